This is an optimization exercise on Yosys and OpenROAD, whose aim is small area, not a production implementation. At most, simulation tests tie the RTL to the original design; equivalence was not proved. Order is by start time. A run may have started before the one above it ended, and the first run may already hold edits. Not every run is shown, and edits may drop behaviour that the tests do not exercise. Function not checked in runs 8, 10 and 11: the RTL went through the layout flow alone. In runs 4 to 13 the design's own scripts or RTL, not TritonCTS, make the clock network. The clock port is modelled as an ideal driver, which makes a skipped or thinned clock tree look cheaper than it is; a real chip needs a root buffer or a tree.

===== flow/design.v =====
module ModeMessage (
    input [2:0] mode,
	input wire [3:0] msg,
    output reg [41:0] display
);
    parameter UNARM   =  3'b000;     
    parameter ARMS    =  3'b001;     
    parameter ARMA    =  3'b010;     
    parameter RESET   =  3'b011;     
	parameter DISPLAY =  3'b100;     
    localparam A    = 7'b0001000;
    localparam E    = 7'b0000110;
    localparam M1   = 7'b0101011;  
	localparam M2   = 7'b0101011;  
    localparam N    = 7'b1001000; 
    localparam R    = 7'b0101111;
    localparam S    = 7'b0010010;
    localparam T    = 7'b0000111;
    localparam U    = 7'b1000001;
    localparam OFF  = 7'b1111111;
	localparam ONE  = 7'b1111001;
	localparam ZERO = 7'b1000000;
    always@(*) begin
        case(mode)
            UNARM: begin
				display[41:35] = U;
                display[34:28] = N;
                display[27:21] = A;
                display[20:14] = R;
                display[13:7]  = M1;
                display[6:0]   = M2;
            end
            ARMS: begin
				display[41:35] = A;
                display[34:28] = R;
                display[27:21] = M1;
                display[20:14] = M2;
                display[13:7]  = OFF;
                display[6:0]   = S;
            end
            ARMA: begin
				display[41:35] = A;
                display[34:28] = R;
                display[27:21] = M1;
                display[20:14] = M2;
                display[13:7]  = OFF;
                display[6:0]   = A;
            end
            RESET: begin
				display[41:35] = OFF;
                display[34:28] = R;
                display[27:21] = E;
                display[20:14] = S;
                display[13:7]  = E;
                display[6:0]   = T;
            end
			DISPLAY: begin
				display[41:35] = OFF;
                display[34:28] = OFF;
                display[27:21] = msg[0]? ZERO: ONE;
                display[20:14] = msg[1]? ZERO: ONE;
                display[13:7]  = msg[2]? ZERO: ONE;
                display[6:0]   = msg[3]? ZERO: ONE;
				end
			default: begin
			    display[41:35] = OFF;
                display[34:28] = OFF;
                display[27:21] = OFF;
                display[20:14] = OFF;
                display[13:7]  = OFF;
                display[6:0]   = OFF;
		    end
        endcase
    end
endmodule
module HCSRO4 (
    input wire clk,                
    input wire rst,                
    input wire echo,               
    output reg trig,               
    output reg [32:0] distance_cm  
);
    parameter TRIG_DELAY  = 500;      
    parameter DELAY_60_MS = 30000;    
    localparam IDLE       = 3'b000;
    localparam SEND_PULSE = 3'b001;
    localparam WAIT_ECHO  = 3'b010;
    localparam MEASURE    = 3'b011;
    localparam WAIT_CYCLE = 3'b100;
	reg cycle_complete;
    reg [3:0] state;
    reg [21:0] counter;          
    reg [32:0] echo_counter;     
    always@(posedge clk) begin
        counter <= (cycle_complete || !rst)? 0 : counter + 1;
        if(!rst) begin
            trig           <= 0;
            state          <= IDLE;
            cycle_complete <= 0;
            echo_counter   <= 0;
            distance_cm    <= 0;
        end else begin
            case(state) 
                IDLE: begin
					cycle_complete <= 0;
                    echo_counter <= 0; 
                    trig <= 1;
                    state <= SEND_PULSE;
                end
                SEND_PULSE: begin  
                    if(counter > TRIG_DELAY) begin  
                        trig  <= 0;
                        state <= WAIT_ECHO;
                    end
                end
                WAIT_ECHO: begin  
                    if(echo) echo_counter <= echo_counter + 1;  
                    else if (echo_counter) state <= MEASURE;
                end
                MEASURE: begin  
                    distance_cm <= echo_counter / 2900;  
                    state <= WAIT_CYCLE;
                end
                WAIT_CYCLE: begin  
                    if(counter > DELAY_60_MS) begin
                        cycle_complete <= 1;
						state <= IDLE;
					end
                end
				default: state <= IDLE;
            endcase
        end
    end
endmodule
module AlarmDrive (
	input wire clk,
	input wire rst_n,
	input wire [1:0] alarm_state,
	output wire buzzer,
	output reg police_led,
    output reg [2:0] alarm_leds
);
	parameter ALRMCYCLE_DELAY_1S = 50000;    
	parameter BUZZ_CYCLE_DELAY   = 655;      
	localparam ALRMOFF = 2'b00;   
	localparam ALRMON  = 2'b01;   
	localparam AWAYSEQ = 2'b10;   
	localparam PLCCLD  = 2'b11;   
    reg clk_1hz;
	reg buz_clk;
	reg buz_active;
	reg [2:0] led_state;
	reg [15:0] buz_counter;
	reg [25:0] counter_1hz;
	wire tick_1hz = (counter_1hz >= ALRMCYCLE_DELAY_1S) && !clk_1hz;
	wire tick_buz = (buz_counter >= BUZZ_CYCLE_DELAY) && !buz_clk;
	BuzzerDrive buzz(.clk(clk), .rst_n(rst_n), .tick(tick_buz), .active(buz_active), .buzzer(buzzer));
	always@(posedge clk) begin
		if(!rst_n) begin
			counter_1hz <= 0;
			clk_1hz     <= 0;
			buz_counter <= 0;
			buz_clk     <= 0;
		end else begin
			counter_1hz <= (counter_1hz > ALRMCYCLE_DELAY_1S)? 0 : counter_1hz + 1;
			if(counter_1hz >= ALRMCYCLE_DELAY_1S) clk_1hz <= ~clk_1hz;
			buz_counter <= (buz_counter > BUZZ_CYCLE_DELAY)? 0 : buz_counter + 1;
			if(buz_counter >= BUZZ_CYCLE_DELAY) buz_clk <= ~buz_clk;
		end
	end
	always@(posedge clk) begin 
		if(!rst_n) begin
			buz_active <= 0;
			led_state  <= 3'b010;
			police_led <= 0;
			alarm_leds <= 0;
		end else if(tick_1hz) begin
			case(alarm_state) 
				ALRMOFF: begin
					buz_active <= 0;
					police_led <= 0;
					alarm_leds <= 0;
				end
				ALRMON: begin
				    led_state <= ~led_state;
					buz_active <= ~buz_active;
					police_led <= 0;
					alarm_leds <= led_state;
				end
				AWAYSEQ: begin
					buz_active <= ~buz_active;
					police_led <= 0;
					alarm_leds <= 3'b111;
				end
				PLCCLD: begin
					buz_active <= ~buz_active;
					police_led <= ~police_led;
					alarm_leds <= 0;
				end
			endcase
		end
	end
endmodule
module BuzzerDrive (
	input wire clk,
	input wire rst_n,
	input wire tick,
	input wire active,
	output reg buzzer
);
	always@(posedge clk) begin
		if(!rst_n) buzzer <= 0;
		else if(tick) begin
			if(active) 	buzzer <= ~buzzer;
			else buzzer <= 0;
		end
	end
endmodule
module SecuritySystem (
    input wire clk,                               
    input wire rst_n,                             
    input wire multipurpose_button, mode_change,  
	input wire [3:0] passcode_in,                 
    input wire echo,                             
    output wire trig,                            
    output wire buzzer, police_led,              
    output wire [2:0] alarm_leds,                
    output wire [41:0] display 			         
);
    localparam AWAY_SEQ_DELAY_2S        = 100000;  
    localparam PASSCODE_INPUT_DELAY_10S = 500000;  
    localparam TRESHOLD_DISTANCE_CM     = 5;       
	localparam UNARM =  2'b00;  
    localparam ARMS  =  2'b01;  
    localparam ARMA  =  2'b10;  
    localparam RESET =  2'b11;  
    localparam UNARM_MSG   =  3'b000;  
    localparam ARMS_MSG    =  3'b001;  
    localparam ARMA_MSG    =  3'b010;  
    localparam RESET_MSG   =  3'b011;  
	localparam DISPLAY_MSG =  3'b100;  
    localparam ALRMOFF = 2'b00;   
	localparam ALRMON  = 2'b01;   
	localparam AWAYSEQ = 2'b10;   
	localparam PLCCLD  = 2'b11;   
	localparam TURNOFF   = 2'b00;
	localparam CONFRPASS = 2'b01;
	localparam RESETPASS = 2'b10;
    reg passcode_confirmed;
    reg [2:0] mode_state;
    reg [3:0] passcode;
	reg [1:0] state;
	reg [1:0] alarm_state;
	reg [1:0] button_state;
    reg [27:0] away_seq_delay_counter;
    reg [28:0] passcode_delay_counter;
    reg mode_change_q;
    wire mode_change_fall = mode_change_q && !mode_change;
    wire [1:0] state_next = mode_change_fall ? state + 2'd1 : state;
    wire [32:0] distance_cm;
    ModeMessage #(
        .UNARM(UNARM_MSG), .ARMS(ARMS_MSG), .ARMA(ARMA_MSG), .RESET(RESET_MSG), .DISPLAY(DISPLAY_MSG)
    ) message(.mode(mode_state), .msg(passcode_in), .display(display));
	AlarmDrive alarm(.clk(clk), .rst_n(rst_n), .alarm_state(alarm_state), .buzzer(buzzer), .police_led(police_led), .alarm_leds(alarm_leds));
    HCSRO4 sonic(.clk(clk), .rst(rst_n), .echo(echo), .trig(trig), .distance_cm(distance_cm));
	always@(posedge clk) begin
		if(!rst_n) begin
			state         <= UNARM;
			mode_change_q <= 1;
		end else begin
			state         <= state_next;
			mode_change_q <= mode_change;
		end
	end
    always@(posedge clk) begin
        if(!rst_n) begin
            passcode_confirmed     <= 0;
            mode_state             <= UNARM_MSG;
            passcode               <= 0;
            alarm_state            <= ALRMOFF;
            button_state           <= TURNOFF;
            away_seq_delay_counter <= 0;
            passcode_delay_counter <= 0;
        end else if(!mode_change) begin 
			passcode_delay_counter <= 0;
			away_seq_delay_counter <= 0;
			case(state_next)
                UNARM: begin  
				    button_state <= TURNOFF;
					alarm_state <= ALRMOFF;
					mode_state <= UNARM_MSG;
                end
                ARMS: begin  
					button_state <= CONFRPASS;
					alarm_state <= ALRMOFF;
					mode_state <= ARMS_MSG;
                end
                ARMA: begin  
					button_state <= CONFRPASS;
					alarm_state <= AWAYSEQ;
					mode_state <= ARMA_MSG;
					away_seq_delay_counter <= 1;  
                end
                RESET: begin
					button_state <= CONFRPASS;
					alarm_state <= ALRMOFF;
					mode_state <= RESET_MSG;
                end
                default: begin  
                    button_state <= TURNOFF;
					alarm_state <= ALRMOFF;
					mode_state <= UNARM_MSG;
                end
            endcase
        end else if (!multipurpose_button) begin  
			case(button_state)
				TURNOFF: begin 
				    alarm_state <= ALRMOFF;
				end
				CONFRPASS: begin  
					passcode_confirmed <= 0;
					if(passcode == passcode_in) begin 
						passcode_confirmed <= 1;
						case(state)
							RESET: begin 
								button_state <= RESETPASS;
							end
						    ARMS: begin 
								alarm_state <= ALRMOFF;
								passcode_delay_counter <= 0;
							    away_seq_delay_counter <= 0;
							end
							ARMA: begin 
							    alarm_state <= ALRMOFF;
								passcode_delay_counter <= 0;
								away_seq_delay_counter <= 0;
							end
					    endcase
					end
				end
				RESETPASS: begin
				    button_state <= CONFRPASS;
					mode_state <= DISPLAY_MSG;  
					passcode <= passcode_in;
					passcode_confirmed <= 0;
				end
				default: button_state <= CONFRPASS;  
			endcase
        end else begin
            case(state)
                ARMS: begin  
                    if(alarm_state == ALRMON) begin
                        if(passcode_delay_counter  < PASSCODE_INPUT_DELAY_10S) begin 
                            passcode_delay_counter <= passcode_delay_counter + 1;
                        end else passcode_delay_counter <= 0;
                        if(passcode_delay_counter > 0) begin
                            if(passcode_confirmed) begin  
							    alarm_state <= ALRMOFF;
							    passcode_delay_counter <= 0;
							end
                        end else if (!passcode_delay_counter) begin  
                            alarm_state <= PLCCLD;
                        end
                    end else if(distance_cm < TRESHOLD_DISTANCE_CM) begin  
                        alarm_state <= ALRMON;  
                    end	  
                end
                ARMA: begin  
                    if(away_seq_delay_counter > 0) begin
                        if(away_seq_delay_counter  < AWAY_SEQ_DELAY_2S) begin 
                            away_seq_delay_counter <= away_seq_delay_counter + 1;
                        end else begin 
							away_seq_delay_counter <= 0;
							alarm_state <= ALRMOFF;
						end
                    end else begin  
                        if(alarm_state == ALRMON) begin
						    if(passcode_delay_counter  < PASSCODE_INPUT_DELAY_10S) begin 
						        passcode_delay_counter <= passcode_delay_counter + 1;
							end else passcode_delay_counter <= 0;
							if(passcode_delay_counter > 0) begin
								if(passcode_confirmed) begin  
								    alarm_state <= ALRMOFF;
									passcode_delay_counter <= 0;
								end
							end else if (!passcode_delay_counter) begin  
								alarm_state <= PLCCLD;
							end
						end else if(distance_cm < TRESHOLD_DISTANCE_CM) begin  
							alarm_state <= ALRMON;  
						end
                    end
                end
            endcase 
        end
    end
endmodule

===== flow/run.sh =====
#!/bin/bash
# synth_recipe.tcl (not shown) runs the flow's synth.tcl, then flattens the netlist and writes it again
# the make line also repeats each setting of config.mk as NAME=value (left out here)
make -C /OpenROAD-flow-scripts/flow DESIGN_CONFIG=/design/flow/config.mk WORK_HOME=/design/flow/orfs CLKGATE_MAP_FILE= SYNTH_SCRIPT=/design/flow/synth_recipe.tcl finish

===== flow/config.mk =====
export PLATFORM = sky130hd
export DESIGN_NAME = SecuritySystem
export DESIGN_NICKNAME = SecuritySystem
export VERILOG_FILES = /design/flow/design.v
export SDC_FILE = /design/flow/constraint.sdc
export NUM_CORES = 4
export LEC_CHECK = 0
export CAP_MARGIN = 20
export CORE_MARGIN = 2
export CORE_UTILIZATION = 40
export SLEW_MARGIN = 20

===== flow/constraint.sdc =====
create_clock -name core_clock -period 25.0 [get_ports {clk}]
set_input_delay 5.0000 -clock core_clock [delete_from_list [all_inputs] [get_ports {clk}]]
set_output_delay 5.0000 -clock core_clock [all_outputs]
set_load 0.01 [all_outputs]

==> run summary, run 1 <==
The flow ran to the end and the layout has no timing, DRC or antenna violations. Clock tree synthesis inserted a total of 24 buffers. Of all cell types, the one taking the most synthesized area is sky130_fd_sc_hd__dfxtp_1. The depth of the CTS H-tree is 1. The final count of pins violating max slew came out at 0. After layout, the worst path uses 91.9% of the clock period. The cell depth of the worst hold path is 2. Summed over its instances, the top area cell type makes up 20.0% of the synthesized netlist area.

The total DRC errors in the routed layout is 0. The post-route clock skew came out at 23.1 ps. The largest individual stage delay along the critical path comes from the cell sky130_fd_sc_hd__o22ai_1.

After routing, the total negative slack on setup checks comes to 0 ps. TritonCTS built the clock tree. For the pin with the worst max-slew slack, the measured transition is 1030 ps.

The clock transition at the register clock pins on the worst setup and hold paths after CTS is 70 ps. The clock tree buffer depth came out at 3. The weighted congestion reported at the end of routability-driven placement is 0.888. The number of violations of the max-capacitance limit is 0. The number of clock sinks is 207. The number of global-route vias before repair is 19.6k. For this configuration, the core starts out at a cell density of 40.4%. The global route total overflow is 0. The floorplan has 83 rows.

The worst hold path belongs to the class reg2reg. STA classifies the critical path endpoint as a register. The number of top-level design ports is 57.

Summing every instance area after synthesis gives 20,700 um^2. The time the worst path needs with I/O delays and setup came out at 22,970 ps. The total track usage came out at 20.4%.

In this run the standard cell core region covers 51,300 um^2. The post-layout net count came out at 2,847. The floorplan step defined a die boundary enclosing 53,600 um^2.

After synthesis, the largest family of logic cells by area is compound AO/OA/AOI/OAI gates. The worst setup path is of the reg2reg kind. The proportion of synthesized chip area in sequential cells came out at 20.0%. The post-synthesis area per instance came out at 7.23 um^2. The cts-stage hold buffer count came out at 0. Before antenna repair, the detailed router went through 6 iterations.

The first-pass GRT wire length came out at 95,800 um. The proportion of synthesized flip-flops having asynchronous set or reset is 0%. The multiplexer share of the synthesized area came out at 3.20%.

For this block, the routed nets add up to 56,900 um of wire. The starting DRC count in detailed routing is 1,772. The adder and majority cell fraction of the synthesized area is 1.32%. The count of port buffers added during placement is 55.

Among all flip-flop cells after synthesis, the most frequent one is sky130_fd_sc_hd__dfxtp_1. The synthesized netlist devotes 28.9% of its cell area to simple gates. STA classifies the critical path startpoint as a register. Setup repair after global routing left no endpoint under its margin. The hold violation count in the final report is 0. The wire length per cell came out at 16.2 um. Along the worst path, the maximum fanout reaches 27. The final setup violation count came out at 0. The number of flops mapped to enable cells by yosys is 0. The number of antenna repair diodes is 0. The total via count after detailed routing came out at 21.4k. The count of unique library cells instantiated by Yosys is 144. The clock insertion delay at the later pin of the skew report is 530 ps. The worst slew slack as a fraction of its limit came out at 31.0%. For this run, the slowest stage of the critical path takes 750 ps. The achievable frequency is 0.0435 GHz. The number of synthesized register bits is 207. The synthesis-to-finish area growth is 8.66%.

Fill cells in the final layout number 5,231. The post-synthesis share of cell area spent on xor and xnor gates is 9.19%. The required time at the endpoint of the critical path is 25,470 ps. Entering global routing, the biggest net connects 50 pins. Cells with a size suffix above 1 make up 8.00% of the layout. The number of cells on the worst reg-to-reg path is 71. The y dimension of the die is 232 um.

CTS placed an instance of sky130_fd_sc_hd__clkbuf_16 at the clock tree root. The estimated wirelength of the detail-placed design is 42,600 um. Sorting the synthesized cells by area gives the leading types as sky130_fd_sc_hd__dfxtp_1 (20%), sky130_fd_sc_hd__nor2_1 (6.8%), sky130_fd_sc_hd__xnor2_1 (4.9%). In the synthesized netlist, the number of instances is 2,864.

Yosys printed 5 warnings. Summing the areas of all compound-gate instances in the mapped netlist gives 32.5% of the synthesized area. The data arrival at the endpoint of the critical path is 23,440 ps. The post-detailed-route count of antenna-violating nets is 0.

The x dimension of the die is 232 um. The via density per instance is 6.09. The number of antenna violations at the first check in global routing was 0.
[metrics by stage]
stage / hold slack [ps] / cell area (um^2) / worst slack, ps / util [%] / std cells
after floorplan: 426 / 20800 / 6820 / - / 2879
after global placement: 442 / 21600 / 2090 / 42.0 / 3469
after detailed placement: 446 / 21600 / 1260 / 42.0 / 3469
after CTS: 457 / 22400 / 1210 / 43.7 / 3511
after global routing: 482 / 22500 / 91.2 / 43.9 / 3517
final: 455 / 22500 / 2030 / 43.9 / 3517
[per-layer routing]
metal / wire, um / global-route usage [%]
met1: 26600 / 27.5
met5: 0 / 0
met2: 26700 / 35.2
met4: 1010 / 5.23
met3: 2590 / 1.71
[Yosys cell counts (11+ instances only)]
cell	number
sky130_fd_sc_hd__a211o_1	14
sky130_fd_sc_hd__a211oi_1	41
sky130_fd_sc_hd__a21o_1	27
sky130_fd_sc_hd__a21oi_1	201
sky130_fd_sc_hd__a22oi_1	22
sky130_fd_sc_hd__a31oi_1	49
sky130_fd_sc_hd__and2_1	44
sky130_fd_sc_hd__and3_1	44
sky130_fd_sc_hd__buf_2	24
sky130_fd_sc_hd__buf_4	20
sky130_fd_sc_hd__clkbuf_1	103
sky130_fd_sc_hd__dfxtp_1	207
sky130_fd_sc_hd__ha_1	17
sky130_fd_sc_hd__inv_1	74
sky130_fd_sc_hd__mux2i_1	45
sky130_fd_sc_hd__nand2_1	248
sky130_fd_sc_hd__nand2b_1	23
sky130_fd_sc_hd__nand3_1	117
sky130_fd_sc_hd__nand4_1	41
sky130_fd_sc_hd__nor2_1	378
sky130_fd_sc_hd__nor2b_1	25
sky130_fd_sc_hd__nor3_1	105
sky130_fd_sc_hd__nor3b_1	11
sky130_fd_sc_hd__nor4_1	43
sky130_fd_sc_hd__o2111ai_1	18
sky130_fd_sc_hd__o211a_1	11
sky130_fd_sc_hd__o211ai_1	40
sky130_fd_sc_hd__o21a_1	23
sky130_fd_sc_hd__o21ai_0	126
sky130_fd_sc_hd__o21ai_1	29
sky130_fd_sc_hd__o221ai_1	20
sky130_fd_sc_hd__o22ai_1	28
sky130_fd_sc_hd__o31ai_1	21
sky130_fd_sc_hd__or2_2	20
sky130_fd_sc_hd__or3_1	46
sky130_fd_sc_hd__xnor2_1	116
sky130_fd_sc_hd__xor2_1	77
[worst paths after layout]
path,from,end,slack (ps)
worst max-delay path,sonic.echo_counter[26]$_SDFFE_PN0P_,sonic.distance_cm[0]$_SDFFE_PN0P_,2030
worst min-delay path,sonic.distance_cm[1]$_SDFFE_PN0P_,sonic.distance_cm[1]$_SDFFE_PN0P_,460
worst max register to register,sonic.echo_counter[26]$_SDFFE_PN0P_,sonic.distance_cm[0]$_SDFFE_PN0P_,2030
worst min register to register,sonic.distance_cm[1]$_SDFFE_PN0P_,sonic.distance_cm[1]$_SDFFE_PN0P_,460
[registers in the layout, summed over array words and instances, names as in the netlist, 3 cells and up]
name and cells:
mode_state 3, alarm.led_state 3, alarm.counter_1hz 26, sonic.state 3, alarm.buz_counter 16, passcode_delay_counter 29, sonic.distance_cm 22, sonic.counter 22
alarm.alarm_leds 3, away_seq_delay_counter 28, sonic.echo_counter 33, passcode 4
[logic make-up after synthesis]
kind of cell	Yosys count
and+or+nand+nor	1217
AOI/OAI and AO/OA	914
buffers and inverters	236
DFF	207
xor gates and xnor gates	205
muxes	60
adders and majority gates	23
other	2
[layout make-up]
type / instances / area [um^2] / share of cell area (%)
Clock buffer: 32 / 672 / 2.98
Clock inverter: 10 / 164 / 0.728
Inverter: 79 / 297 / 1.32
Multi-Input combinational cell: 2436 / 15700 / 69.7
Sequential cell: 207 / 4140 / 18.4
Tap cell: 680 / 851 / 3.78
Timing Repair Buffer: 73 / 689 / 3.06
[cell usage in the layout, fill, tap and decap left out, types with 73 or more instances in the layout]
cell type	synthesis	routed
sky130_fd_sc_hd__nor2_1	378	377
sky130_fd_sc_hd__nand2_1	248	247
sky130_fd_sc_hd__dfxtp_1	207	207
sky130_fd_sc_hd__a21oi_1	201	200
sky130_fd_sc_hd__o21ai_0	126	126
sky130_fd_sc_hd__nand3_1	117	116
sky130_fd_sc_hd__xnor2_1	116	113
sky130_fd_sc_hd__nor3_1	105	105
sky130_fd_sc_hd__xor2_1	77	77
sky130_fd_sc_hd__inv_1	74	73
[worst max-delay path: cells and delay by family (launching register included)]
family                 cells  cell delay, ps
AO/OA/AOI/OAI             45           14340
XOR/XNOR                   4            1440
buffers and inverters      2             520
AND/OR/NAND/NOR           16            4140
flip-flops                 1             670
multiplexers               4            1800
[repair_timing]
action                                  4_1_cts  5_1_grt
resized for setup                             0        9
endpoints found under the setup margin        0        2
endpoints found under the hold margin         0        0
setup buffers                                 0        5
Power of run 1 is not shown: the default activity estimate is doubtful for this run.
==> inputs of run 2 (changes only) <==
==> flow/design.v (replaced) <==
module ModeMessage (
    input [2:0] mode,
	input wire [3:0] msg,
    output reg [41:0] display
);
    parameter UNARM   =  3'b000;     
    parameter ARMS    =  3'b001;     
    parameter ARMA    =  3'b010;     
    parameter RESET   =  3'b011;     
	parameter DISPLAY =  3'b100;     
    localparam A    = 7'b0001000;
    localparam E    = 7'b0000110;
    localparam M1   = 7'b0101011;  
	localparam M2   = 7'b0101011;  
    localparam N    = 7'b1001000; 
    localparam R    = 7'b0101111;
    localparam S    = 7'b0010010;
    localparam T    = 7'b0000111;
    localparam U    = 7'b1000001;
    localparam OFF  = 7'b1111111;
	localparam ONE  = 7'b1111001;
	localparam ZERO = 7'b1000000;
    always@(*) begin
        case(mode)
            UNARM: begin
				display[41:35] = U;
                display[34:28] = N;
                display[27:21] = A;
                display[20:14] = R;
                display[13:7]  = M1;
                display[6:0]   = M2;
            end
            ARMS: begin
				display[41:35] = A;
                display[34:28] = R;
                display[27:21] = M1;
                display[20:14] = M2;
                display[13:7]  = OFF;
                display[6:0]   = S;
            end
            ARMA: begin
				display[41:35] = A;
                display[34:28] = R;
                display[27:21] = M1;
                display[20:14] = M2;
                display[13:7]  = OFF;
                display[6:0]   = A;
            end
            RESET: begin
				display[41:35] = OFF;
                display[34:28] = R;
                display[27:21] = E;
                display[20:14] = S;
                display[13:7]  = E;
                display[6:0]   = T;
            end
			DISPLAY: begin
				display[41:35] = OFF;
                display[34:28] = OFF;
                display[27:21] = msg[0]? ZERO: ONE;
                display[20:14] = msg[1]? ZERO: ONE;
                display[13:7]  = msg[2]? ZERO: ONE;
                display[6:0]   = msg[3]? ZERO: ONE;
				end
			default: begin
			    display[41:35] = OFF;
                display[34:28] = OFF;
                display[27:21] = OFF;
                display[20:14] = OFF;
                display[13:7]  = OFF;
                display[6:0]   = OFF;
		    end
        endcase
    end
endmodule
module HCSRO4 (
    input wire clk,
    input wire rst,           
    input wire echo,
    output wire trig,
    output reg door_open
);
    localparam IDLE0  = 3'd0;   
    localparam SEND   = 3'd1;   
    localparam WAITE0 = 3'd2;   
    localparam WAITE1 = 3'd3;   
    localparam MEAS   = 3'd4;
    localparam WCYC   = 3'd5;
    localparam IDLE   = 3'd6;
    reg [2:0] state;
    assign trig = (state == SEND);
    reg [14:0] m;
    wire m_low0 = (m[13:0] == 14'd0);
    wire m_sat  = m_low0 & ~m[14];
    wire m_501  = (m[13] & ~m[12] & ~m[9] & ~m[8] & ~m[7] & ~m[4] & m[3] & ~m[1]);
    wire [14:0] m_step = {m[13:0], (m[14] ^ m[13]) & ~m_low0};
    reg [13:0] e;
    wire e_low0 = (e[12:0] == 13'd0);
    wire e_sat  = e_low0 & ~e[13];
    wire [13:0] e_step = {e[12:0], (e[13] ^ e[1] ^ e[2] ^ e[7]) & ~e_low0};
    always @(posedge clk) begin
        m <= (state == IDLE0) ? 15'b011011000001110 : (state == IDLE) ? 15'b001101100000111 : m_step;
        e <= (state == WAITE0) ? 14'b00100101011010 : e_step;
        if (!rst) begin
            state     <= IDLE0;
            door_open <= 1;
        end else begin
            case (state)
                IDLE0:  state <= SEND;
                IDLE:   state <= SEND;
                SEND:   if (m_501) state <= WAITE0;
                WAITE0: if (echo) state <= WAITE1;
                WAITE1: if (!echo) state <= MEAS;
                MEAS: begin
                    door_open <= ~e_sat;
                    state <= WCYC;
                end
                WCYC:   if (m_sat) state <= IDLE;
                default: state <= IDLE;
            endcase
        end
    end
endmodule
module AlarmDrive (
    input wire clk,
    input wire rst_n,
    input wire [1:0] alarm_state,
    output reg buzzer,
    output reg police_led,
    output wire [2:0] alarm_leds
);
    reg [15:0] t;
    wire tick_1hz = (~t[15] & t[14] & t[13] & ~t[12] & t[11] & ~t[10] & ~t[9] & ~t[8] & ~t[7] & ~t[6] & t[5] & ~t[4] & ~t[3] & ~t[2] & ~t[1] & ~t[0]);
    reg [9:0] b;
    wire tick_buz = (~b[9] & ~b[8] & ~b[7] & b[6] & ~b[5] & ~b[4] & b[3] & b[2] & b[1] & ~b[0]);
    reg buz_active;
    reg led_state;         
    reg led_a, led_b;      
    assign alarm_leds = {led_a, led_b, led_a};
    always @(posedge clk) begin
        if (!rst_n) begin
            t <= 16'b1010000010000011;
            b <= 10'b0100111001;
        end else begin
            t <= {t[14:0], t[15] ^ t[2] ^ tick_1hz};
            b <= {b[8:0], b[9] ^ b[2] ^ tick_buz};
        end
    end
    always @(posedge clk) begin
        if (!rst_n) begin
            buz_active <= 0;
            led_state  <= 0;
            police_led <= 0;
            led_a      <= 0;
            led_b      <= 0;
            buzzer     <= 0;
        end else begin
            if (tick_1hz) begin
                case (alarm_state)
                    2'b00: begin
                        buz_active <= 0; police_led <= 0; led_a <= 0; led_b <= 0;
                    end
                    2'b01: begin
                        led_state <= ~led_state;
                        buz_active <= ~buz_active; police_led <= 0;
                        led_a <= led_state; led_b <= ~led_state;
                    end
                    2'b10: begin
                        buz_active <= ~buz_active; police_led <= 0; led_a <= 1; led_b <= 1;
                    end
                    2'b11: begin
                        buz_active <= ~buz_active; police_led <= ~police_led; led_a <= 0; led_b <= 0;
                    end
                endcase
            end
            if (tick_buz) buzzer <= buz_active & ~buzzer;
        end
    end
endmodule
module SecuritySystem (
    input wire clk,
    input wire rst_n,                             
    input wire multipurpose_button, mode_change,  
    input wire [3:0] passcode_in,
    input wire echo,
    output wire trig,
    output wire buzzer, police_led,
    output wire [2:0] alarm_leds,
    output wire [41:0] display
);
    localparam UNARM = 2'b00;
    localparam ARMS  = 2'b01;
    localparam ARMA  = 2'b10;
    localparam RESET = 2'b11;
    localparam ALRMOFF = 2'b00;
    localparam ALRMON  = 2'b01;
    localparam AWAYSEQ = 2'b10;
    localparam PLCCLD  = 2'b11;
    reg [1:0] state;
    reg mode_change_q;
    reg passcode_confirmed;
    reg show_passcode;          
    reg reset_pass;             
    reg [3:0] passcode;
    reg [1:0] alarm_state;
    reg alarm_new;              
    reg [18:0] c;
    wire c_end = (c[18] & ~c[17] & ~c[16] & c[15] & ~c[14] & ~c[13] & c[12] & ~c[11] & c[10] & ~c[9] & ~c[8] & c[7] & c[6] & ~c[5] & ~c[4] & c[3] & c[2] & ~c[1] & c[0]);
    wire [18:0] c_step = {c[17:0], c[18] ^ c[12]};
    wire mode_change_fall = mode_change_q & ~mode_change;
    wire [1:0] state_next = mode_change_fall ? state + 2'd1 : state;
    wire door_open;
    wire armed = state[0] ^ state[1];
    ModeMessage message(.mode({show_passcode, show_passcode ? 2'b00 : state}), .msg(passcode_in), .display(display));
    AlarmDrive alarm(.clk(clk), .rst_n(rst_n), .alarm_state(alarm_state), .buzzer(buzzer), .police_led(police_led), .alarm_leds(alarm_leds));
    HCSRO4 sonic(.clk(clk), .rst(rst_n), .echo(echo), .trig(trig), .door_open(door_open));
    wire counting = (alarm_state == AWAYSEQ) | ((alarm_state == ALRMON) & ~alarm_new);
    always @(posedge clk) begin
        if (!rst_n) begin
            state         <= UNARM;
            mode_change_q <= 1;
        end else begin
            state         <= state_next;
            mode_change_q <= mode_change;
        end
    end
    always @(posedge clk) begin
        if (!mode_change) c <= 19'b1100000111011010101;
        else if (multipurpose_button) c <= counting ? c_step : 19'b1100010111011010101;
    end
    always @(posedge clk) begin
        if (!rst_n) begin
            passcode_confirmed <= 0;
            show_passcode      <= 0;
            reset_pass         <= 0;
            passcode           <= 0;
            alarm_state        <= ALRMOFF;
        end else if (!mode_change) begin
            show_passcode <= 0;
            reset_pass    <= 0;
            alarm_state   <= (state_next == ARMA) ? AWAYSEQ : ALRMOFF;
        end else if (!multipurpose_button) begin
            if (state != UNARM) begin
                if (reset_pass) begin
                    reset_pass         <= 0;
                    show_passcode      <= 1;
                    passcode           <= passcode_in;
                    passcode_confirmed <= 0;
                end else begin
                    passcode_confirmed <= (passcode == passcode_in);
                    if (passcode == passcode_in) begin
                        if (state == RESET) reset_pass <= 1;
                        else alarm_state <= ALRMOFF;
                    end
                end
            end
        end else if (armed) begin
            case (alarm_state)
                AWAYSEQ: if (c_end) alarm_state <= ALRMOFF;
                ALRMON: begin
                    if (alarm_new) alarm_state <= PLCCLD;
                    else if (passcode_confirmed) alarm_state <= ALRMOFF;
                    alarm_new <= c_end;
                end
                default: if (door_open) begin
                    alarm_state <= ALRMON;
                    alarm_new <= (alarm_state == ALRMOFF);
                end
            endcase
        end
    end
endmodule
==> run 2 against run 1 <==
  * Design area is 79% lower
  * Hold slack got worse by 15 ps
  * Sequential share of layout area is 23 points higher
  * Critical path depth decreased by 67
  * Core utilization is 4.6 points higher
  * Largest cell class is now flip-flops and latches
  * First-iteration DRC count shrank 92%
  * Routed wire length down 87%
  * Count of clock-buffer cells in the layout decreased by 19
  * Cell count is 84% lower
==> run summary, run 2 <==
Entering global routing, the biggest net connects 50 pins. The number of synthesized register bits came out at 97. The clock insertion delay at the later pin of the skew report came out at 360 ps.

The flip-flop count of the largest register, all copies and words added is 19. The post-route clock skew is 10.2 ps. The summed negative setup slack over all endpoints is 0 ps. The number of clock sinks is 97. The achievable frequency is 0.0881 GHz. The dominant cell type by area after synthesis is sky130_fd_sc_hd__dfxtp_1.

The number of setup buffers added after CTS is 0. The number of warnings printed during yosys synthesis came out at 4. The post-route fraction of the period consumed by the critical path is 45.4%. The count of unique library cells instantiated by Yosys came out at 54. The starting DRC count in detailed routing came out at 144. Counting the buffers created by CTS gives 9. The number of flops mapped to enable cells by yosys came out at 1.

In this run the vertical extent of the chip is 103 um. Measured against its own limit, the worst slew margin works out to 57.6%. The share of final-layout standard cells stronger than drive strength 1 came out at 6.82%. The first-pass GRT wire length is 12,000 um.

The type of origin of the critical path is an input pin. The flow ran to the end and the layout has no timing, DRC or antenna violations. The worst setup path is of the in2out kind. The initial cell density of the core came out at 40.6%. The via density per instance came out at 4.83. The number of violations of the max-capacitance limit came out at 0. Setup repair after global routing left no endpoint under its margin. The final setup violation count came out at 0. The final count of pins violating max slew came out at 0. Fill cells in the final layout number 933. The transition time of the tightest slew-check pin is 635 ps. The startpoint identified for the worst hold timing path is sonic.e[10]$_SDFF_PP0_.

STA classifies the critical path endpoint as a primary output. Summed over all nets, the half-perimeter wirelength after detailed placement is 5180 um. The sum of routed wire length over all layers came out at 7240 um. The die area came out at 10,600 um^2. In the final routed layout, each cell accounts on average for 12.6 um. The number of global-route vias before repair is 2,624.

The gate count of the mapped netlist came out at 404. The post-synthesis area per instance came out at 9.70 um^2. The startpoint of the lowest-slack register-to-register path is state[1]$_SDFF_PN0_. The number of antenna violations at the first check in global routing came out at 0. In this run the biggest area consumer among cell types represents 49.1% of the synthesized area. The critical path starts at passcode_in[2]. The total DRC errors in the routed layout came out at 0.

No sink is reached through more buffers than the 2 on the longest clock path. The post-detailed-route count of antenna-violating nets came out at 0. The quantity of gates resized following cts came out at 0. In this run the standard cell core region covers 9640 um^2. The global route total overflow is 0. The first-pass iteration count of the detailed router is 4. In the layout the commonest cells are sky130_fd_sc_hd__dfxtp_1 (96), sky130_fd_sc_hd__clkdlybuf4s50_1 (55), sky130_fd_sc_hd__nand2_1 (29). The worst hold path belongs to the class reg2reg.

Leaving out fill and tap cells, the most frequent cell in the layout is sky130_fd_sc_hd__dfxtp_1. In the synthesized netlist the dominant register cell turns out to be sky130_fd_sc_hd__dfxtp_1. The tree is rooted in a sky130_fd_sc_hd__clkbuf_8. The weighted congestion reported at the end of routability-driven placement is 0.781.

The total number of placement rows is 36. In the final layout, the registers with the most flip-flops are c: 19 flops, alarm.t: 16 flops, sonic.m: 15 flops. The total track usage came out at 14.6%.

Clock-pin slew was measured on the worst setup and hold paths at 80 ps. The x dimension of the die came out at 103 um. The time the worst path needs with I/O delays and setup is 11,350 ps. The count of port buffers added during placement is 55.

The synthesis-to-finish area growth is 19.2%. After synthesis, the most frequently instantiated cells are sky130_fd_sc_hd__dfxtp_1 (96), sky130_fd_sc_hd__nand2_1 (29), sky130_fd_sc_hd__nor2b_1 (27), sky130_fd_sc_hd__nor2_1 (25), sky130_fd_sc_hd__and2_1 (19). TritonCTS built the clock tree. The data arrival at the endpoint of the critical path came out at 6350 ps. In the post-synthesis netlist, the cell with the most instances is sky130_fd_sc_hd__dfxtp_1. The post-layout net count is 452. The proportion of synthesized chip area in sequential cells is 49.8%. Sorting the synthesized cells by area gives the leading types as sky130_fd_sc_hd__dfxtp_1 (49%), sky130_fd_sc_hd__nor2b_1 (4.3%), sky130_fd_sc_hd__buf_4 (3.3%). The largest fanout of any net on the critical path came out at 3. After synthesis, the share of flip-flops with an asynchronous set or reset is 0%. In this run the cell area of the synthesized design comes to 3920 um^2. The number of antenna repair diodes is 0. The total via count after detailed routing came out at 2,765. The hold violation count in the final report came out at 0. The cts-stage hold buffer count came out at 0. The H-tree was split into 3 levels. Data on the critical path is required at its endpoint by 20,000 ps. The number of top-level design ports came out at 57.

More flip-flops sit in one register than any other, and that register is c.
-- run 2: cell types whose count changed after synthesis, sizes merged, moves of 114 or more --
cell,previous run,this run
o21ai,164,13
nor2,383,25
nand3,121,4
nand2,249,29
xnor2,125,11
a21oi,209,15
-- run 2: cell families (layout without fill, tap and decap cells) --
logic type / Yosys count / after routing / synth area share, %
buffers and inverters: 49 / 85 / 6.45
multiplexers: 8 / 8 / 2.04
AND/OR/NAND/NOR: 167 / 167 / 25.5
flip-flops: 97 / 97 / 49.8
XOR/XNOR: 14 / 14 / 3.13
other: 1 / 1 / 0.0957
adder cells (fa/ha/maj): 7 / 7 / 2.24
AO/OA/AOI/OAI: 61 / 61 / 10.7
-- run 2: layout make-up --
cell class	count	area [um^2]	area share [%]
flip-flops and latches	97	1950	41.8
multi-input cells	258	1710	36.7
repair buffers	56	558	11.9
clock buffers	13	169	3.62
well taps	133	166	3.56
clock inverters	2	60.1	1.29
inverters	14	52.6	1.13
-- run 2: final timing paths --
kind                               to  slack, ps  depth (start not counted)
max                       display[12]      13650                          4
min            sonic.e[11]$_SDFF_PP1_        440                          1
max reg2reg  passcode[1]$_SDFFE_PN0P_      23170                          6
min reg2reg    sonic.e[11]$_SDFF_PP1_        440                          1
-- run 2: metrics by stage --
stage,utilization [%],hold WS (ps),instance area (um^2),std cells,setup WS [ps]
global route,48.5,474,4670,573,13580
CTS,48.5,447,4670,573,13640
detailed placement,46.1,424,4440,558,13640
floorplan,-,403,3920,404,14410
finish,48.5,440,4670,573,13650
global placement,46.1,414,4440,558,13670
-- run 2: metal layers --
| metal | part of all wire, % | global-route usage, % |
|---|---|---|
| met2 | 46 | 24.3 |
| met1 | 47 | 17.9 |
| met5 | 0 | 0 |
| met4 | 0.98 | 5.47 |
| met3 | 6.2 | 4.34 |
-- run 2: worst max-delay path: stages --
cell and delay [ps]:
sky130_fd_sc_hd__clkdlybuf4s50_1 450, sky130_fd_sc_hd__o21ai_1 170, sky130_fd_sc_hd__nand2b_1 170, sky130_fd_sc_hd__clkdlybuf4s50_1 550
Power of run 2 is not shown: the default activity estimate is doubtful for this run.
==> inputs of run 3 (changes only) <==
--- a/flow/config.mk
+++ b/flow/config.mk
@@ -6,4 +6,5 @@
 export NUM_CORES = 4
 export LEC_CHECK = 0
+export ABC_AREA = 1
 export CAP_MARGIN = 20
 export CORE_MARGIN = 2
==> run 3 against run 2 <==
  * Critical endpoint is now display[19]
  * Critical path type unchanged
  * Critical path depth shrank 1
  * Non-clock buffer count is the same
  * First-iteration DRC count shrank 6.9%
  * Highest routed layer unchanged
  * Still clean
==> run summary, run 3 <==
The clock insertion delay at the later pin of the skew report came out at 360 ps. The estimated wirelength of the detail-placed design is 5480 um. The worst hold endpoint is alarm.t[13]$_SDFF_PN1_. The number of synthesized register bits came out at 97.

The critical path capture point type is a primary output. The flow ran to the end and the layout has no timing, DRC or antenna violations. The total DRC errors in the routed layout is 0. The hold violation count in the final report is 0. The data arrival at the endpoint of the critical path came out at 6360 ps. The register with the most flip-flops in the final layout is c. The layout has 977 filler cells.

The library cell used most frequently in the layout, excluding fill and tap cells, is sky130_fd_sc_hd__inv_1. The largest net degree at the start of global routing came out at 35. Setup repair after global routing left no endpoint under its margin. The cell depth of the worst hold path came out at 2. The startpoint-to-endpoint class of the critical path is in2out.

Dividing the detail-routed wire length by the instance count gives 11.1 um. The gate count of the mapped netlist came out at 512. The flip-flop count of the largest register, all copies and words added is 19. The total number of placement rows is 36.

The final setup violation count is 0. The summed negative setup slack over all endpoints is 0 ps. The worst slew slack as a fraction of its limit is 44.0%. The clock tree buffer depth is 2. The pre-antenna-repair detailed-routing pass consisted of 4 iterations. The total track usage came out at 14.6%. Clock-pin slew was measured on the worst setup and hold paths at 90 ps. The number of flops mapped to enable cells by yosys is 1. The quantity of gates resized following cts is 0. For the worst setup path, the data required time is 20,000 ps. For the finished layout, the period the worst path requires is 11,360 ps. In this run the biggest area consumer among cell types represents 48.5% of the synthesized area. The number of violations of the max-capacitance limit is 0. The total setup buffers inserted after CTS is 0.

The repair_antennas step left the layout with diodes totalling 0. The CTS tree is built. The setup slack on the worst flop-to-flop path is 22,920 ps. The endpoint identified for the worst register-to-register timing path is c[13]$_SDFFE_PN0P_.

The placed instance count came out at 670. The number of warnings printed during yosys synthesis came out at 4. The via density per instance is 4.60. The post-synthesis share of cell area spent on xor and xnor gates is 1.77%. The detailed router finished its first iteration with 134 violations. The largest registers in the layout are c: 19 flops, alarm.t: 16 flops, sonic.m: 15 flops.

The die covers 10,700 um^2. The total via count after detailed routing came out at 3,157. After synthesis, the mean cell area works out to 7.75 um^2. The y dimension of the die is 104 um.

The post-layout net count came out at 564. The TritonCTS buffer count came out at 9. The global route total overflow came out at 0. The clock tree root buffer cell is sky130_fd_sc_hd__clkbuf_8. The type of origin of the critical path is an input pin. The weighted congestion reported at the end of routability-driven placement came out at 0.877. The x dimension of the die is 104 um.

The worst min-delay path startpoint is alarm.t[12]$_SDFF_PN0_. In this run the worst hold path is classified as reg2reg. The number of antenna violations at the first check in global routing is 0.

The post-route clock skew is 10.1 ps. In this run the standard cell core region covers 9680 um^2. Sequential elements use 49.2% of the synthesized area. By count the netlist is led by sky130_fd_sc_hd__inv_1 (103), sky130_fd_sc_hd__dfxtp_1 (96), sky130_fd_sc_hd__nand2_1 (88), sky130_fd_sc_hd__nor2_1 (51), sky130_fd_sc_hd__a21oi_1 (21).

Summing the areas of all fa, ha and maj instances in the mapped netlist gives 2.21% of the synthesized area. The first-pass GRT wire length is 13,100 um. The most instantiated flip-flop cell in the synthesis netlist is sky130_fd_sc_hd__dfxtp_1. Cells with a size suffix above 1 make up 6.87% of the layout. The main combinational cell family by area after synthesis is simple AND/OR/NAND/NOR gates. The number of clock sinks is 97. The simple-gate portion of the synthesized area came out at 20.6%.

The cts-stage hold buffer count came out at 0. Input and output buffers added on the ports amount to 55. The top cell types in the final layout, fill and taps aside, are sky130_fd_sc_hd__inv_1 (103), sky130_fd_sc_hd__dfxtp_1 (96), sky130_fd_sc_hd__nand2_1 (88). After the flow finishes, the layout carries non-filler instances totaling 686.

At the pin with the least slew margin, the transition time is 834 ps. After layout, the worst path uses 45.4% of the clock period. By area the synthesized netlist is led by sky130_fd_sc_hd__dfxtp_1 (48%), sky130_fd_sc_hd__inv_1 (9.7%), sky130_fd_sc_hd__nand2_1 (8.3%). Once the floorplan was initialized, standard cells occupied 41.0% of the core. The sum of routed wire length over all layers came out at 7580 um.

The share of the synthesized area in compound gates (AO/OA/AOI/OAI) came out at 10.9%. The worst register-to-register path begins at alarm_state[1]$_SDFFE_PN0P_. The achievable frequency is 0.0881 GHz. The multiplexer share of the synthesized area is 0%. The post-synth design cell area is 3970 um^2. The synthesis-to-finish area growth is 18.4%.

Along the worst path, the maximum fanout reaches 4. The final count of pins violating max slew came out at 0. The post-detailed-route count of antenna-violating nets came out at 0.

The proportion of synthesized flip-flops having asynchronous set or reset came out at 0%. Of all cell types, the one taking the most synthesized area is sky130_fd_sc_hd__dfxtp_1. The H-tree generated during clock tree synthesis spans 3 levels.

The number of top-level design ports is 57. Yosys mapped the design onto 35 distinct sky130hd cell types. The final core utilization is 48.5%.

The number of global-route vias before repair is 2,970. The library cell with the highest instance count after synthesis is sky130_fd_sc_hd__inv_1. The number of cells on the worst reg-to-reg path came out at 7.
[run 3: per-stage QoR]
step | hold WS, ps | setup WS (ps) | instance area, um^2
2_1_floorplan | 392 | 14420 | 3970
3_3_place_gp | 411 | 13660 | 4500
3_5_place_dp | 415 | 13630 | 4500
4_1_cts | 436 | 13630 | 4700
5_1_grt | 456 | 13540 | 4700
6_report | 427 | 13640 | 4700
[run 3: layer usage]
metal,vias up,part of all wire (%),track usage (%)
met5,-,0,0
met4,0,1.3,5.89
met3,10,5.6,4.09
met2,74,45,25.1
met1,1425,48,17.4
li1,1648,-,-
[run 3: worst max path at each step]
stage	startpoint	to	slack, ps	cells after the start
2_1_floorplan	passcode_in[1]	display[17]	14420	2
3_3_place_gp	passcode_in[1]	display[19]	13660	3
3_5_place_dp	passcode_in[1]	display[19]	13630	3
4_1_cts	passcode_in[1]	display[19]	13630	3
5_1_grt	passcode_in[1]	display[19]	13540	3
6_report	passcode_in[1]	display[19]	13640	3
[run 3: final cells by class]
type | count | area, um^2 | share of cell area [%]
multi-input combinational | 273 | 1410 | 30.0
timing repair buffer | 56 | 558 | 11.9
sequential | 97 | 1950 | 41.6
inverter | 111 | 417 | 8.87
clock inverter | 5 | 53.8 | 1.15
clock buffer | 11 | 141 | 3.01
tap | 133 | 166 | 3.54
[run 3: logic make-up (layout without fill, tap and decap cells)]
group,Yosys count,after routing
DFF,97,97
adders and majority gates,7,7
xor gates and xnor gates,8,8
AOI/OAI and AO/OA,69,69
and+or+nand+nor,188,188
buffers and inverters,142,183
other,1,1
[run 3: worst max-delay path: stages]
cell and delay [ps]:
sky130_fd_sc_hd__clkdlybuf4s50_1 470, sky130_fd_sc_hd__o21ai_0 290, sky130_fd_sc_hd__clkdlybuf4s50_1 600
Power of run 3 is not shown: the default activity estimate is doubtful for this run.
==> inputs of run 4 (changes only) <==
--- a/flow/design.v
+++ b/flow/design.v
@@ -1,17 +1,11 @@
 module ModeMessage (
-    input [2:0] mode,
-	input wire [3:0] msg,
+    input wire [2:0] mode,
+    input wire [3:0] msg,
     output reg [41:0] display
 );
-    parameter UNARM   =  3'b000;     
-    parameter ARMS    =  3'b001;     
-    parameter ARMA    =  3'b010;     
-    parameter RESET   =  3'b011;     
-	parameter DISPLAY =  3'b100;     
     localparam A    = 7'b0001000;
     localparam E    = 7'b0000110;
-    localparam M1   = 7'b0101011;  
-	localparam M2   = 7'b0101011;  
-    localparam N    = 7'b1001000; 
+    localparam M    = 7'b0101011;
+    localparam N    = 7'b1001000;
     localparam R    = 7'b0101111;
     localparam S    = 7'b0010010;
@@ -19,56 +13,14 @@
     localparam U    = 7'b1000001;
     localparam OFF  = 7'b1111111;
-	localparam ONE  = 7'b1111001;
-	localparam ZERO = 7'b1000000;
-    always@(*) begin
-        case(mode)
-            UNARM: begin
-				display[41:35] = U;
-                display[34:28] = N;
-                display[27:21] = A;
-                display[20:14] = R;
-                display[13:7]  = M1;
-                display[6:0]   = M2;
-            end
-            ARMS: begin
-				display[41:35] = A;
-                display[34:28] = R;
-                display[27:21] = M1;
-                display[20:14] = M2;
-                display[13:7]  = OFF;
-                display[6:0]   = S;
-            end
-            ARMA: begin
-				display[41:35] = A;
-                display[34:28] = R;
-                display[27:21] = M1;
-                display[20:14] = M2;
-                display[13:7]  = OFF;
-                display[6:0]   = A;
-            end
-            RESET: begin
-				display[41:35] = OFF;
-                display[34:28] = R;
-                display[27:21] = E;
-                display[20:14] = S;
-                display[13:7]  = E;
-                display[6:0]   = T;
-            end
-			DISPLAY: begin
-				display[41:35] = OFF;
-                display[34:28] = OFF;
-                display[27:21] = msg[0]? ZERO: ONE;
-                display[20:14] = msg[1]? ZERO: ONE;
-                display[13:7]  = msg[2]? ZERO: ONE;
-                display[6:0]   = msg[3]? ZERO: ONE;
-				end
-			default: begin
-			    display[41:35] = OFF;
-                display[34:28] = OFF;
-                display[27:21] = OFF;
-                display[20:14] = OFF;
-                display[13:7]  = OFF;
-                display[6:0]   = OFF;
-		    end
+    localparam ONE  = 7'b1111001;
+    localparam ZERO = 7'b1000000;
+    always @(*) begin
+        casez (mode)
+            3'b000: display = {U, N, A, R, M, M};
+            3'b001: display = {A, R, M, M, OFF, S};
+            3'b011: display = {A, R, M, M, OFF, A};
+            3'b010: display = {OFF, R, E, S, E, T};
+            default: display = {OFF, OFF, msg[0] ? ZERO : ONE, msg[1] ? ZERO : ONE,
+                                msg[2] ? ZERO : ONE, msg[3] ? ZERO : ONE};
         endcase
     end
@@ -81,25 +33,27 @@
     output reg door_open
 );
-    localparam IDLE0  = 3'd0;   
-    localparam SEND   = 3'd1;   
-    localparam WAITE0 = 3'd2;   
-    localparam WAITE1 = 3'd3;   
-    localparam MEAS   = 3'd4;
-    localparam WCYC   = 3'd5;
-    localparam IDLE   = 3'd6;
+    localparam IDLE0  = 3'd4;
+    localparam SEND   = 3'd2;
+    localparam WAITE0 = 3'd6;
+    localparam WAITE1 = 3'd7;
+    localparam MEAS   = 3'd3;
+    localparam WCYC   = 3'd0;
+    localparam IDLE   = 3'd1;
     reg [2:0] state;
     assign trig = (state == SEND);
-    reg [14:0] m;
+    localparam [14:0] M_P = 15'b010101010101010;
+    reg  [14:0] my;
+    wire [14:0] m = my ^ M_P;
     wire m_low0 = (m[13:0] == 14'd0);
     wire m_sat  = m_low0 & ~m[14];
     wire m_501  = (m[13] & ~m[12] & ~m[9] & ~m[8] & ~m[7] & ~m[4] & m[3] & ~m[1]);
-    wire [14:0] m_step = {m[13:0], (m[14] ^ m[13]) & ~m_low0};
-    reg [13:0] e;
+    localparam [13:0] E_P = 14'b10101010101010;
+    reg  [13:0] ey;
+    wire [13:0] e = ey ^ E_P;
     wire e_low0 = (e[12:0] == 13'd0);
     wire e_sat  = e_low0 & ~e[13];
-    wire [13:0] e_step = {e[12:0], (e[13] ^ e[1] ^ e[2] ^ e[7]) & ~e_low0};
-    always @(posedge clk) begin
-        m <= (state == IDLE0) ? 15'b011011000001110 : (state == IDLE) ? 15'b001101100000111 : m_step;
-        e <= (state == WAITE0) ? 14'b00100101011010 : e_step;
+    always @(posedge clk) begin
+        my <= ((!rst || state == IDLE) ? 15'b001101100000111 : {m[13:0], (m[14] ^ m[13]) & ~m_low0}) ^ M_P;
+        ey <= ((state == WAITE0) ? 14'b00100101011010 : {e[12:0], (e[13] ^ e[1] ^ e[2] ^ e[7]) & ~e_low0}) ^ E_P;
         if (!rst) begin
             state     <= IDLE0;
@@ -130,7 +84,11 @@
     output wire [2:0] alarm_leds
 );
-    reg [15:0] t;
+    localparam [15:0] T_P = 16'b1010101010101010;
+    reg  [15:0] ty;
+    wire [15:0] t = ty ^ T_P;
     wire tick_1hz = (~t[15] & t[14] & t[13] & ~t[12] & t[11] & ~t[10] & ~t[9] & ~t[8] & ~t[7] & ~t[6] & t[5] & ~t[4] & ~t[3] & ~t[2] & ~t[1] & ~t[0]);
-    reg [9:0] b;
+    localparam [9:0] B_P = 10'b1010101010;
+    reg  [9:0] by;
+    wire [9:0] b = by ^ B_P;
     wire tick_buz = (~b[9] & ~b[8] & ~b[7] & b[6] & ~b[5] & ~b[4] & b[3] & b[2] & b[1] & ~b[0]);
     reg buz_active;
@@ -139,11 +97,6 @@
     assign alarm_leds = {led_a, led_b, led_a};
     always @(posedge clk) begin
-        if (!rst_n) begin
-            t <= 16'b1010000010000011;
-            b <= 10'b0100111001;
-        end else begin
-            t <= {t[14:0], t[15] ^ t[2] ^ tick_1hz};
-            b <= {b[8:0], b[9] ^ b[2] ^ tick_buz};
-        end
+        ty <= (rst_n ? {t[14:0], t[15] ^ t[2] ^ tick_1hz} : 16'b1010000010000011) ^ T_P;
+        by <= (rst_n ? {b[8:0], b[9] ^ b[2] ^ tick_buz} : 10'b0100111001) ^ B_P;
     end
     always @(posedge clk) begin
@@ -191,6 +144,6 @@
     localparam UNARM = 2'b00;
     localparam ARMS  = 2'b01;
-    localparam ARMA  = 2'b10;
-    localparam RESET = 2'b11;
+    localparam ARMA  = 2'b11;
+    localparam RESET = 2'b10;
     localparam ALRMOFF = 2'b00;
     localparam ALRMON  = 2'b01;
@@ -205,13 +158,15 @@
     reg [1:0] alarm_state;
     reg alarm_new;              
-    reg [18:0] c;
-    wire c_end = (c[18] & ~c[17] & ~c[16] & c[15] & ~c[14] & ~c[13] & c[12] & ~c[11] & c[10] & ~c[9] & ~c[8] & c[7] & c[6] & ~c[5] & ~c[4] & c[3] & c[2] & ~c[1] & c[0]);
-    wire [18:0] c_step = {c[17:0], c[18] ^ c[12]};
+    localparam [18:0] C_P = 19'b1111111000000000000;
+    reg  [18:0] cy;
+    wire [18:0] c = cy ^ C_P;
+    wire c_end = (~c[18] & c[17] & ~c[16] & ~c[15] & c[14] & ~c[13] & ~c[12] & ~c[11] & c[10] & ~c[9] & ~c[8] & c[7] & ~c[6] & c[5] & c[4] & ~c[3] & ~c[2] & ~c[1] & ~c[0]);
     wire mode_change_fall = mode_change_q & ~mode_change;
-    wire [1:0] state_next = mode_change_fall ? state + 2'd1 : state;
+    wire [1:0] state_next = mode_change_fall ? {state[0], ~state[1]} : state;
     wire door_open;
-    wire armed = state[0] ^ state[1];
-    ModeMessage message(.mode({show_passcode, show_passcode ? 2'b00 : state}), .msg(passcode_in), .display(display));
-    AlarmDrive alarm(.clk(clk), .rst_n(rst_n), .alarm_state(alarm_state), .buzzer(buzzer), .police_led(police_led), .alarm_leds(alarm_leds));
+    wire armed = state[0];
+    ModeMessage message(.mode({show_passcode, state}), .msg(passcode_in), .display(display));
+    AlarmDrive alarm(.clk(clk), .rst_n(rst_n), .alarm_state(alarm_state), .buzzer(buzzer),
+                     .police_led(police_led), .alarm_leds(alarm_leds));
     HCSRO4 sonic(.clk(clk), .rst(rst_n), .echo(echo), .trig(trig), .door_open(door_open));
     wire counting = (alarm_state == AWAYSEQ) | ((alarm_state == ALRMON) & ~alarm_new);
@@ -226,6 +181,6 @@
     end
     always @(posedge clk) begin
-        if (!mode_change) c <= 19'b1100000111011010101;
-        else if (multipurpose_button) c <= counting ? c_step : 19'b1100010111011010101;
+        if (!mode_change) cy <= 19'b1111001000000010100 ^ C_P;
+        else if (multipurpose_button) cy <= (counting ? {c[17:0], c[18] ^ c[12]} : 19'b1111111000000000000) ^ C_P;
     end
     always @(posedge clk) begin
==> flow/flow/run.sh (new file) <==
#!/bin/bash
# The standard layout (standard.sh) with these changes:
#  - synthesis maps logic with an area-oriented ABC script and no adder extraction
#    (flow/my_synth.tcl, flow/area.abc); registers are the standard synthesis's;
#  - port buffers are sky130_fd_sc_hd__buf_1;
#  - CTS without dummy loads; then the CTS tree is replaced by a two-level tree
#    (one root buffer, a few clkbuf_8 leaves, flow/ctree.tcl) when its estimated
#    clock-pin slew stays under 110 ps; otherwise the CTS tree is kept.
set -euo pipefail
HERE=$(pwd)
export FLOW_ABC_SCRIPT=$HERE/flow/area.abc
export BUFFER_PORTS_ARGS="-buffer_cell sky130_fd_sc_hd__buf_1"
export CTS_ARGS="-sink_clustering_enable -repair_clock_nets -dont_use_dummy_load -buf_list sky130_fd_sc_hd__clkbuf_8 -sink_clustering_size 50 -sink_clustering_max_diameter 150"
export PLATFORM_DIR=$FLOW_HOME/platforms/$FLOW_PLATFORM
sed "s#SYNTH_SCRIPT=[^ ]*#SYNTH_SCRIPT=$HERE/flow/my_synth.tcl#" standard.sh > my_standard.sh
grep -q "SYNTH_SCRIPT=$HERE/flow/my_synth.tcl" my_standard.sh
R=$HERE/orfs/results/$FLOW_PLATFORM/SecuritySystem/base
bash my_standard.sh synth > flow_synth.log 2>&1
# registers are paired with the standard synthesis by name: if any register
# came out with an anonymous name, use the standard synthesis instead.
if grep -qE 'sky130_fd_sc_hd__\w*df\w* _[0-9]+_ ' $R/1_2_yosys.v; then
  echo "anonymous register name: standard synthesis" > synth_choice.log
  rm -rf $HERE/orfs
  cp standard.sh my_standard.sh
else
  echo "area synthesis" > synth_choice.log
fi
bash my_standard.sh cts > flow_to_cts.log 2>&1
cp $R/4_cts.odb ctree_in.odb
chosen=""
for cfg in "5 sky130_fd_sc_hd__clkbuf_8 sky130_fd_sc_hd__clkbuf_2" "6 sky130_fd_sc_hd__clkbuf_8 sky130_fd_sc_hd__clkbuf_2" "7 sky130_fd_sc_hd__clkbuf_8 sky130_fd_sc_hd__clkbuf_2"; do
  set -- $cfg
  rm -f ctree_out.odb
  if IN_ODB=ctree_in.odb IN_SDC=$R/4_cts.sdc OUT_ODB=ctree_out.odb NBUF=$1 BUFM=$2 ROOT=$3 SLACKN=0 \
       openroad -no_init -exit flow/ctree.tcl > ctree_$1.log 2>&1 && [ -f ctree_out.odb ]; then
    s=$(grep "RESULT worst clock pin slew" ctree_$1.log | awk '{print $NF}')
    if [ -n "$s" ] && python3 -c "import sys; sys.exit(0 if float('$s') < 0.110 else 1)"; then chosen=$1; break; fi
  fi
done
echo "clock tree: ${chosen:-CTS}" > ctree_choice.log
if [ -n "$chosen" ]; then
  cp ctree_out.odb $R/4_1_cts.odb
  cp ctree_out.odb $R/4_cts.odb
  touch $R/4_cts.sdc
fi
bash my_standard.sh finish > flow_finish.log 2>&1
==> flow/flow/area.abc (new file) <==
strash
dch -f
amap -m
mfs2
strash
dch -f
amap -m
mfs2
strash
dch -f
amap -m
topo
==> flow/flow/ctree.tcl (new file) <==
# Replace the clock tree made by CTS: clk -> ROOT buffer -> NBUF leaf buffers (BUFM); sinks grouped by capacitated k-means.
read_lef $::env(PLATFORM_DIR)/lef/sky130_fd_sc_hd.tlef
read_lef $::env(PLATFORM_DIR)/lef/sky130_fd_sc_hd_merged.lef
read_liberty $::env(PLATFORM_DIR)/lib/sky130_fd_sc_hd__tt_025C_1v80.lib
read_db $::env(IN_ODB)
read_sdc $::env(IN_SDC)
source $::env(PLATFORM_DIR)/setRC.tcl
set block [ord::get_db_block]
set db [ord::get_db]
set clk [$block findNet clk]
set rm {}
foreach inst [$block getInsts] {
  set n [$inst getName]
  if {[string match clkbuf_* $n] || [string match clkload* $n]} { lappend rm $inst }
}
set rmnets {}
foreach inst $rm { foreach it [$inst getITerms] { set net [$it getNet]; if {$net ne "NULL" && [$net getName] ne "clk" && [$it isOutputSignal]} { lappend rmnets $net } } }
set sinks {}
foreach inst [$block getInsts] { if {[string match *df* [[$inst getMaster] getName]]} { lappend sinks [$inst findITerm CLK] } }
foreach inst $rm { odb::dbInst_destroy $inst }
foreach net $rmnets { odb::dbNet_destroy $net }
set k $::env(NBUF)
set pts {}
foreach it $sinks { set b [[$it getInst] getBBox]; lappend pts [list [expr {([$b xMin]+[$b xMax])/2.0}] [expr {([$b yMin]+[$b yMax])/2.0}] $it] }
# k-means, balanced-ish: init centers from sorted x
set sorted [lsort -real -index 0 $pts]
set cs {}
for {set g 0} {$g < $k} {incr g} { set p [lindex $sorted [expr {int(($g+0.5)*[llength $pts]/$k)}]]; lappend cs [list [lindex $p 0] [lindex $p 1]] }
set cap [expr {int(ceil([llength $pts]*1.0/$k)) + $::env(SLACKN)}]
for {set iter 0} {$iter < 30} {incr iter} {
  # capacitated assignment: greedy by distance
  set pairs {}
  set i 0
  foreach p $pts { set g 0; foreach c $cs { lappend pairs [list [expr {abs([lindex $p 0]-[lindex $c 0])+abs([lindex $p 1]-[lindex $c 1])}] $i $g]; incr g }; incr i }
  set pairs [lsort -real -index 0 $pairs]
  array unset asg; array unset cnt
  for {set g 0} {$g < $k} {incr g} { set cnt($g) 0 }
  foreach pr $pairs { lassign $pr d i g; if {[info exists asg($i)]} continue; if {$cnt($g) >= $cap} continue; set asg($i) $g; incr cnt($g) }
  set ncs {}
  for {set g 0} {$g < $k} {incr g} { set sx 0; set sy 0; set n 0; set i 0; foreach p $pts { if {$asg($i) == $g} { set sx [expr {$sx+[lindex $p 0]}]; set sy [expr {$sy+[lindex $p 1]}]; incr n }; incr i }; if {$n>0} {lappend ncs [list [expr {$sx/$n}] [expr {$sy/$n}]]} else {lappend ncs [lindex $cs $g]} }
  set cs $ncs
}
set src $clk
if {[info exists ::env(ROOT)] && $::env(ROOT) ne ""} {
  set r [odb::dbInst_create $block [$db findMaster $::env(ROOT)] clkbuf_root]
  set rn [odb::dbNet_create $block clknet_root]
  $rn setSigType CLOCK
  [$r findITerm A] connect $clk
  [$r findITerm X] connect $rn
  set sx 0; set sy 0; foreach c $cs { set sx [expr {$sx+[lindex $c 0]}]; set sy [expr {$sy+[lindex $c 1]}] }
  $r setLocation [expr {int($sx/$k)}] [expr {int($sy/$k)}]
  $r setPlacementStatus PLACED
  set src $rn
}
set master [$db findMaster $::env(BUFM)]
for {set g 0} {$g < $k} {incr g} {
  set inst [odb::dbInst_create $block $master clkbuf_leaf_$g]
  set net [odb::dbNet_create $block clknet_leaf_$g]
  $net setSigType CLOCK
  [$inst findITerm A] connect $src
  [$inst findITerm X] connect $net
  set i 0
  foreach p $pts { if {$asg($i) == $g} { [lindex $p 2] connect $net }; incr i }
  set c [lindex $cs $g]
  $inst setLocation [expr {int([lindex $c 0])}] [expr {int([lindex $c 1])}]
  $inst setPlacementStatus PLACED
}
detailed_placement
check_placement
set_propagated_clock [all_clocks]
estimate_parasitics -placement
set worst 0
foreach it $sinks { foreach rf {rise fall} { set s [get_property [get_pins "[[$it getInst] getName]/CLK"] slew_max_$rf]; if {$s > $worst} { set worst $s } } }
puts "RESULT worst clock pin slew: $worst"
report_clock_skew
report_worst_slack -min
if {[info exists ::env(OUT_ODB)]} { write_db $::env(OUT_ODB) }
==> flow/flow/my_synth.tcl (new file) <==
# synth_recipe.tcl (the standard synthesis) with two changes: ABC maps the logic
# with an area-oriented script (flow/area.abc) instead of ORFS's speed script,
# and no adder/half-adder cells are extracted (ADDER_MAP_FILE unset).
proc synth {args} { yosys synth -nofsm -noshare {*}$args }
proc abc {args} {
  set i [lsearch $args -script]
  if {$i >= 0} { lset args [expr {$i+1}] $::env(FLOW_ABC_SCRIPT) }
  yosys abc {*}$args
}
set ::env(ADDER_MAP_FILE) ""
source $::env(SCRIPTS_DIR)/synth.tcl
# left out here: clear keep_hierarchy, flatten, clean up, hide names made inside functions, write 1_2_yosys.v
==> flow/standard.sh (new file) <==
#!/bin/bash
# synth_recipe.tcl (not shown) runs the flow's synth.tcl, then flattens the netlist and writes it again
# the make line also repeats each setting of config.mk as NAME=value (left out here)
make -C /OpenROAD-flow-scripts/flow DESIGN_CONFIG=/design/flow/config.mk WORK_HOME=/design/flow/orfs CLKGATE_MAP_FILE= SYNTH_SCRIPT=/design/flow/synth_recipe.tcl "${@:-finish}"
--- a/flow/config.mk
+++ b/flow/config.mk
@@ -6,5 +6,4 @@
 export NUM_CORES = 4
 export LEC_CHECK = 0
-export ABC_AREA = 1
 export CAP_MARGIN = 20
 export CORE_MARGIN = 2
removed: flow/run.sh
==> run 4 against run 3 <==
  * Critical endpoint is now display[3]
  * Synthesized cell count shrank 20%
  * Routed wire length decreased by 15%
  * Via count fell by 11%
  * Setup slack better by 710 ps
  * Sequential share of layout area grew 9.9 points
  * Largest cell class unchanged
  * Core utilization shrank 4.6 points
  * Area after synthesis shrank 11%
  * Global-route usage fell by 1.4 points
  * Die area is 11% lower
==> run summary, run 4 <==
Global routing finished with a remaining overflow of 0. Setup repair after global routing left no endpoint under its margin. The critical path's slowest cell is sky130_fd_sc_hd__o21ai_0. The number of cells on the worst reg-to-reg path came out at 8. Counting flops with a built-in enable in the synthesized netlist gives 1. The worst register-to-register path has a setup slack of 22,860 ps. Summed over all instances, the cell type with the most area after synthesis is sky130_fd_sc_hd__dfxtp_1.

The share of final-layout standard cells stronger than drive strength 1 came out at 1.99%. The routed design uses 351 um of met3 wire. The post-detailed-route count of antenna-violating nets is 0.

The minimum setup slack after placement is 14,340 ps. The required time at the endpoint of the critical path came out at 20,000 ps. The first-pass GRT wire length is 11,000 um. The library cell with the highest instance count after synthesis is sky130_fd_sc_hd__dfxtp_1.

The worst setup path is launched from an input pin. The clock transition at the register clock pins on the worst setup and hold paths after CTS is 90 ps. The synthesized design devotes to its leading area cell type 54.5% of total area. The worst hold endpoint is sonic.my[8]$_SDFF_PP1_. The number of global-route vias before repair came out at 2,535. The clock insertion delay at the later pin of the skew report came out at 520 ps. The achievable frequency came out at 0.0939 GHz. The via density per instance came out at 5.01. By startpoint and endpoint, the worst setup path is classified as in2out. The number of hold buffers added after CTS was 0. The clock drives 97 sinks. Routed signal wires occupy layers up through met4. The number of antenna repair diodes is 0. The die area is 9580 um^2. The total DRC errors in the routed layout is 0.

Data on the critical path arrives at its endpoint at 5650 ps. The largest incremental delay on the critical path is 210 ps. The total track usage is 13.2%. Synthesis inferred 97 register bits. The estimated wirelength of the detail-placed design came out at 4580 um. The critical path capture point type is a primary output. Once routing completed, OpenROAD measured the worst setup slack at 14,350 ps. The number of violations of the max-capacitance limit is 0.

The final core utilization is 43.9%. The post-route met1 wirelength is 2990 um. By instance count, the cell type seen most on the critical path is sky130_fd_sc_hd__buf_1.

The quantity of gates resized following cts came out at 0. The total via count after detailed routing came out at 2,807. In the layout the commonest cells are sky130_fd_sc_hd__dfxtp_1 (96), sky130_fd_sc_hd__nor2_1 (82), sky130_fd_sc_hd__buf_1 (55).

The y dimension of the die came out at 97.9 um. The time the worst path needs with I/O delays and setup is 10,650 ps. The share of the Yosys chip area taken by registers is 55.4%. The family with the most delay on the worst path is compound AO/OA/AOI/OAI gates. The total met2 wirelength after detailed routing is 3020 um.

The starting DRC count in detailed routing came out at 67. The library cell used most frequently in the layout, excluding fill and tap cells, is sky130_fd_sc_hd__dfxtp_1. Averaged over all synthesized cells, the footprint is 8.56 um^2. The path class of the tightest hold or removal check is reg2reg. The final count of pins violating max slew came out at 0. The hold violation count in the final report came out at 0.

The flip-flop count of the largest register, all copies and words added is 19. In the final design database the tool counted 463 nets. The flow ran to the end and the layout has no timing, DRC or antenna violations. In the synthesized netlist the dominant register cell turns out to be sky130_fd_sc_hd__dfxtp_1. The signal on the critical path passes through buf_1, o21ai_0, o21bai_1, buf_1.

By area the synthesized netlist is led by sky130_fd_sc_hd__dfxtp_1 (55%), sky130_fd_sc_hd__nor2_1 (8.7%), sky130_fd_sc_hd__clkinv_1 (5.2%). The total setup buffers inserted after CTS is 0. The post-route clock skew came out at 9.39 ps. The startpoint of the lowest-slack register-to-register path is sonic.state[2]$_SDFFE_PN1P_. The sum of routed wire length over all layers came out at 6460 um. The final critical path takes up 42.6% of the cycle. The post-synth design cell area is 3530 um^2. The summed negative setup slack over all endpoints came out at 0 ps.

The largest net degree at the start of global routing is 32. The final-layout worst hold slack is 390 ps. The proportion of synthesized flip-flops having asynchronous set or reset is 0%. The cell depth of the worst hold path is 1. The count of port buffers added during placement came out at 55.

The count of buffering cells on the critical path with inverters included came out at 2. The count of unique library cells instantiated by Yosys is 30. The number of antenna violations at the first check in global routing came out at 0.

The placeable core region came out at 8640 um^2. The total number of placement rows came out at 34. The final setup violation count came out at 0. In the synthesized netlist, the number of instances is 412. 57 I/O pins were placed. The first-pass iteration count of the detailed router came out at 4. The worst slew slack as a fraction of its limit came out at 31.9%. By count the netlist is led by sky130_fd_sc_hd__dfxtp_1 (96), sky130_fd_sc_hd__nor2_1 (82), sky130_fd_sc_hd__clkinv_1 (49), sky130_fd_sc_hd__nand2_1 (41), sky130_fd_sc_hd__o21ai_0 (26).

Compared with the post-synthesis result, the final layout area differs by 7.52%. The startpoint identified for the worst hold timing path is sonic.my[7]$_DFF_P_. The endpoint identified for the worst register-to-register timing path is sonic.state[0]$_SDFFE_PN0P_. Of all nets on the critical path, the largest fanout is 6. In the final layout, the registers with the most flip-flops are cy: 19 flops, alarm.ty: 16 flops, sonic.my: 15 flops. The register with the most flip-flops in the final layout is cy. The x dimension of the die came out at 97.9 um.

The initial cell density of the core came out at 40.8%. Dividing the detail-routed wire length by the instance count gives 11.5 um. During synthesis, Yosys emitted a total of 4 warnings. For the pin with the worst max-slew slack, the measured transition is 1020 ps. The weighted congestion reported at the end of routability-driven placement came out at 0.772.
==> run 4: worst max path at each step <==
| stage | slack, ps | depth (start not counted) | endpoint | from |
|---|---|---|---|---|
| after floorplan | 14420 | 2 | display[10] | passcode_in[2] |
| after global placement | 14350 | 4 | display[3] | passcode_in[3] |
| after global routing | 14280 | 4 | display[3] | passcode_in[3] |
| after detailed placement | 14340 | 4 | display[3] | passcode_in[3] |
| final | 14350 | 4 | display[3] | passcode_in[3] |
| after CTS | 14340 | 4 | display[3] | passcode_in[3] |
==> run 4: final cells by class <==
class	instances	area [um^2]
timing repair buffer	57	219
sequential	97	1950
multi-input combinational	242	1210
fill	891	4840
tap	108	135
buffer	7	87.6
inverter	49	184
==> run 4: stage by stage <==
stage	cell area, um^2	instances
floorplan	3530	412
global placement	3700	552
detailed placement	3700	552
CTS	3820	561
global route	3790	560
finish	3790	560
==> run 4: logic make-up (layout without fill, tap and decap cells) <==
family,count (synthesis),count (layout),share of synthesized area [%]
and+or+nand+nor,162,162,19.3
AOI/OAI and AO/OA,78,78,14.7
xor gates and xnor gates,1,1,0.248
buffers and inverters,73,113,10.2
other,1,1,0.106
DFF,97,97,55.4
==> run 4: worst register-to-register path, stage by stage (launching register included) <==
cell and delay (ps):
sky130_fd_sc_hd__dfxtp_1 430, sky130_fd_sc_hd__clkinv_1 160, sky130_fd_sc_hd__nor2_1 420, sky130_fd_sc_hd__clkinv_1 340, sky130_fd_sc_hd__o21ai_0 290, sky130_fd_sc_hd__a21oi_1 60
sky130_fd_sc_hd__o21ai_0 100, sky130_fd_sc_hd__a221o_1 140, sky130_fd_sc_hd__a21oi_1 60
==> run 4: metal layers <==
metal | global-route usage [%] | vias up
met5 | 0 | -
met4 | 3.10 | 0
met3 | 2.36 | 9
met2 | 23.6 | 66
met1 | 16.6 | 1271
li1 | - | 1461
Power of run 4 is not shown: the default activity estimate is doubtful for this run.
==> inputs of run 5 (changes only) <==
--- a/flow/design.v
+++ b/flow/design.v
@@ -55,5 +55,5 @@
     always @(posedge clk) begin
         my <= ((!rst || state == IDLE) ? 15'b001101100000111 : {m[13:0], (m[14] ^ m[13]) & ~m_low0}) ^ M_P;
-        ey <= ((state == WAITE0) ? 14'b00100101011010 : {e[12:0], (e[13] ^ e[1] ^ e[2] ^ e[7]) & ~e_low0}) ^ E_P;
+        ey <= ((state == WAITE0) ? 14'b00011000001100 : {e[12:0], (e[13] ^ (e[0] | e[1])) & ~e_low0}) ^ E_P;
         if (!rst) begin
             state     <= IDLE0;
@@ -87,9 +87,9 @@
     reg  [15:0] ty;
     wire [15:0] t = ty ^ T_P;
-    wire tick_1hz = (~t[15] & t[14] & t[13] & ~t[12] & t[11] & ~t[10] & ~t[9] & ~t[8] & ~t[7] & ~t[6] & t[5] & ~t[4] & ~t[3] & ~t[2] & ~t[1] & ~t[0]);
+    wire tick_1hz = (~t[15] & t[14] & ~t[12] & t[11] & ~t[10] & ~t[9] & ~t[8] & ~t[7] & ~t[6] & ~t[4] & ~t[3] & ~t[2] & ~t[1] & ~t[0]);
     localparam [9:0] B_P = 10'b1010101010;
     reg  [9:0] by;
     wire [9:0] b = by ^ B_P;
-    wire tick_buz = (~b[9] & ~b[8] & ~b[7] & b[6] & ~b[5] & ~b[4] & b[3] & b[2] & b[1] & ~b[0]);
+    wire tick_buz = (~b[9] & ~b[8] & b[6] & ~b[5] & ~b[4] & b[3] & b[1] & ~b[0]);
     reg buz_active;
     reg led_state;         
--- a/flow/flow/run.sh
+++ b/flow/flow/run.sh
@@ -1,6 +1,7 @@
 #!/bin/bash
 # The standard layout (standard.sh) with these changes:
-#  - synthesis maps logic with an area-oriented ABC script and no adder extraction
-#    (flow/my_synth.tcl, flow/area.abc); registers are the standard synthesis's;
+#  - synthesis maps logic with several area-oriented ABC scripts and keeps the
+#    smallest result, with no adder extraction (flow/my_synth.tcl, flow/abc/*.abc,
+#    plus &deepsyn scripts written below); registers are the standard synthesis's;
 #  - port buffers are sky130_fd_sc_hd__buf_1;
 #  - CTS without dummy loads; then the CTS tree is replaced by a two-level tree
@@ -9,5 +10,9 @@
 set -euo pipefail
 HERE=$(pwd)
-export FLOW_ABC_SCRIPT=$HERE/flow/area.abc
+mkdir -p abc_deepsyn
+for S in 1 2 3 4 5 6 7 8; do
+  printf '%s\n' strash "&get -n" "&deepsyn -S $S -T 30" "&put" "dch -f" "amap -m" mfs2 strash "dch -f" amap topo > abc_deepsyn/ds$S.abc
+done
+export FLOW_ABC_SCRIPTS="$(ls $HERE/flow/abc/*.abc $HERE/abc_deepsyn/*.abc | tr '\n' ' ')"
 export BUFFER_PORTS_ARGS="-buffer_cell sky130_fd_sc_hd__buf_1"
 export CTS_ARGS="-sink_clustering_enable -repair_clock_nets -dont_use_dummy_load -buf_list sky130_fd_sc_hd__clkbuf_8 -sink_clustering_size 50 -sink_clustering_max_diameter 150"
==> flow/flow/abc/a4.abc (new file) <==
strash
dc2
dch -f
amap
topo
==> flow/flow/abc/c2.abc (new file) <==
strash
dch -f
amap -m
mfs2
strash
dch -f
amap -m
mfs2
strash
dch -f
amap -m
topo
==> flow/flow/abc/c3.abc (new file) <==
strash
dc2
dch -f
amap
mfs2
strash
dc2
dch -f
amap
mfs2
strash
dc2
dch -f
amap
topo
==> flow/flow/abc/d1.abc (new file) <==
strash
dc2
dch -f
amap -m
mfs2
strash
dc2
dch -f
amap -m
mfs2
strash
dc2
dch -f
amap -m
topo
==> flow/flow/abc/e2.abc (new file) <==
strash
balance;rewrite;refactor;balance;rewrite;rewrite -z;balance;refactor -z;rewrite -z;balance
dch -f
amap
mfs2
strash
dch -f
amap
topo
==> flow/flow/abc/e3.abc (new file) <==
strash
balance;rewrite;refactor;balance;rewrite;rewrite -z;balance;refactor -z;rewrite -z;balance
dch -f
amap -m
mfs2
strash
balance;rewrite;refactor;balance;rewrite;rewrite -z;balance;refactor -z;rewrite -z;balance
dch -f
amap -m
topo
==> flow/flow/abc/e4.abc (new file) <==
strash
dc2
dch -f
amap
mfs2
strash
dc2
dch -f
amap
topo
==> flow/flow/abc/e6.abc (new file) <==
strash
dc2
dc2
dch -f
amap
topo
==> flow/flow/my_synth.tcl (replaced) <==
# synth_recipe.tcl (the standard synthesis) with two changes to the logic
# mapping only: ABC runs each area-oriented script listed in FLOW_ABC_SCRIPTS
# and the smallest mapped result is kept; no adder cells are extracted.
proc synth {args} { yosys synth -nofsm -noshare {*}$args }
proc abc {args} {
  set i [lsearch $args -script]
  set li [lsearch $args -liberty]
  set lib [lindex $args [expr {$li+1}]]
  yosys design -save pre_abc
  set best ""
  set bestarea 1e18
  set k 0
  foreach scr $::env(FLOW_ABC_SCRIPTS) {
    yosys design -load pre_abc
    lset args [expr {$i+1}] $scr
    yosys abc {*}$args
    set f $::env(RESULTS_DIR)/abc_try_$k.stat
    yosys tee -q -o $f stat -liberty $lib
    set fh [open $f r]; set txt [read $fh]; close $fh
    regexp {Chip area for module '[^']*': ([0-9.]+)} $txt -> area
    puts "ABC script $scr: area $area"
    if {$area < $bestarea} { set bestarea $area; set best $k; yosys design -save best_abc }
    incr k
  }
  puts "ABC best: try $best area $bestarea"
  yosys design -load best_abc
}
set ::env(ADDER_MAP_FILE) ""
source $::env(SCRIPTS_DIR)/synth.tcl
# left out here: clear keep_hierarchy, flatten, clean up, hide names made inside functions, write 1_2_yosys.v
removed: flow/flow/area.abc
==> run 5 against run 4 <==
  * Hold slack got worse by 12 ps
  * Still clean
  * Flip-flop and latch count did not move
  * Clock skew rose by 5.7 ps
  * Sequential share of layout area rose by 2.1 points
  * Setup slack got worse by 69 ps
  * Core utilization rose by 0.46 points
  * Via count fell by 6.6%
==> run summary, run 5 <==
The run finished with no timing, DRC or antenna violations. By instance count, the cell type seen most on the critical path is sky130_fd_sc_hd__buf_1. The number of warnings printed during yosys synthesis is 4. The cts-stage hold buffer count is 0.

The number of antenna violations at the first check in global routing came to 0. The total via count after detailed routing came out at 2,621. The total number of placement rows came out at 33. The die is 96.0 um wide. Setup violations remaining at the end of the flow were counted as 0.

Walking the worst path, the cells encountered are buf_1, clkinv_1, nor2_1, o22ai_1, buf_1. The gate count of the mapped netlist came out at 385. The total track usage is 13.4%. The register with the most flip-flops in the layout has 19 of them. The proportion of synthesized chip area in sequential cells came out at 57.6%. The worst slew slack as a fraction of its limit came out at 34.9%. The quantity of gates resized following cts came out at 0. After detailed placement, the total cell area comes to 3560 um^2. The summed negative setup slack over all endpoints came out at 0 ps. For the worst setup path, the data arrival time is 5720 ps. The post-layout net count came out at 435.

The number of violations of the max-capacitance limit came out at 0. The finished cells cover 3640 um^2. The number of global-route vias before repair is 2,256. The transition time of the tightest slew-check pin is 966 ps. The estimated wirelength of the detail-placed design is 4510 um. The worst hold path class is reg2reg. The post-synthesis area per instance is 8.80 um^2.

Yosys instantiated no cell more often than sky130_fd_sc_hd__dfxtp_1. In the final layout, the registers with the most flip-flops are cy: 19 flops, alarm.ty: 16 flops, sonic.my: 15 flops. The number of top-level design ports is 57.

The clock insertion delay at the later pin of the skew report came out at 490 ps. The y dimension of the die came out at 96.0 um. The via density per instance is 4.95. The synthesis-to-finish area growth came out at 7.57%. The count of unique library cells instantiated by Yosys came out at 36. The number of clock sinks came out at 97. The share of final-layout standard cells stronger than drive strength 1 came out at 1.89%. The die area came out at 9220 um^2. The first-pass iteration count of the detailed router came out at 4. The weighted congestion reported at the end of routability-driven placement is 0.734.

The first global-routing pass estimated 10,000 um of wire. The number of synthesized register bits came out at 97. Registers take 1950 um^2. The achievable frequency is 0.0933 GHz.

The post-route clock skew came out at 15.1 ps. The register with the most flip-flops in the final layout is cy. The critical path is of the in2out type. The type of origin of the critical path is an input pin. The slowest stage of the critical path is the sky130_fd_sc_hd__nor2_1 cell. The library cell used most frequently in the layout, excluding fill and tap cells, is sky130_fd_sc_hd__dfxtp_1. The total DRC errors in the routed layout came out at 0. The initial cell density of the core is 41.2%. After clock tree synthesis, the setup repair step added 0 buffers. The final count of pins violating max slew came out at 0. Entering global routing, the biggest net connects 26 pins. After clock tree synthesis, the clock-pin slew on the worst setup and hold paths is 100 ps. The post-synth design cell area is 3390 um^2. The fraction of post-synthesis cell area in the top cell type by area is 56.7%.

The count of port buffers added during placement is 55. In the final routed layout, each cell accounts on average for 11.5 um. The largest fanout of any net on the critical path is 4. In this run the remaining antenna-violating nets after routing total 0. The number of flops mapped to enable cells by yosys came out at 1. The time the worst path needs with I/O delays and setup came out at 10,720 ps. On the worst path, the slowest cell contributes a delay of 230 ps. Summed over all instances, the cell type with the most area after synthesis is sky130_fd_sc_hd__dfxtp_1.

Setup repair after global routing left no endpoint under its margin. The starting DRC count in detailed routing came out at 96. The global route total overflow is 0.

Counting flops with an async set or reset pin after synthesis yields a share of 0%. The most instantiated flip-flop cell in the synthesis netlist is sky130_fd_sc_hd__dfxtp_1. The sum of routed wire length over all layers came out at 6110 um. The required time at the endpoint of the critical path is 20,000 ps. The post-route fraction of the period consumed by the critical path came out at 42.9%. The filler cell count in the final layout is 831. The total area of multi-input combinational cells is 1060 um^2.

The hold violation count in the final report is 0. STA classifies the critical path endpoint as a primary output. The number of antenna repair diodes came out at 0. By count the netlist is led by sky130_fd_sc_hd__dfxtp_1 (96), sky130_fd_sc_hd__nor2_1 (64), sky130_fd_sc_hd__clkinv_1 (52), sky130_fd_sc_hd__nand2_1 (39), sky130_fd_sc_hd__o22ai_1 (24). In the layout the commonest cells are sky130_fd_sc_hd__dfxtp_1 (96), sky130_fd_sc_hd__nor2_1 (64), sky130_fd_sc_hd__buf_1 (55).

In the post-synthesis netlist, the biggest area contributors are sky130_fd_sc_hd__dfxtp_1 (57%), sky130_fd_sc_hd__nor2_1 (7.1%), sky130_fd_sc_hd__clkinv_1 (5.8%). The placeable core region came out at 8220 um^2.
[run 5: cell count changes after synthesis, moves of 3 or more]
cell | previous run | this run
sky130_fd_sc_hd__o21ai_0 | 26 | 14
sky130_fd_sc_hd__nor3_1 | 14 | 10
sky130_fd_sc_hd__clkinv_1 | 49 | 52
sky130_fd_sc_hd__nor2_1 | 82 | 64
sky130_fd_sc_hd__o22ai_1 | 7 | 24
sky130_fd_sc_hd__nand4_1 | 8 | 5
sky130_fd_sc_hd__a211oi_1 | 6 | 1
sky130_fd_sc_hd__o221ai_1 | 0 | 6
sky130_fd_sc_hd__o32ai_1 | 14 | 0
[run 5: area by class of cell]
type	count	share of cell area, %
multi-input cells	212	29.2
flip-flops and latches	97	53.6
plain buffers	7	2.40
well taps	105	3.60
inverters	52	5.36
repair buffers	56	5.87
[run 5: per-stage QoR]
step	worst slack [ps]	hold slack (ps)	util, %	instances
5_1_grt	14180	394	44.4	529
3_3_place_gp	14290	354	43.3	522
6_report	14280	378	44.4	529
2_1_floorplan	14420	350	-	385
3_5_place_dp	14270	356	43.3	522
4_1_cts	14270	376	44.8	531
[run 5: cell families after synthesis]
family	Yosys count	synth area share, %
and+or+nand+nor	140	17.9
DFF	97	57.6
buffers and inverters	76	11.0
AOI/OAI and AO/OA	70	13.2
xor gates and xnor gates	1	0.259
other	1	0.111
[run 5: worst paths after layout]
check,startpoint,endpoint,slack [ps],cells past startpoint
setup / recovery,passcode_in[3],display[3],14280,5
hold / removal,alarm.by[7]$_DFF_P_,alarm.by[8]$_SDFF_PN1_,380,1
setup reg to reg,passcode[3]$_SDFFE_PN0P_,alarm_state[0]$_SDFFE_PN0P_,22730,8
hold reg to reg,alarm.by[7]$_DFF_P_,alarm.by[8]$_SDFF_PN1_,380,1
[run 5: worst max-delay path, delay by kind of cell]
family / cells / cell delay, ps
compound gates: 1 / 110
buf+inv: 3 / 370
simple gates: 1 / 230
[run 5: per-layer routing]
layer / part of all wire, % / track usage (%) / routed length (um)
met4: 1.3 / 3.69 / 81
met3: 6.0 / 2.43 / 364
met2: 46 / 23.4 / 2790
met1: 47 / 16.9 / 2880
met5: 0 / 0 / 0
Power of run 5 is not shown: the default activity estimate is doubtful for this run.
==> inputs of run 6 (changes only) <==
==> flow/flow/run.sh (replaced) <==
#!/bin/bash
# The standard layout (standard.sh) with these changes:
#  - synthesis (flow/my_synth.tcl) maps the logic with a portfolio of area-oriented
#    ABC scripts (flow/abc/*.abc and &deepsyn scripts written below), run in four
#    parallel synthesis runs, and keeps the smallest result; no adder extraction.
#    Everything before ABC is the standard synthesis, so the registers are its own;
#  - port buffers are sky130_fd_sc_hd__buf_1;
#  - CTS without dummy loads; then the CTS tree is replaced by a two-level tree
#    (one root buffer, a few clkbuf_8 leaves, flow/ctree.tcl) when its estimated
#    clock-pin slew stays under 110 ps; otherwise the CTS tree is kept.
set -euo pipefail
HERE=$(pwd)
export BUFFER_PORTS_ARGS="-buffer_cell sky130_fd_sc_hd__buf_1"
export CTS_ARGS="-sink_clustering_enable -repair_clock_nets -dont_use_dummy_load -buf_list sky130_fd_sc_hd__clkbuf_8 -sink_clustering_size 50 -sink_clustering_max_diameter 150"
export PLATFORM_DIR=$FLOW_HOME/platforms/$FLOW_PLATFORM
RR=results/$FLOW_PLATFORM/SecuritySystem/base
mkdir -p abc_scripts
for S in 1 2 3 4 5 6 7 8 9 10 11 12; do
  printf '%s\n' strash "&get -n" "&deepsyn -S $S -T 30" "&put" "dch -f" "amap -m" mfs2 strash "dch -f" amap topo > abc_scripts/ds${S}_a.abc
  printf '%s\n' strash "&get -n" "&deepsyn -S $S -T 30" "&put" "dch -f" amap mfs2 strash "dch -f" "amap -m" mfs2 strash "dch -f" amap topo > abc_scripts/ds${S}_b.abc
done
cp flow/abc/*.abc abc_scripts/
ALL=($(ls $HERE/abc_scripts/*.abc))
pids=()
for g in 0 1 2 3; do
  list=""
  for ((i=g; i<${#ALL[@]}; i+=4)); do list="$list ${ALL[$i]}"; done
  sed -e "s#SYNTH_SCRIPT=[^ ]*#SYNTH_SCRIPT=$HERE/flow/my_synth.tcl#" -e "s#WORK_HOME=[^ ]*#WORK_HOME=$HERE/orfs_g$g#" standard.sh > synth_g$g.sh
  grep -q "WORK_HOME=$HERE/orfs_g$g " synth_g$g.sh
  FLOW_ABC_SCRIPTS="$list" bash synth_g$g.sh synth > synth_g$g.log 2>&1 &
  pids+=($!)
done
for p in "${pids[@]}"; do wait $p || true; done
best=""; bestarea=""
for g in 0 1 2 3; do
  f=$HERE/orfs_g$g/$RR/1_2_yosys.v
  [ -f $HERE/orfs_g$g/$RR/1_synth.odb ] || continue
  # registers are paired with the standard synthesis by name: skip a result
  # with an anonymous register name
  if grep -qE 'sky130_fd_sc_hd__\w*df\w* _[0-9]+_ ' $f; then continue; fi
  a=$(grep -h "ABC best" $HERE/orfs_g$g/logs/$FLOW_PLATFORM/SecuritySystem/base/1_2_yosys.log | awk '{print $NF}')
  if [ -z "$best" ] || python3 -c "import sys; sys.exit(0 if float('$a') < float('$bestarea') else 1)"; then best=$g; bestarea=$a; fi
done
if [ -n "$best" ]; then
  echo "synthesis: area portfolio, group $best, ABC area $bestarea" > synth_choice.log
  mv $HERE/orfs_g$best $HERE/orfs
  sed "s#SYNTH_SCRIPT=[^ ]*#SYNTH_SCRIPT=$HERE/flow/my_synth.tcl#" standard.sh > my_standard.sh
else
  echo "synthesis: standard" > synth_choice.log
  cp standard.sh my_standard.sh
fi
R=$HERE/orfs/$RR
bash my_standard.sh cts > flow_to_cts.log 2>&1
cp $R/4_cts.odb ctree_in.odb
chosen=""
for cfg in "5 sky130_fd_sc_hd__clkbuf_8 sky130_fd_sc_hd__clkbuf_2" "6 sky130_fd_sc_hd__clkbuf_8 sky130_fd_sc_hd__clkbuf_2" "7 sky130_fd_sc_hd__clkbuf_8 sky130_fd_sc_hd__clkbuf_2"; do
  set -- $cfg
  rm -f ctree_out.odb
  if IN_ODB=ctree_in.odb IN_SDC=$R/4_cts.sdc OUT_ODB=ctree_out.odb NBUF=$1 BUFM=$2 ROOT=$3 SLACKN=0 \
       openroad -no_init -exit flow/ctree.tcl > ctree_$1.log 2>&1 && [ -f ctree_out.odb ]; then
    s=$(grep "RESULT worst clock pin slew" ctree_$1.log | awk '{print $NF}')
    if [ -n "$s" ] && python3 -c "import sys; sys.exit(0 if float('$s') < 0.110 else 1)"; then chosen=$1; break; fi
  fi
done
echo "clock tree: ${chosen:-CTS}" > ctree_choice.log
if [ -n "$chosen" ]; then
  cp ctree_out.odb $R/4_1_cts.odb
  cp ctree_out.odb $R/4_cts.odb
  touch $R/4_cts.sdc
fi
bash my_standard.sh finish > flow_finish.log 2>&1
==> run 6 against run 5 <==
  * Global-route usage up 0.56 points
  * Die area fell by 0.18%
  * Critical path depth unchanged
  * Register-to-register slack hardly changed
  * Hold slack improved by 0.56 ps
  * Highest routed layer unchanged
  * First-iteration DRC count fell by 41%
  * Sequential share of layout area is 0.092 points higher
  * Core utilization decreased by 0.076 points
  * Via count grew 1.0%
  * Maximum frequency down 0.39%
  * Clock skew is 5.5 ps lower
==> run summary, run 6 <==
The flow ran to the end and the layout has no timing, DRC or antenna violations. The largest registers in the layout are cy: 19 flops, alarm.ty: 16 flops, sonic.my: 15 flops. The quantity of gates resized following cts came out at 0. Once layout is done, the placed cells without fillers occupy 3640 um^2.

The post-route clock skew came out at 9.62 ps. The commonest cells after synthesis are sky130_fd_sc_hd__dfxtp_1 (96), sky130_fd_sc_hd__nor2_1 (62), sky130_fd_sc_hd__clkinv_1 (49), sky130_fd_sc_hd__nand2_1 (42), sky130_fd_sc_hd__o22ai_1 (24). The region available for standard cell placement spans 8220 um^2. The number of clock sinks came out at 97. The final count of pins violating max slew is 0. In the routed design, unresolved DRC markers number 0. The largest fanout of any net on the critical path came out at 4. The starting DRC count in detailed routing is 57. The post-layout net count is 433. The post-synth design cell area came out at 3380 um^2. Measured against its own limit, the worst slew margin works out to 41.7%. For this run, asynchronously set or reset flops after synthesis account for 0%. The clock transition at the register clock pins on the worst setup and hold paths after CTS came out at 100 ps.

Among all flip-flop cells after synthesis, the most frequent one is sky130_fd_sc_hd__dfxtp_1. The summed negative setup slack over all endpoints is 0 ps. Compared with the post-synthesis result, the final layout area differs by 7.58%. The post-detailed-route count of antenna-violating nets came out at 0. The fraction of post-synthesis cell area in the top cell type by area came out at 56.8%. The achievable frequency came out at 0.0929 GHz. In the post-synthesis netlist, the cell with the most instances is sky130_fd_sc_hd__dfxtp_1. The number of global-route vias before repair is 2,372. The commonest non-fill, non-tap cell in the layout is sky130_fd_sc_hd__dfxtp_1.

The x dimension of the die came out at 96.0 um. After detailed routing, the total wire length is 6240 um. After clock tree synthesis, the setup repair step added 0 buffers. The number of warnings printed during yosys synthesis is 4.

Yosys attributes the largest share of cell area to sky130_fd_sc_hd__dfxtp_1 (57%), sky130_fd_sc_hd__nor2_1 (6.9%), sky130_fd_sc_hd__clkinv_1 (5.4%). STA classifies the critical path startpoint as an input pin. In the layout the commonest cells are sky130_fd_sc_hd__dfxtp_1 (96), sky130_fd_sc_hd__nor2_1 (62), sky130_fd_sc_hd__buf_1 (55).

The critical path is of the in2out type. At the end of routability-driven placement, the weighted congestion stood at 0.805. Synthesis produced 383 cells. The count of buffering cells on the critical path with inverters included is 3. cy holds more flip-flops than any other register. On the worst path, the slowest cell contributes a delay of 290 ps. The worst setup path is captured at a primary output.

The number of flops mapped to enable cells by yosys came out at 1. Summed over all instances, the cell type with the most area after synthesis is sky130_fd_sc_hd__dfxtp_1. The total number of placement rows is 33.

Cells fill 44.3% of the core in the end. The first detailed-routing pass ran for 4 iterations. The first-pass GRT wire length came out at 10,500 um. Once the floorplan was initialized, standard cells occupied 41.2% of the core. The total overflow left after global routing is 0.

The cell that appears most often on the critical path is sky130_fd_sc_hd__buf_1. Data on the critical path arrives at its endpoint at 5760 ps. From bottom edge to top edge, the die measures 96.0 um. The largest net degree at the start of global routing came out at 24.

The total track usage came out at 14.0%. The final setup violation count is 0. The flip-flop count of the largest register, all copies and words added is 19. For this design, the CTS-stage hold fixing added 0 buffers. The die area came out at 9210 um^2. Walking the worst path, the cells encountered are buf_1, clkinv_1, nor2_1, o22ai_1, buf_1.

The proportion of synthesized chip area in sequential cells is 57.7%. The count of port buffers added during placement came out at 55. The number of violations of the max-capacitance limit is 0.

The number of top-level design ports is 57. The wire length per cell came out at 11.8 um. The estimated wirelength of the detail-placed design came out at 4580 um. Setup repair after global routing left no endpoint under its margin. For the pin with the worst max-slew slack, the measured transition is 865 ps. The total via count after detailed routing came out at 2,648. The number of synthesized register bits is 97. On the critical path, the stage with the largest delay is an instance of sky130_fd_sc_hd__nor2_1. The family with the most delay on the worst path is buffers and inverters. In this run, distinct cell masters in the synthesized netlist total 37. The post-route fraction of the period consumed by the critical path came out at 43.0%.

The number of antenna repair diodes came out at 0. The worst hold path class is reg2reg. The via density per instance is 5.02. The hold violation count in the final report is 0. The number of antenna violations at the first check in global routing came out at 0. Of the cells placed in the final design, the portion with a size suffix greater than 1 is 1.90%. Across all hold checks on the routed design, the worst slack comes to 378 ps.

The post-synthesis area per instance came out at 8.83 um^2. The required time at the endpoint of the critical path came out at 20,000 ps. The routed design could run at a clock period as short as 10,760 ps. The clock insertion delay at the later pin of the skew report is 500 ps. The instance area after placement is 3550 um^2.
## run 6: changes by cell type in the layout (fill, tap and decap cells not counted), sizes merged, moves of 2 or more
cell and change:
clkinv -3, nor3 -3, o221ai -2, nand4 +4, nand2 +3, nor2 -2
a31oi +2
## run 6: final cells by class
cell class / count / area (um^2)
fillers: 834 / 4580
flip-flops and latches: 97 / 1950
multi-input cells: 213 / 1070
repair buffers: 56 / 214
inverters: 49 / 184
well taps: 105 / 131
plain buffers: 7 / 87.6
## run 6: final timing paths
kind	to	slack [ps]	from	depth (start not counted)
hold / removal	alarm.by[8]$_SDFF_PN1_	380	alarm.by[7]$_DFF_P_	1
setup reg to reg	alarm_state[0]$_SDFFE_PN0P_	22730	cy[12]$_SDFFE_PN0P_	7
setup / recovery	display[3]	14240	passcode_in[3]	5
hold reg to reg	alarm.by[8]$_SDFF_PN1_	380	alarm.by[7]$_DFF_P_	1
## run 6: per-layer routing
layer / vias to the layer above / share of wire (%) / global-route usage (%) / wire, um
met1: 1208 / 47 / 17.9 / 2940
li1: 1360 / - / - / -
met5: - / 0 / 0 / 0
met4: 0 / 1.0 / 2.86 / 64
met2: 75 / 46 / 24.7 / 2900
met3: 5 / 5.4 / 2.51 / 335
## run 6: cell families after synthesis
group | share of synthesized area, %
buf+inv | 10.7
xor+xnor | 0.259
simple gates | 18.3
other cells | 0.111
flops | 57.7
compound gates | 13.0
## run 6: worst reg2reg max path, cell delays in order (launching register included)
cell and delay [ps]:
sky130_fd_sc_hd__dfxtp_1 380, sky130_fd_sc_hd__nand4_1 130, sky130_fd_sc_hd__or4_1 500, sky130_fd_sc_hd__or3_1 400, sky130_fd_sc_hd__o22a_1 200, sky130_fd_sc_hd__o21a_1 160
sky130_fd_sc_hd__o21ai_0 260, sky130_fd_sc_hd__o21ai_0 120
## run 6: stage by stage
step                      setup slack [ps]  cells
after floorplan                      14420    383
after global routing                 14180    527
after CTS                            14220    529
final                                14240    527
after global placement               14260    520
after detailed placement             14230    520
Power of run 6 is not shown: the default activity estimate is doubtful for this run.
==> inputs of run 7 (changes only) <==
--- a/flow/design.v
+++ b/flow/design.v
@@ -158,5 +158,5 @@
     reg [1:0] alarm_state;
     reg alarm_new;              
-    localparam [18:0] C_P = 19'b1111111000000000000;
+    localparam [18:0] C_P = 19'b0000000111111111111;
     reg  [18:0] cy;
     wire [18:0] c = cy ^ C_P;
==> run 7 against run 6 <==
  * Maximum frequency rose by 0.82%
  * Global-route usage down 0.97 points
  * Setup slack improved by 87 ps
  * Routed wire length down 4.9%
  * Critical path type unchanged
  * Critical endpoint unchanged
  * Highest routed layer unchanged
==> run summary, run 7 <==
The flow ran to the end and the layout has no timing, DRC or antenna violations. The die area is 9160 um^2. In the final layout, the registers with the most flip-flops are cy: 19 flops, alarm.ty: 16 flops, sonic.my: 15 flops. The final setup violation count came out at 0. After synthesis the cells add up to 3360 um^2. The estimated wirelength of the detail-placed design is 4300 um.

The cell depth of the worst hold path is 1. For this run, the slowest stage of the critical path takes 240 ps. The first-pass iteration count of the detailed router is 4.

The placed instance count came out at 507. The number of hold buffers added after CTS was 0. By area the synthesized netlist is led by sky130_fd_sc_hd__dfxtp_1 (57%), sky130_fd_sc_hd__nor2_1 (6.7%), sky130_fd_sc_hd__buf_4 (5.1%). The floorplan has 33 rows. The final count of pins violating max slew is 0. The count of unique library cells instantiated by Yosys came out at 37.

The hold violation count in the final report is 0. The final layout contains 420 nets. The total via count after detailed routing is 2,581. The total DRC errors in the routed layout is 0. Counting every sink on the clock net gives 97. Measured against its own limit, the worst slew margin works out to 40.0%.

The number of warnings printed during yosys synthesis came out at 4. The weighted congestion reported at the end of routability-driven placement is 0.819. The synthesized design contains 97 register bits.

The largest net degree at the start of global routing came out at 22. The y dimension of the die is 95.7 um. The critical path in this run is classified as in2out.

The sum of routed wire length over all layers is 5930 um. The filler cell count in the final layout is 840. The met2 global-route usage came out at 23.1%. The number of antenna violations at the first check in global routing came out at 0. The critical path capture point type is a primary output. Yosys instantiated no cell more often than sky130_fd_sc_hd__dfxtp_1.

The fraction of post-synthesis cell area in the top cell type by area is 57.1%. The count of port buffers added during placement is 55. For hold timing, the worst endpoint is alarm.ty[14]$_SDFF_PN0_. The required time at the endpoint of the critical path is 20,000 ps.

The synthesis-to-finish area growth is 7.63%. The x dimension of the die came out at 95.7 um. The layer flagged by global routing as most heavily used is met2. The library cells used most frequently in the layout, excluding fill and tap cells, are sky130_fd_sc_hd__dfxtp_1 (96), sky130_fd_sc_hd__nor2_1 (60), sky130_fd_sc_hd__buf_1 (55). The endpoint identified for the worst register-to-register timing path is cy[5]$_SDFFE_PN1P_. Summed over all instances, the cell type with the most area after synthesis is sky130_fd_sc_hd__dfxtp_1. The most numerous cell type found on the critical path is sky130_fd_sc_hd__buf_1. Setup repair after global routing left no endpoint under its margin.

Setup total negative slack on the finished layout was measured at 0 ps. The clock reaches the later pin of the worst-skew pair after 500 ps. For this run, the register share of the synthesized area comes to 58.0%.

The number of top-level design ports came out at 57. The register with the most flip-flops in the final layout is cy. The share of final-layout standard cells stronger than drive strength 1 is 1.96%.

The worst register-to-register path begins at alarm_state[1]$_SDFFE_PN0P_. The wire length per cell is 11.5 um. The quantity of gates resized following cts is 0. In this run the remaining antenna-violating nets after routing total 0. The setup slack on the worst flop-to-flop path is 23,020 ps. The register with the most flip-flops in the layout has 19 of them.

The achievable frequency came out at 0.0937 GHz. In this run the worst hold path is classified as reg2reg. For the worst flop-to-flop path, the logic depth is 6.

The largest fanout of any net on the critical path is 5. The time the worst path needs with I/O delays and setup came out at 10,670 ps. The placeable core region came out at 8180 um^2. The slowest stage of the critical path is the sky130_fd_sc_hd__o21ai_0 cell. The first-pass GRT wire length came out at 9790 um. The number of global-route vias before repair is 2,200.

The commonest non-fill, non-tap cell in the layout is sky130_fd_sc_hd__dfxtp_1. The repair_antennas step left the layout with diodes totalling 0. The total setup buffers inserted after CTS came out at 0. The type of origin of the critical path is an input pin. The met1 track utilization from global routing is 16.4%. For this configuration, the core starts out at a cell density of 41.1%. Counting instances in the post-synthesis netlist gives the leading cell types as sky130_fd_sc_hd__dfxtp_1 (96), sky130_fd_sc_hd__nor2_1 (60), sky130_fd_sc_hd__nand2_1 (45), sky130_fd_sc_hd__clkinv_1 (30), sky130_fd_sc_hd__buf_4 (23). Synthesis produced 370 cells.

The starting DRC count in detailed routing is 42. The post-synthesis area per instance came out at 9.09 um^2. Dividing the detail-routed via count by the number of cells gives 5.02. The final instance count without filler cells came out at 514. The clock transition at the register clock pins on the worst setup and hold paths after CTS is 100 ps. In the synthesized netlist the dominant register cell turns out to be sky130_fd_sc_hd__dfxtp_1.

The data arrival at the endpoint of the critical path came out at 5670 ps. The post-route fraction of the period consumed by the critical path is 42.7%. The proportion of synthesized flip-flops having asynchronous set or reset is 0%. The total track usage is 13.0%.

For the pin with the worst max-slew slack, the measured transition is 899 ps. Walking the worst path, the cells encountered are buf_1, o21ai_0, o21bai_1, buf_1. The number of violations of the max-capacitance limit came out at 0.

The startpoint identified for the worst hold timing path is alarm.ty[13]$_DFF_P_. The number of flops mapped to enable cells by yosys came out at 1. The global-route met3 utilization is 2.58%. The global route total overflow is 0. Clock skew on the completed layout was measured at 10.6 ps.
run 7: per-stage QoR:
step	util, %	setup WS [ps]	hold slack [ps]	area (um^2)
CTS	44.7	14320	361	3660
detailed placement	43.2	14330	356	3530
finish	44.3	14330	382	3620
global placement	43.2	14350	354	3530
global route	44.3	14220	397	3620
floorplan	-	14420	350	3360
run 7: cell families (layout without fill, tap and decap cells):
logic type                count (synthesis)  count (layout)  share of synthesized area (%)
xor gates and xnor gates                  1               1                          0.260
buffers and inverters                    54              93                           8.59
DFF                                      97              97                           58.0
AOI/OAI and AO/OA                        76              76                           14.8
other                                     1               1                          0.112
and+or+nand+nor                         141             141                           18.2
run 7: final cells by class:
class / count / area [um^2] / share of cell area [%]
Inverter: 30 / 113 / 3.11
Sequential cell: 97 / 1950 / 53.9
Timing Repair Buffer: 56 / 214 / 5.91
Buffer: 7 / 87.6 / 2.42
Tap cell: 105 / 131 / 3.63
Multi-Input combinational cell: 219 / 1120 / 31.0
run 7: worst max path at each step:
stage	start	endpoint	slack (ps)	cells after the start
final	passcode_in[3]	display[3]	14330	4
after global placement	passcode_in[3]	display[3]	14350	4
after floorplan	passcode_in[1]	display[17]	14420	2
after detailed placement	passcode_in[3]	display[3]	14330	4
after CTS	passcode_in[3]	display[3]	14320	4
after global routing	passcode_in[3]	display[3]	14220	4
run 7: metal layers:
| layer | part of all wire [%] | wire [um] | vias to the layer above |
|---|---|---|---|
| met5 | 0 | 0 | - |
| met4 | 1.1 | 66 | 0 |
| met3 | 5.5 | 327 | 7 |
| met2 | 47 | 2770 | 67 |
| met1 | 47 | 2770 | 1184 |
| li1 | - | - | 1323 |
run 7: critical path, delay by kind of cell:
| kind | cells | cell delay, ps |
|---|---|---|
| buf+inv | 2 | 280 |
| compound gates | 2 | 380 |
Power of run 7 is not shown: the default activity estimate is doubtful for this run.
==> inputs of run 8 (changes only) <==
--- a/flow/design.v
+++ b/flow/design.v
@@ -111,16 +111,16 @@
             if (tick_1hz) begin
                 case (alarm_state)
-                    2'b00: begin
+                    2'b01: begin   
                         buz_active <= 0; police_led <= 0; led_a <= 0; led_b <= 0;
                     end
-                    2'b01: begin
+                    2'b10: begin   
                         led_state <= ~led_state;
                         buz_active <= ~buz_active; police_led <= 0;
                         led_a <= led_state; led_b <= ~led_state;
                     end
-                    2'b10: begin
+                    2'b11: begin   
                         buz_active <= ~buz_active; police_led <= 0; led_a <= 1; led_b <= 1;
                     end
-                    2'b11: begin
+                    2'b00: begin   
                         buz_active <= ~buz_active; police_led <= ~police_led; led_a <= 0; led_b <= 0;
                     end
@@ -146,8 +146,8 @@
     localparam ARMA  = 2'b11;
     localparam RESET = 2'b10;
-    localparam ALRMOFF = 2'b00;
-    localparam ALRMON  = 2'b01;
-    localparam AWAYSEQ = 2'b10;
-    localparam PLCCLD  = 2'b11;
+    localparam ALRMOFF = 2'b01;
+    localparam ALRMON  = 2'b10;
+    localparam AWAYSEQ = 2'b11;
+    localparam PLCCLD  = 2'b00;
     reg [1:0] state;
     reg mode_change_q;
==> run 8 against run 7 <==
  * Hold slack worse by 1.9 ps
  * Routed wire length is 1.4% higher
  * Register-to-register slack worse by 40 ps
  * Design area is 0.17% higher
==> run summary, run 8 <==
The final setup violation count is 0. After synthesis, the share of flip-flops with an asynchronous set or reset is 0%. The terminus of the critical flop-to-flop path is alarm.police_led$_SDFFE_PN0P_.

The number of violations of the max-capacitance limit is 0. The total setup buffers inserted after CTS came out at 0. The clock transition at the register clock pins on the worst setup and hold paths after CTS is 90 ps. The post-detailed-route count of antenna-violating nets came out at 0. After synthesis, the cell types taking the most area are sky130_fd_sc_hd__dfxtp_1 (57%), sky130_fd_sc_hd__nor2_1 (7.1%), sky130_fd_sc_hd__buf_4 (5.1%).

The weighted congestion reported at the end of routability-driven placement came out at 0.758. The number of global-route vias before repair is 2,312. The startpoint of the lowest-slack register-to-register path is alarm.ty[6]$_SDFF_PN0_. The slowest stage of the critical path is the sky130_fd_sc_hd__o21ai_0 cell. Leaving out fill and tap cells, the most frequent cell in the layout is sky130_fd_sc_hd__dfxtp_1. The first-pass GRT wire length came out at 10,200 um. The proportion of synthesized chip area in sequential cells came out at 57.9%. The largest incremental delay on the critical path came out at 260 ps. The total track usage is 13.6%. The wire-length estimate of the detail-placed layout is 4330 um. The number of antenna repair diodes is 0. The initial cell density of the core is 41.2%.

The placeable core region is 8180 um^2. The post-synth design cell area is 3370 um^2. The sum of routed wire length over all layers came out at 6020 um. The achievable frequency is 0.0934 GHz.

The most prevalent standard cell on the critical path is sky130_fd_sc_hd__buf_1. The tree built by TritonCTS fans out to 97 sinks. STA classifies the critical path endpoint as a primary output. The gate count of the mapped netlist came out at 376. Data arrives at the worst endpoint at 5710 ps. In this design, the largest share of critical-path delay is due to compound AO/OA/AOI/OAI gates. The time the worst path needs with I/O delays and setup came out at 10,710 ps.

The y dimension of the die is 95.8 um. The most critical setup path has its endpoint at display[3]. The transition time of the tightest slew-check pin came out at 872 ps. The signal on the critical path passes through buf_1, o21ai_0, o21bai_1, buf_1. The floorplan has 33 rows. The total via count after detailed routing came out at 2,556. The flow ran to the end and the layout has no timing, DRC or antenna violations. The quantity of gates resized following cts came out at 0.

The Yosys step of the flow raised 4 warnings. The worst hold path class is reg2reg. The highest metal layer carrying signal wires in the routed design is met4. The clock insertion delay at the later pin of the skew report is 480 ps.

The commonest cells after synthesis are sky130_fd_sc_hd__dfxtp_1 (96), sky130_fd_sc_hd__nor2_1 (64), sky130_fd_sc_hd__nand2_1 (42), sky130_fd_sc_hd__clkinv_1 (35), sky130_fd_sc_hd__buf_4 (23). The share of final-layout standard cells stronger than drive strength 1 came out at 1.93%. Data on the critical path is required at its endpoint by 20,000 ps. The number of top-level design ports is 57. The first routing iteration left 76 violations. The final count of pins violating max slew came out at 0.

In the final layout, the registers with the most flip-flops are cy: 19 flops, alarm.ty: 16 flops, sonic.my: 15 flops. The number of cells on the worst reg-to-reg path is 6. Entering global routing, the biggest net connects 25 pins. Summed over all instances, the cell type with the most area after synthesis is sky130_fd_sc_hd__dfxtp_1.

The setup check on the worst reg-to-reg path leaves a slack of 22,980 ps. The type of origin of the critical path is an input pin. The flip-flop count of the largest register, all copies and words added is 19.

On the final layout, the worst clock skew is 11.8 ps. The startpoint-to-endpoint class of the critical path is in2out. The first-pass iteration count of the detailed router is 4. In this run the worst path has a maximum fanout of 5. In this run the number of cells on the critical path is 4. The total DRC errors in the routed layout came out at 0. The most critical setup path has its startpoint at passcode_in[3]. The area growth from synthesis to layout is 7.61%.

The summed negative setup slack over all endpoints came out at 0 ps. The routed wire length on met3 came out at 330 um. The number of antenna violations at the first check in global routing came out at 0.

The hold violation count in the final report came out at 0. The via density per instance came out at 4.92. For this run the aggregate overflow at the end of global routing stands at 0. The worst slew slack as a fraction of its limit came out at 41.3%. Of the available clock period, the critical path in the final layout requires 42.8%. The total met2 wirelength after detailed routing came out at 2660 um. The count of port buffers added during placement came out at 55. The number of synthesized register bits came out at 97.

In the layout the commonest cells are sky130_fd_sc_hd__dfxtp_1 (96), sky130_fd_sc_hd__nor2_1 (64), sky130_fd_sc_hd__buf_1 (55). The fraction of post-synthesis cell area in the top cell type by area is 57.0%. The most common cell in the synthesized netlist is sky130_fd_sc_hd__dfxtp_1.

The cts-stage hold buffer count came out at 0. The post-synthesis area per instance came out at 8.96 um^2. In the final routing, the length of wire on met1 measures 2930 um. After detailed routing, the average wire length per cell comes to 11.6 um. The filler cell count in the final layout is 825. For this run, the leading register cell type out of synthesis is sky130_fd_sc_hd__dfxtp_1. Yosys mapped a number of flops with a built-in enable equal to 1. The post-layout net count is 426. The count of buffering cells on the critical path with inverters included is 2. Setup repair after global routing left no endpoint under its margin. The count of unique library cells instantiated by Yosys is 32. The register bank with the most flops is cy. The die area is 9170 um^2. The x dimension of the die is 95.8 um.
run 8: how the worst min path moves through the flow:
| stage | endpoint | startpoint | depth (start not counted) | slack [ps] |
|---|---|---|---|---|
| after global placement | alarm.by[8]$_SDFF_PN1_ | alarm.by[7]$_DFF_P_ | 1 | 360 |
| after floorplan | alarm.by[8]$_SDFF_PN1_ | alarm.by[7]$_DFF_P_ | 1 | 340 |
| after CTS | alarm.by[8]$_SDFF_PN1_ | alarm.by[7]$_DFF_P_ | 1 | 360 |
| after detailed placement | alarm.by[8]$_SDFF_PN1_ | alarm.by[7]$_DFF_P_ | 1 | 350 |
| after global routing | alarm.ty[6]$_SDFF_PN0_ | alarm.ty[5]$_DFF_P_ | 1 | 400 |
| final | alarm.ty[14]$_SDFF_PN0_ | alarm.ty[13]$_DFF_P_ | 1 | 380 |
run 8: metrics by stage:
stage	util (%)	instance area [um^2]	setup slack, ps	cells	hold slack, ps
after floorplan	-	3370	14420	376	343
after global routing	44.4	3630	14210	520	401
after global placement	43.3	3540	14340	513	359
after CTS	44.8	3660	14290	522	363
final	44.4	3630	14290	520	380
after detailed placement	43.3	3540	14290	513	352
run 8: area by class of cell:
cell class | count | area, um^2 | area share [%]
Sequential cell | 97 | 1950 | 53.8
Multi-Input combinational cell | 220 | 1110 | 30.6
Timing Repair Buffer | 56 | 214 | 5.90
Inverter | 35 | 131 | 3.62
Tap cell | 105 | 131 | 3.62
Buffer | 7 | 87.6 | 2.42
run 8: layer usage:
metal  vias to the layer above  track usage [%]
met4                         0             3.33
met2                        61             23.6
li1                       1334                -
met1                      1152             17.6
met5                         -                0
met3                         9             2.51
run 8: cell families (layout without fill, tap and decap cells):
| family | Yosys count | in the layout | synth area share (%) |
|---|---|---|---|
| DFF | 97 | 97 | 57.9 |
| other | 1 | 1 | 0.111 |
| buffers and inverters | 59 | 98 | 9.13 |
| and+or+nand+nor | 139 | 139 | 17.5 |
| AOI/OAI and AO/OA | 80 | 80 | 15.4 |
Power of run 8 is not shown: the default activity estimate is doubtful for this run.
==> inputs of run 9 (changes only) <==
--- a/flow/design.v
+++ b/flow/design.v
@@ -111,16 +111,16 @@
             if (tick_1hz) begin
                 case (alarm_state)
-                    2'b01: begin   
+                    2'b00: begin
                         buz_active <= 0; police_led <= 0; led_a <= 0; led_b <= 0;
                     end
-                    2'b10: begin   
+                    2'b01: begin
                         led_state <= ~led_state;
                         buz_active <= ~buz_active; police_led <= 0;
                         led_a <= led_state; led_b <= ~led_state;
                     end
-                    2'b11: begin   
+                    2'b10: begin
                         buz_active <= ~buz_active; police_led <= 0; led_a <= 1; led_b <= 1;
                     end
-                    2'b00: begin   
+                    2'b11: begin
                         buz_active <= ~buz_active; police_led <= ~police_led; led_a <= 0; led_b <= 0;
                     end
@@ -146,8 +146,8 @@
     localparam ARMA  = 2'b11;
     localparam RESET = 2'b10;
-    localparam ALRMOFF = 2'b01;
-    localparam ALRMON  = 2'b10;
-    localparam AWAYSEQ = 2'b11;
-    localparam PLCCLD  = 2'b00;
+    localparam ALRMOFF = 2'b00;
+    localparam ALRMON  = 2'b01;
+    localparam AWAYSEQ = 2'b10;
+    localparam PLCCLD  = 2'b11;
     reg [1:0] state;
     reg mode_change_q;
--- a/flow/flow/run.sh
+++ b/flow/flow/run.sh
@@ -16,7 +16,8 @@
 RR=results/$FLOW_PLATFORM/SecuritySystem/base
 mkdir -p abc_scripts
-for S in 1 2 3 4 5 6 7 8 9 10 11 12; do
+for S in $(seq 1 16); do
   printf '%s\n' strash "&get -n" "&deepsyn -S $S -T 30" "&put" "dch -f" "amap -m" mfs2 strash "dch -f" amap topo > abc_scripts/ds${S}_a.abc
   printf '%s\n' strash "&get -n" "&deepsyn -S $S -T 30" "&put" "dch -f" amap mfs2 strash "dch -f" "amap -m" mfs2 strash "dch -f" amap topo > abc_scripts/ds${S}_b.abc
+  printf '%s\n' strash "&get -n" "&deepsyn -S $S -T 30" "&put" "dch -f" "amap -m" mfs2 strash "dch -f" "amap -m" mfs2 strash "dch -f" "amap -m" mfs2 strash "dch -f" amap topo > abc_scripts/ds${S}_c.abc
 done
 cp flow/abc/*.abc abc_scripts/
==> run 9 against run 8 <==
  * Global-route usage fell by 0.62 points
  * Design area fell by 0.17%
  * Area after synthesis fell by 0.19%
  * Hold slack improved by 1.9 ps
  * First-iteration DRC count fell by 45%
  * Still clean on timing, DRC and antenna
  * Sequential share of layout area rose by 0.093 points
  * Synthesized cell count fell by 1.6%
  * Critical path depth did not move
  * Flip-flop and latch count did not move
  * Cell count fell by 1.2%
  * Critical path type unchanged
==> run summary, run 9 <==
The number of warnings printed during yosys synthesis came out at 4. In the post-synthesis netlist, the biggest area contributors are sky130_fd_sc_hd__dfxtp_1 (57%), sky130_fd_sc_hd__nor2_1 (6.7%), sky130_fd_sc_hd__buf_4 (5.1%). The most used flip-flop cell after synthesis is sky130_fd_sc_hd__dfxtp_1. The sum of routed wire length over all layers is 5930 um. The first-pass GRT wire length came out at 9790 um.

The largest fanout of any net on the critical path came out at 5. The post-layout net count came out at 420. The via density per instance is 5.02. cy holds more flip-flops than any other register. The weighted congestion reported at the end of routability-driven placement came out at 0.819. The commonest non-fill, non-tap cell in the layout is sky130_fd_sc_hd__dfxtp_1. 57 I/O pins were placed. The worst slew slack as a fraction of its limit is 40.0%. The fraction of post-synthesis cell area in the top cell type by area came out at 57.1%.

The final core utilization came out at 44.3%. The worst setup path is launched from an input pin. The hold violation count in the final report came out at 0. Setup repair after global routing left no endpoint under its margin. The setup slack on the worst flop-to-flop path came out at 23,020 ps. The quantity of gates resized following cts is 0.

Counting flops with a built-in enable in the synthesized netlist gives 1. Input and output buffers added on the ports amount to 55. The number of global-route vias before repair is 2,200. The starting DRC count in detailed routing is 42. The estimated wirelength of the detail-placed design came out at 4300 um. The total met2 wirelength after detailed routing is 2770 um. Synthesis handed over a netlist of 370 instances.

The proportion of synthesized chip area in sequential cells is 58.0%. Entering global routing, the biggest net connects 22 pins. The flow ran to the end and the layout has no timing, DRC or antenna violations. The largest registers in the layout are cy: 19 flops, alarm.ty: 16 flops, sonic.my: 15 flops. The number of antenna diodes in the final layout is 0. The initial cell density of the core is 41.1%. For this run, design rule violations remaining after detail routing come to 0.

The required time at the endpoint of the critical path is 20,000 ps. The number of clock sinks came out at 97. The summed negative setup slack over all endpoints is 0 ps. By instance count, the leading cell after synthesis is sky130_fd_sc_hd__dfxtp_1.

The x dimension of the die is 95.7 um. The post-route fraction of the period consumed by the critical path is 42.7%. The wire length per cell is 11.5 um.

The critical path in this run is classified as in2out. The post-detailed-route count of antenna-violating nets came out at 0. The number of antenna violations at the first check in global routing came out at 0.

The time the worst path needs with I/O delays and setup came out at 10,670 ps. The clock transition at the register clock pins on the worst setup and hold paths after CTS came out at 100 ps. After detailed routing, no signal wire sits above met4.

The critical path capture point type is a primary output. The final count of pins violating max slew came out at 0. The transition time of the tightest slew-check pin came out at 899 ps.

The number of violations of the max-capacitance limit is 0. The placeable core region is 8180 um^2. The data arrival at the endpoint of the critical path is 5670 ps. The flip-flop count of the largest register, all copies and words added is 19.

Relative to the synthesized area, the layout overhead comes to 7.63%. The achievable frequency is 0.0937 GHz. The post-synth design cell area is 3360 um^2. The total track usage came out at 13.0%. The commonest cells after synthesis are sky130_fd_sc_hd__dfxtp_1 (96), sky130_fd_sc_hd__nor2_1 (60), sky130_fd_sc_hd__nand2_1 (45), sky130_fd_sc_hd__clkinv_1 (30), sky130_fd_sc_hd__buf_4 (23). The die is 95.7 um tall. The die covers 9160 um^2.

The post-synthesis area per instance is 9.09 um^2. After global routing the overflow that remains totals 0. The total number of placement rows came out at 33.

The path class of the tightest hold or removal check is reg2reg. The post-route clock skew came out at 10.6 ps. The clock reaches the later pin of the worst-skew pair after 500 ps.

The final setup violation count is 0. The largest total area in the synthesized netlist belongs to sky130_fd_sc_hd__dfxtp_1. The first-pass iteration count of the detailed router came out at 4. The number of synthesized register bits came out at 97. The total setup buffers inserted after CTS came out at 0. In the layout the commonest cells are sky130_fd_sc_hd__dfxtp_1 (96), sky130_fd_sc_hd__nor2_1 (60), sky130_fd_sc_hd__buf_1 (55). The share of final-layout standard cells stronger than drive strength 1 came out at 1.96%. The routed wire length on met3 came out at 327 um. The total via count after detailed routing is 2,581.

In the final routing, the length of wire on met1 measures 2770 um. After synthesis, the share of flip-flops with an asynchronous set or reset is 0%. After synthesis, the netlist uses 37 different library cells. The cts-stage hold buffer count is 0.
[run 9: layer usage]
| metal | vias to the layer above | track usage, % |
|---|---|---|
| met5 | - | 0 |
| met2 | 67 | 23.1 |
| met4 | 0 | 2.86 |
| met1 | 1184 | 16.4 |
| li1 | 1323 | - |
| met3 | 7 | 2.58 |
[run 9: kinds of logic after synthesis]
| family | after synthesis | synth area share (%) |
|---|---|---|
| other | 1 | 0.112 |
| xor gates and xnor gates | 1 | 0.260 |
| buffers and inverters | 54 | 8.59 |
| and+or+nand+nor | 141 | 18.2 |
| AOI/OAI and AO/OA | 76 | 14.8 |
| DFF | 97 | 58.0 |
[run 9: final timing paths]
path                          startpoint                      end  cells past startpoint
max                       passcode_in[3]               display[3]                      4
min reg2reg         alarm.ty[13]$_DFF_P_  alarm.ty[14]$_SDFF_PN0_                      1
min                 alarm.ty[13]$_DFF_P_  alarm.ty[14]$_SDFF_PN0_                      1
max reg2reg  alarm_state[1]$_SDFFE_PN0P_       cy[5]$_SDFFE_PN1P_                      6
[run 9: layout make-up]
class	instances	area [um^2]
sequential	97	1950
timing repair buffer	56	214
fill	840	4560
multi-input combinational	219	1120
buffer	7	87.6
inverter	30	113
tap	105	131
[run 9: stage by stage]
stage               setup WS [ps]  hold WS (ps)  cell area [um^2]  cells
finish                      14330           382              3620    514
global route                14220           397              3620    514
CTS                         14320           361              3660    516
detailed placement          14330           356              3530    507
global placement            14350           354              3530    507
floorplan                   14420           350              3360    370
[run 9: critical path: stages]
cell                       delay, ps
sky130_fd_sc_hd__buf_1           120
sky130_fd_sc_hd__o21ai_0         240
sky130_fd_sc_hd__o21bai_1        140
sky130_fd_sc_hd__buf_1           160
Power of run 9 is not shown: the default activity estimate is doubtful for this run.
==> inputs of run 10 (changes only) <==
--- a/flow/design.v
+++ b/flow/design.v
@@ -55,5 +55,5 @@
     always @(posedge clk) begin
         my <= ((!rst || state == IDLE) ? 15'b001101100000111 : {m[13:0], (m[14] ^ m[13]) & ~m_low0}) ^ M_P;
-        ey <= ((state == WAITE0) ? 14'b00011000001100 : {e[12:0], (e[13] ^ (e[0] | e[1])) & ~e_low0}) ^ E_P;
+        ey <= ((state != WAITE1 && state != MEAS) ? 14'b00011000001100 : {e[12:0], (e[13] ^ (e[0] | e[1])) & ~e_low0}) ^ E_P;
         if (!rst) begin
             state     <= IDLE0;
--- a/flow/flow/run.sh
+++ b/flow/flow/run.sh
@@ -16,8 +16,7 @@
 RR=results/$FLOW_PLATFORM/SecuritySystem/base
 mkdir -p abc_scripts
-for S in $(seq 1 16); do
+for S in 1 2 3 4 5 6 7 8 9 10 11 12; do
   printf '%s\n' strash "&get -n" "&deepsyn -S $S -T 30" "&put" "dch -f" "amap -m" mfs2 strash "dch -f" amap topo > abc_scripts/ds${S}_a.abc
   printf '%s\n' strash "&get -n" "&deepsyn -S $S -T 30" "&put" "dch -f" amap mfs2 strash "dch -f" "amap -m" mfs2 strash "dch -f" amap topo > abc_scripts/ds${S}_b.abc
-  printf '%s\n' strash "&get -n" "&deepsyn -S $S -T 30" "&put" "dch -f" "amap -m" mfs2 strash "dch -f" "amap -m" mfs2 strash "dch -f" "amap -m" mfs2 strash "dch -f" amap topo > abc_scripts/ds${S}_c.abc
 done
 cp flow/abc/*.abc abc_scripts/
==> run 10 against run 9 <==
  * Cell count is 0.58% higher
  * Still clean on timing, DRC and antenna
  * Area after synthesis is 0.48% higher
  * Routed wire length is 1.4% lower
  * Design area is 0.45% higher
  * Via count is 3.7% lower
  * Clock skew is 7.9 ps higher
==> run summary, run 10 <==
The x dimension of the die is 95.9 um. The final setup violation count is 0. The top cell type by area accounts for 56.9% of the synthesized area.

In the post-synthesis netlist, the cell with the most instances is sky130_fd_sc_hd__dfxtp_1. The hold violation count in the final report came to 0. Adding up every negative setup slack in the final design gives 0 ps. The transition time of the tightest slew-check pin is 716 ps. Clock-pin slew was measured on the worst setup and hold paths at 80 ps. The post-route clock skew came out at 18.5 ps. The startpoint-to-endpoint class of the critical path is in2out. STA classifies the critical path startpoint as an input pin.

For the worst-skew pair, the clock arrives at the later sink with an insertion delay of 480 ps. The setup slack on the worst flop-to-flop path is 22,860 ps. The worst slew slack as a fraction of its limit came out at 51.1%.

The cell depth of the worst hold path is 1. At the end of routability-driven placement, the weighted congestion stood at 0.787. The number of warnings printed during yosys synthesis is 4. In the final layout, the registers with the most flip-flops are cy: 19 flops, alarm.ty: 16 flops, sonic.my: 15 flops. The synthesized design spends more area on one cell type than any other, namely sky130_fd_sc_hd__dfxtp_1. The number of antenna violations at the first check in global routing came out at 0. In this run the count of I/O pins placed on the die edge is 57. The initial cell density of the core came out at 41.1%. The proportion of synthesized flip-flops having asynchronous set or reset came out at 0%. The data arrival at the endpoint of the critical path is 5700 ps. The placed instance count is 510. The y dimension of the die is 95.9 um. The instance area after placement came out at 3550 um^2. The worst hold path begins at alarm.by[7]$_DFF_P_. For this run, the detailed router's first-pass iteration total came to 4.

The flow ran to the end and the layout has no timing, DRC or antenna violations. The worst register-to-register path begins at passcode[2]$_SDFFE_PN0P_. The sum of routed wire length over all layers is 5850 um. Global routing used 13.1% of the available tracks. The count of cells in the finished layout, fillers not included, comes to 517. The total via count after detailed routing is 2,485. In the layout the commonest cells are sky130_fd_sc_hd__dfxtp_1 (96), sky130_fd_sc_hd__nor2_1 (60), sky130_fd_sc_hd__buf_1 (55).

Counting flops with a built-in enable in the synthesized netlist gives 1. The total setup buffers inserted after CTS came out at 0. The via density per instance came out at 4.81. The post-route fraction of the period consumed by the critical path is 42.8%. The filler cell count in the final layout came out at 809. For hold timing, the worst endpoint is alarm.by[8]$_SDFF_PN1_. During placement, the flow inserted port buffers numbering 55. The largest net degree at the start of global routing came out at 23. The terminus of the critical flop-to-flop path is alarm_state[1]$_SDFFE_PN0P_. The number of antenna diodes in the final layout is 0. Setup repair after global routing left no endpoint under its margin. The total number of placement rows is 33. The proportion of synthesized chip area in sequential cells came out at 57.8%.

The register bank with the most flops is cy. The number of synthesized register bits came out at 97. The worst hold path class is reg2reg. The starting DRC count in detailed routing came out at 111.

The total DRC errors in the routed layout came out at 0. For this run, the leading register cell type out of synthesis is sky130_fd_sc_hd__dfxtp_1. Detailed placement finished with a half-perimeter wire length of 4230 um. The final count of pins violating max slew came out at 0.

The finished layout cell area came out at 3640 um^2. The cts-stage hold buffer count came out at 0. The die area is 9200 um^2.

The number of global-route vias before repair is 2,153. The flip-flop count of the largest register, all copies and words added is 19. The global route total overflow came out at 0.

The gate count of the mapped netlist is 373. The required time at the endpoint of the critical path came out at 20,000 ps. The first-pass GRT wire length is 9810 um. The wire length per cell came out at 11.3 um. The final-layout worst hold slack came out at 374 ps. The achievable frequency is 0.0935 GHz. Dividing the synthesized area by the synthesized cell count gives 9.06 um^2. The number of clock sinks came out at 97. The number of violations of the max-capacitance limit came out at 0.

From synthesis to final layout, the design area changed by 7.59%. The post-detailed-route count of antenna-violating nets is 0. The worst setup path is captured at a primary output. The count of unique library cells instantiated by Yosys is 36.

The largest fanout of any net on the critical path is 5. Counting instances in the post-synthesis netlist gives the leading cell types as sky130_fd_sc_hd__dfxtp_1 (96), sky130_fd_sc_hd__nor2_1 (60), sky130_fd_sc_hd__nand2_1 (45), sky130_fd_sc_hd__clkinv_1 (35), sky130_fd_sc_hd__buf_4 (23). Post-CTS repair changed the size of 0 cells. For the worst flop-to-flop path, the logic depth is 8.

After synthesis, the cell types taking the most area are sky130_fd_sc_hd__dfxtp_1 (57%), sky130_fd_sc_hd__nor2_1 (6.7%), sky130_fd_sc_hd__buf_4 (5.1%). The post-layout net count came out at 423. The time the worst path needs with I/O delays and setup came out at 10,700 ps. Summing every instance area after synthesis gives 3380 um^2.

The share of final-layout standard cells stronger than drive strength 1 came out at 1.94%. The region available for standard cell placement spans 8220 um^2. The commonest non-fill, non-tap cell in the layout is sky130_fd_sc_hd__dfxtp_1.
[run 10: cell count changes in the layout (fill, tap and decap cells not counted), moves of 2 or more]
cell,previous run,this run
sky130_fd_sc_hd__clkinv_1,30,35
sky130_fd_sc_hd__a21oi_1,15,11
sky130_fd_sc_hd__nor3_1,8,11
sky130_fd_sc_hd__o21a_1,1,4
sky130_fd_sc_hd__o21ai_0,20,17
sky130_fd_sc_hd__a22oi_1,0,2
sky130_fd_sc_hd__a31oi_1,2,4
sky130_fd_sc_hd__nand4_1,6,4
[run 10: per-layer routing]
metal | track usage [%] | wire length (um) | share of wire, % | vias up
met3 | 2.74 | 310 | 5.3 | 8
met2 | 21.2 | 2440 | 42 | 67
met1 | 17.8 | 2990 | 51 | 1080
met5 | 0 | 0 | 0 | -
li1 | - | - | - | 1330
met4 | 3.81 | 106 | 1.8 | 0
[run 10: area by class of cell]
class	count	area [um^2]	share of cell area [%]
sequential	97	1950	53.7
buffer	7	87.6	2.41
timing repair buffer	56	214	5.88
tap	105	131	3.61
inverter	35	131	3.61
multi-input combinational	217	1120	30.8
[run 10: how the worst max path moves through the flow]
stage / from / end
global route: passcode_in[3] / display[3]
floorplan: passcode_in[2] / display[10]
global placement: passcode_in[3] / display[3]
finish: passcode_in[3] / display[3]
CTS: passcode_in[3] / display[3]
detailed placement: passcode_in[3] / display[3]
[run 10: worst max-delay path, stage by stage]
cell and delay (ps):
sky130_fd_sc_hd__buf_1 120, sky130_fd_sc_hd__o21ai_0 250, sky130_fd_sc_hd__o21bai_1 160, sky130_fd_sc_hd__buf_1 170
[run 10: cell families after synthesis]
logic type	count (synthesis)	share of synthesized area (%)
DFF	97	57.8
and+or+nand+nor	140	17.9
xor gates and xnor gates	1	0.259
buffers and inverters	59	9.11
AOI/OAI and AO/OA	75	14.9
other	1	0.111
[run 10: stage by stage]
step | setup WS (ps) | utilization [%]
after global routing | 14180 | 44.3
after detailed placement | 14310 | 43.2
after floorplan | 14420 | -
final | 14300 | 44.3
after CTS | 14300 | 44.7
after global placement | 14360 | 43.2
Power of run 10 is not shown: the default activity estimate is doubtful for this run.
==> inputs of run 11 (changes only) <==
--- a/flow/design.v
+++ b/flow/design.v
@@ -181,4 +181,8 @@
     end
     always @(posedge clk) begin
+        if (!mode_change || multipurpose_button)
+            alarm_new <= (alarm_state == ALRMON) ? c_end : (alarm_state == ALRMOFF);
+    end
+    always @(posedge clk) begin
         if (!mode_change) cy <= 19'b1111001000000010100 ^ C_P;
         else if (multipurpose_button) cy <= (counting ? {c[17:0], c[18] ^ c[12]} : 19'b1111111000000000000) ^ C_P;
@@ -216,9 +220,7 @@
                     if (alarm_new) alarm_state <= PLCCLD;
                     else if (passcode_confirmed) alarm_state <= ALRMOFF;
-                    alarm_new <= c_end;
                 end
                 default: if (door_open) begin
                     alarm_state <= ALRMON;
-                    alarm_new <= (alarm_state == ALRMOFF);
                 end
             endcase
==> run 11 against run 10 <==
  * Die area down 0.39%
  * Clock skew down 6.8 ps
  * Flip-flop and latch count unchanged
  * Setup slack worse by 28 ps
  * Register-to-register slack worse by 190 ps
  * Area after synthesis down 0.41%
  * Critical path type unchanged
  * Maximum frequency down 0.26%
  * Critical path depth unchanged
  * Largest cell class unchanged
  * Routed wire length up 4.9%
  * Hold slack better by 9.0 ps
==> run summary, run 11 <==
The first routing iteration left 103 violations. The worst setup path is captured at a primary output. The share of final-layout standard cells stronger than drive strength 1 is 1.95%. The total track usage came out at 13.3%. The wire length per cell came out at 11.9 um.

The flip-flop count of the largest register, all copies and words added came out at 19. The post-route fraction of the period consumed by the critical path is 42.9%. The die area is 9160 um^2. The clock insertion delay at the later pin of the skew report is 500 ps. The count of port buffers added during placement is 55.

The x dimension of the die is 95.7 um. The largest total area in the synthesized netlist belongs to sky130_fd_sc_hd__dfxtp_1. The number of flops mapped to enable cells by yosys is 1.

In the synthesized netlist the dominant register cell turns out to be sky130_fd_sc_hd__dfxtp_1. Across the run, the number of max-cap violations was 0. The final count of pins violating max slew came out at 0. The run finished with no timing, DRC or antenna violations.

The placeable core region is 8180 um^2. Among cell families on the critical path, the largest total delay comes from compound AO/OA/AOI/OAI gates. The layout has 848 filler cells. The proportion of synthesized flip-flops having asynchronous set or reset came out at 0%. In this run the tightest slew margin relative to its limit is 48.1%. In this run, post-CTS hold repair placed 0 buffers. The number of synthesized register bits came out at 97. The number of cells on the worst reg-to-reg path came out at 9. The cell depth of the worst setup path came out at 4.

The commonest cells after synthesis are sky130_fd_sc_hd__dfxtp_1 (96), sky130_fd_sc_hd__nor2_1 (65), sky130_fd_sc_hd__nand2_1 (43), sky130_fd_sc_hd__clkinv_1 (30), sky130_fd_sc_hd__buf_4 (23). The count of unique library cells instantiated by Yosys is 37. After legalization and detailed placement, the total HPWL measured 4460 um. The first-pass iteration count of the detailed router came out at 4. For this run, the slowest stage of the critical path takes 270 ps. The post-synth design cell area came out at 3370 um^2. The number of warnings printed during yosys synthesis came out at 4. The proportion of synthesized chip area in sequential cells came out at 58.0%. Ranked by total cell area, the synthesized netlist is headed by sky130_fd_sc_hd__dfxtp_1 (57%), sky130_fd_sc_hd__nor2_1 (7.2%), sky130_fd_sc_hd__buf_4 (5.1%).

Among the stages of the critical path, the cell type that occurs most often is sky130_fd_sc_hd__buf_1. The fraction of post-synthesis cell area in the top cell type by area is 57.1%. The critical path contains buffers and inverters numbering 2 combined. The weighted congestion reported at the end of routability-driven placement came out at 0.791. The time the worst path needs with I/O delays and setup is 10,730 ps. The critical path ends at display[3]. Ranked by flip-flop count, first place goes to cy. The number of antenna repair diodes came out at 0. The number of global-route vias before repair came to 2,266. The register area came out at 1950 um^2. The summed negative setup slack over all endpoints is 0 ps. The data arrival at the endpoint of the critical path came out at 5730 ps.

Setup repair after global routing left no endpoint under its margin. The achievable frequency came out at 0.0932 GHz. The total DRC errors in the routed layout came out at 0. Compared with the post-synthesis result, the final layout area differs by 7.62%. The total number of placement rows came out at 33.

The clock transition at the register clock pins on the worst setup and hold paths after CTS came out at 100 ps. Setup violations remaining at the end of the flow were counted as 0. The library cell used most frequently in the layout, excluding fill and tap cells, is sky130_fd_sc_hd__dfxtp_1. The post-route clock skew is 11.6 ps. The startpoint of the lowest-slack register-to-register path is passcode[1]$_SDFFE_PN0P_. The number of antenna violations at the first check in global routing is 0.

In this run the remaining antenna-violating nets after routing total 0. The number of top-level design ports is 57. The hold violation count in the final report came to 0. The total setup buffers inserted after CTS is 0. The signal on the critical path passes through buf_1, o21ai_0, o21bai_1, buf_1.

The first-pass GRT wire length is 10,000 um. The largest registers in the layout are cy: 19 flops, alarm.ty: 16 flops, sonic.my: 15 flops. The post-layout net count came out at 421. The largest net degree at the start of global routing came out at 24. The number of clock sinks came out at 97.

The y dimension of the die came out at 95.7 um. The startpoint identified for the worst hold timing path is alarm.ty[13]$_DFF_P_. STA classifies the critical path startpoint as an input pin. The initial cell density of the core is 41.2%. In this run the critical register-to-register path is captured at alarm_state[1]$_SDFFE_PN0P_.

Post-CTS repair changed the size of 0 cells. The transition time of the tightest slew-check pin came out at 775 ps. Tracing the worst setup path back leads to its startpoint at passcode_in[3]. The largest fanout of any net on the critical path came out at 5. The total overflow left after global routing is 0. The worst hold path class is reg2reg.

The startpoint-to-endpoint class of the critical path is in2out. For the worst setup path, the data required time is 20,000 ps. In the layout the commonest cells are sky130_fd_sc_hd__dfxtp_1 (96), sky130_fd_sc_hd__nor2_1 (65), sky130_fd_sc_hd__buf_1 (55). The setup slack on the worst flop-to-flop path came out at 22,670 ps. The most common cell in the synthesized netlist is sky130_fd_sc_hd__dfxtp_1. Each instance of the synthesized netlist takes up on average 9.07 um^2.

The largest individual stage delay along the critical path comes from the cell sky130_fd_sc_hd__o21ai_0. The total area of multi-input combinational cells came out at 1120 um^2. For this block, the routed nets add up to 6130 um of wire. After technology mapping, the gate count stands at 371. For this block, the via count after detailed routing is 2,559. Dividing the detail-routed via count by the number of cells gives 4.97.
==> run 11: cell type report <==
| class | instances | share of cell area, % |
|---|---|---|
| Timing Repair Buffer | 56 | 5.91 |
| Buffer | 7 | 2.42 |
| Tap cell | 105 | 3.63 |
| Sequential cell | 97 | 53.9 |
| Inverter | 30 | 3.11 |
| Multi-Input combinational cell | 220 | 31.1 |
==> run 11: worst min path at each step <==
| stage | to | cells after the start |
|---|---|---|
| after global placement | alarm.by[8]$_SDFF_PN1_ | 1 |
| after CTS | alarm.ty[11]$_DFF_P_ | 1 |
| after detailed placement | sonic.ey[13]$_DFF_P_ | 1 |
| after floorplan | alarm.by[8]$_SDFF_PN1_ | 1 |
| final | alarm.ty[14]$_SDFF_PN0_ | 1 |
| after global routing | alarm.ty[14]$_SDFF_PN0_ | 1 |
==> run 11: logic make-up after synthesis <==
kind of cell	Yosys count	synth area share [%]
buf+inv	54	8.59
other cells	1	0.111
xor+xnor	1	0.260
compound gates	73	14.2
flops	97	58.0
simple gates	145	18.8
==> run 11: through the flow <==
step	hold slack, ps	instances	worst slack, ps	util, %	cell area [um^2]
floorplan	350	371	14420	-	3370
global placement	361	508	14320	43.2	3530
detailed placement	364	508	14270	43.2	3530
CTS	364	517	14260	44.8	3660
global route	397	515	14200	44.3	3620
finish	383	515	14270	44.3	3620
==> run 11: metal layers <==
metal	vias up	GRT usage (%)	wire length [um]
met1	1165	17.0	2910
met2	64	23.5	2800
met4	0	2.50	79
met5	-	0	0
met3	6	2.58	340
li1	1324	-	-
Power of run 11 is not shown: the default activity estimate is doubtful for this run.
==> inputs of run 12 (changes only) <==
--- a/flow/design.v
+++ b/flow/design.v
@@ -55,5 +55,5 @@
     always @(posedge clk) begin
         my <= ((!rst || state == IDLE) ? 15'b001101100000111 : {m[13:0], (m[14] ^ m[13]) & ~m_low0}) ^ M_P;
-        ey <= ((state != WAITE1 && state != MEAS) ? 14'b00011000001100 : {e[12:0], (e[13] ^ (e[0] | e[1])) & ~e_low0}) ^ E_P;
+        ey <= ((state == WAITE0) ? 14'b00011000001100 : {e[12:0], (e[13] ^ (e[0] | e[1])) & ~e_low0}) ^ E_P;
         if (!rst) begin
             state     <= IDLE0;
@@ -181,8 +181,4 @@
     end
     always @(posedge clk) begin
-        if (!mode_change || multipurpose_button)
-            alarm_new <= (alarm_state == ALRMON) ? c_end : (alarm_state == ALRMOFF);
-    end
-    always @(posedge clk) begin
         if (!mode_change) cy <= 19'b1111001000000010100 ^ C_P;
         else if (multipurpose_button) cy <= (counting ? {c[17:0], c[18] ^ c[12]} : 19'b1111111000000000000) ^ C_P;
@@ -220,7 +216,9 @@
                     if (alarm_new) alarm_state <= PLCCLD;
                     else if (passcode_confirmed) alarm_state <= ALRMOFF;
+                    alarm_new <= c_end;
                 end
                 default: if (door_open) begin
                     alarm_state <= ALRMON;
+                    alarm_new <= (alarm_state == ALRMOFF);
                 end
             endcase
--- a/flow/flow/run.sh
+++ b/flow/flow/run.sh
@@ -6,7 +6,4 @@
 #    Everything before ABC is the standard synthesis, so the registers are its own;
 #  - port buffers are sky130_fd_sc_hd__buf_1;
-#  - CTS without dummy loads; then the CTS tree is replaced by a two-level tree
-#    (one root buffer, a few clkbuf_8 leaves, flow/ctree.tcl) when its estimated
-#    clock-pin slew stays under 110 ps; otherwise the CTS tree is kept.
 set -euo pipefail
 HERE=$(pwd)
@@ -54,11 +51,11 @@
 cp $R/4_cts.odb ctree_in.odb
 chosen=""
-for cfg in "5 sky130_fd_sc_hd__clkbuf_8 sky130_fd_sc_hd__clkbuf_2" "6 sky130_fd_sc_hd__clkbuf_8 sky130_fd_sc_hd__clkbuf_2" "7 sky130_fd_sc_hd__clkbuf_8 sky130_fd_sc_hd__clkbuf_2"; do
+for cfg in "5 sky130_fd_sc_hd__clkbuf_8 sky130_fd_sc_hd__clkbuf_2" "5 sky130_fd_sc_hd__clkbuf_8 sky130_fd_sc_hd__clkbuf_4" "6 sky130_fd_sc_hd__clkbuf_8 sky130_fd_sc_hd__clkbuf_2" "7 sky130_fd_sc_hd__clkbuf_8 sky130_fd_sc_hd__clkbuf_2"; do
   set -- $cfg
   rm -f ctree_out.odb
   if IN_ODB=ctree_in.odb IN_SDC=$R/4_cts.sdc OUT_ODB=ctree_out.odb NBUF=$1 BUFM=$2 ROOT=$3 SLACKN=0 \
-       openroad -no_init -exit flow/ctree.tcl > ctree_$1.log 2>&1 && [ -f ctree_out.odb ]; then
-    s=$(grep "RESULT worst clock pin slew" ctree_$1.log | awk '{print $NF}')
-    if [ -n "$s" ] && python3 -c "import sys; sys.exit(0 if float('$s') < 0.110 else 1)"; then chosen=$1; break; fi
+       openroad -no_init -exit flow/ctree.tcl > ctree_$1_${3##*_}.log 2>&1 && [ -f ctree_out.odb ]; then
+    s=$(grep "RESULT worst clock pin slew" ctree_$1_${3##*_}.log | awk '{print $NF}')
+    if [ -n "$s" ] && python3 -c "import sys; sys.exit(0 if float('$s') < 0.120 else 1)"; then chosen="$1 leaves, root ${3##*__}"; break; fi
   fi
 done
==> run 12 against run 11 <==
  * Still clean
  * Setup slack better by 55 ps
  * Critical path depth did not move
  * Area after synthesis is essentially flat
  * Die area hardly changed
  * Via count rose by 0.78%
  * Clock skew decreased by 5.9 ps
  * Cell count down 0.39%
  * Core utilization is 0.20 points lower
  * First-iteration DRC count shrank 42%
  * Sequential share of layout area is 0.24 points higher
  * Hold slack got worse by 3.5 ps
  * Largest cell class unchanged
==> run summary, run 12 <==
The dominant cell type by area after synthesis is sky130_fd_sc_hd__dfxtp_1. The final instance count without filler cells came out at 513. The post-detailed-route count of antenna-violating nets is 0. The fraction of post-synthesis cell area in the top cell type by area came out at 57.1%. The final count of pins violating max slew was 0. In this run the mean area of a mapped cell was 9.09 um^2. The register area is 1950 um^2. Sorting the synthesized cells by how often they occur yields sky130_fd_sc_hd__dfxtp_1 (96), sky130_fd_sc_hd__nor2_1 (60), sky130_fd_sc_hd__nand2_1 (45), sky130_fd_sc_hd__clkinv_1 (30), sky130_fd_sc_hd__buf_4 (23). The flip-flop count of the largest register, all copies and words added came out at 19. The transition time of the tightest slew-check pin came out at 892 ps.

Along the worst path, the maximum fanout reaches 5. The cts-stage hold buffer count came out at 0. The hold violation count in the final report is 0. The flow ran to the end and the layout has no timing, DRC or antenna violations. The number of clock sinks is 97. The post-route fraction of the period consumed by the critical path is 42.7%. The worst register-to-register path begins at alarm_state[1]$_SDFFE_PN0P_. Using the TritonRoute via totals, the vias-per-cell ratio works out to 5.03.

The worst setup path is captured at a primary output. The critical path is of the in2out type. The summed negative setup slack over all endpoints came out at 0 ps. The largest incremental delay on the critical path is 240 ps. In the post-synthesis netlist, the biggest area contributors are sky130_fd_sc_hd__dfxtp_1 (57%), sky130_fd_sc_hd__nor2_1 (6.7%), sky130_fd_sc_hd__buf_4 (5.1%). The die area is 9160 um^2. sky130_fd_sc_hd__dfxtp_1 is the most common cell in the netlist.

The total area of multi-input combinational cells is 1120 um^2. In this run the tool buffered the top-level ports with 55 buffer cells. The proportion of synthesized chip area in sequential cells is 58.0%. Data arrives at the worst endpoint at 5670 ps. Setup repair after global routing left no endpoint under its margin. Counting flops per register, the top entry is cy.

The worst hold path belongs to the class reg2reg. The cell depth of the worst setup path came out at 4. The worst slew slack as a fraction of its limit came out at 40.5%.

The core region is 8180 um^2. The synthesized netlist contains 37 unique library cells. The count of buffering cells on the critical path with inverters included is 2. Summed over all layers, the routed wires come to 6010 um. The main combinational cell family by area after synthesis is simple AND/OR/NAND/NOR gates. Data on the critical path is required at its endpoint by 20,000 ps. Across all register-to-register paths, the minimum setup slack is 23,000 ps. The total DRC errors in the routed layout is 0. The achievable frequency came out at 0.0937 GHz. The worst setup path is launched from an input pin. The terminus of the critical flop-to-flop path is cy[8]$_SDFFE_PN1P_. For this configuration, the core starts out at a cell density of 41.1%. Of the total synthesized cell area, the portion taken by XOR and XNOR cells is 0.260%.

For this design, the slowest cell found on the critical path is sky130_fd_sc_hd__o21ai_0. The die is 95.7 um wide. The commonest non-fill, non-tap cell in the layout is sky130_fd_sc_hd__dfxtp_1.

The largest net degree at the start of global routing came out at 22. The wire length per cell came out at 11.7 um. The number of global-route vias before repair was 2,216. The share of final-layout standard cells stronger than drive strength 1 is 1.72%. The most critical setup path has its startpoint at passcode_in[3].

The placed instance count came out at 507. The clock transition at the register clock pins on the worst setup and hold paths after CTS is 110 ps. The final setup violation count is 0. Counting the fill cells in the layout gives 851.

Synthesis produced 370 cells. In the global route stage, overall resource usage came out at 13.2%. Across the routed clock network, the largest skew measured is 5.71 ps.

The total number of placement rows came out at 33. The cell that appears most often on the critical path is sky130_fd_sc_hd__buf_1. The simple-gate portion of the synthesized area is 18.2%. The final core utilization came out at 44.1%.

The critical path goes through buf_1, o21ai_0, o21bai_1, buf_1. The number of cells on the worst reg-to-reg path came out at 6. The number of flops mapped to enable cells by yosys came out at 1. The multiplexer share of the synthesized area came out at 0%.

The first-pass iteration count of the detailed router came out at 4. The number of antenna repair diodes came out at 0. The first-pass GRT wire length is 9890 um. For this run, the number of Yosys warnings is 4.

The starting DRC count in detailed routing came out at 60. Following the worst setup path forward leads to its endpoint at display[3]. The number of top-level design ports is 57. The library cells used most frequently in the layout, excluding fill and tap cells, are sky130_fd_sc_hd__dfxtp_1 (96), sky130_fd_sc_hd__nor2_1 (60), sky130_fd_sc_hd__buf_1 (55). The synthesis-to-finish area growth came out at 7.22%. Summing the areas of all compound-gate instances in the mapped netlist gives 14.8% of the synthesized area. After the last flow step, the layout net total stands at 419.

Post-CTS repair changed the size of 0 cells. The synthesized netlist occupies a cell area of 3360 um^2. The clock insertion delay at the later pin of the skew report came out at 480 ps. The weighted congestion reported at the end of routability-driven placement is 0.819. Once the clock tree was built, the setup fixing pass inserted 0 buffers. The number of antenna violations at the first check in global routing came out at 0. The family with the most delay on the worst path is compound AO/OA/AOI/OAI gates.

The time the worst path needs with I/O delays and setup is 10,670 ps. The y dimension of the die is 95.7 um. The total via count after detailed routing is 2,579. For this run, the leading register cell type out of synthesis is sky130_fd_sc_hd__dfxtp_1. The largest registers in the layout are cy: 19 flops, alarm.ty: 16 flops, sonic.my: 15 flops.

The proportion of synthesized flip-flops having asynchronous set or reset came out at 0%. The number of synthesized register bits came out at 97. Summed over all layers, the global routing overflow is 0. The estimated wirelength of the detail-placed design is 4300 um. The number of violations of the max-capacitance limit is 0. The synthesized netlist devotes 0% of its cell area to adder and majority cells.
## run 12: area by class of cell
cell class | count | share of cell area, %
Buffer | 6 | 2.05
Sequential cell | 97 | 54.1
Tap cell | 105 | 3.64
Inverter | 30 | 3.12
Timing Repair Buffer | 56 | 5.93
Multi-Input combinational cell | 219 | 31.1
## run 12: worst min-delay path by stage
| stage | start | end | slack, ps | cells after the start |
|---|---|---|---|---|
| 2_1_floorplan | alarm.by[7]$_DFF_P_ | alarm.by[8]$_SDFF_PN1_ | 350 | 1 |
| 3_3_place_gp | alarm.by[7]$_DFF_P_ | alarm.by[8]$_SDFF_PN1_ | 350 | 1 |
| 3_5_place_dp | alarm.by[7]$_DFF_P_ | alarm.by[8]$_SDFF_PN1_ | 360 | 1 |
| 4_1_cts | alarm.ty[13]$_DFF_P_ | alarm.ty[14]$_SDFF_PN0_ | 360 | 1 |
| 5_1_grt | alarm.by[7]$_DFF_P_ | alarm.by[8]$_SDFF_PN1_ | 390 | 1 |
| 6_report | alarm.by[7]$_DFF_P_ | alarm.by[8]$_SDFF_PN1_ | 380 | 1 |
## run 12: cell families (layout without fill, tap and decap cells)
| logic type | count (synthesis) | count (layout) |
|---|---|---|
| other | 1 | 1 |
| and+or+nand+nor | 141 | 141 |
| xor gates and xnor gates | 1 | 1 |
| buffers and inverters | 54 | 92 |
| DFF | 97 | 97 |
| AOI/OAI and AO/OA | 76 | 76 |
## run 12: metal layers
metal / share of wire, % / global-route usage (%) / wire length (um)
met1: 47 / 16.6 / 2800
met2: 47 / 23.5 / 2820
met3: 4.5 / 2.04 / 272
met4: 2.0 / 3.33 / 119
met5: 0 / 0 / 0
## run 12: metrics by stage
step	setup slack, ps	hold slack (ps)	cell area, um^2
final	14330	380	3610
after global routing	14220	392	3610
after CTS	14320	361	3660
after detailed placement	14330	356	3530
after global placement	14350	354	3530
after floorplan	14420	350	3360
Power of run 12 is not shown: the default activity estimate is doubtful for this run.
==> inputs of run 13 (changes only) <==
--- a/flow/flow/run.sh
+++ b/flow/flow/run.sh
@@ -51,8 +51,8 @@
 cp $R/4_cts.odb ctree_in.odb
 chosen=""
-for cfg in "5 sky130_fd_sc_hd__clkbuf_8 sky130_fd_sc_hd__clkbuf_2" "5 sky130_fd_sc_hd__clkbuf_8 sky130_fd_sc_hd__clkbuf_4" "6 sky130_fd_sc_hd__clkbuf_8 sky130_fd_sc_hd__clkbuf_2" "7 sky130_fd_sc_hd__clkbuf_8 sky130_fd_sc_hd__clkbuf_2"; do
+for cfg in "4 sky130_fd_sc_hd__clkbuf_8 none" "5 sky130_fd_sc_hd__clkbuf_8 sky130_fd_sc_hd__clkbuf_2" "5 sky130_fd_sc_hd__clkbuf_8 sky130_fd_sc_hd__clkbuf_4" "6 sky130_fd_sc_hd__clkbuf_8 sky130_fd_sc_hd__clkbuf_2" "7 sky130_fd_sc_hd__clkbuf_8 sky130_fd_sc_hd__clkbuf_2"; do
   set -- $cfg
   rm -f ctree_out.odb
-  if IN_ODB=ctree_in.odb IN_SDC=$R/4_cts.sdc OUT_ODB=ctree_out.odb NBUF=$1 BUFM=$2 ROOT=$3 SLACKN=0 \
+  if IN_ODB=ctree_in.odb IN_SDC=$R/4_cts.sdc OUT_ODB=ctree_out.odb NBUF=$1 BUFM=$2 ROOT=${3#none} SLACKN=0 \
        openroad -no_init -exit flow/ctree.tcl > ctree_$1_${3##*_}.log 2>&1 && [ -f ctree_out.odb ]; then
     s=$(grep "RESULT worst clock pin slew" ctree_$1_${3##*_}.log | awk '{print $NF}')
--- a/flow/config.mk
+++ b/flow/config.mk
@@ -8,4 +8,4 @@
 export CAP_MARGIN = 20
 export CORE_MARGIN = 2
-export CORE_UTILIZATION = 40
+export CORE_UTILIZATION = 70
 export SLEW_MARGIN = 20
==> run 13 against run 12 <==
  * Still clean
  * Flip-flop and latch count unchanged
  * Synthesized cell count unchanged
  * Sequential share of layout area up 0.98 points
  * Maximum frequency up 0.37%
  * First-iteration DRC count up 58%
  * Register-to-register slack worse by 20 ps
  * Via count down 0.85%
  * Setup slack better by 39 ps
  * Critical path type unchanged
  * Largest cell class unchanged
  * Highest routed layer unchanged
==> run summary, run 13 <==
The run finished with no timing, DRC or antenna violations. The first global-routing pass estimated 9360 um of wire. The placeable core region came out at 4690 um^2. The largest net degree at the start of global routing came out at 22. In this run the worst hold path is classified as reg2reg. The number of antenna repair diodes is 0.

The final setup violation count is 0. The number of antenna violations at the first check in global routing came out at 0. STA classifies the critical path startpoint as an input pin. The setup slack on the worst flop-to-flop path came out at 22,980 ps. The number of clock sinks is 97.

The commonest cells after synthesis are sky130_fd_sc_hd__dfxtp_1 (96), sky130_fd_sc_hd__nor2_1 (60), sky130_fd_sc_hd__nand2_1 (45), sky130_fd_sc_hd__clkinv_1 (30), sky130_fd_sc_hd__buf_4 (23). Counting stages on the worst path, the most repeated cell is sky130_fd_sc_hd__buf_1. In the synthesized netlist the dominant register cell turns out to be sky130_fd_sc_hd__dfxtp_1. Hold timing on the final database bottoms out at a slack of 380 ps. Of the total synthesized cell area, the portion taken by XOR and XNOR cells is 0.260%. The largest registers in the layout are cy: 19 flops, alarm.ty: 16 flops, sonic.my: 15 flops. The final count of pins violating max slew came out at 0. The flip-flop count of the largest register, all copies and words added is 19. The total DRC errors in the routed layout is 0. The hold violation count in the final report is 0. Yosys attributes the largest share of cell area to sky130_fd_sc_hd__dfxtp_1 (57%), sky130_fd_sc_hd__nor2_1 (6.7%), sky130_fd_sc_hd__buf_4 (5.1%). At the end of routability-driven placement, the weighted congestion stood at 0.864. At the later pin of the worst-skew pair, clock insertion delay measures 440 ps.

The clock transition at the register clock pins on the worst setup and hold paths after CTS is 110 ps. On the worst path, the slowest cell contributes a delay of 210 ps. The time the worst path needs with I/O delays and setup came out at 10,630 ps.

The floorplan has 25 rows. The commonest non-fill, non-tap cell in the layout is sky130_fd_sc_hd__dfxtp_1. The count of buffering cells on the critical path with inverters included came out at 2. The post-route clock skew came out at 4.25 ps. The achievable frequency is 0.0941 GHz.

The number of flops mapped to enable cells by yosys is 1. The share of the synthesized area in compound gates (AO/OA/AOI/OAI) came out at 14.8%. The wire length per cell came out at 12.5 um.

Grouping stages by cell kind, the critical path spends the most delay in compound AO/OA/AOI/OAI gates. In the finished design, the share of the clock period the worst path needs comes to 42.5%. In this run the remaining antenna-violating nets after routing total 0. Setup repair after global routing left no endpoint under its margin. In this run the critical register-to-register path is launched from alarm_state[1]$_SDFFE_PN0P_. The biggest area contributor in the post-synthesis netlist is sky130_fd_sc_hd__dfxtp_1. STA classifies the critical path endpoint as a primary output. The number of violations of the max-capacitance limit is 0. Hold repair after CTS inserted 0 buffers.

The number of warnings printed during yosys synthesis is 4. The die covers 5380 um^2. The worst slew slack as a fraction of its limit is 44.8%.

The post-layout net count came out at 419. The main combinational cell family by area after synthesis is simple AND/OR/NAND/NOR gates. The summed negative setup slack over all endpoints came out at 0 ps. The proportion of synthesized flip-flops having asynchronous set or reset is 0%. After synthesis, the largest area contributor takes up 57.1% of total cell area. The number of top-level design ports came out at 57. The share of final-layout standard cells stronger than drive strength 1 came out at 1.72%.

Summing every instance area after synthesis gives 3360 um^2. The multiplexer share of the synthesized area is 0%. The instance area after placement came out at 3470 um^2. The simple-gate portion of the synthesized area came out at 18.2%. The total via count after detailed routing came out at 2,557. The sum of routed wire length over all layers is 5750 um. Walking the worst path, the cells encountered are buf_1, o21ai_0, o21bai_1, buf_1.

In the layout the commonest cells are sky130_fd_sc_hd__dfxtp_1 (96), sky130_fd_sc_hd__nor2_1 (60), sky130_fd_sc_hd__buf_1 (55). The cell depth of the worst hold path is 1. Buffers added to address setup during post-CTS repair amount to 0. By startpoint and endpoint, the worst setup path is classified as in2out. The slowest stage of the critical path is the sky130_fd_sc_hd__o21ai_0 cell. The proportion of synthesized chip area in sequential cells is 58.0%. The post-synthesis area per instance is 9.09 um^2. The number of synthesized register bits is 97. The number of cells on the worst reg-to-reg path came out at 6.

The initial cell density of the core came out at 71.7%. From synthesis to final layout, the design area changed by 5.32%. The count of buffers added on input and output ports is 55. The die is 73.3 um wide. The number of global-route vias before repair came out at 2,209. For the worst setup path, the data arrival time is 5630 ps. The register bank with the most flops is cy. The starting DRC count in detailed routing came out at 95.

The total track usage came out at 21.3%. Along the worst path, the maximum fanout reaches 5. The synthesized netlist devotes 0% of its cell area to adder and majority cells. The gate count of the mapped netlist is 370. The floorplan step set the die height to 73.3 um. For hold timing, the worst endpoint is alarm.by[8]$_SDFF_PN1_.

The via density per instance came out at 5.53. The worst min-delay path startpoint is alarm.by[7]$_DFF_P_. The first-pass iteration count of the detailed router is 4. Summed over all nets, the half-perimeter wirelength after detailed placement is 4180 um. The global route total overflow came out at 0. The required time at the endpoint of the critical path is 20,000 ps. By instance count, the leading cell after synthesis is sky130_fd_sc_hd__dfxtp_1. At the pin with the least slew margin, the transition time is 828 ps. The count of unique library cells instantiated by Yosys came out at 37. The terminus of the critical flop-to-flop path is cy[8]$_SDFFE_PN1P_. The finished layout cell area came out at 3540 um^2. The quantity of gates resized following cts is 0.
run 13: layout make-up:
| cell class | count | area [um^2] |
|---|---|---|
| Timing Repair Buffer | 56 | 214 |
| Tap cell | 54 | 67.6 |
| Fill cell | 356 | 1150 |
| Inverter | 30 | 113 |
| Sequential cell | 97 | 1950 |
| Multi-Input combinational cell | 219 | 1120 |
| Buffer | 6 | 73.8 |
run 13: routing by layer:
metal  up-vias  GRT usage, %  wire (um)
li1       1316             -          -
met1      1177          28.1       2650
met2        55          37.1       2780
met3         9          3.02        235
met4         0          4.85         87
met5         -             0          0
run 13: worst max-delay path by stage:
stage | from | to | slack, ps | cells after the start
final | passcode_in[3] | display[3] | 14370 | 4
after global routing | passcode_in[3] | display[3] | 14240 | 4
after CTS | passcode_in[3] | display[3] | 14370 | 4
after detailed placement | passcode_in[3] | display[3] | 14360 | 4
after global placement | passcode_in[3] | display[3] | 14390 | 4
after floorplan | passcode_in[1] | display[17] | 14420 | 2
run 13: metrics by stage:
step	setup slack (ps)	utilization [%]	instances
6_report	14370	75.5	462
5_1_grt	14240	75.5	462
4_1_cts	14370	76.6	465
3_5_place_dp	14360	73.9	456
3_3_place_gp	14390	73.9	456
2_1_floorplan	14420	-	370
run 13: cells by family after synthesis:
kind of cell	after synthesis
AND/OR/NAND/NOR	141
AO/OA/AOI/OAI	76
other	1
flip-flops	97
buffers and inverters	54
XOR/XNOR	1
Power of run 13 is not shown: the default activity estimate is doubtful for this run.

## what the ideal ports hide
The flow's constraints put no driver on any port. The routed layouts listed below were extracted and timed again, unchanged, in two steps.
Step 1 (the two cells are an assumption about what drives the block):
set clk [get_ports {clk}]
set_driving_cell -lib_cell sky130_fd_sc_hd__clkbuf_16 $clk
set_driving_cell -lib_cell sky130_fd_sc_hd__buf_2 [delete_from_list [all_inputs] $clk]
Step 2 moves the port delays by t, midway between the first and last clock arrival at a register: inputs arrive t later, outputs are due t later. That takes back most of the time a late clock gives input paths.
Slacks: ideal ports / drivers / drivers and shift; pairs: ideal ports / drivers.
run | t (ns) | setup WS [ns] | slew at the worst register clock pin (ns) | worst data-port slew with drivers (ns)
run 1 | 0.574 | 2.031 / 2.031 / 2.031 | 0.07 / 0.07 | 0.06
run 2 | 0.385 | 13.649 / 13.620 / 13.620 | 0.09 / 0.09 | 0.04
run 3 | 0.387 | 13.643 / 13.613 / 13.613 | 0.09 / 0.09 | 0.04
run 4 | 0.540 | 14.352 / 14.328 / 14.328 | 0.10 / 0.10 | 0.03
run 5 | 0.511 | 14.283 / 14.255 / 14.255 | 0.10 / 0.10 | 0.03
run 6 | 0.520 | 14.241 / 14.218 / 14.218 | 0.10 / 0.10 | 0.03
run 7 | 0.524 | 14.328 / 14.306 / 14.306 | 0.10 / 0.10 | 0.04
run 8 | 0.501 | 14.292 / 14.270 / 14.270 | 0.10 / 0.10 | 0.04
run 9 | 0.524 | 14.328 / 14.306 / 14.306 | 0.10 / 0.10 | 0.04
run 10 | 0.494 | 14.302 / 14.276 / 14.276 | 0.10 / 0.10 | 0.03
run 11 | 0.518 | 14.273 / 14.248 / 14.248 | 0.10 / 0.10 | 0.03
run 12 | 0.506 | 14.328 / 14.306 / 14.306 | 0.11 / 0.11 | 0.04
run 13 | 0.461 | 14.368 / 14.339 / 14.339 | 0.11 / 0.11 | 0.03
After both steps every run listed still meets setup and hold. For run 3, which loses most, drivers alone change the setup slack by -0.030 ns; drivers and shift together by -0.030 ns.
